Context: an optimization exercise on an open-source flow, tuned for small area. The choices shown serve that exercise and are no tape-out recipe.
Where RTL was checked, it was by simulation tests only, not by an equivalence proof against the original.
The runs stand in the order in which they began. Some may have run side by side, so a run need not build on the results above it, and the first need not be the original design.
The series may have gaps, and a smaller design here may also do less where the tests do not look.
The RTL of runs 3, 4 and 9 was laid out without a check of its function.
Power figures rest on the tool's default switching activity, not on a simulated workload.

==> flow/design.v <==
module nco_sig 
(input clk,
input rst,
input [63:0] phase_inc_carr,
output reg [63:0] phase_accum
);
always@(posedge clk) begin
	if (rst)
		phase_accum <= 64'b0;
	else
		phase_accum <= phase_accum + phase_inc_carr;
end
endmodule
module SinCos (
    input wire        Clock,
    input wire        ClkEn,
    input wire        Reset,
    input wire [9:0]  Theta,    
    output reg [9:0]  Sine,     
    output reg [9:0]  Cosine    
);
wire [1:0] quad = Theta[9:8];        
wire [7:0] phase = Theta[7:0];       
wire [7:0] lut_addr;                 
reg [9:0] lut_value;                
assign lut_addr = (quad == 2'b01 || quad == 2'b11) ? (8'd255 - phase) : phase;
reg [9:0] sin_lut [0:255];
initial begin
        sin_lut[0] = 10'd0;
        sin_lut[1] = 10'd3;
        sin_lut[2] = 10'd6;
        sin_lut[3] = 10'd9;
        sin_lut[4] = 10'd12;
        sin_lut[5] = 10'd15;
        sin_lut[6] = 10'd18;
        sin_lut[7] = 10'd21;
        sin_lut[8] = 10'd25;
        sin_lut[9] = 10'd28;
        sin_lut[10] = 10'd31;
        sin_lut[11] = 10'd34;
        sin_lut[12] = 10'd37;
        sin_lut[13] = 10'd40;
        sin_lut[14] = 10'd43;
        sin_lut[15] = 10'd46;
        sin_lut[16] = 10'd50;
        sin_lut[17] = 10'd53;
        sin_lut[18] = 10'd56;
        sin_lut[19] = 10'd59;
        sin_lut[20] = 10'd62;
        sin_lut[21] = 10'd65;
        sin_lut[22] = 10'd68;
        sin_lut[23] = 10'd71;
        sin_lut[24] = 10'd74;
        sin_lut[25] = 10'd78;
        sin_lut[26] = 10'd81;
        sin_lut[27] = 10'd84;
        sin_lut[28] = 10'd87;
        sin_lut[29] = 10'd90;
        sin_lut[30] = 10'd93;
        sin_lut[31] = 10'd96;
        sin_lut[32] = 10'd99;
        sin_lut[33] = 10'd102;
        sin_lut[34] = 10'd105;
        sin_lut[35] = 10'd108;
        sin_lut[36] = 10'd111;
        sin_lut[37] = 10'd115;
        sin_lut[38] = 10'd118;
        sin_lut[39] = 10'd121;
        sin_lut[40] = 10'd124;
        sin_lut[41] = 10'd127;
        sin_lut[42] = 10'd130;
        sin_lut[43] = 10'd133;
        sin_lut[44] = 10'd136;
        sin_lut[45] = 10'd139;
        sin_lut[46] = 10'd142;
        sin_lut[47] = 10'd145;
        sin_lut[48] = 10'd148;
        sin_lut[49] = 10'd151;
        sin_lut[50] = 10'd154;
        sin_lut[51] = 10'd157;
        sin_lut[52] = 10'd160;
        sin_lut[53] = 10'd163;
        sin_lut[54] = 10'd166;
        sin_lut[55] = 10'd169;
        sin_lut[56] = 10'd172;
        sin_lut[57] = 10'd175;
        sin_lut[58] = 10'd178;
        sin_lut[59] = 10'd180;
        sin_lut[60] = 10'd183;
        sin_lut[61] = 10'd186;
        sin_lut[62] = 10'd189;
        sin_lut[63] = 10'd192;
        sin_lut[64] = 10'd195;
        sin_lut[65] = 10'd198;
        sin_lut[66] = 10'd201;
        sin_lut[67] = 10'd204;
        sin_lut[68] = 10'd207;
        sin_lut[69] = 10'd209;
        sin_lut[70] = 10'd212;
        sin_lut[71] = 10'd215;
        sin_lut[72] = 10'd218;
        sin_lut[73] = 10'd221;
        sin_lut[74] = 10'd224;
        sin_lut[75] = 10'd226;
        sin_lut[76] = 10'd229;
        sin_lut[77] = 10'd232;
        sin_lut[78] = 10'd235;
        sin_lut[79] = 10'd238;
        sin_lut[80] = 10'd240;
        sin_lut[81] = 10'd243;
        sin_lut[82] = 10'd246;
        sin_lut[83] = 10'd249;
        sin_lut[84] = 10'd251;
        sin_lut[85] = 10'd254;
        sin_lut[86] = 10'd257;
        sin_lut[87] = 10'd260;
        sin_lut[88] = 10'd262;
        sin_lut[89] = 10'd265;
        sin_lut[90] = 10'd268;
        sin_lut[91] = 10'd270;
        sin_lut[92] = 10'd273;
        sin_lut[93] = 10'd276;
        sin_lut[94] = 10'd278;
        sin_lut[95] = 10'd281;
        sin_lut[96] = 10'd283;
        sin_lut[97] = 10'd286;
        sin_lut[98] = 10'd289;
        sin_lut[99] = 10'd291;
        sin_lut[100] = 10'd294;
        sin_lut[101] = 10'd296;
        sin_lut[102] = 10'd299;
        sin_lut[103] = 10'd301;
        sin_lut[104] = 10'd304;
        sin_lut[105] = 10'd306;
        sin_lut[106] = 10'd309;
        sin_lut[107] = 10'd311;
        sin_lut[108] = 10'd314;
        sin_lut[109] = 10'd316;
        sin_lut[110] = 10'd319;
        sin_lut[111] = 10'd321;
        sin_lut[112] = 10'd324;
        sin_lut[113] = 10'd326;
        sin_lut[114] = 10'd328;
        sin_lut[115] = 10'd331;
        sin_lut[116] = 10'd333;
        sin_lut[117] = 10'd336;
        sin_lut[118] = 10'd338;
        sin_lut[119] = 10'd340;
        sin_lut[120] = 10'd343;
        sin_lut[121] = 10'd345;
        sin_lut[122] = 10'd347;
        sin_lut[123] = 10'd350;
        sin_lut[124] = 10'd352;
        sin_lut[125] = 10'd354;
        sin_lut[126] = 10'd356;
        sin_lut[127] = 10'd359;
        sin_lut[128] = 10'd361;
        sin_lut[129] = 10'd363;
        sin_lut[130] = 10'd365;
        sin_lut[131] = 10'd367;
        sin_lut[132] = 10'd370;
        sin_lut[133] = 10'd372;
        sin_lut[134] = 10'd374;
        sin_lut[135] = 10'd376;
        sin_lut[136] = 10'd378;
        sin_lut[137] = 10'd380;
        sin_lut[138] = 10'd382;
        sin_lut[139] = 10'd384;
        sin_lut[140] = 10'd386;
        sin_lut[141] = 10'd388;
        sin_lut[142] = 10'd391;
        sin_lut[143] = 10'd393;
        sin_lut[144] = 10'd395;
        sin_lut[145] = 10'd396;
        sin_lut[146] = 10'd398;
        sin_lut[147] = 10'd400;
        sin_lut[148] = 10'd402;
        sin_lut[149] = 10'd404;
        sin_lut[150] = 10'd406;
        sin_lut[151] = 10'd408;
        sin_lut[152] = 10'd410;
        sin_lut[153] = 10'd412;
        sin_lut[154] = 10'd414;
        sin_lut[155] = 10'd415;
        sin_lut[156] = 10'd417;
        sin_lut[157] = 10'd419;
        sin_lut[158] = 10'd421;
        sin_lut[159] = 10'd423;
        sin_lut[160] = 10'd424;
        sin_lut[161] = 10'd426;
        sin_lut[162] = 10'd428;
        sin_lut[163] = 10'd430;
        sin_lut[164] = 10'd431;
        sin_lut[165] = 10'd433;
        sin_lut[166] = 10'd435;
        sin_lut[167] = 10'd436;
        sin_lut[168] = 10'd438;
        sin_lut[169] = 10'd439;
        sin_lut[170] = 10'd441;
        sin_lut[171] = 10'd443;
        sin_lut[172] = 10'd444;
        sin_lut[173] = 10'd446;
        sin_lut[174] = 10'd447;
        sin_lut[175] = 10'd449;
        sin_lut[176] = 10'd450;
        sin_lut[177] = 10'd452;
        sin_lut[178] = 10'd453;
        sin_lut[179] = 10'd455;
        sin_lut[180] = 10'd456;
        sin_lut[181] = 10'd457;
        sin_lut[182] = 10'd459;
        sin_lut[183] = 10'd460;
        sin_lut[184] = 10'd461;
        sin_lut[185] = 10'd463;
        sin_lut[186] = 10'd464;
        sin_lut[187] = 10'd465;
        sin_lut[188] = 10'd467;
        sin_lut[189] = 10'd468;
        sin_lut[190] = 10'd469;
        sin_lut[191] = 10'd470;
        sin_lut[192] = 10'd472;
        sin_lut[193] = 10'd473;
        sin_lut[194] = 10'd474;
        sin_lut[195] = 10'd475;
        sin_lut[196] = 10'd476;
        sin_lut[197] = 10'd477;
        sin_lut[198] = 10'd478;
        sin_lut[199] = 10'd480;
        sin_lut[200] = 10'd481;
        sin_lut[201] = 10'd482;
        sin_lut[202] = 10'd483;
        sin_lut[203] = 10'd484;
        sin_lut[204] = 10'd485;
        sin_lut[205] = 10'd486;
        sin_lut[206] = 10'd487;
        sin_lut[207] = 10'd488;
        sin_lut[208] = 10'd488;
        sin_lut[209] = 10'd489;
        sin_lut[210] = 10'd490;
        sin_lut[211] = 10'd491;
        sin_lut[212] = 10'd492;
        sin_lut[213] = 10'd493;
        sin_lut[214] = 10'd494;
        sin_lut[215] = 10'd494;
        sin_lut[216] = 10'd495;
        sin_lut[217] = 10'd496;
        sin_lut[218] = 10'd497;
        sin_lut[219] = 10'd497;
        sin_lut[220] = 10'd498;
        sin_lut[221] = 10'd499;
        sin_lut[222] = 10'd499;
        sin_lut[223] = 10'd500;
        sin_lut[224] = 10'd501;
        sin_lut[225] = 10'd501;
        sin_lut[226] = 10'd502;
        sin_lut[227] = 10'd502;
        sin_lut[228] = 10'd503;
        sin_lut[229] = 10'd504;
        sin_lut[230] = 10'd504;
        sin_lut[231] = 10'd504;
        sin_lut[232] = 10'd505;
        sin_lut[233] = 10'd505;
        sin_lut[234] = 10'd506;
        sin_lut[235] = 10'd506;
        sin_lut[236] = 10'd507;
        sin_lut[237] = 10'd507;
        sin_lut[238] = 10'd507;
        sin_lut[239] = 10'd508;
        sin_lut[240] = 10'd508;
        sin_lut[241] = 10'd508;
        sin_lut[242] = 10'd509;
        sin_lut[243] = 10'd509;
        sin_lut[244] = 10'd509;
        sin_lut[245] = 10'd509;
        sin_lut[246] = 10'd510;
        sin_lut[247] = 10'd510;
        sin_lut[248] = 10'd510;
        sin_lut[249] = 10'd510;
        sin_lut[250] = 10'd510;
        sin_lut[251] = 10'd510;
        sin_lut[252] = 10'd510;
        sin_lut[253] = 10'd510;
        sin_lut[254] = 10'd510;
        sin_lut[255] = 10'd510;
end
always @(posedge Clock) begin
    if (ClkEn) lut_value <= sin_lut[lut_addr];
end
wire [9:0] sin_raw = lut_value;
wire [9:0] cos_raw = sin_lut[8'd255 - lut_addr];
always @(posedge Clock) begin
    if (Reset) begin
        Sine   <= 10'd0;
        Cosine <= 10'd511;  
    end
    else if (ClkEn) begin
        case (quad)
            2'b00: Sine <=  sin_raw;        
            2'b01: Sine <=  sin_raw;        
            2'b10: Sine <= -sin_raw;        
            2'b11: Sine <= -sin_raw;        
        endcase
        case (quad)
            2'b00: Cosine <=  cos_raw;      
            2'b01: Cosine <= -cos_raw;      
            2'b10: Cosine <= -cos_raw;      
            2'b11: Cosine <=  cos_raw;      
        endcase
    end
end
endmodule
module CIC 
  (input wire clk,
   input wire rst,
   input wire [7:0]		Gain,
   input wire signed [19:0]  d_in,
   output reg signed [31:0]  d_out,
   output reg 				 d_clk);
  parameter WIDTH = 80;  
  parameter DECIMATION_RATIO = 4096;   
  reg signed [WIDTH-1:0] d_tmp, d_d_tmp;
  reg signed [WIDTH-1:0]  d_out1;
  reg signed [WIDTH-1:0] d1, d1_x;
  reg signed [WIDTH-1:0] d2;
  reg signed [WIDTH-1:0] d3;
  reg signed [WIDTH-1:0] d4;
  reg signed [WIDTH-1:0] d5;
  reg signed [WIDTH-1:0] d6, d_d6;
  reg signed [WIDTH-1:0] d7, d_d7;
  reg signed [WIDTH-1:0] d8, d_d8;
  reg signed [WIDTH-1:0] d9, d_d9;
  reg signed [WIDTH-1:0] d10;
  reg [15:0] count;
  reg v_comb;   
  reg d_clk_tmp;
  always @(posedge clk)
    begin
d1_x <=  $signed(d_in);   
      d1 <= (d1_x) + d1;
      d2 <= d1 + d2;
      d3 <= d2 + d3;
      d4 <= d3 + d4;
      d5 <= d4 + d5;
      if (rst)
        begin
          count <= 16'b0;
          d_clk_tmp <= 1'b0;
          v_comb <= 1'b0;
        end else if (count == DECIMATION_RATIO - 1)
        begin
          count <= 16'b0;
          d_tmp <= d5;
          d_clk_tmp <= 1'b1;
          v_comb <= 1'b1;
        end else if (count == DECIMATION_RATIO >> 1)
          begin
			d_clk_tmp <= 1'b0;
            count <= count + 16'd1;
            v_comb <= 1'b0;
          end else
            begin
			  d_clk_tmp <= 1'b0;
              count <= count + 16'd1;
              v_comb <= 1'b0;
            end
    end
  always @(posedge clk)   
    begin
      d_clk <= rst ? 1'b0 : d_clk_tmp;
      if (v_comb)
        begin
          d_d_tmp <= d_tmp;
          d6 <= d_tmp - d_d_tmp;
          d_d6 <= d6;
          d7 <= d6 - d_d6;
          d_d7 <= d7;
          d8 <= d7 - d_d7;
          d_d8 <= d8;
          d9 <= d8 - d_d8;
          d_d9 <= d9;
          d10 <= d9 - d_d9;
d_out <= (d10 >>> (WIDTH - 32 - Gain));
end
    end		
endmodule
module Hilbert (
 input  clk  ,
 input  data_ready  ,
 input  [31:0] Q_in,
 input  [31:0] I_in,
 output reg signed [31:0] Q_out,
 output reg signed [31:0] I_out
 );
integer TAPS;
integer TAPS_D;
parameter COEFF_WIDTH = 13;
parameter DATA_WIDTH = 32;
parameter N = 55;     
parameter DELAY_TAPS = 28;
reg signed [COEFF_WIDTH-1:0] k[0:N/2-1];
reg signed [DATA_WIDTH-1:0] v_Q[0:N-1];
reg signed [DATA_WIDTH-1:0] v_I[0:DELAY_TAPS ];
reg signed [DATA_WIDTH + COEFF_WIDTH + 2:0] sum[0:N/2-1];
reg signed [DATA_WIDTH+5+COEFF_WIDTH:0] mac_result;
reg [7:0] tap_counter;
initial begin
   k[0] = 8 ;
   k[1] = 10 ;
   k[2] = 15 ;
   k[3] = 23 ;
   k[4] = 36 ;
   k[5] = 55 ;
   k[6] = 80 ;
   k[7] = 114 ;
   k[8] = 159 ;
   k[9] = 223 ;
   k[10] = 319 ;
   k[11] = 482 ;
   k[12] = 845 ;
   k[13] = 2599 ;
end
always @(posedge clk)
 begin
              if (tap_counter < N/4+1) begin
                 mac_result <= mac_result + (sum[tap_counter]);
                 tap_counter <= tap_counter + 1;
             end
   if ((data_ready) && (tap_counter >= N/4+1))
       begin
                 Q_out <= mac_result[DATA_WIDTH + COEFF_WIDTH-2:COEFF_WIDTH-1];  
                 I_out <= v_I[0];
                 mac_result <= 0;
                 tap_counter <= 0;
        sum[0] <= (v_Q[0] - v_Q[54]) * k[0] ;
        sum[1] <= (v_Q[2] - v_Q[52]) * k[1] ;
        sum[2] <= (v_Q[4] - v_Q[50]) * k[2] ;
        sum[3] <= (v_Q[6] - v_Q[48]) * k[3] ;
        sum[4] <= (v_Q[8] - v_Q[46]) * k[4] ;
        sum[5] <= (v_Q[10] - v_Q[44]) * k[5] ;
        sum[6] <= (v_Q[12] - v_Q[42]) * k[6] ;
        sum[7] <= (v_Q[14] - v_Q[40]) * k[7] ;
        sum[8] <= (v_Q[16] - v_Q[38]) * k[8] ;
        sum[9] <= (v_Q[18] - v_Q[36]) * k[9] ;
        sum[10] <= (v_Q[20] - v_Q[34]) * k[10] ;
        sum[11] <= (v_Q[22] - v_Q[32]) * k[11] ;
        sum[12] <= (v_Q[24] - v_Q[30]) * k[12] ;
        sum[13] <= (v_Q[26] - v_Q[28]) * k[13] ;
 for (TAPS = 0 ; TAPS < N-1; TAPS = TAPS + 1) begin
                    v_Q[TAPS] <= v_Q[TAPS+1];
                 end
                 v_Q[N-1] <= Q_in;
 for (TAPS_D = 0 ; TAPS_D < DELAY_TAPS; TAPS_D = TAPS_D + 1) begin
                    v_I[TAPS_D] <= v_I[TAPS_D+1];
                 end
                 v_I[DELAY_TAPS] <= I_in;
      end
   end
endmodule
module SPI_Master (
	input              osc_clk  ,
	input              rst      ,
	input      [ 31:0] data_in  ,
	output reg [ 31:0] data_out ,
	input              MISO     , 
	input              StartSPI ,
	output reg         SCK      ,
	output             MOSI     ,
	output reg         SSEL     
);
	parameter BAUD_DIVISOR = 7;  
	reg  [15:0] SIO_count        ;
	reg  [31:0] MOSIdata         ;  
	reg  [31:0] MISOdata         ;  
	reg  [31:0] data_in_1        ;
	reg         StartSPI_synced  ;
	reg         clk_scaled_enable;
	reg  [ 7:0] clk_counter      ;
	reg  [ 2:0] SCKr             ;
	reg  [ 2:0] SSELr            ;
	wire        SCK_risingedge  ;
	wire        SSEL_fallingedge ;
	always @(posedge osc_clk )
		begin
			if (rst)
				begin
					SSEL            <= 1'b1;
					SIO_count       <= 16'h0;
					SCK             <= 1'b0;
				end
			else if (StartSPI) 
				begin  
					SSEL            <= 1'b0;
					SIO_count       <= 16'h 40 * 8 + 6;
					SCK             <= 1'b0;
					MOSIdata <= data_in;
				end
			else 
				begin
						if (SIO_count == 16'h0)   
							begin  
								SSEL     <= 1'b1;
								SCK      <= 1'b0;
								data_out <= MISOdata;
							end
						else
							begin  
								SIO_count <= SIO_count -16'b1;
								if (SIO_count[2:0] == 3'b 111)
									begin
										SCK <= ~SCK;
									end
								if (SIO_count[3:0] == 4'b 0111)
									begin
										MOSIdata[31:0] <= {MOSIdata[30:0], 1'b0};
									end
							end
				end
	end
always @(posedge osc_clk )
		begin
				begin		
					SCKr <= {SCKr[1:0], SCK};
				end
		end	
assign SCK_risingedge = (SCKr[1:0]==2'b01);
	assign MOSI = MOSIdata[31];   
	always @(posedge osc_clk)
		begin
			if (SCK_risingedge)
				begin
					MISOdata[31:0] <= {MISOdata[30:0], MISO};  
				end
		end
endmodule
module PWM
(input clk,
input rst,
input [11:0] DataIn,
output reg PWMOut
);
reg [9:0] counter;
reg [11:0] SimIn;
reg [11:0] DataInNoSign;
reg [11:0] DataInReg;
always @(posedge clk)
	begin
		if (rst)
			counter <= 10'b0;
		else
			counter <= counter + 1'b 1;
		if (counter == 0)
			DataInReg <= DataIn+  12'd 512;  
		if (counter > (DataInReg[9:0]))  
			PWMOut <= 1'b 0;
		else
			PWMOut <= 1'b 1;
	end
endmodule
module top
  (
	input osc_clk,
	input rst,
	input [63:0] tune,
   	output [7:0] MYLED,
	output TX_NCO,
	input  RFIn,
	output RFOut,
	output MOSI_I,
	input MISO_I,
	output SCK_I,
	output SSEL_I,
	output MOSI_Q,
	input MISO_Q,
	output SCK_Q,
	output SSEL_Q,
	output PWMOut
	);
wire signed[9:0] LOSine;
wire signed[9:0] LOCosine;
reg signed[63:0] phase_inc_carrGen;
reg signed[63:0] phase_inc_carrGen1;
wire [63:0] phase_accum;
wire CIC_out_clkI;   
wire CIC_out_clkQ;
reg [7:0] CICGain;
reg signed [19:0] MixerOutI;
reg signed [19:0] MixerOutQ;
wire [31:0] MOSI_Val_I;
wire [31:0] MOSI_Val_Q;
reg StartSPI_I;
wire [31:0] data_out_I;
reg StartSPI_Q;
wire [31:0] data_out_Q;
reg RFInR;
reg RFInR1;
wire signed [31:0] I_out;
wire signed [31:0] Q_out;
reg signed [31:0] audio_out;
  always @(posedge osc_clk)
    begin
      RFInR1 <= RFIn;
      RFInR <= RFInR1;
    end
  assign RFOut = RFInR1;
  always @(posedge osc_clk)
    begin
      if (RFInR == 1'b 0)
        begin
          MixerOutI <= LOSine <<< 10;
          MixerOutQ <= LOCosine <<< 10;
        end
      else
        begin
          MixerOutI <= -LOSine <<< 10;
          MixerOutQ <= -LOCosine <<< 10;
        end
    end
CIC  #(.WIDTH(80), .DECIMATION_RATIO(4096)) CIC_I (
.clk (osc_clk),
.rst (rst),
.Gain (CICGain[7:0]),
.d_in (MixerOutI[19:0]),
.d_out (MOSI_Val_I),
.d_clk (CIC_out_clkI)
);
CIC  #(.WIDTH(80), .DECIMATION_RATIO(4096)) CIC_Q (
.clk (osc_clk),
.rst (rst),
.Gain (CICGain[7:0]),
.d_in (MixerOutQ[19:0]),
.d_out (MOSI_Val_Q),
.d_clk (CIC_out_clkQ)
);
SinCos SinCos1 (
.Clock (osc_clk),
.ClkEn (1'b 1),
.Reset (1'b 0),
.Theta (phase_accum[63:54]),
.Sine (LOSine),
.Cosine (LOCosine)
);
nco_sig	 ncoGen (
.clk (osc_clk),
.rst (rst),
.phase_inc_carr ( phase_inc_carrGen1),
.phase_accum (phase_accum)
);
Hilbert Hilbert (
.clk (osc_clk),
.I_in (MOSI_Val_Q[31:0]),
.Q_in (MOSI_Val_I[31:0]),
.data_ready (CIC_out_clkI),
.I_out (I_out[31:0]),
.Q_out (Q_out[31:0])
);
assign MYLED[7:6] = 1;  
assign MYLED[5] = data_out_Q[0];  
assign MYLED[4] = data_out_I[0];  
assign MYLED[3] =  1;  
assign MYLED[2] = LOSine[4];  
assign MYLED[1] = LOSine[9]; 
assign MYLED[0] = 1;  
assign TX_NCO = phase_accum[43];
always @ (posedge (osc_clk))
	begin
	phase_inc_carrGen1 <= phase_inc_carrGen;
	CICGain <= 1;   
	audio_out <= Q_out + I_out;   
	phase_inc_carrGen <= tune;  
  end
always @(posedge osc_clk )
begin
		if (CIC_out_clkI)
			begin
				StartSPI_I <= 1'b1;
			end
			else
			begin
				StartSPI_I <= 1'b0;
			end
end
always @(posedge osc_clk )
begin
		if (CIC_out_clkQ)
			begin
				StartSPI_Q <= 1'b1;
			end
			else
			begin
				StartSPI_Q <= 1'b0;
			end
end
SPI_Master SPI_Master_I (
.osc_clk (osc_clk ),
.rst (rst),
.data_in (I_out),
.data_out (data_out_I),
.StartSPI (StartSPI_I),
.SCK (SCK_I),
.MOSI (MOSI_I),
.MISO (MISO_I),
.SSEL (SSEL_I)
);
SPI_Master SPI_Master_Q (
.osc_clk (osc_clk),
.rst (rst),
.data_in (Q_out),
.data_out (data_out_Q),
.StartSPI (StartSPI_Q),
.SCK (SCK_Q),
.MOSI (MOSI_Q),
.MISO (MISO_Q),
.SSEL (SSEL_Q)
);
PWM PWM1 (
.clk (osc_clk),
.rst (rst),
.DataIn (audio_out[31:20]),
.PWMOut (PWMOut)
);
endmodule
==> flow/run.sh <==
#!/bin/bash
# synth_recipe.tcl (not shown) runs the flow's synth.tcl, then flattens the netlist and writes it again
# the make line also repeats each setting of config.mk as NAME=value (left out here)
make -C /OpenROAD-flow-scripts/flow DESIGN_CONFIG=/design/flow/config.mk WORK_HOME=/design/flow/orfs CLKGATE_MAP_FILE= SYNTH_SCRIPT=/design/flow/synth_recipe.tcl finish
==> flow/config.mk <==
export PLATFORM = sky130hd
export DESIGN_NAME = top
export DESIGN_NICKNAME = top
export VERILOG_FILES = /design/flow/design.v
export SDC_FILE = /design/flow/constraint.sdc
export NUM_CORES = 4
export LEC_CHECK = 0
export CAP_MARGIN = 20
export CORE_MARGIN = 2
export CORE_UTILIZATION = 40
export SLEW_MARGIN = 20
==> flow/constraint.sdc <==
create_clock -name core_clock -period 15.4 [get_ports {osc_clk}]
set_input_delay 3.0800 -clock core_clock [delete_from_list [all_inputs] [get_ports {osc_clk}]]
set_output_delay 3.0800 -clock core_clock [all_outputs]
set_load 0.01 [all_outputs]
==> results of run 1 <==
## power breakdown
part	internal, mW	switching, mW
logic	8.54	12.2
clock network	10.1	7.04
registers	19.7	1.17
total	38.4	20.4
## per-stage QoR
| step | TNS [ns] | utilization | area, sq um | instances | worst slack, ns |
|---|---|---|---|---|---|
| after floorplan | -2208.34 | - | 365000 | 31900 | -2.88 |
| after global placement | 0 | 0.419 | 380000 | 43800 | 4.77 |
| after detailed placement | 0 | 0.419 | 381000 | 43800 | 4.93 |
| after CTS | 0 | 0.445 | 404000 | 45100 | 4.92 |
| after global routing | 0 | 0.445 | 404000 | 45100 | 4.53 |
| final | 0 | 0.445 | 404000 | 45100 | 5.01 |
## logic make-up after synthesis
logic type / after synthesis / synth area share
adders and majority gates: 4945 / 0.192
AOI/OAI and AO/OA: 7778 / 0.139
other: 2 / 0.0000206
and+or+nand+nor: 5864 / 0.0784
buffers and inverters: 4603 / 0.0475
muxes: 104 / 0.00313
DFF: 6238 / 0.483
xor gates and xnor gates: 2386 / 0.0574
## how the worst min path moves through the flow
stage / to / slack [ns] / cells past startpoint / start
final: StartSPI_Q / 0.31 / 0 / CIC_Q.d_clk
after detailed placement: CIC_Q.d1_x[12] / 0.31 / 0 / MixerOutQ[12]
after floorplan: CIC_I.d1_x[10] / 0.31 / 0 / MixerOutI[10]
after CTS: StartSPI_Q / 0.31 / 0 / CIC_Q.d_clk
after global placement: phase_inc_carrGen1[1] / 0.32 / 0 / phase_inc_carrGen[1]
after global routing: StartSPI_Q / 0.32 / 0 / CIC_Q.d_clk
## per-layer routing
layer / GRT usage / vias to the layer above / wire, um
li1: - / 116000 / -
met1: 0.240 / 117000 / 384000
met2: 0.370 / 5361 / 488000
met3: 0.0278 / 1889 / 40200
met4: 0.105 / 18 / 56000
met5: 0 / - / 174
## cell usage in the layout (no fill, tap or decap), types with 79 or more instances in the layout
master	instances
a22oi_1	108
clkbuf_16	735
clkinv_2	117
clkbuf_1	120
clkdlybuf4s50_1	80
a221oi_1	182
and4_1	81
xor2_1	766
a21oi_1	2365
clkinv_1	106
or2_2	101
dfxtp_1	1120
xnor2_1	1593
or3_1	124
nor2b_1	390
mux2_2	80
nor2_1	1557
nand2b_1	371
o31ai_1	127
edfxtp_1	5110
a31oi_1	250
a21boi_0	79
and3_1	240
o21a_1	307
a21o_1	1466
and2_1	144
o21bai_1	378
nand3_1	518
nor3_1	360
fa_1	1066
ha_1	3872
inv_1	3982
buf_4	224
a211oi_1	201
nand2_1	1398
o211ai_1	106
o21ai_0	1256
nand4_1	365
## area by class of cell
class	instances	area, sq um	area share
antenna	77	193	0.000477
timing repair buffer	324	2840	0.00704
sequential	6238	176000	0.436
clock buffer	888	19300	0.0477
multi-input combinational	21100	172000	0.425
clock inverter	382	4020	0.00994
inverter	3985	15000	0.0370
tap	12100	15200	0.0376
==> summary.md, run 1 <==
| Metric | Value |
|---|---|
| Max-cap viol count | `0` |
| Core Box Area | `908,000 sq um` |
| Slowest stage delay, CP | `0.79 ns` |
| CTS tree | `built` |
| Hpwl dp | `758,000 um` |
| Finish-stage setup viols | `0` |
| Final nets | `37,400` |
| Crit path launch type | `flop` |
| Post-route ant nets | `0` |
| Root Driver | `clkbuf_16` |
| Layout area overhead | `10.9%` |
| Final Max Tran Viols | `0` |
| Clk sinks | `6,238` |
| WP buf/inv | `7` |
| Post_cts resized | `0` |
| Die H | `958 um` |
| P per Cell Area | `146 nW/um^2` |
| # fillers | `83,600` |
| Starting density of the core | `0.401` |
| Yosys Warn Count | `634` |
| Required @ worst endpoint | `16.26 ns` |
| Worst r2r path cells | `33` |
| DRC | `0` |
| FP Rows | `350` |
| CP startpoint | `Hilbert.v_Q[24][0]` |
| Total global-route track usage | `0.206` |
| Final hold violation count | `0` |
| Largest net degree at the start of global routing | `200` |
| Initial antenna violation count | `66` |
| Slew @ Worst Pin | `1.31 ns` |
| I/O pin cnt | `86` |
| RR Startpoint | `Hilbert.v_Q[24][0]` |
| Port buffer count | `81` |
| Top cell type's share of synthesized area | `0.421` |
| Crit Path Class | `flop to flop` |
| CP top delay family | `compound AO/OA/AOI/OAI gates` |
| Peak supply drop | `0.000228 V` |
| DRT iter0 DRCs | `16,500` |
| Final cycle utilization of the critical path | `0.675` |
| Drt pass-1 iters | `6` |
| Longest Clk Path Bufs | `5` |
| GPL Wtd Cong | `0.956` |
| Share of cells above drive strength 1 | `0.0502` |
| CP max stage cell | `a221oi_1` |
| WP data arrival | `11.26 ns` |
| Largest fanout on the critical path | `6` |
| CP Depth | `33` |
| CP endpoint kind | `flop` |
| Clk latency of the worst-skew pair | `1.16 ns` |
| Synthesized area per cell | `11.4 sq um` |
| Total power | `58.8 mW` |
| R2R setup slack | `5.01 ns` |
| Syn Inst Count | `31,900` |
| Die area | `919,000 sq um` |
| Hold buffer count at cts | `0` |
| Most used DFF post-synth | `edfxtp_1` |
| Commonest cells post-synth | `edfxtp_1, inv_1, ha_1, a21oi_1, xnor2_1` |
| Cell mode on critical path | `inv_1` |
| Total number of vias | `240,000` |
| Final WL | `969,000 um` |
| Wire length per cell | `21.5 um` |
| Leakage | `169 nW` |
| Largest area contributor in the synthesized netlist | `edfxtp_1` |
| Top cells by area, synth | `edfxtp_1, ha_1, dfxtp_1` |
| H-tree depth | `6` |
| RSZ-0062 raised after global routing | `no` |
| Vias/cell | `5.32` |
| Critical path endpoint | `Hilbert.sum[12][43]` |
| Achievable clock frequency | `96.2 MHz` |
| Sequential area share after synthesis | `0.483` |
| Gr ovfl total | `0` |
| Hold Path Class | `flop to flop` |
| Fraction of registers with async set/reset | `0` |
| Largest register FFs | `1,760` |
| Number of enable flip-flop cells after synthesis | `5,110` |
| Top reg by flops | `Hilbert.v_Q` |
| FF+latch count, synth | `6,238` |
| Status | `timing/DRC/antenna clean` |
| # Post-CTS Setup Buffers | `0` |
| Worst r2r dst | `Hilbert.sum[12][43]` |
| Worst Skew | `0.102 ns` |
| Die width | `958 um` |
| Largest registers | `Hilbert.v_Q (1760), Hilbert.v_I (928), Hilbert.sum (596)` |
| First-pass GRT wire length | `1,450,000 um` |
| Synth cell types | `105` |
| Max_slew headroom | `0.116` |
| Synthesized area | `364,000 sq um` |
| CTS clk-pin slew, worst paths | `0.06 ns` |
| Cts bufs inserted | `724` |
| Worst hold margin | `0.312 ns` |
| Final worst path period need | `10.39 ns` |
| Most frequent cell after synthesis | `edfxtp_1` |
| Number of global-route vias before repair | `243,000` |
==> inputs of run 2 (changes only) <==
==> flow/design.v (replaced) <==
module nco_sig (
  input         clk,
  input         rst,
  input  [63:0] tune,
  output [31:0] ph_hi     
);
  reg [63:0] g0;
  reg [31:0] g1h;
  reg [31:0] L, H;
  reg        cL;
  wire [31:0] sL, sH;
  wire        coL, coH;
  rca #(32) al (.a(L), .b(g0[31:0]), .ci(1'b0), .s(sL), .co(coL));
  rca #(32) ah (.a(H), .b(g1h),      .ci(cL),   .s(sH), .co(coH));
  always @(posedge clk) begin
    g0  <= tune;
    g1h <= g0[63:32];
    if (rst) begin
      L  <= g0[31:0];
      cL <= 1'b0;
      H  <= 32'd0;
    end else begin
      L  <= sL;
      cL <= coL;
      H  <= sH;
    end
  end
  assign ph_hi = H;
endmodule
module SinCos (
  input        Clock,
  input  [9:0] Theta,
  output reg       sin_neg,
  output reg [8:0] sin_mag,
  output reg       cos_neg,
  output reg [8:0] cos_mag
);
  wire [1:0] quad = Theta[9:8];
  wire [7:0] addr = quad[0] ? ~Theta[7:0] : Theta[7:0];
  wire [8:0] sv, cv;
  reg  [8:0] lut_value;
  sin_tbl ts (.a(addr),  .v(sv));
  sin_tbl tc (.a(~addr), .v(cv));
  always @(posedge Clock) begin
    lut_value <= sv;
    sin_neg   <= quad[1];
    sin_mag   <= lut_value;
    cos_neg   <= quad[1] ^ quad[0];
    cos_mag   <= cv;
  end
endmodule
module sin_tbl(input [7:0] a, output reg [8:0] v);
always @* begin
  case (a)
    8'd0: v = 9'd0;
    8'd1: v = 9'd3;
    8'd2: v = 9'd6;
    8'd3: v = 9'd9;
    8'd4: v = 9'd12;
    8'd5: v = 9'd15;
    8'd6: v = 9'd18;
    8'd7: v = 9'd21;
    8'd8: v = 9'd25;
    8'd9: v = 9'd28;
    8'd10: v = 9'd31;
    8'd11: v = 9'd34;
    8'd12: v = 9'd37;
    8'd13: v = 9'd40;
    8'd14: v = 9'd43;
    8'd15: v = 9'd46;
    8'd16: v = 9'd50;
    8'd17: v = 9'd53;
    8'd18: v = 9'd56;
    8'd19: v = 9'd59;
    8'd20: v = 9'd62;
    8'd21: v = 9'd65;
    8'd22: v = 9'd68;
    8'd23: v = 9'd71;
    8'd24: v = 9'd74;
    8'd25: v = 9'd78;
    8'd26: v = 9'd81;
    8'd27: v = 9'd84;
    8'd28: v = 9'd87;
    8'd29: v = 9'd90;
    8'd30: v = 9'd93;
    8'd31: v = 9'd96;
    8'd32: v = 9'd99;
    8'd33: v = 9'd102;
    8'd34: v = 9'd105;
    8'd35: v = 9'd108;
    8'd36: v = 9'd111;
    8'd37: v = 9'd115;
    8'd38: v = 9'd118;
    8'd39: v = 9'd121;
    8'd40: v = 9'd124;
    8'd41: v = 9'd127;
    8'd42: v = 9'd130;
    8'd43: v = 9'd133;
    8'd44: v = 9'd136;
    8'd45: v = 9'd139;
    8'd46: v = 9'd142;
    8'd47: v = 9'd145;
    8'd48: v = 9'd148;
    8'd49: v = 9'd151;
    8'd50: v = 9'd154;
    8'd51: v = 9'd157;
    8'd52: v = 9'd160;
    8'd53: v = 9'd163;
    8'd54: v = 9'd166;
    8'd55: v = 9'd169;
    8'd56: v = 9'd172;
    8'd57: v = 9'd175;
    8'd58: v = 9'd178;
    8'd59: v = 9'd180;
    8'd60: v = 9'd183;
    8'd61: v = 9'd186;
    8'd62: v = 9'd189;
    8'd63: v = 9'd192;
    8'd64: v = 9'd195;
    8'd65: v = 9'd198;
    8'd66: v = 9'd201;
    8'd67: v = 9'd204;
    8'd68: v = 9'd207;
    8'd69: v = 9'd209;
    8'd70: v = 9'd212;
    8'd71: v = 9'd215;
    8'd72: v = 9'd218;
    8'd73: v = 9'd221;
    8'd74: v = 9'd224;
    8'd75: v = 9'd226;
    8'd76: v = 9'd229;
    8'd77: v = 9'd232;
    8'd78: v = 9'd235;
    8'd79: v = 9'd238;
    8'd80: v = 9'd240;
    8'd81: v = 9'd243;
    8'd82: v = 9'd246;
    8'd83: v = 9'd249;
    8'd84: v = 9'd251;
    8'd85: v = 9'd254;
    8'd86: v = 9'd257;
    8'd87: v = 9'd260;
    8'd88: v = 9'd262;
    8'd89: v = 9'd265;
    8'd90: v = 9'd268;
    8'd91: v = 9'd270;
    8'd92: v = 9'd273;
    8'd93: v = 9'd276;
    8'd94: v = 9'd278;
    8'd95: v = 9'd281;
    8'd96: v = 9'd283;
    8'd97: v = 9'd286;
    8'd98: v = 9'd289;
    8'd99: v = 9'd291;
    8'd100: v = 9'd294;
    8'd101: v = 9'd296;
    8'd102: v = 9'd299;
    8'd103: v = 9'd301;
    8'd104: v = 9'd304;
    8'd105: v = 9'd306;
    8'd106: v = 9'd309;
    8'd107: v = 9'd311;
    8'd108: v = 9'd314;
    8'd109: v = 9'd316;
    8'd110: v = 9'd319;
    8'd111: v = 9'd321;
    8'd112: v = 9'd324;
    8'd113: v = 9'd326;
    8'd114: v = 9'd328;
    8'd115: v = 9'd331;
    8'd116: v = 9'd333;
    8'd117: v = 9'd336;
    8'd118: v = 9'd338;
    8'd119: v = 9'd340;
    8'd120: v = 9'd343;
    8'd121: v = 9'd345;
    8'd122: v = 9'd347;
    8'd123: v = 9'd350;
    8'd124: v = 9'd352;
    8'd125: v = 9'd354;
    8'd126: v = 9'd356;
    8'd127: v = 9'd359;
    8'd128: v = 9'd361;
    8'd129: v = 9'd363;
    8'd130: v = 9'd365;
    8'd131: v = 9'd367;
    8'd132: v = 9'd370;
    8'd133: v = 9'd372;
    8'd134: v = 9'd374;
    8'd135: v = 9'd376;
    8'd136: v = 9'd378;
    8'd137: v = 9'd380;
    8'd138: v = 9'd382;
    8'd139: v = 9'd384;
    8'd140: v = 9'd386;
    8'd141: v = 9'd388;
    8'd142: v = 9'd391;
    8'd143: v = 9'd393;
    8'd144: v = 9'd395;
    8'd145: v = 9'd396;
    8'd146: v = 9'd398;
    8'd147: v = 9'd400;
    8'd148: v = 9'd402;
    8'd149: v = 9'd404;
    8'd150: v = 9'd406;
    8'd151: v = 9'd408;
    8'd152: v = 9'd410;
    8'd153: v = 9'd412;
    8'd154: v = 9'd414;
    8'd155: v = 9'd415;
    8'd156: v = 9'd417;
    8'd157: v = 9'd419;
    8'd158: v = 9'd421;
    8'd159: v = 9'd423;
    8'd160: v = 9'd424;
    8'd161: v = 9'd426;
    8'd162: v = 9'd428;
    8'd163: v = 9'd430;
    8'd164: v = 9'd431;
    8'd165: v = 9'd433;
    8'd166: v = 9'd435;
    8'd167: v = 9'd436;
    8'd168: v = 9'd438;
    8'd169: v = 9'd439;
    8'd170: v = 9'd441;
    8'd171: v = 9'd443;
    8'd172: v = 9'd444;
    8'd173: v = 9'd446;
    8'd174: v = 9'd447;
    8'd175: v = 9'd449;
    8'd176: v = 9'd450;
    8'd177: v = 9'd452;
    8'd178: v = 9'd453;
    8'd179: v = 9'd455;
    8'd180: v = 9'd456;
    8'd181: v = 9'd457;
    8'd182: v = 9'd459;
    8'd183: v = 9'd460;
    8'd184: v = 9'd461;
    8'd185: v = 9'd463;
    8'd186: v = 9'd464;
    8'd187: v = 9'd465;
    8'd188: v = 9'd467;
    8'd189: v = 9'd468;
    8'd190: v = 9'd469;
    8'd191: v = 9'd470;
    8'd192: v = 9'd472;
    8'd193: v = 9'd473;
    8'd194: v = 9'd474;
    8'd195: v = 9'd475;
    8'd196: v = 9'd476;
    8'd197: v = 9'd477;
    8'd198: v = 9'd478;
    8'd199: v = 9'd480;
    8'd200: v = 9'd481;
    8'd201: v = 9'd482;
    8'd202: v = 9'd483;
    8'd203: v = 9'd484;
    8'd204: v = 9'd485;
    8'd205: v = 9'd486;
    8'd206: v = 9'd487;
    8'd207: v = 9'd488;
    8'd208: v = 9'd488;
    8'd209: v = 9'd489;
    8'd210: v = 9'd490;
    8'd211: v = 9'd491;
    8'd212: v = 9'd492;
    8'd213: v = 9'd493;
    8'd214: v = 9'd494;
    8'd215: v = 9'd494;
    8'd216: v = 9'd495;
    8'd217: v = 9'd496;
    8'd218: v = 9'd497;
    8'd219: v = 9'd497;
    8'd220: v = 9'd498;
    8'd221: v = 9'd499;
    8'd222: v = 9'd499;
    8'd223: v = 9'd500;
    8'd224: v = 9'd501;
    8'd225: v = 9'd501;
    8'd226: v = 9'd502;
    8'd227: v = 9'd502;
    8'd228: v = 9'd503;
    8'd229: v = 9'd504;
    8'd230: v = 9'd504;
    8'd231: v = 9'd504;
    8'd232: v = 9'd505;
    8'd233: v = 9'd505;
    8'd234: v = 9'd506;
    8'd235: v = 9'd506;
    8'd236: v = 9'd507;
    8'd237: v = 9'd507;
    8'd238: v = 9'd507;
    8'd239: v = 9'd508;
    8'd240: v = 9'd508;
    8'd241: v = 9'd508;
    8'd242: v = 9'd509;
    8'd243: v = 9'd509;
    8'd244: v = 9'd509;
    8'd245: v = 9'd509;
    8'd246: v = 9'd510;
    8'd247: v = 9'd510;
    8'd248: v = 9'd510;
    8'd249: v = 9'd510;
    8'd250: v = 9'd510;
    8'd251: v = 9'd510;
    8'd252: v = 9'd510;
    8'd253: v = 9'd510;
    8'd254: v = 9'd510;
    8'd255: v = 9'd510;
    default: v = 9'd0;
  endcase
end
endmodule
module rca #(parameter N = 8) (
  input  [N-1:0] a,
  input  [N-1:0] b,
  input          ci,
  output [N-1:0] s,
  output         co
);
  wire [N:0] c;
  assign c[0] = ci;
  genvar i;
  generate
    for (i = 0; i < N; i = i + 1) begin : g
      assign s[i]   = a[i] ^ b[i] ^ c[i];
      assign c[i+1] = (a[i] & b[i]) | (a[i] & c[i]) | (b[i] & c[i]);
    end
  endgenerate
  assign co = c[N];
endmodule
module cic_ch (
  input        clk,
  input        sgn,       
  input  [8:0] mag,
  input  [2:0] dump,      
  input        go,        
  input  [6:0] ph,
  input        ph_last,   
  input        s_in_en,   
  input        s_out_en,  
  output       s_out
);
  localparam W = 23;
  reg [W-1:0] d1 [0:2];
  reg [W-1:0] d2 [0:2];
  reg [W-1:0] d3 [0:2];
  reg [W-1:0] d4 [0:2];
  reg [W-1:0] e5 [0:2];
  reg [W-1:0] dt [0:2];
  reg [1:0] c1r, c2r, c3r, c4r, c5r;
  wire [W-1:0] xs [0:2];
  assign xs[0] = {{(W-10){1'b0}}, ~sgn, mag ^ {9{sgn}}};
  assign xs[1] = {W{1'b0}};
  assign xs[2] = {W{1'b0}};
  genvar s;
  generate
    for (s = 0; s < 3; s = s + 1) begin : seg
      wire ci1 = (s == 0) ? sgn  : c1r[(s==0)?0:s-1];
      wire ci2 = (s == 0) ? 1'b0 : c2r[(s==0)?0:s-1];
      wire ci3 = (s == 0) ? 1'b0 : c3r[(s==0)?0:s-1];
      wire ci4 = (s == 0) ? 1'b0 : c4r[(s==0)?0:s-1];
      wire ci5 = (s == 0) ? 1'b0 : c5r[(s==0)?0:s-1];
      wire [W-1:0] s1, s2, s3, s4, s5;
      wire co1, co2, co3, co4, co5;
      wire [W-1:0] e5in = dump[s] ? {W{1'b0}} : e5[s];
      rca #(W) a1 (.a(d1[s]), .b(xs[s]), .ci(ci1), .s(s1), .co(co1));
      rca #(W) a2 (.a(d2[s]), .b(d1[s]), .ci(ci2), .s(s2), .co(co2));
      rca #(W) a3 (.a(d3[s]), .b(d2[s]), .ci(ci3), .s(s3), .co(co3));
      rca #(W) a4 (.a(d4[s]), .b(d3[s]), .ci(ci4), .s(s4), .co(co4));
      rca #(W) a5 (.a(e5in),  .b(d4[s]), .ci(ci5), .s(s5), .co(co5));
      always @(posedge clk) begin
        d1[s] <= s1;
        d2[s] <= s2;
        d3[s] <= s3;
        d4[s] <= s4;
        e5[s] <= s5;
        if (dump[s]) dt[s] <= e5[s];
      end
      if (s < 2) begin : cr
        always @(posedge clk) begin
          c1r[s] <= co1;
          c2r[s] <= co2;
          c3r[s] <= co3;
          c4r[s] <= co4;
          c5r[s] <= co5;
        end
      end
    end
  endgenerate
  wire [68:0] dtw = {dt[2], dt[1], dt[0]};
  wire c1 = dtw[ph];
  reg [68:0] p1, p2, p3, p4;
  reg b2, b3, b4, b5;
  wire q1 = p1[0], q2 = p2[0], q3 = p3[0], q4 = p4[0];
  wire c2 = c1 ^ q1 ^ b2;
  wire c3 = c2 ^ q2 ^ b3;
  wire c4 = c3 ^ q3 ^ b4;
  wire c5 = c4 ^ q4 ^ b5;
  wire o2 = (~c1 & (q1 | b2)) | (q1 & b2);
  wire o3 = (~c2 & (q2 | b3)) | (q2 & b3);
  wire o4 = (~c3 & (q3 | b4)) | (q3 & b4);
  wire o5 = (~c4 & (q4 | b5)) | (q4 & b5);
  always @(posedge clk) begin
    b2 <= ph_last ? 1'b0 : o2;
    b3 <= ph_last ? 1'b0 : o3;
    b4 <= ph_last ? 1'b0 : o4;
    b5 <= ph_last ? 1'b0 : o5;
    p1 <= {go ? c1 : q1, p1[68:1]};
    p2 <= {go ? c2 : q2, p2[68:1]};
    p3 <= {go ? c3 : q3, p3[68:1]};
    p4 <= {go ? c4 : q4, p4[68:1]};
  end
  reg [31:0] S;
  always @(posedge clk)
    if (s_in_en | s_out_en) S <= {c5, S[31:1]};
  assign s_out = S[0];
endmodule
module Hilbert (
  input             clk,
  input             rst,
  input      [11:0] count,
  input             sI,       
  input             sQ,       
  output            wrI,      
  output            wrQ,      
  output reg [31:0] accl,
  output reg [11:0] acch,
  output reg [31:0] Iout
);
  wire [4:0] b5   = count[4:0];
  wire       last = (b5 == 5'd31);
  wire       b0   = (b5 == 5'd0);
  wire       tick = (count == 12'd4000);
  reg [5:0] aI, aQ;
  always @(posedge clk) begin
    if (rst) begin
      aI <= 6'd0;
      aQ <= 6'd0;
    end else begin
      if (last)      aI <= (aI == 6'd0)  ? 6'd59 : aI - 6'd1;
      else if (tick) aI <= (aI == 6'd59) ? 6'd0  : aI + 6'd1;
      if (last)      aQ <= (aQ == 6'd0)  ? 6'd32 : aQ - 6'd1;
      else if (tick) aQ <= (aQ == 6'd32) ? 6'd0  : aQ + 6'd1;
    end
  end
  reg [11:0] cmag;
  reg        cneg;
  always @* begin
    cmag = 12'd0;
    case (aI)
      6'd0: cmag = 12'd8;
      6'd6: cmag = 12'd8;
      6'd8: cmag = 12'd10;
      6'd10: cmag = 12'd15;
      6'd12: cmag = 12'd23;
      6'd14: cmag = 12'd36;
      6'd16: cmag = 12'd55;
      6'd18: cmag = 12'd80;
      6'd20: cmag = 12'd114;
      6'd22: cmag = 12'd159;
      6'd24: cmag = 12'd223;
      6'd26: cmag = 12'd319;
      6'd28: cmag = 12'd482;
      6'd30: cmag = 12'd845;
      6'd32: cmag = 12'd2599;
      6'd34: cmag = 12'd2599;
      6'd36: cmag = 12'd845;
      6'd38: cmag = 12'd482;
      6'd40: cmag = 12'd319;
      6'd42: cmag = 12'd223;
      6'd44: cmag = 12'd159;
      6'd46: cmag = 12'd114;
      6'd48: cmag = 12'd80;
      6'd50: cmag = 12'd55;
      6'd52: cmag = 12'd36;
      6'd54: cmag = 12'd23;
      6'd56: cmag = 12'd15;
      6'd58: cmag = 12'd10;
      default: cmag = 12'd0;
    endcase
  end
  always @* begin
    cneg = 1'b0;
    case (aI)
      6'd6: cneg = 1'b1;
      6'd8: cneg = 1'b1;
      6'd10: cneg = 1'b1;
      6'd12: cneg = 1'b1;
      6'd14: cneg = 1'b1;
      6'd16: cneg = 1'b1;
      6'd18: cneg = 1'b1;
      6'd20: cneg = 1'b1;
      6'd22: cneg = 1'b1;
      6'd24: cneg = 1'b1;
      6'd26: cneg = 1'b1;
      6'd28: cneg = 1'b1;
      6'd30: cneg = 1'b1;
      6'd32: cneg = 1'b1;
      default: cneg = 1'b0;
    endcase
  end
  reg [1919:0] RI;
  wire bitI = RI[0];
  wire pass  = (count >= 12'd1056) && (count < 12'd2976);
  wire firstw = (count[11:5] == 7'd33);           
  assign wrI = pass && (aI == 6'd0);
  always @(posedge clk)
    RI <= {wrI ? sI : bitI, RI[1919:1]};
  wire        neg  = cneg ^ last;
  wire        xb   = pass & bitI;
  wire [13:0] opnd = {14{xb}} & ({2'b00, cmag} ^ {14{neg}});
  reg  [12:0] T;
  wire [13:0] tin  = b0 ? 14'd0 : {T[12], T};
  wire [13:0] tsum;
  wire        tco;
  rca #(14) at (.a(tin), .b(opnd), .ci(xb & neg), .s(tsum), .co(tco));
  reg  cy;
  wire ab  = firstw ? 1'b0 : accl[0];
  wire e   = tsum[0];
  wire ci  = b0 ? 1'b0 : cy;
  wire sb  = ab ^ e ^ ci;
  wire co  = (ab & e) | (ab & ci) | (e & ci);
  wire [11:0] hsum;
  wire        hco;
  wire hadd = b0 && (count >= 12'd1088) && (count <= 12'd2976);
  rca #(12) ah (.a((count == 12'd1088) ? 12'd0 : acch), .b(T[11:0]), .ci(cy),
                .s(hsum), .co(hco));
  always @(posedge clk) begin
    T    <= tsum[13:1];
    cy   <= co;
    accl <= {pass ? sb : accl[0], accl[31:1]};
    if (hadd) acch <= hsum;
  end
  reg [1055:0] RQ;
  wire bitQ = RQ[0];
  reg  qp;
  assign wrQ = qp && (aQ == 6'd0);
  always @(posedge clk) begin
    RQ   <= {wrQ ? sQ : bitQ, RQ[1055:1]};
    Iout <= {wrQ ? bitQ : Iout[0], Iout[31:1]};
    if (rst)                    qp <= 1'b0;
    else if (count == 12'd1055) qp <= 1'b1;
    else if (wrQ && last)       qp <= 1'b0;
  end
endmodule
module SPI_Master (
  input         osc_clk,
  input  [11:0] count,
  input  [31:0] rot,        
  input  [11:0] hi,         
  input         MISO,
  output        MOSI,
  output reg    led         
);
  parameter LO = 0;         
  wire       win = (count >= 12'd3) && (count <= 12'd514);
  wire [8:0] rem = 9'd2 - count[8:0];      
  wire [5:0] k   = {1'b0, rem[8:4]} + LO;  
  wire [4:0] pos = k[4:0] - count[4:0];
  assign MOSI = win & (k[5] ? hi[k[3:0]] : rot[pos]);
  reg m0;
  always @(posedge osc_clk) begin
    if (count == 12'd508) m0  <= MISO;
    if (count == 12'd521) led <= m0;
  end
endmodule
module SPI_Ctl (
  input  [11:0] count,
  output        SCK,
  output        SSEL
);
  wire [11:0] t = count - 12'd11;
  assign SSEL = !((count >= 12'd3) && (count <= 12'd521));
  assign SCK  = (count >= 12'd11) && (count <= 12'd514) && !t[3];
endmodule
module PWM (
  input         clk,
  input  [11:0] count,
  input  [31:0] a,
  input  [31:0] b,
  output reg    PWMOut
);
  wire [29:0] s;
  wire        co;
  rca #(30) ad (.a(a[29:0]), .b(b[29:0]), .ci(1'b0), .s(s), .co(co));
  reg [9:0] DataInReg;
  always @(posedge clk) begin
    if (count == 12'd1024) DataInReg <= {~s[29], s[28:20]};
    PWMOut <= !(count[9:0] > DataInReg);
  end
endmodule
module top
  (
	input osc_clk,
	input rst,
	input [63:0] tune,
	output [7:0] MYLED,
	output TX_NCO,
	input  RFIn,
	output RFOut,
	output MOSI_I,
	input MISO_I,
	output SCK_I,
	output SSEL_I,
	output MOSI_Q,
	input MISO_Q,
	output SCK_Q,
	output SSEL_Q,
	output PWMOut
	);
  reg [11:0] count;
  always @(posedge osc_clk)
    count <= rst ? 12'd0 : count + 12'd1;
  reg RFInR1, RFInR;
  always @(posedge osc_clk) begin
    RFInR1 <= RFIn;
    RFInR  <= RFInR1;
  end
  assign RFOut = RFInR1;
  wire [31:0] ph_hi;
  nco_sig ncoGen (.clk(osc_clk), .rst(rst), .tune(tune), .ph_hi(ph_hi));
  wire sin_neg, cos_neg;
  wire [8:0] sin_mag, cos_mag;
  SinCos SinCos1 (.Clock(osc_clk), .Theta(ph_hi[31:22]),
                  .sin_neg(sin_neg), .sin_mag(sin_mag),
                  .cos_neg(cos_neg), .cos_mag(cos_mag));
  assign TX_NCO = ph_hi[11];
  assign MYLED[2] = sin_mag[4] ^ (sin_neg & (|sin_mag[3:0]));
  assign MYLED[1] = sin_neg & (|sin_mag);
  assign MYLED[7:6] = 2'b01;
  assign MYLED[3] = 1'b1;
  assign MYLED[0] = 1'b1;
  wire [2:0] dump = {count == 12'd4095, count == 12'd4094, count == 12'd4093};
  reg [6:0] ph;
  reg go, pend;
  wire ph_last = (ph == 7'd68);
  always @(posedge osc_clk) begin
    if (rst) begin
      ph <= 7'd0;
      go <= 1'b0;
      pend <= 1'b0;
    end else begin
      ph <= ph_last ? 7'd0 : ph + 7'd1;
      if (ph_last) go <= pend;
      if (count == 12'd4095) pend <= 1'b1;
      else if (ph_last) pend <= 1'b0;
    end
  end
  wire s_in_en = go && (ph >= 7'd37);
  wire sI, sQ, wrI, wrQ;
  cic_ch CIC_I (.clk(osc_clk), .sgn(RFInR ^ sin_neg), .mag(sin_mag), .dump(dump),
                .go(go), .ph(ph), .ph_last(ph_last), .s_in_en(s_in_en),
                .s_out_en(wrI), .s_out(sI));
  cic_ch CIC_Q (.clk(osc_clk), .sgn(RFInR ^ cos_neg), .mag(cos_mag), .dump(dump),
                .go(go), .ph(ph), .ph_last(ph_last), .s_in_en(s_in_en),
                .s_out_en(wrQ), .s_out(sQ));
  wire [31:0] accl, Iout;
  wire [11:0] acch;
  Hilbert Hilbert (.clk(osc_clk), .rst(rst), .count(count), .sI(sI), .sQ(sQ),
                   .wrI(wrI), .wrQ(wrQ), .accl(accl), .acch(acch), .Iout(Iout));
  SPI_Master #(.LO(0)) SPI_Master_I (.osc_clk(osc_clk), .count(count), .rot(Iout),
                           .hi(12'd0), .MISO(MISO_I), .MOSI(MOSI_I), .led(MYLED[4]));
  SPI_Master #(.LO(12)) SPI_Master_Q (.osc_clk(osc_clk), .count(count), .rot(accl),
                           .hi(acch), .MISO(MISO_Q), .MOSI(MOSI_Q), .led(MYLED[5]));
  wire sck, ssel;
  SPI_Ctl spictl (.count(count), .SCK(sck), .SSEL(ssel));
  assign SCK_I = sck;
  assign SCK_Q = sck;
  assign SSEL_I = ssel;
  assign SSEL_Q = ssel;
  PWM PWM1 (.clk(osc_clk), .count(count), .a({acch, accl[31:12]}), .b(Iout),
            .PWMOut(PWMOut));
endmodule
==> run 2 against run 1 <==
- still clean
- clock skew is 0.027 ns lower
- register-to-register slack worse by 4.4 ns
- sequential cell count fell by 1447
- first-iteration DRC count fell by 86%
- hold slack lost 0.060 ns
- count of clock-buffer cells in the layout is 258 lower
- critical path depth up 1
- non-clock buffer count down 204
- sequential power down 35%
- clock power shrank 36%
- critical path type unchanged
- highest routed layer unchanged
==> summary.md, run 2 <==
| Metric | Value |
|---|---|
| CP top delay family | `adder cells` |
| CTS tree | `built` |
| Die width | `564 um (-41%)` |
| Final core utilization | `0.469 (+0.0239)` |
| Syn Inst Count | `7,507 (-76%)` |
| Synthesized area | `126,000 sq um (-66%)` |
| Crit Path Class | `flop to flop` |
| Gr ovfl total | `0 (unchanged)` |
| Clk sinks | `4,791 (-23%)` |
| I/O pin cnt | `86 (unchanged)` |
| Hold Path Class | `flop to flop` |
| GPL Wtd Cong | `0.830 (-13%)` |
| Clk latency of the worst-skew pair | `0.91 ns (-0.25 ns)` |
| Largest registers | `Hilbert.RI (1920), Hilbert.RQ (1056)` |
| Final hold violation count | `0 (unchanged)` |
| Fraction of synthesized cell area in xor and xnor cells | `0.00740 (-0.0500)` |
| Longest Clk Path Bufs | `4 (-1)` |
| Multi-input logic area | `25,800 sq um (-85%)` |
| First-pass GRT wire length | `301,000 um (-79%)` |
| Max_slew headroom | `0.335 (+0.219)` |
| Sequential area share after synthesis | `0.782 (+0.299)` |
| # fillers | `26,300 (-69%)` |
| Required @ worst endpoint | `16.20 ns (-0.06 ns)` |
| Largest fanout on the critical path | `1 (-5)` |
| Yosys Warn Count | `21 (-97%)` |
| Multiplexer area fraction after synthesis | `0.0185 (+0.0154)` |
| Number of global-route vias before repair | `55,700 (-77%)` |
| Starting density of the core | `0.402 (+0.000823)` |
| Fraction of registers with async set/reset | `0 (unchanged)` |
| Most frequent cells in the layout | `dfxtp_1, fa_1, clkbuf_16` |
| Storage cell area | `98,200 sq um (-44%)` |
| Final worst path period need | `14.82 ns (+4.42 ns)` |
| Root Driver | `clkbuf_16` |
| Layout area overhead | `16.6%` |
| Worst Skew | `0.0749 ns (-0.0271 ns)` |
| Share of cells above drive strength 1 | `0.111 (+0.0607)` |
| Cts bufs inserted | `435 (-40%)` |
| Commonest cells post-synth | `dfxtp_1, fa_1, inv_1, edfxtp_1, ha_1` |
| Synth Area in Compound Gates | `0.0282 (-0.111)` |
| Combinational family with the most area after synthesis | `adder cells` |
| Clk pwr share | `0.380 (+0.089)` |
| Die area | `318,000 sq um (-65%)` |
| Vias/cell | `4.21 (-21%)` |
| NetSw | `7.45 mW (-64%)` |
| Dpl cells | `11,600 (-74%)` |
| Top cells by area, synth | `dfxtp_1, fa_1, edfxtp_1` |
| DRC | `0 (unchanged)` |
| Achievable clock frequency | `67.5 MHz (-30%)` |
| Top cell type's share of synthesized area | `0.728 (+0.307)` |
| Leakage | `59.4 nW (-65%)` |
| Final cycle utilization of the critical path | `0.962 (+0.287)` |
| Combinational share of power | `0.146 (-0.207)` |
| # Post-CTS Setup Buffers | `0 (unchanged)` |
| Drt pass-1 iters | `8 (+2)` |
| WP buf/inv | `1 (-6)` |
| Top reg by flops | `Hilbert.RI` |
| Post-Synth Simple-Gate Area | `0.0281 (-0.0503)` |
| DRT iter0 DRCs | `2,375 (-86%)` |
| Cell mode on critical path | `fa_1` |
| Finish-stage setup viols | `0 (unchanged)` |
| Die H | `564 um (-41%)` |
| WP data arrival | `15.62 ns (+4.36 ns)` |
| Total number of vias | `52,100 (-78%)` |
| Commonest non-fill, non-tap cell in the layout | `dfxtp_1` |
| Initial antenna violation count | `11 (-83%)` |
| Largest register FFs | `1,920 (+9.1%)` |
| FF+latch count, synth | `4,791 (-23%)` |
| Final cell count without fillers | `12,400 (-73%)` |
| Largest net degree at the start of global routing | `69 (-66%)` |
| Total global-route track usage | `0.115 (-0.0907)` |
| Core Box Area | `312,000 sq um (-66%)` |
| Post-route ant nets | `0 (unchanged)` |
| CP endpoint kind | `flop` |
| Largest area contributor in the synthesized netlist | `dfxtp_1` |
| Total power | `28.7 mW (-51%)` |
| Slowest stage delay, CP | `0.47 ns (-0.32 ns)` |
| Sw Share | `0.260 (-0.0879)` |
| FP Rows | `205 (-41%)` |
| Hpwl dp | `105,000 um (-86%)` |
| Max-cap viol count | `0 (unchanged)` |
| Flop pwr share | `0.474 (+0.119)` |
| Wire length per cell | `14.2 um (-34%)` |
| Post-synthesis adder-cell area fraction | `0.122 (-0.0696)` |
| H-tree depth | `5 (-1)` |
| Status | `timing/DRC/antenna clean` |
| Peak supply drop | `0.000122 V (-46%)` |
| Final WL | `176,000 um (-82%)` |
| Port buffer count | `81 (unchanged)` |
| Final nets | `8,784 (-77%)` |
| Internal | `21.2 mW (-45%)` |
| Crit path launch type | `flop` |
| Most used DFF post-synth | `dfxtp_1` |
| Synth cell types | `90 (-14%)` |
| Synthesized area per cell | `16.7 sq um (+46%)` |
| CTS clk-pin slew, worst paths | `0.06 ns (about the same)` |
| P per Cell Area | `196 nW/um^2 (+35%)` |
| Final Max Tran Viols | `0 (unchanged)` |
| Number of enable flip-flop cells after synthesis | `228 (-96%)` |
| Most frequent cell after synthesis | `dfxtp_1` |
| CP max stage cell | `fa_1` |
| RSZ-0062 raised after global routing | `no` |
| Slew @ Worst Pin | `0.973 ns (-0.333 ns)` |
| Setup TNS | `0 ns (unchanged)` |
[run 2: cell types whose count changed in the layout (fill, tap and decap cells not counted), moves of 1258 or more]
cell,before,now
a21o_1,1466,16
a21oi_1,2365,121
dfxtp_1,1120,4556
edfxtp_1,5110,228
ha_1,3872,164
inv_1,3982,234
nand2_1,1398,140
nor2_1,1557,161
xnor2_1,1593,66
[run 2: worst paths after layout]
path	start	end	slack (ns)	cells past startpoint
max	ncoGen.L[0]	ncoGen.L[31]	0.58	34
min	Hilbert.RI[962]	Hilbert.RI[961]	0.25	0
max reg2reg	ncoGen.L[0]	ncoGen.L[31]	0.58	34
min reg2reg	Hilbert.RI[962]	Hilbert.RI[961]	0.25	0
[run 2: metal layers]
layer | vias up | wire (um) | part of all wire | global-route usage
met4 | 6 | 5540 | 0.031 | 0.0405
met3 | 439 | 9090 | 0.051 | 0.0261
li1 | 25200 | - | - | -
met2 | 1052 | 74200 | 0.42 | 0.169
met1 | 25400 | 87600 | 0.50 | 0.168
met5 | - | 37 | 0.00021 | 0
[run 2: through the flow]
stage	setup WS (ns)	hold WS, ns	cell area (sq um)
after global placement	0.227	0.310	131000
final	0.582	0.252	146000
after detailed placement	0.215	0.312	131000
after CTS	0.175	0.255	146000
after floorplan	0.715	0.310	126000
after global routing	0.0285	0.254	146000
[run 2: final cells by class]
class / count / share of cell area
Multi-Input combinational cell: 2299 / 0.176
Clock inverter: 173 / 0.0158
Tap cell: 4140 / 0.0354
Timing Repair Buffer: 120 / 0.00753
Clock buffer: 630 / 0.0874
Antenna cell: 2 / 0.0000342
Inverter: 243 / 0.00624
Sequential cell: 4791 / 0.671
[run 2: kinds of logic after synthesis]
| kind of cell | count (synthesis) |
|---|---|
| DFF | 4791 |
| adders and majority gates | 829 |
| and+or+nand+nor | 691 |
| AOI/OAI and AO/OA | 528 |
| buffers and inverters | 419 |
| muxes | 141 |
| xor gates and xnor gates | 106 |
| other | 2 |
[run 2: power by group through the flow]
| stage | Combinational, mW | Sequential [mW] | Clock (mW) |
|---|---|---|---|
| after global placement | 4.12 | 13.9 | 0 |
| final | 4.18 | 13.6 | 10.9 |
| after global routing | 4.87 | 13.7 | 11.8 |
| after floorplan | 2.97 | 13.8 | 0 |
| after detailed placement | 4.24 | 13.9 | 0 |
| after CTS | 4.27 | 13.6 | 11.2 |
[run 2: repair_timing]
action / CTS / global route
gates resized for setup: 0 / 6
hold buffers: 0 / 0
setup endpoints to repair: 0 / 2
==> inputs of run 3 (changes only) <==
--- a/flow/design.v
+++ b/flow/design.v
@@ -2,30 +2,22 @@
   input         clk,
   input         rst,
   input  [63:0] tune,
-  output [31:0] ph_hi     
+  output reg [10:0] Pobs    
 );
   reg [63:0] g0;
-  reg [31:0] g1h;
-  reg [31:0] L, H;
-  reg        cL;
-  wire [31:0] sL, sH;
-  wire        coL, coH;
-  rca #(32) al (.a(L), .b(g0[31:0]), .ci(1'b0), .s(sL), .co(coL));
-  rca #(32) ah (.a(H), .b(g1h),      .ci(cL),   .s(sH), .co(coH));
+  reg [31:0] E, H;
+  reg        cE;
+  wire [31:0] sE, sH;
+  wire        coE, coH;
+  rca #(32) al (.a(rst ? g0[31:0] : E), .b(tune[31:0]), .ci(1'b0), .s(sE), .co(coE));
+  rca #(32) ah (.a(rst ? 32'd0 : H), .b(g0[63:32]), .ci(~rst & cE), .s(sH), .co(coH));
   always @(posedge clk) begin
-    g0  <= tune;
-    g1h <= g0[63:32];
-    if (rst) begin
-      L  <= g0[31:0];
-      cL <= 1'b0;
-      H  <= 32'd0;
-    end else begin
-      L  <= sL;
-      cL <= coL;
-      H  <= sH;
-    end
+    g0   <= tune;
+    E    <= sE;
+    cE   <= coE;
+    H    <= sH;
+    Pobs <= rst ? 11'd0 : {H[31:22], H[11]};
   end
-  assign ph_hi = H;
 endmodule
 module SinCos (
   input        Clock,
@@ -335,11 +327,10 @@
   input        sgn,       
   input  [8:0] mag,
   input  [2:0] dump,      
-  input        go,        
-  input  [6:0] ph,
-  input        ph_last,   
-  input        s_in_en,   
-  input        s_out_en,  
+  input        plo,       
+  input        phi,       
+  input        pfirst,    
+  input        pout,      
   output       s_out
 );
   localparam W = 23;
@@ -348,7 +339,6 @@
   reg [W-1:0] d3 [0:2];
   reg [W-1:0] d4 [0:2];
   reg [W-1:0] e5 [0:2];
-  reg [W-1:0] dt [0:2];
   reg [1:0] c1r, c2r, c3r, c4r, c5r;
   wire [W-1:0] xs [0:2];
   assign xs[0] = {{(W-10){1'b0}}, ~sgn, mag ^ {9{sgn}}};
@@ -376,7 +366,6 @@
         d3[s] <= s3;
         d4[s] <= s4;
         e5[s] <= s5;
-        if (dump[s]) dt[s] <= e5[s];
       end
       if (s < 2) begin : cr
         always @(posedge clk) begin
@@ -389,32 +378,60 @@
       end
     end
   endgenerate
-  wire [68:0] dtw = {dt[2], dt[1], dt[0]};
-  wire c1 = dtw[ph];
-  reg [68:0] p1, p2, p3, p4;
+  wire [68:0] e5w = {e5[2], e5[1], e5[0]};
+  reg  [63:0] dt;
+  reg  [4:0]  dth;
+  genvar p;
+  generate
+    for (p = 0; p < 64; p = p + 1) begin : dtp
+      localparam integer J0 = (p - 29 + 128) % 64;    
+      localparam integer J1 = (p - 28 + 128) % 64;    
+      localparam integer J2 = (p - 27 + 128) % 64;    
+      wire ld0 = dump[0] && (J0 < 23);
+      wire ld1 = dump[1] && (J1 >= 23) && (J1 < 46);
+      wire ld2 = dump[2] && (J2 >= 46);
+      always @(posedge clk)
+        dt[p] <= ld0 ? e5w[J0] : ld1 ? e5w[J1] : ld2 ? e5w[J2] : dt[(p + 1) % 64];
+    end
+  endgenerate
+  always @(posedge clk)
+    if (dump[2])  dth <= e5w[68:64];
+    else if (phi) dth <= {1'b0, dth[4:1]};
+  wire c1 = plo ? dt[0] : dth[0];
+  reg [63:0] p1, p2, p3, p4;
+  reg [4:0]  h1, h2, h3, h4;
   reg b2, b3, b4, b5;
-  wire q1 = p1[0], q2 = p2[0], q3 = p3[0], q4 = p4[0];
-  wire c2 = c1 ^ q1 ^ b2;
-  wire c3 = c2 ^ q2 ^ b3;
-  wire c4 = c3 ^ q3 ^ b4;
-  wire c5 = c4 ^ q4 ^ b5;
-  wire o2 = (~c1 & (q1 | b2)) | (q1 & b2);
-  wire o3 = (~c2 & (q2 | b3)) | (q2 & b3);
-  wire o4 = (~c3 & (q3 | b4)) | (q3 & b4);
-  wire o5 = (~c4 & (q4 | b5)) | (q4 & b5);
+  wire q1 = plo ? p1[0] : h1[0];
+  wire q2 = plo ? p2[0] : h2[0];
+  wire q3 = plo ? p3[0] : h3[0];
+  wire q4 = plo ? p4[0] : h4[0];
+  wire i2 = pfirst ? 1'b0 : b2;
+  wire i3 = pfirst ? 1'b0 : b3;
+  wire i4 = pfirst ? 1'b0 : b4;
+  wire i5 = pfirst ? 1'b0 : b5;
+  wire c2 = c1 ^ q1 ^ i2;
+  wire c3 = c2 ^ q2 ^ i3;
+  wire c4 = c3 ^ q3 ^ i4;
+  wire c5 = c4 ^ q4 ^ i5;
   always @(posedge clk) begin
-    b2 <= ph_last ? 1'b0 : o2;
-    b3 <= ph_last ? 1'b0 : o3;
-    b4 <= ph_last ? 1'b0 : o4;
-    b5 <= ph_last ? 1'b0 : o5;
-    p1 <= {go ? c1 : q1, p1[68:1]};
-    p2 <= {go ? c2 : q2, p2[68:1]};
-    p3 <= {go ? c3 : q3, p3[68:1]};
-    p4 <= {go ? c4 : q4, p4[68:1]};
+    b2 <= (~c1 & (q1 | i2)) | (q1 & i2);
+    b3 <= (~c2 & (q2 | i3)) | (q2 & i3);
+    b4 <= (~c3 & (q3 | i4)) | (q3 & i4);
+    b5 <= (~c4 & (q4 | i5)) | (q4 & i5);
+    p1 <= {plo ? c1 : p1[0], p1[63:1]};
+    p2 <= {plo ? c2 : p2[0], p2[63:1]};
+    p3 <= {plo ? c3 : p3[0], p3[63:1]};
+    p4 <= {plo ? c4 : p4[0], p4[63:1]};
+    if (phi) begin
+      h1 <= {c1, h1[4:1]};
+      h2 <= {c2, h2[4:1]};
+      h3 <= {c3, h3[4:1]};
+      h4 <= {c4, h4[4:1]};
+    end
   end
   reg [31:0] S;
   always @(posedge clk)
-    if (s_in_en | s_out_en) S <= {c5, S[31:1]};
+    S <= {pout ? c5 : S[0], S[31:1]};
   assign s_out = S[0];
 endmodule
 module Hilbert (
@@ -619,43 +636,29 @@
     RFInR  <= RFInR1;
   end
   assign RFOut = RFInR1;
-  wire [31:0] ph_hi;
-  nco_sig ncoGen (.clk(osc_clk), .rst(rst), .tune(tune), .ph_hi(ph_hi));
+  wire [10:0] Pobs;
+  nco_sig ncoGen (.clk(osc_clk), .rst(rst), .tune(tune), .Pobs(Pobs));
   wire sin_neg, cos_neg;
   wire [8:0] sin_mag, cos_mag;
-  SinCos SinCos1 (.Clock(osc_clk), .Theta(ph_hi[31:22]),
+  SinCos SinCos1 (.Clock(osc_clk), .Theta(Pobs[10:1]),
                   .sin_neg(sin_neg), .sin_mag(sin_mag),
                   .cos_neg(cos_neg), .cos_mag(cos_mag));
-  assign TX_NCO = ph_hi[11];
+  assign TX_NCO = Pobs[0];
   assign MYLED[2] = sin_mag[4] ^ (sin_neg & (|sin_mag[3:0]));
   assign MYLED[1] = sin_neg & (|sin_mag);
   assign MYLED[7:6] = 2'b01;
   assign MYLED[3] = 1'b1;
   assign MYLED[0] = 1'b1;
   wire [2:0] dump = {count == 12'd4095, count == 12'd4094, count == 12'd4093};
-  reg [6:0] ph;
-  reg go, pend;
-  wire ph_last = (ph == 7'd68);
-  always @(posedge osc_clk) begin
-    if (rst) begin
-      ph <= 7'd0;
-      go <= 1'b0;
-      pend <= 1'b0;
-    end else begin
-      ph <= ph_last ? 7'd0 : ph + 7'd1;
-      if (ph_last) go <= pend;
-      if (count == 12'd4095) pend <= 1'b1;
-      else if (ph_last) pend <= 1'b0;
-    end
-  end
-  wire s_in_en = go && (ph >= 7'd37);
+  wire plo    = (count >= 12'd27) && (count <= 12'd90);
+  wire phi    = (count >= 12'd91) && (count <= 12'd95);
+  wire pfirst = (count == 12'd27);
+  wire pout   = (count >= 12'd64) && (count <= 12'd95);
   wire sI, sQ, wrI, wrQ;
   cic_ch CIC_I (.clk(osc_clk), .sgn(RFInR ^ sin_neg), .mag(sin_mag), .dump(dump),
-                .go(go), .ph(ph), .ph_last(ph_last), .s_in_en(s_in_en),
-                .s_out_en(wrI), .s_out(sI));
+                .plo(plo), .phi(phi), .pfirst(pfirst), .pout(pout), .s_out(sI));
   cic_ch CIC_Q (.clk(osc_clk), .sgn(RFInR ^ cos_neg), .mag(cos_mag), .dump(dump),
-                .go(go), .ph(ph), .ph_last(ph_last), .s_in_en(s_in_en),
-                .s_out_en(wrQ), .s_out(sQ));
+                .plo(plo), .phi(phi), .pfirst(pfirst), .pout(pout), .s_out(sQ));
   wire [31:0] accl, Iout;
   wire [11:0] acch;
   Hilbert Hilbert (.clk(osc_clk), .rst(rst), .count(count), .sI(sI), .sQ(sQ),
--- a/flow/config.mk
+++ b/flow/config.mk
@@ -5,7 +5,10 @@
 export SDC_FILE = /design/flow/constraint.sdc
 export NUM_CORES = 4
 export LEC_CHECK = 0
+export ABC_AREA = 1
 export CAP_MARGIN = 20
 export CORE_MARGIN = 2
 export CORE_UTILIZATION = 40
+export CTS_CLUSTER_DIAMETER = 60
+export CTS_CLUSTER_SIZE = 30
 export SLEW_MARGIN = 20
==> run 3 against run 2 <==
- worst setup slack worse by 0.25 ns
- register-to-register slack better by 1.9 ns
- final area is 4.9% lower
- sequential cell count decreased by 30
- still clean
- utilization fell by 1.3 points
- power decreased by 12%
- clock skew decreased by 0.022 ns
- sequential power about the same
- largest power group unchanged
- largest cell class unchanged
- global-route usage is 0.66 points lower
==> summary.md, run 3 <==
| Metric | Value |
|---|---|
| Achievable clock frequency | `66.4 MHz (-1.7%)` |
| Combinational share of power | `0.124 (-0.022)` |
| Most used DFF post-synth | `dfxtp_1` |
| Gr ovfl total | `0 (unchanged)` |
| FF+latch count, synth | `4,761 (-0.63%)` |
| Clk latency of the worst-skew pair | `0.90 ns (about the same)` |
| Slew @ Worst Pin | `0.939 ns (-0.0333 ns)` |
| Final WL | `162,000 um (-8.5%)` |
| Die area | `311,000 sq um (-2.3%)` |
| Commonest non-fill, non-tap cell in the layout | `dfxtp_1` |
| WP data arrival | `15.82 ns (+0.20 ns)` |
| Core Box Area | `305,000 sq um (-2.2%)` |
| Die width | `558 um (-1.2%)` |
| Post-route ant nets | `0 (unchanged)` |
| Cell mode on critical path | `fa_1` |
| Top cell type's share of synthesized area | `0.765 (+0.0374)` |
| Final core utilization | `0.456 (-0.0131)` |
| Hold Path Class | `flop to flop` |
| Port buffer count | `81 (unchanged)` |
| RSZ-0062 raised after global routing | `no` |
| NetSw | `6.82 mW (-8.5%)` |
| # Post-CTS Setup Buffers | `0 (unchanged)` |
| Root Driver | `clkbuf_16` |
| Worst setup margin | `0.332 ns (-0.251 ns)` |
| P per Cell Area | `181 nW/um^2 (-7.9%)` |
| Post-route cell area | `139,000 sq um (-4.9%)` |
| Placement Setup Slack | `-0.599 ns (-0.814 ns)` |
| Sequential area share after synthesis | `0.784 (+0.00145)` |
| DRT iter0 DRCs | `2,298 (-3.2%)` |
| Flop pwr share | `0.533 (+0.059)` |
| Met3 WL | `6610 um (-27%)` |
| Max_slew headroom | `0.373 (+0.0381)` |
| Multi-input logic area | `23,900 sq um (-7.3%)` |
| CTS tree | `built` |
| Wire length per cell | `13.0 um (-9.0%)` |
| CP endpoint kind | `flop` |
| DRC | `0 (unchanged)` |
| Syn Inst Count | `7,836 (+4.4%)` |
| I/O pin cnt | `86 (unchanged)` |
| Synthesized area per cell | `15.6 sq um (-6.4%)` |
| Post_cts resized | `0 (unchanged)` |
| Synthesized area | `123,000 sq um (-2.3%)` |
| Final cycle utilization of the critical path | `0.978 (+0.0163)` |
| Slowest stage delay, CP | `0.42 ns (-0.05 ns)` |
| Leakage | `59.1 nW (-0.64%)` |
| Storage cell area | `96,100 sq um (-2.2%)` |
| Layout area overhead | `13.5%` |
| Uppermost layer routed | `met4` |
| Internal | `18.3 mW (-14%)` |
| Final worst path period need | `15.07 ns (+0.251 ns)` |
| FP Rows | `203 (-0.98%)` |
| Post-route met1 wirelength | `82,900 um (-5.4%)` |
| H-tree depth | `5 (unchanged)` |
| Most frequent cell after synthesis | `dfxtp_1` |
| Wire length on met2 | `66,000 um (-11%)` |
| Starting density of the core | `0.401 (-0.000599)` |
| Final nets | `9,025 (+2.7%)` |
| Cts bufs inserted | `289 (-34%)` |
| Share of cells above drive strength 1 | `0.0907 (-0.0201)` |
| First-pass GRT wire length | `280,000 um (-7.0%)` |
| Yosys Warn Count | `19 (-9.5%)` |
| Die H | `558 um (-1.2%)` |
| Status | `timing/DRC/antenna clean` |
| Fraction of registers with async set/reset | `0 (unchanged)` |
| Largest register FFs | `1,920 (unchanged)` |
| Peak supply drop | `0.000109 V (-11%)` |
| Clk pwr share | `0.343 (-0.037)` |
| CTS clk-pin slew, worst paths | `0.10 ns (+0.04 ns)` |
| # fillers | `26,600 (+1.2%)` |
| Initial antenna violation count | `4 (-7)` |
| Worst hold margin | `0.272 ns (+0.0199 ns)` |
| Sw Share | `0.271 (+0.0117)` |
| Hpwl dp | `97,700 um (-6.6%)` |
| Clk sinks | `4,761 (-0.63%)` |
| Commonest cells post-synth | `dfxtp_1, fa_1, nand2_1, inv_1, nor2_1` |
| Number of global-route vias before repair | `53,600 (-3.7%)` |
| Required @ worst endpoint | `16.15 ns (-0.05 ns)` |
| Number of enable flip-flop cells after synthesis | `76 (-67%)` |
| Largest area contributor in the synthesized netlist | `dfxtp_1` |
| Hold buffer count at cts | `0 (unchanged)` |
| CP max stage cell | `fa_1` |
| Final Max Tran Viols | `0 (unchanged)` |
| GPL Wtd Cong | `0.801 (-3.4%)` |
| Total number of vias | `50,500 (-3.2%)` |
| Crit Path Class | `primary input to flop` |
| Total global-route track usage | `0.109 (-0.00657)` |
| Final hold violation count | `0 (unchanged)` |
| Total power | `25.1 mW (-12%)` |
| Largest net degree at the start of global routing | `97 (+41%)` |
| Placed Area | `128,000 sq um (-2.2%)` |
| Synth cell types | `68 (-24%)` |
| Top cells by area, synth | `dfxtp_1, fa_1, edfxtp_1` |
| Largest fanout on the critical path | `7 (+6)` |
| Drt pass-1 iters | `6 (-2)` |
| Crit path launch type | `primary input` |
| Worst Skew | `0.0525 ns (-0.0224 ns)` |
| Finish-stage setup viols | `0 (unchanged)` |
| Most frequent cells in the layout | `dfxtp_1, fa_1, nand2_1` |
| Largest registers | `Hilbert.RI (1920), Hilbert.RQ (1056)` |
| Top reg by flops | `Hilbert.RI` |
| Longest Clk Path Bufs | `4 (unchanged)` |
| Vias/cell | `4.05 (-3.8%)` |
| Max-cap viol count | `0 (unchanged)` |
-- run 3: cell count changes after synthesis, moves of 23 or more --
cell,before,now
nand2_1,141,608
dfxtp_1,4563,4685
mux2_2,46,129
mux4_2,68,0
nor2_1,161,207
nor2b_1,62,0
xnor2_1,72,30
inv_1,236,562
and2_1,150,0
edfxtp_1,228,76
o21ai_0,117,140
clkbuf_1,109,55
mux2i_1,27,4
-- run 3: cell type report --
cell class                 count  area share
timing repair buffer         116     0.00802
tap                         4100      0.0369
clock inverter               199      0.0211
inverter                     580      0.0157
antenna                        7    0.000126
clock buffer                 322      0.0555
sequential                  4761       0.691
multi-input combinational   2387       0.172
-- run 3: path summary, 6_finish.rpt --
| kind | slack, ns | from | depth (start not counted) | to |
|---|---|---|---|---|
| worst max-delay path | 0.33 | rst | 36 | ncoGen.H[31] |
| worst min-delay path | 0.27 | Hilbert.RQ[602] | 0 | Hilbert.RQ[601] |
| worst max register to register | 2.48 | ncoGen.H[0] | 35 | ncoGen.H[31] |
| worst min register to register | 0.27 | Hilbert.RQ[602] | 0 | Hilbert.RQ[601] |
-- run 3: logic make-up after synthesis --
family	Yosys count	share of synthesized area
fa+ha+maj	821	0.124
xor+xnor	88	0.00678
mux	133	0.0122
flops	4761	0.784
other cells	2	0.0000613
buf+inv	690	0.0220
simple gates	941	0.0314
compound gates	400	0.0195
-- run 3: metrics by stage --
stage	std cells	setup TNS, ns
floorplan	7838	-0.0314
global placement	11900	-1.93
detailed placement	11900	-1.92
CTS	12500	0
global route	12500	0
finish	12500	0
-- run 3: power by group through the flow --
stage	Combinational, mW	Sequential, mW	Clock [mW]
finish	3.13	13.4	8.62
global route	3.78	13.5	9.42
CTS	3.23	13.4	8.97
detailed placement	3.18	13.7	0
global placement	3.10	13.7	0
floorplan	2.25	13.6	0
-- run 3: routing by layer --
| metal | GRT usage | up-vias |
|---|---|---|
| met5 | 0 | - |
| met4 | 0.0445 | 0 |
| met3 | 0.0194 | 401 |
| met2 | 0.155 | 764 |
| met1 | 0.163 | 24400 |
| li1 | - | 25000 |
-- run 3: critical path, delay by kind of cell --
| family | cells | cell delay [ns] |
|---|---|---|
| fa+ha+maj | 31 | 12.12 |
| xor+xnor | 2 | 0.29 |
| buf+inv | 2 | 0.26 |
| simple gates | 1 | 0.05 |
==> inputs of run 4 (changes only) <==
--- a/flow/config.mk
+++ b/flow/config.mk
@@ -9,6 +9,6 @@
 export CAP_MARGIN = 20
 export CORE_MARGIN = 2
 export CORE_UTILIZATION = 40
-export CTS_CLUSTER_DIAMETER = 60
-export CTS_CLUSTER_SIZE = 30
+export CTS_CLUSTER_DIAMETER = 100
+export CTS_CLUSTER_SIZE = 24
 export SLEW_MARGIN = 20
==> run 4 against run 3 <==
- via count decreased by 1.3%
- first-iteration DRC count is 2.0% lower
- non-clock buffer count unchanged
- register-to-register slack worse by 0.04 ns
- combinational power about the same
- still clean on timing, DRC and antenna
- synthesized cell count stayed put
- power decreased by 9.4%
- critical path depth fell by 1
- final area fell by 3.3%
- maximum frequency hardly changed
==> summary.md, run 4 <==
| Metric | Value |
|---|---|
| Final Max Tran Viols | `0 (unchanged)` |
| Hpwl dp | `97,700 um (unchanged)` |
| Final worst path period need | `15.08 ns (+0.00889 ns)` |
| Final cycle utilization of the critical path | `0.979 (about the same)` |
| Sw Share | `0.258 (-0.0136)` |
| Worst r2r dst | `ncoGen.H[31]` |
| Synth cell types | `68 (unchanged)` |
| Commonest non-fill, non-tap cell in the layout | `dfxtp_1` |
| NetSw | `5.87 mW (-14%)` |
| Synthesized area | `123,000 sq um (unchanged)` |
| Post-route cell area | `134,000 sq um (-3.3%)` |
| FP Rows | `203 (unchanged)` |
| Yosys Warn Count | `19 (unchanged)` |
| Crit Path Class | `primary input to flop` |
| GPL Wtd Cong | `0.801 (unchanged)` |
| Placed Area | `128,000 sq um (unchanged)` |
| Total number of vias | `49,800 (-1.3%)` |
| Core Box Area | `305,000 sq um (unchanged)` |
| Clk sinks | `4,761 (unchanged)` |
| Starting density of the core | `0.401 (unchanged)` |
| Post_cts resized | `0 (unchanged)` |
| DRT iter0 DRCs | `2,251 (-2.0%)` |
| Clk latency of the worst-skew pair | `0.91 ns (about the same)` |
| Largest fanout on the critical path | `2 (-5)` |
| # Post-CTS Setup Buffers | `0 (unchanged)` |
| Cell mode on critical path | `fa_1` |
| Peak supply drop | `0.000122 V (+12%)` |
| Final nets | `8,959 (-0.73%)` |
| Die H | `558 um (unchanged)` |
| Layout area overhead | `9.72%` |
| Sequential area share after synthesis | `0.784 (unchanged)` |
| Root Driver | `clkbuf_16` |
| Internal | `16.9 mW (-7.7%)` |
| Die area | `311,000 sq um (unchanged)` |
| Top reg by flops | `Hilbert.RI` |
| Post-route ant nets | `0 (unchanged)` |
| CP startpoint | `tune[0]` |
| Largest register FFs | `1,920 (unchanged)` |
| Final hold violation count | `0 (unchanged)` |
| Share of cells above drive strength 1 | `0.0606 (-0.0302)` |
| Max-cap viol count | `0 (unchanged)` |
| Total power | `22.8 mW (-9.4%)` |
| RSZ-0062 raised after global routing | `no` |
| RR Startpoint | `ncoGen.H[0]` |
| Number of global-route vias before repair | `52,900 (-1.3%)` |
| Synthesized area per cell | `15.6 sq um (unchanged)` |
| Die width | `558 um (unchanged)` |
| CTS clk-pin slew, worst paths | `0.10 ns (about the same)` |
| WP data arrival | `15.96 ns (+0.14 ns)` |
| Port buffer count | `81 (unchanged)` |
| Top cell type's share of synthesized area | `0.765 (unchanged)` |
| P per Cell Area | `169 nW/um^2 (-6.3%)` |
| Setup TNS | `0 ns (unchanged)` |
| Top cells by area, synth | `dfxtp_1, fa_1, edfxtp_1` |
| CTS tree | `built` |
| Cts bufs inserted | `223 (-23%)` |
| First-pass GRT wire length | `277,000 um (-1.3%)` |
| Initial antenna violation count | `4 (unchanged)` |
| DRC | `0 (unchanged)` |
| Worst hold margin | `0.276 ns (+0.00441 ns)` |
| Flop pwr share | `0.588 (+0.055)` |
| Required @ worst endpoint | `16.28 ns (+0.13 ns)` |
| CP top delay family | `adder cells` |
| R2R setup slack | `2.44 ns (-0.04 ns)` |
| Max_slew headroom | `0.375 (+0.00208)` |
| Achievable clock frequency | `66.3 MHz (about the same)` |
| FF+latch count, synth | `4,761 (unchanged)` |
| Clk pwr share | `0.276 (-0.067)` |
| Crit path launch type | `primary input` |
| WP buf/inv | `3 (+1)` |
| Most frequent cells in the layout | `dfxtp_1, fa_1, nand2_1` |
| Largest registers | `Hilbert.RI (1920), Hilbert.RQ (1056)` |
| Final core utilization | `0.440 (-0.0151)` |
| Combinational share of power | `0.137 (+0.013)` |
| Vias/cell | `4.08 (+0.81%)` |
| Wire length per cell | `13.1 um (+0.83%)` |
| Hold Path Class | `flop to flop` |
| Worst r2r path cells | `35 (unchanged)` |
| H-tree depth | `4 (-1)` |
| CP max stage cell | `clkdlybuf4s50_1` |
| Status | `timing/DRC/antenna clean` |
| Largest net degree at the start of global routing | `97 (unchanged)` |
| Drt pass-1 iters | `6 (unchanged)` |
| CP Depth | `35 (-2.8%)` |
| Number of enable flip-flop cells after synthesis | `76 (unchanged)` |
| Critical path endpoint | `ncoGen.E[31]` |
| Longest Clk Path Bufs | `4 (unchanged)` |
| Finish-stage setup viols | `0 (unchanged)` |
| Fraction of registers with async set/reset | `0 (unchanged)` |
| Final WL | `159,000 um (-1.3%)` |
| Commonest cells post-synth | `dfxtp_1, fa_1, nand2_1, inv_1, nor2_1` |
| Leakage | `56.9 nW (-3.7%)` |
| Most frequent cell after synthesis | `dfxtp_1` |
| Most used DFF post-synth | `dfxtp_1` |
| Slowest stage delay, CP | `0.43 ns (about the same)` |
| Largest area contributor in the synthesized netlist | `dfxtp_1` |
| Gr ovfl total | `0 (unchanged)` |
| Hold buffer count at cts | `0 (unchanged)` |
| Syn Inst Count | `7,836 (unchanged)` |
| CP endpoint kind | `flop` |
| Worst Skew | `0.0603 ns (+0.00775 ns)` |
| Total global-route track usage | `0.107 (-0.00140)` |
| I/O pin cnt | `86 (unchanged)` |
| Slew @ Worst Pin | `0.936 ns (-0.00311 ns)` |
==> run 4: power by group through the flow <==
stage	clock network [mW]	logic, mW	registers [mW]
after floorplan	0	2.25	13.6
after global placement	0	3.10	13.7
after detailed placement	0	3.18	13.7
after CTS	6.60	3.22	13.4
after global routing	7.02	3.77	13.5
final	6.28	3.12	13.4
==> run 4: kinds of logic (layout without fill, tap and decap cells) <==
group / after synthesis / count (layout) / synth area share
DFF: 4761 / 4761 / 0.784
and+or+nand+nor: 941 / 941 / 0.0314
AOI/OAI and AO/OA: 400 / 400 / 0.0195
buffers and inverters: 690 / 959 / 0.0220
xor gates and xnor gates: 88 / 88 / 0.00678
adders and majority gates: 821 / 821 / 0.124
other: 2 / 7 / 0.0000613
muxes: 133 / 133 / 0.0122
==> run 4: metal layers <==
metal / vias up / track usage / share of wire
met4: 0 / 0.0347 / 0.032
met2: 713 / 0.154 / 0.41
met5: - / 0 / 0
met3: 333 / 0.0204 / 0.043
met1: 24200 / 0.162 / 0.51
li1: 24600 / - / -
==> run 4: cell type report <==
class / count / area [sq um]
Timing Repair Buffer: 116 / 1120
Tap cell: 4100 / 5130
Inverter: 580 / 2180
Multi-Input combinational cell: 2387 / 23900
Clock buffer: 246 / 5770
Fill cell: 27000 / 171000
Sequential cell: 4761 / 96100
Clock inverter: 17 / 280
Antenna cell: 3 / 7.51
==> run 4: metrics by stage <==
step	std cells	worst slack, ns
3_5_place_dp	11900	-0.599
3_3_place_gp	11900	-0.622
5_1_grt	12200	0.0115
4_1_cts	12200	0.411
2_1_floorplan	7838	-0.0314
6_report	12200	0.323
==> run 4: worst min-delay path by stage <==
stage                startpoint          endpoint  slack [ns]  cells after the start
2_1_floorplan        CIC_I.S[1]        CIC_I.S[0]        0.31                      0
3_3_place_gp   Hilbert.RI[1817]  Hilbert.RI[1816]        0.31                      0
3_5_place_dp       CIC_I.p4[51]      CIC_I.p4[50]        0.31                      0
4_1_cts         Hilbert.RQ[264]   Hilbert.RQ[263]        0.29                      0
5_1_grt        Hilbert.RI[1883]  Hilbert.RI[1882]        0.30                      0
6_report        Hilbert.RQ[264]   Hilbert.RQ[263]        0.28                      0
==> run 4: worst register-to-register path: cells and delay by family (launching register included) <==
family | cells | cell delay, ns
flops | 1 | 0.31
buf+inv | 1 | 0.05
simple gates | 1 | 0.05
fa+ha+maj | 31 | 12.12
xor+xnor | 2 | 0.29
==> inputs of run 5 (changes only) <==
--- a/flow/design.v
+++ b/flow/design.v
@@ -31,8 +31,7 @@
   wire [7:0] addr = quad[0] ? ~Theta[7:0] : Theta[7:0];
   wire [8:0] sv, cv;
   reg  [8:0] lut_value;
-  sin_tbl ts (.a(addr),  .v(sv));
-  sin_tbl tc (.a(~addr), .v(cv));
+  sc_tbl t (.a(addr), .s(sv), .c(cv));
   always @(posedge Clock) begin
     lut_value <= sv;
     sin_neg   <= quad[1];
@@ -41,268 +40,144 @@
     cos_mag   <= cv;
   end
 endmodule
-module sin_tbl(input [7:0] a, output reg [8:0] v);
-always @* begin
-  case (a)
-    8'd0: v = 9'd0;
-    8'd1: v = 9'd3;
-    8'd2: v = 9'd6;
-    8'd3: v = 9'd9;
-    8'd4: v = 9'd12;
-    8'd5: v = 9'd15;
-    8'd6: v = 9'd18;
-    8'd7: v = 9'd21;
-    8'd8: v = 9'd25;
-    8'd9: v = 9'd28;
-    8'd10: v = 9'd31;
-    8'd11: v = 9'd34;
-    8'd12: v = 9'd37;
-    8'd13: v = 9'd40;
-    8'd14: v = 9'd43;
-    8'd15: v = 9'd46;
-    8'd16: v = 9'd50;
-    8'd17: v = 9'd53;
-    8'd18: v = 9'd56;
-    8'd19: v = 9'd59;
-    8'd20: v = 9'd62;
-    8'd21: v = 9'd65;
-    8'd22: v = 9'd68;
-    8'd23: v = 9'd71;
-    8'd24: v = 9'd74;
-    8'd25: v = 9'd78;
-    8'd26: v = 9'd81;
-    8'd27: v = 9'd84;
-    8'd28: v = 9'd87;
-    8'd29: v = 9'd90;
-    8'd30: v = 9'd93;
-    8'd31: v = 9'd96;
-    8'd32: v = 9'd99;
-    8'd33: v = 9'd102;
-    8'd34: v = 9'd105;
-    8'd35: v = 9'd108;
-    8'd36: v = 9'd111;
-    8'd37: v = 9'd115;
-    8'd38: v = 9'd118;
-    8'd39: v = 9'd121;
-    8'd40: v = 9'd124;
-    8'd41: v = 9'd127;
-    8'd42: v = 9'd130;
-    8'd43: v = 9'd133;
-    8'd44: v = 9'd136;
-    8'd45: v = 9'd139;
-    8'd46: v = 9'd142;
-    8'd47: v = 9'd145;
-    8'd48: v = 9'd148;
-    8'd49: v = 9'd151;
-    8'd50: v = 9'd154;
-    8'd51: v = 9'd157;
-    8'd52: v = 9'd160;
-    8'd53: v = 9'd163;
-    8'd54: v = 9'd166;
-    8'd55: v = 9'd169;
-    8'd56: v = 9'd172;
-    8'd57: v = 9'd175;
-    8'd58: v = 9'd178;
-    8'd59: v = 9'd180;
-    8'd60: v = 9'd183;
-    8'd61: v = 9'd186;
-    8'd62: v = 9'd189;
-    8'd63: v = 9'd192;
-    8'd64: v = 9'd195;
-    8'd65: v = 9'd198;
-    8'd66: v = 9'd201;
-    8'd67: v = 9'd204;
-    8'd68: v = 9'd207;
-    8'd69: v = 9'd209;
-    8'd70: v = 9'd212;
-    8'd71: v = 9'd215;
-    8'd72: v = 9'd218;
-    8'd73: v = 9'd221;
-    8'd74: v = 9'd224;
-    8'd75: v = 9'd226;
-    8'd76: v = 9'd229;
-    8'd77: v = 9'd232;
-    8'd78: v = 9'd235;
-    8'd79: v = 9'd238;
-    8'd80: v = 9'd240;
-    8'd81: v = 9'd243;
-    8'd82: v = 9'd246;
-    8'd83: v = 9'd249;
-    8'd84: v = 9'd251;
-    8'd85: v = 9'd254;
-    8'd86: v = 9'd257;
-    8'd87: v = 9'd260;
-    8'd88: v = 9'd262;
-    8'd89: v = 9'd265;
-    8'd90: v = 9'd268;
-    8'd91: v = 9'd270;
-    8'd92: v = 9'd273;
-    8'd93: v = 9'd276;
-    8'd94: v = 9'd278;
-    8'd95: v = 9'd281;
-    8'd96: v = 9'd283;
-    8'd97: v = 9'd286;
-    8'd98: v = 9'd289;
-    8'd99: v = 9'd291;
-    8'd100: v = 9'd294;
-    8'd101: v = 9'd296;
-    8'd102: v = 9'd299;
-    8'd103: v = 9'd301;
-    8'd104: v = 9'd304;
-    8'd105: v = 9'd306;
-    8'd106: v = 9'd309;
-    8'd107: v = 9'd311;
-    8'd108: v = 9'd314;
-    8'd109: v = 9'd316;
-    8'd110: v = 9'd319;
-    8'd111: v = 9'd321;
-    8'd112: v = 9'd324;
-    8'd113: v = 9'd326;
-    8'd114: v = 9'd328;
-    8'd115: v = 9'd331;
-    8'd116: v = 9'd333;
-    8'd117: v = 9'd336;
-    8'd118: v = 9'd338;
-    8'd119: v = 9'd340;
-    8'd120: v = 9'd343;
-    8'd121: v = 9'd345;
-    8'd122: v = 9'd347;
-    8'd123: v = 9'd350;
-    8'd124: v = 9'd352;
-    8'd125: v = 9'd354;
-    8'd126: v = 9'd356;
-    8'd127: v = 9'd359;
-    8'd128: v = 9'd361;
-    8'd129: v = 9'd363;
-    8'd130: v = 9'd365;
-    8'd131: v = 9'd367;
-    8'd132: v = 9'd370;
-    8'd133: v = 9'd372;
-    8'd134: v = 9'd374;
-    8'd135: v = 9'd376;
-    8'd136: v = 9'd378;
-    8'd137: v = 9'd380;
-    8'd138: v = 9'd382;
-    8'd139: v = 9'd384;
-    8'd140: v = 9'd386;
-    8'd141: v = 9'd388;
-    8'd142: v = 9'd391;
-    8'd143: v = 9'd393;
-    8'd144: v = 9'd395;
-    8'd145: v = 9'd396;
-    8'd146: v = 9'd398;
-    8'd147: v = 9'd400;
-    8'd148: v = 9'd402;
-    8'd149: v = 9'd404;
-    8'd150: v = 9'd406;
-    8'd151: v = 9'd408;
-    8'd152: v = 9'd410;
-    8'd153: v = 9'd412;
-    8'd154: v = 9'd414;
-    8'd155: v = 9'd415;
-    8'd156: v = 9'd417;
-    8'd157: v = 9'd419;
-    8'd158: v = 9'd421;
-    8'd159: v = 9'd423;
-    8'd160: v = 9'd424;
-    8'd161: v = 9'd426;
-    8'd162: v = 9'd428;
-    8'd163: v = 9'd430;
-    8'd164: v = 9'd431;
-    8'd165: v = 9'd433;
-    8'd166: v = 9'd435;
-    8'd167: v = 9'd436;
-    8'd168: v = 9'd438;
-    8'd169: v = 9'd439;
-    8'd170: v = 9'd441;
-    8'd171: v = 9'd443;
-    8'd172: v = 9'd444;
-    8'd173: v = 9'd446;
-    8'd174: v = 9'd447;
-    8'd175: v = 9'd449;
-    8'd176: v = 9'd450;
-    8'd177: v = 9'd452;
-    8'd178: v = 9'd453;
-    8'd179: v = 9'd455;
-    8'd180: v = 9'd456;
-    8'd181: v = 9'd457;
-    8'd182: v = 9'd459;
-    8'd183: v = 9'd460;
-    8'd184: v = 9'd461;
-    8'd185: v = 9'd463;
-    8'd186: v = 9'd464;
-    8'd187: v = 9'd465;
-    8'd188: v = 9'd467;
-    8'd189: v = 9'd468;
-    8'd190: v = 9'd469;
-    8'd191: v = 9'd470;
-    8'd192: v = 9'd472;
-    8'd193: v = 9'd473;
-    8'd194: v = 9'd474;
-    8'd195: v = 9'd475;
-    8'd196: v = 9'd476;
-    8'd197: v = 9'd477;
-    8'd198: v = 9'd478;
-    8'd199: v = 9'd480;
-    8'd200: v = 9'd481;
-    8'd201: v = 9'd482;
-    8'd202: v = 9'd483;
-    8'd203: v = 9'd484;
-    8'd204: v = 9'd485;
-    8'd205: v = 9'd486;
-    8'd206: v = 9'd487;
-    8'd207: v = 9'd488;
-    8'd208: v = 9'd488;
-    8'd209: v = 9'd489;
-    8'd210: v = 9'd490;
-    8'd211: v = 9'd491;
-    8'd212: v = 9'd492;
-    8'd213: v = 9'd493;
-    8'd214: v = 9'd494;
-    8'd215: v = 9'd494;
-    8'd216: v = 9'd495;
-    8'd217: v = 9'd496;
-    8'd218: v = 9'd497;
-    8'd219: v = 9'd497;
-    8'd220: v = 9'd498;
-    8'd221: v = 9'd499;
-    8'd222: v = 9'd499;
-    8'd223: v = 9'd500;
-    8'd224: v = 9'd501;
-    8'd225: v = 9'd501;
-    8'd226: v = 9'd502;
-    8'd227: v = 9'd502;
-    8'd228: v = 9'd503;
-    8'd229: v = 9'd504;
-    8'd230: v = 9'd504;
-    8'd231: v = 9'd504;
-    8'd232: v = 9'd505;
-    8'd233: v = 9'd505;
-    8'd234: v = 9'd506;
-    8'd235: v = 9'd506;
-    8'd236: v = 9'd507;
-    8'd237: v = 9'd507;
-    8'd238: v = 9'd507;
-    8'd239: v = 9'd508;
-    8'd240: v = 9'd508;
-    8'd241: v = 9'd508;
-    8'd242: v = 9'd509;
-    8'd243: v = 9'd509;
-    8'd244: v = 9'd509;
-    8'd245: v = 9'd509;
-    8'd246: v = 9'd510;
-    8'd247: v = 9'd510;
-    8'd248: v = 9'd510;
-    8'd249: v = 9'd510;
-    8'd250: v = 9'd510;
-    8'd251: v = 9'd510;
-    8'd252: v = 9'd510;
-    8'd253: v = 9'd510;
-    8'd254: v = 9'd510;
-    8'd255: v = 9'd510;
-    default: v = 9'd0;
-  endcase
-end
+module sc_tbl (input [7:0] a, output [8:0] s, output [8:0] c);
+  wire [6:0] x = a[7] ? ~a[6:0] : a[6:0];
+  reg  [8:0] t1, t2;      
+  always @* begin
+    case (x)
+      7'd0: begin t1 = 9'd0; t2 = 9'd510; end
+      7'd1: begin t1 = 9'd3; t2 = 9'd510; end
+      7'd2: begin t1 = 9'd6; t2 = 9'd510; end
+      7'd3: begin t1 = 9'd9; t2 = 9'd510; end
+      7'd4: begin t1 = 9'd12; t2 = 9'd510; end
+      7'd5: begin t1 = 9'd15; t2 = 9'd510; end
+      7'd6: begin t1 = 9'd18; t2 = 9'd510; end
+      7'd7: begin t1 = 9'd21; t2 = 9'd510; end
+      7'd8: begin t1 = 9'd25; t2 = 9'd510; end
+      7'd9: begin t1 = 9'd28; t2 = 9'd510; end
+      7'd10: begin t1 = 9'd31; t2 = 9'd509; end
+      7'd11: begin t1 = 9'd34; t2 = 9'd509; end
+      7'd12: begin t1 = 9'd37; t2 = 9'd509; end
+      7'd13: begin t1 = 9'd40; t2 = 9'd509; end
+      7'd14: begin t1 = 9'd43; t2 = 9'd508; end
+      7'd15: begin t1 = 9'd46; t2 = 9'd508; end
+      7'd16: begin t1 = 9'd50; t2 = 9'd508; end
+      7'd17: begin t1 = 9'd53; t2 = 9'd507; end
+      7'd18: begin t1 = 9'd56; t2 = 9'd507; end
+      7'd19: begin t1 = 9'd59; t2 = 9'd507; end
+      7'd20: begin t1 = 9'd62; t2 = 9'd506; end
+      7'd21: begin t1 = 9'd65; t2 = 9'd506; end
+      7'd22: begin t1 = 9'd68; t2 = 9'd505; end
+      7'd23: begin t1 = 9'd71; t2 = 9'd505; end
+      7'd24: begin t1 = 9'd74; t2 = 9'd504; end
+      7'd25: begin t1 = 9'd78; t2 = 9'd504; end
+      7'd26: begin t1 = 9'd81; t2 = 9'd504; end
+      7'd27: begin t1 = 9'd84; t2 = 9'd503; end
+      7'd28: begin t1 = 9'd87; t2 = 9'd502; end
+      7'd29: begin t1 = 9'd90; t2 = 9'd502; end
+      7'd30: begin t1 = 9'd93; t2 = 9'd501; end
+      7'd31: begin t1 = 9'd96; t2 = 9'd501; end
+      7'd32: begin t1 = 9'd99; t2 = 9'd500; end
+      7'd33: begin t1 = 9'd102; t2 = 9'd499; end
+      7'd34: begin t1 = 9'd105; t2 = 9'd499; end
+      7'd35: begin t1 = 9'd108; t2 = 9'd498; end
+      7'd36: begin t1 = 9'd111; t2 = 9'd497; end
+      7'd37: begin t1 = 9'd115; t2 = 9'd497; end
+      7'd38: begin t1 = 9'd118; t2 = 9'd496; end
+      7'd39: begin t1 = 9'd121; t2 = 9'd495; end
+      7'd40: begin t1 = 9'd124; t2 = 9'd494; end
+      7'd41: begin t1 = 9'd127; t2 = 9'd494; end
+      7'd42: begin t1 = 9'd130; t2 = 9'd493; end
+      7'd43: begin t1 = 9'd133; t2 = 9'd492; end
+      7'd44: begin t1 = 9'd136; t2 = 9'd491; end
+      7'd45: begin t1 = 9'd139; t2 = 9'd490; end
+      7'd46: begin t1 = 9'd142; t2 = 9'd489; end
+      7'd47: begin t1 = 9'd145; t2 = 9'd488; end
+      7'd48: begin t1 = 9'd148; t2 = 9'd488; end
+      7'd49: begin t1 = 9'd151; t2 = 9'd487; end
+      7'd50: begin t1 = 9'd154; t2 = 9'd486; end
+      7'd51: begin t1 = 9'd157; t2 = 9'd485; end
+      7'd52: begin t1 = 9'd160; t2 = 9'd484; end
+      7'd53: begin t1 = 9'd163; t2 = 9'd483; end
+      7'd54: begin t1 = 9'd166; t2 = 9'd482; end
+      7'd55: begin t1 = 9'd169; t2 = 9'd481; end
+      7'd56: begin t1 = 9'd172; t2 = 9'd480; end
+      7'd57: begin t1 = 9'd175; t2 = 9'd478; end
+      7'd58: begin t1 = 9'd178; t2 = 9'd477; end
+      7'd59: begin t1 = 9'd180; t2 = 9'd476; end
+      7'd60: begin t1 = 9'd183; t2 = 9'd475; end
+      7'd61: begin t1 = 9'd186; t2 = 9'd474; end
+      7'd62: begin t1 = 9'd189; t2 = 9'd473; end
+      7'd63: begin t1 = 9'd192; t2 = 9'd472; end
+      7'd64: begin t1 = 9'd195; t2 = 9'd470; end
+      7'd65: begin t1 = 9'd198; t2 = 9'd469; end
+      7'd66: begin t1 = 9'd201; t2 = 9'd468; end
+      7'd67: begin t1 = 9'd204; t2 = 9'd467; end
+      7'd68: begin t1 = 9'd207; t2 = 9'd465; end
+      7'd69: begin t1 = 9'd209; t2 = 9'd464; end
+      7'd70: begin t1 = 9'd212; t2 = 9'd463; end
+      7'd71: begin t1 = 9'd215; t2 = 9'd461; end
+      7'd72: begin t1 = 9'd218; t2 = 9'd460; end
+      7'd73: begin t1 = 9'd221; t2 = 9'd459; end
+      7'd74: begin t1 = 9'd224; t2 = 9'd457; end
+      7'd75: begin t1 = 9'd226; t2 = 9'd456; end
+      7'd76: begin t1 = 9'd229; t2 = 9'd455; end
+      7'd77: begin t1 = 9'd232; t2 = 9'd453; end
+      7'd78: begin t1 = 9'd235; t2 = 9'd452; end
+      7'd79: begin t1 = 9'd238; t2 = 9'd450; end
+      7'd80: begin t1 = 9'd240; t2 = 9'd449; end
+      7'd81: begin t1 = 9'd243; t2 = 9'd447; end
+      7'd82: begin t1 = 9'd246; t2 = 9'd446; end
+      7'd83: begin t1 = 9'd249; t2 = 9'd444; end
+      7'd84: begin t1 = 9'd251; t2 = 9'd443; end
+      7'd85: begin t1 = 9'd254; t2 = 9'd441; end
+      7'd86: begin t1 = 9'd257; t2 = 9'd439; end
+      7'd87: begin t1 = 9'd260; t2 = 9'd438; end
+      7'd88: begin t1 = 9'd262; t2 = 9'd436; end
+      7'd89: begin t1 = 9'd265; t2 = 9'd435; end
+      7'd90: begin t1 = 9'd268; t2 = 9'd433; end
+      7'd91: begin t1 = 9'd270; t2 = 9'd431; end
+      7'd92: begin t1 = 9'd273; t2 = 9'd430; end
+      7'd93: begin t1 = 9'd276; t2 = 9'd428; end
+      7'd94: begin t1 = 9'd278; t2 = 9'd426; end
+      7'd95: begin t1 = 9'd281; t2 = 9'd424; end
+      7'd96: begin t1 = 9'd283; t2 = 9'd423; end
+      7'd97: begin t1 = 9'd286; t2 = 9'd421; end
+      7'd98: begin t1 = 9'd289; t2 = 9'd419; end
+      7'd99: begin t1 = 9'd291; t2 = 9'd417; end
+      7'd100: begin t1 = 9'd294; t2 = 9'd415; end
+      7'd101: begin t1 = 9'd296; t2 = 9'd414; end
+      7'd102: begin t1 = 9'd299; t2 = 9'd412; end
+      7'd103: begin t1 = 9'd301; t2 = 9'd410; end
+      7'd104: begin t1 = 9'd304; t2 = 9'd408; end
+      7'd105: begin t1 = 9'd306; t2 = 9'd406; end
+      7'd106: begin t1 = 9'd309; t2 = 9'd404; end
+      7'd107: begin t1 = 9'd311; t2 = 9'd402; end
+      7'd108: begin t1 = 9'd314; t2 = 9'd400; end
+      7'd109: begin t1 = 9'd316; t2 = 9'd398; end
+      7'd110: begin t1 = 9'd319; t2 = 9'd396; end
+      7'd111: begin t1 = 9'd321; t2 = 9'd395; end
+      7'd112: begin t1 = 9'd324; t2 = 9'd393; end
+      7'd113: begin t1 = 9'd326; t2 = 9'd391; end
+      7'd114: begin t1 = 9'd328; t2 = 9'd388; end
+      7'd115: begin t1 = 9'd331; t2 = 9'd386; end
+      7'd116: begin t1 = 9'd333; t2 = 9'd384; end
+      7'd117: begin t1 = 9'd336; t2 = 9'd382; end
+      7'd118: begin t1 = 9'd338; t2 = 9'd380; end
+      7'd119: begin t1 = 9'd340; t2 = 9'd378; end
+      7'd120: begin t1 = 9'd343; t2 = 9'd376; end
+      7'd121: begin t1 = 9'd345; t2 = 9'd374; end
+      7'd122: begin t1 = 9'd347; t2 = 9'd372; end
+      7'd123: begin t1 = 9'd350; t2 = 9'd370; end
+      7'd124: begin t1 = 9'd352; t2 = 9'd367; end
+      7'd125: begin t1 = 9'd354; t2 = 9'd365; end
+      7'd126: begin t1 = 9'd356; t2 = 9'd363; end
+      7'd127: begin t1 = 9'd359; t2 = 9'd361; end
+      default: begin t1 = 9'd0; t2 = 9'd0; end
+    endcase
+  end
+  assign s = a[7] ? t2 : t1;
+  assign c = a[7] ? t1 : t2;
 endmodule
 module rca #(parameter N = 8) (
   input  [N-1:0] a,
@@ -330,8 +205,8 @@
   input        plo,       
   input        phi,       
   input        pfirst,    
-  input        pout,      
-  output       s_out
+  input        alt,       
+  output       c5         
 );
   localparam W = 23;
   reg [W-1:0] d1 [0:2];
@@ -397,14 +272,16 @@
   always @(posedge clk)
     if (dump[2])  dth <= e5w[68:64];
     else if (phi) dth <= {1'b0, dth[4:1]};
-  wire c1 = plo ? dt[0] : dth[0];
+  wire c1 = plo ? (alt ? dt[32] : dt[0]) : dth[0];
   reg [63:0] p1, p2, p3, p4;
   reg [4:0]  h1, h2, h3, h4;
   reg b2, b3, b4, b5;
-  wire q1 = plo ? p1[0] : h1[0];
-  wire q2 = plo ? p2[0] : h2[0];
-  wire q3 = plo ? p3[0] : h3[0];
-  wire q4 = plo ? p4[0] : h4[0];
+  wire q1 = plo ? (alt ? p1[32] : p1[0]) : h1[0];
+  wire q2 = plo ? (alt ? p2[32] : p2[0]) : h2[0];
+  wire q3 = plo ? (alt ? p3[32] : p3[0]) : h3[0];
+  wire q4 = plo ? (alt ? p4[32] : p4[0]) : h4[0];
+  wire w0 = plo & ~alt;     
+  wire w1 = plo &  alt;     
   wire i2 = pfirst ? 1'b0 : b2;
   wire i3 = pfirst ? 1'b0 : b3;
   wire i4 = pfirst ? 1'b0 : b4;
@@ -412,16 +289,16 @@
   wire c2 = c1 ^ q1 ^ i2;
   wire c3 = c2 ^ q2 ^ i3;
   wire c4 = c3 ^ q3 ^ i4;
-  wire c5 = c4 ^ q4 ^ i5;
+  assign c5 = c4 ^ q4 ^ i5;
   always @(posedge clk) begin
     b2 <= (~c1 & (q1 | i2)) | (q1 & i2);
     b3 <= (~c2 & (q2 | i3)) | (q2 & i3);
     b4 <= (~c3 & (q3 | i4)) | (q3 & i4);
     b5 <= (~c4 & (q4 | i5)) | (q4 & i5);
-    p1 <= {plo ? c1 : p1[0], p1[63:1]};
-    p2 <= {plo ? c2 : p2[0], p2[63:1]};
-    p3 <= {plo ? c3 : p3[0], p3[63:1]};
-    p4 <= {plo ? c4 : p4[0], p4[63:1]};
+    p1 <= {w0 ? c1 : p1[0], p1[63:33], w1 ? c1 : p1[32], p1[31:1]};
+    p2 <= {w0 ? c2 : p2[0], p2[63:33], w1 ? c2 : p2[32], p2[31:1]};
+    p3 <= {w0 ? c3 : p3[0], p3[63:33], w1 ? c3 : p3[32], p3[31:1]};
+    p4 <= {w0 ? c4 : p4[0], p4[63:33], w1 ? c4 : p4[32], p4[31:1]};
     if (phi) begin
       h1 <= {c1, h1[4:1]};
       h2 <= {c2, h2[4:1]};
@@ -429,10 +306,6 @@
       h4 <= {c4, h4[4:1]};
     end
   end
-  reg [31:0] S;
-  always @(posedge clk)
-    S <= {pout ? c5 : S[0], S[31:1]};
-  assign s_out = S[0];
 endmodule
 module Hilbert (
   input             clk,
@@ -442,6 +315,8 @@
   input             sQ,       
   output            wrI,      
   output            wrQ,      
+  output            stI,      
+  output            stQ,      
   output reg [31:0] accl,
   output reg [11:0] acch,
   output reg [31:0] Iout
@@ -518,6 +393,8 @@
       default: cneg = 1'b0;
     endcase
   end
+  assign stI = (aI == 6'd2) && (b5 == 5'd27) && (count >= 12'd1019) && (count < 12'd2939);
+  assign stQ = (aQ == 6'd2) && (b5 == 5'd27) && (count >= 12'd1019) && (count < 12'd2075);
   reg [1919:0] RI;
   wire bitI = RI[0];
   wire pass  = (count >= 12'd1056) && (count < 12'd2976);
@@ -650,19 +527,20 @@
   assign MYLED[3] = 1'b1;
   assign MYLED[0] = 1'b1;
   wire [2:0] dump = {count == 12'd4095, count == 12'd4094, count == 12'd4093};
-  wire plo    = (count >= 12'd27) && (count <= 12'd90);
-  wire phi    = (count >= 12'd91) && (count <= 12'd95);
-  wire pfirst = (count == 12'd27);
-  wire pout   = (count >= 12'd64) && (count <= 12'd95);
-  wire sI, sQ, wrI, wrQ;
+  wire sI, sQ, wrI, wrQ, stI, stQ;
+  wire ploI, phiI, pfI, altI, ploQ, phiQ, pfQ, altQ;
+  comb_ctl ctlI (.clk(osc_clk), .rst(rst), .start(stI), .count5(count[5]),
+                 .plo(ploI), .phi(phiI), .pfirst(pfI), .alt(altI));
+  comb_ctl ctlQ (.clk(osc_clk), .rst(rst), .start(stQ), .count5(count[5]),
+                 .plo(ploQ), .phi(phiQ), .pfirst(pfQ), .alt(altQ));
   cic_ch CIC_I (.clk(osc_clk), .sgn(RFInR ^ sin_neg), .mag(sin_mag), .dump(dump),
-                .plo(plo), .phi(phi), .pfirst(pfirst), .pout(pout), .s_out(sI));
+                .plo(ploI), .phi(phiI), .pfirst(pfI), .alt(altI), .c5(sI));
   cic_ch CIC_Q (.clk(osc_clk), .sgn(RFInR ^ cos_neg), .mag(cos_mag), .dump(dump),
-                .plo(plo), .phi(phi), .pfirst(pfirst), .pout(pout), .s_out(sQ));
+                .plo(ploQ), .phi(phiQ), .pfirst(pfQ), .alt(altQ), .c5(sQ));
   wire [31:0] accl, Iout;
   wire [11:0] acch;
   Hilbert Hilbert (.clk(osc_clk), .rst(rst), .count(count), .sI(sI), .sQ(sQ),
-                   .wrI(wrI), .wrQ(wrQ), .accl(accl), .acch(acch), .Iout(Iout));
+                   .wrI(wrI), .wrQ(wrQ), .stI(stI), .stQ(stQ), .accl(accl), .acch(acch), .Iout(Iout));
   SPI_Master #(.LO(0)) SPI_Master_I (.osc_clk(osc_clk), .count(count), .rot(Iout),
                            .hi(12'd0), .MISO(MISO_I), .MOSI(MOSI_I), .led(MYLED[4]));
   SPI_Master #(.LO(12)) SPI_Master_Q (.osc_clk(osc_clk), .count(count), .rot(accl),
@@ -676,3 +554,29 @@
   PWM PWM1 (.clk(osc_clk), .count(count), .a({acch, accl[31:12]}), .b(Iout),
             .PWMOut(PWMOut));
 endmodule
+module comb_ctl (
+  input  clk,
+  input  rst,
+  input  start,
+  input  count5,    
+  output plo,
+  output phi,
+  output pfirst,
+  output alt
+);
+  reg       act, alt_r;
+  reg [6:0] k;
+  wire      run = act | start;
+  wire [6:0] kk = start ? 7'd0 : k;
+  always @(posedge clk) begin
+    if (rst)              act <= 1'b0;
+    else if (start)       act <= 1'b1;
+    else if (k == 7'd68)  act <= 1'b0;
+    k <= kk + 7'd1;
+    if (start) alt_r <= count5;
+  end
+  assign alt    = start ? count5 : alt_r;
+  assign plo    = run && (kk < 7'd64);
+  assign phi    = run && (kk >= 7'd64);
+  assign pfirst = start;
+endmodule
==> run 5 against run 4 <==
- combinational power up 4%
- wire length fell by 5.5%
- synthesized area fell by 1.1%
- via count shrank 2.7%
- sequential cell count shrank 46
- utilization fell by 0.053 points
==> summary.md, run 5 <==
| Metric | Value |
|---|---|
| Layout area overhead | `9.69% (about the same)` |
| Top reg by flops | `Hilbert.RI` |
| Combinational share of power | `0.142 (+0.005)` |
| Final Max Tran Viols | `0 (unchanged)` |
| Vias/cell | `4.05 (-0.82%)` |
| Hold Path Class | `flop to flop` |
| Wire length per cell | `12.6 um (-3.6%)` |
| Syn Inst Count | `7,721 (-1.5%)` |
| Finish-stage setup viols | `0 (unchanged)` |
| Clk pwr share | `0.275 (about the same)` |
| Die H | `555 um (-0.54%)` |
| Largest area contributor in the synthesized netlist | `dfxtp_1` |
| RR Startpoint | `ncoGen.H[0]` |
| FF+latch count, synth | `4,715 (-0.97%)` |
| Final worst path period need | `14.97 ns (-0.108 ns)` |
| Final WL | `151,000 um (-5.5%)` |
| Total number of vias | `48,400 (-2.7%)` |
| I/O pin cnt | `86 (unchanged)` |
| CTS tree | `built` |
| Synthesized area per cell | `15.7 sq um (+0.39%)` |
| H-tree depth | `4 (unchanged)` |
| Fraction of registers with async set/reset | `0 (unchanged)` |
| Worst r2r path cells | `36 (+2.9%)` |
| Initial antenna violation count | `13 (+9)` |
| Number of global-route vias before repair | `51,000 (-3.6%)` |
| Final hold violation count | `0 (unchanged)` |
| Die area | `308,000 sq um (-1.1%)` |
| Die width | `555 um (-0.54%)` |
| Largest register FFs | `1,920 (unchanged)` |
| CP Depth | `35 (unchanged)` |
| Achievable clock frequency | `66.8 MHz (+0.72%)` |
| Synth cell types | `59 (-13%)` |
| Worst r2r dst | `ncoGen.H[31]` |
| GPL Wtd Cong | `0.777 (-3.1%)` |
| # Post-CTS Setup Buffers | `0 (unchanged)` |
| Core Box Area | `302,000 sq um (-0.99%)` |
| Status | `timing/DRC/antenna clean` |
| Clk sinks | `4,715 (-0.97%)` |
| Post-route ant nets | `0 (unchanged)` |
| R2R setup slack | `2.56 ns (+0.12 ns)` |
| Leakage | `56.6 nW (-0.61%)` |
| P per Cell Area | `171 nW/um^2 (+1.1%)` |
| FP Rows | `202 (-0.49%)` |
| Root Driver | `clkbuf_16` |
| CTS clk-pin slew, worst paths | `0.09 ns (about the same)` |
| CP max stage cell | `fa_1` |
| Commonest cells post-synth | `dfxtp_1, fa_1, nand2_1, inv_1, nor2_1` |
| Number of enable flip-flop cells after synthesis | `76 (unchanged)` |
| WP buf/inv | `3 (unchanged)` |
| Sequential area share after synthesis | `0.785 (+0.000971)` |
| Internal | `16.8 mW (-0.36%)` |
| Max_slew headroom | `0.298 (-0.0771)` |
| Longest Clk Path Bufs | `4 (unchanged)` |
| Setup TNS | `0 ns (unchanged)` |
| Largest fanout on the critical path | `2 (unchanged)` |
| Most frequent cells in the layout | `dfxtp_1, fa_1, nand2_1` |
| Most used DFF post-synth | `dfxtp_1` |
| Max-cap viol count | `0 (unchanged)` |
| Total power | `22.8 mW (about the same)` |
| Share of cells above drive strength 1 | `0.0598 (-0.000770)` |
| WP data arrival | `15.82 ns (-0.14 ns)` |
| Gr ovfl total | `0 (unchanged)` |
| Total global-route track usage | `0.102 (-0.00545)` |
| Required @ worst endpoint | `16.25 ns (-0.03 ns)` |
| Worst Skew | `0.108 ns (+0.0473 ns)` |
| First-pass GRT wire length | `263,000 um (-4.9%)` |
| Crit path launch type | `primary input` |
| Post-route cell area | `133,000 sq um (-1.1%)` |
| Largest registers | `Hilbert.RI (1920), Hilbert.RQ (1056)` |
| Slowest stage delay, CP | `0.43 ns (about the same)` |
| Final cycle utilization of the critical path | `0.972 (-0.00699)` |
| Critical path endpoint | `ncoGen.E[31]` |
| Peak supply drop | `0.000138 V (+13%)` |
| Most frequent cell after synthesis | `dfxtp_1` |
| Crit Path Class | `primary input to flop` |
| Final nets | `8,851 (-1.2%)` |
| RSZ-0062 raised after global routing | `no` |
| Synthesized area | `121,000 sq um (-1.1%)` |
| Commonest non-fill, non-tap cell in the layout | `dfxtp_1` |
| DRC | `0 (unchanged)` |
| Sw Share | `0.260 (+0.00246)` |
| CP endpoint kind | `flop` |
| Largest net degree at the start of global routing | `54 (-44%)` |
| Top cells by area, synth | `dfxtp_1, fa_1, edfxtp_1` |
| Flop pwr share | `0.583 (-0.005)` |
| Clk latency of the worst-skew pair | `0.92 ns (about the same)` |
| DRT iter0 DRCs | `2,353 (+4.5%)` |
| Starting density of the core | `0.401 (about the same)` |
| Top cell type's share of synthesized area | `0.766 (+0.000768)` |
| Placed Area | `127,000 sq um (-1.2%)` |
| Post_cts resized | `0 (unchanged)` |
| Cts bufs inserted | `224 (+0.45%)` |
| NetSw | `5.92 mW (+0.92%)` |
| Hold buffer count at cts | `0 (unchanged)` |
| Cell mode on critical path | `fa_1` |
| CP startpoint | `tune[0]` |
| CP top delay family | `adder cells` |
| Final cell count without fillers | `12,000 (-1.9%)` |
| Yosys Warn Count | `20 (+1)` |
| Slew @ Worst Pin | `1.05 ns (+0.113 ns)` |
| Drt pass-1 iters | `7 (+1)` |
| Dpl cells | `11,700 (-2.0%)` |
| Port buffer count | `81 (unchanged)` |
| Hpwl dp | `93,400 um (-4.3%)` |
run 5: metal layers:
metal  wire, um  share of wire  global-route usage
met1      76500           0.51               0.150
met2      63500           0.42               0.151
met3       5600          0.037              0.0174
met4       5120          0.034              0.0358
met5         15        0.00010                   0
run 5: worst register-to-register path: cells and delay by family (launching register included):
kind | cells | cell delay [ns]
xor+xnor | 2 | 0.28
fa+ha+maj | 31 | 11.88
buf+inv | 2 | 0.23
flops | 1 | 0.31
simple gates | 1 | 0.04
run 5: stage by stage:
step	utilization	worst slack, ns	hold WS (ns)
final	0.440	0.431	0.242
after global routing	0.440	0.144	0.247
after CTS	0.440	0.498	0.236
after detailed placement	0.420	-0.472	0.312
after global placement	0.420	-0.378	0.310
after floorplan	-	-0.0295	0.310
run 5: cell families after synthesis:
group	after synthesis	share of synthesized area
xor+xnor	101	0.00770
mux	131	0.0121
other cells	2	0.0000619
buf+inv	670	0.0214
flops	4715	0.785
fa+ha+maj	824	0.126
simple gates	950	0.0321
compound gates	328	0.0159
run 5: power groups by stage:
| stage | Sequential [mW] | Clock (mW) | Combinational, mW |
|---|---|---|---|
| finish | 13.3 | 6.26 | 3.23 |
| global route | 13.4 | 6.99 | 3.88 |
| CTS | 13.3 | 6.58 | 3.34 |
| detailed placement | 13.6 | 0 | 3.31 |
| global placement | 13.6 | 0 | 3.19 |
| floorplan | 13.5 | 0 | 2.42 |
run 5: worst min-delay path by stage:
stage                       to  cells after the start  slack (ns)             from
2_1_floorplan     CIC_I.dt[27]                      0        0.31     CIC_I.dt[28]
3_3_place_gp    Hilbert.RQ[22]                      0        0.31   Hilbert.RQ[23]
3_5_place_dp      CIC_Q.p3[35]                      0        0.31     CIC_Q.p3[36]
4_1_cts        Hilbert.RQ[410]                      0        0.24  Hilbert.RQ[411]
5_1_grt        Hilbert.RQ[410]                      0        0.25  Hilbert.RQ[411]
6_report       Hilbert.RQ[410]                      0        0.24  Hilbert.RQ[411]
run 5: cell type report:
class                   instances  area (sq um)
fillers                     26600        169000
flip-flops and latches       4715         95200
multi-input cells            2338         23600
clock buffers                 237          5680
well taps                    3978          4980
inverters                     570          2140
repair buffers                109          1020
clock inverters                25           445
diodes                          1          2.50
==> inputs of run 6 (changes only) <==
--- a/flow/config.mk
+++ b/flow/config.mk
@@ -8,7 +8,7 @@
 export ABC_AREA = 1
 export CAP_MARGIN = 20
 export CORE_MARGIN = 2
-export CORE_UTILIZATION = 40
-export CTS_CLUSTER_DIAMETER = 100
-export CTS_CLUSTER_SIZE = 24
+export CORE_UTILIZATION = 55
+export CTS_CLUSTER_DIAMETER = 150
+export CTS_CLUSTER_SIZE = 28
 export SLEW_MARGIN = 20
==> run 6 against run 5 <==
- global-route usage rose by 3.5 points
- power fell by 2.5%
- highest routed layer is now met4
- critical path depth rose by 1
- hold slack improved by 0.043 ns
- worst setup slack improved by 0.023 ns
- synthesized cell count did not move
- clock skew fell by 0.048 ns
- largest power group unchanged
- register-to-register slack got worse by 0.07 ns
- sequential share of layout area rose by 1.3 points
- synthesized area did not move
- critical path type unchanged
- still clean
==> summary.md, run 6 <==
| Metric | Value |
|---|---|
| Cell mode on critical path | `fa_1` |
| CTS clk-pin slew, worst paths | `0.10 ns (about the same)` |
| Largest area contributor in the synthesized netlist | `dfxtp_1` |
| H-tree depth | `4 (unchanged)` |
| Post-Synth Simple-Gate Area | `0.0321 (unchanged)` |
| Commonest non-fill, non-tap cell in the layout | `dfxtp_1` |
| Max-cap viol count | `0 (unchanged)` |
| Commonest cells post-synth | `dfxtp_1, fa_1, nand2_1, inv_1, nor2_1` |
| Final cell count without fillers | `10,800 (-9.6%)` |
| Post-route ant nets | `0 (unchanged)` |
| Achievable clock frequency | `66.9 MHz (+0.15%)` |
| Worst r2r dst | `ncoGen.H[31]` |
| Total number of vias | `48,000 (-0.92%)` |
| Syn Inst Count | `7,721 (unchanged)` |
| Die area | `224,000 sq um (-27%)` |
| R2R setup slack | `2.49 ns (-0.07 ns)` |
| GPL Wtd Cong | `0.787 (+1.4%)` |
| Number of global-route vias before repair | `49,300 (-3.4%)` |
| First-pass GRT wire length | `254,000 um (-3.4%)` |
| Core Box Area | `220,000 sq um (-27%)` |
| Most frequent cell after synthesis | `dfxtp_1` |
| Synth Area in Compound Gates | `0.0159 (unchanged)` |
| Post-synthesis adder-cell area fraction | `0.126 (unchanged)` |
| Slowest stage delay, CP | `0.44 ns (about the same)` |
| Combinational share of power | `0.146 (+0.004)` |
| Largest fanout on the critical path | `8 (+6)` |
| Worst Skew | `0.0599 ns (-0.0476 ns)` |
| Total power | `22.2 mW (-2.5%)` |
| Worst hold margin | `0.286 ns (+0.0434 ns)` |
| Sw Share | `0.260 (+0.000401)` |
| Final core utilization | `0.595 (+0.155)` |
| Final WL | `145,000 um (-3.8%)` |
| Worst hold endpoint | `Hilbert.RQ[1014]` |
| Top cells by area, synth | `dfxtp_1, fa_1, edfxtp_1` |
| Clk pwr share | `0.256 (-0.019)` |
| Top cell type's share of synthesized area | `0.766 (unchanged)` |
| Leakage | `56.1 nW (-0.84%)` |
| DRC | `0 (unchanged)` |
| Status | `timing/DRC/antenna clean` |
| Max_slew headroom | `0.365 (+0.0671)` |
| Post_cts resized | `0 (unchanged)` |
| Top reg by flops | `Hilbert.RI` |
| Share of cells above drive strength 1 | `0.0547 (-0.00509)` |
| # Post-CTS Setup Buffers | `0 (unchanged)` |
| Synth cell types | `59 (unchanged)` |
| Synthesized area per cell | `15.7 sq um (unchanged)` |
| Initial antenna violation count | `15 (+2)` |
| P per Cell Area | `170 nW/um^2 (-0.75%)` |
| Root Driver | `clkbuf_16` |
| Port buffer count | `81 (unchanged)` |
| Placed Area | `125,000 sq um (-1.1%)` |
| Hold Path Class | `flop to flop` |
| Hold path start | `Hilbert.RQ[1015]` |
| Slew @ Worst Pin | `0.949 ns (-0.100 ns)` |
| Fraction of synthesized cell area in xor and xnor cells | `0.00770 (unchanged)` |
| Setup TNS | `0 ns (unchanged)` |
| Most frequent cells in the layout | `dfxtp_1, fa_1, nand2_1` |
| Fraction of registers with async set/reset | `0 (unchanged)` |
| Flop pwr share | `0.598 (+0.015)` |
| Starting density of the core | `0.552 (+0.151)` |
| Worst setup margin | `0.454 ns (+0.0229 ns)` |
| Drt pass-1 iters | `7 (unchanged)` |
| Die H | `474 um (-15%)` |
| CP max stage cell | `fa_1` |
| Clk latency of the worst-skew pair | `0.86 ns (-0.06 ns)` |
| Largest net degree at the start of global routing | `62 (+15%)` |
| Combinational family with the most area after synthesis | `adder cells` |
| Most used DFF post-synth | `dfxtp_1` |
| Dpl cells | `10,600 (-9.4%)` |
| RR Startpoint | `ncoGen.cE` |
| CP endpoint kind | `flop` |
| Final Max Tran Viols | `0 (unchanged)` |
| Final worst path period need | `14.95 ns (-0.0229 ns)` |
| Multiplexer area fraction after synthesis | `0.0121 (unchanged)` |
| Required @ worst endpoint | `16.13 ns (-0.12 ns)` |
| Synthesized area | `121,000 sq um (unchanged)` |
| FP Rows | `172 (-15%)` |
| Die width | `474 um (-15%)` |
| Total global-route track usage | `0.137 (+0.0350)` |
| Placement Setup Slack | `-0.479 ns (-0.00709 ns)` |
| Peak supply drop | `0.000124 V (-9.9%)` |
| Layout area overhead | `7.77%` |
| DRT iter0 DRCs | `2,146 (-8.8%)` |
| Crit path launch type | `primary input` |
| Longest Clk Path Bufs | `3 (-1)` |
| CTS tree | `built` |
| Hpwl dp | `90,600 um (-3.1%)` |
| Wire length per cell | `13.4 um (+6.5%)` |
| Finish-stage setup viols | `0 (unchanged)` |
| FF+latch count, synth | `4,715 (unchanged)` |
| WP data arrival | `15.68 ns (-0.14 ns)` |
| WHS Path Cells | `0 (unchanged)` |
| Worst r2r path cells | `36 (unchanged)` |
| RSZ-0062 raised after global routing | `no` |
| Vias/cell | `4.43 (+9.6%)` |
| Post-route cell area | `131,000 sq um (-1.7%)` |
| Sequential area share after synthesis | `0.785 (unchanged)` |
| Crit Path Class | `primary input to flop` |
| Final nets | `8,816 (-0.40%)` |
| Cts bufs inserted | `187 (-17%)` |
| Largest registers | `Hilbert.RI (1920), Hilbert.RQ (1056)` |
| Yosys Warn Count | `20 (unchanged)` |
| Final hold violation count | `0 (unchanged)` |
| Clk sinks | `4,715 (unchanged)` |
| Internal | `16.4 mW (-2.5%)` |
| Number of enable flip-flop cells after synthesis | `76 (unchanged)` |
| I/O pin cnt | `86 (unchanged)` |
| Final cycle utilization of the critical path | `0.971 (-0.00149)` |
| NetSw | `5.78 mW (-2.3%)` |
| Hold buffer count at cts | `0 (unchanged)` |
| Largest register FFs | `1,920 (unchanged)` |
| Gr ovfl total | `0 (unchanged)` |
==> run 6: area by class of cell <==
class,instances,area (sq um)
diodes,2,5.00
clock buffers,202,4760
clock inverters,16,404
fillers,16800,88800
inverters,570,2140
multi-input cells,2338,23600
flip-flops and latches,4715,95200
well taps,2871,3590
repair buffers,111,1030
==> run 6: worst max-delay path by stage <==
stage / from / endpoint / cells after the start
4_1_cts: rst / ncoGen.H[31] / 36
2_1_floorplan: rst / ncoGen.H[31] / 37
3_5_place_dp: rst / ncoGen.H[31] / 36
5_1_grt: rst / ncoGen.H[31] / 36
6_report: rst / ncoGen.H[31] / 36
3_3_place_gp: tune[0] / ncoGen.E[31] / 35
==> run 6: cell families after synthesis <==
logic type | Yosys count
adders and majority gates | 824
xor gates and xnor gates | 101
muxes | 131
and+or+nand+nor | 950
DFF | 4715
buffers and inverters | 670
AOI/OAI and AO/OA | 328
other | 2
==> run 6: worst max-delay path: cells and delay by family <==
family	cells	cell delay, ns
XOR/XNOR	2	0.28
AND/OR/NAND/NOR	1	0.07
buffers and inverters	2	0.32
adder cells (fa/ha/maj)	31	11.91
==> run 6: layer usage <==
| layer | GRT usage | routed length (um) | vias up |
|---|---|---|---|
| li1 | - | - | 24100 |
| met4 | 0.0365 | 3430 | 0 |
| met3 | 0.0254 | 5410 | 238 |
| met1 | 0.215 | 76400 | 23200 |
| met5 | 0 | 0 | - |
| met2 | 0.194 | 59800 | 502 |
==> run 6: power groups by stage <==
stage / logic, mW / registers [mW] / clock network, mW
finish: 3.23 / 13.3 / 5.68
global route: 3.91 / 13.4 / 6.36
CTS: 3.35 / 13.3 / 5.93
detailed placement: 3.33 / 13.6 / 0
global placement: 3.22 / 13.6 / 0
floorplan: 2.42 / 13.5 / 0
==> inputs of run 7 (changes only) <==
--- a/flow/config.mk
+++ b/flow/config.mk
@@ -8,7 +8,7 @@
 export ABC_AREA = 1
 export CAP_MARGIN = 20
 export CORE_MARGIN = 2
-export CORE_UTILIZATION = 55
-export CTS_CLUSTER_DIAMETER = 150
-export CTS_CLUSTER_SIZE = 28
+export CORE_UTILIZATION = 65
+export CTS_CLUSTER_DIAMETER = 200
+export CTS_CLUSTER_SIZE = 30
 export SLEW_MARGIN = 20
==> run 7 against run 6 <==
- still clean on timing, DRC and antenna
- utilization rose by 10 points
- critical path depth fell by 1
- global-route usage rose by 2.9 points
- synthesized area did not move
- hold slack improved by 0.015 ns
- combinational power barely moved
- final cell count fell by 3.7%
- synthesized cell count did not move
- sequential power barely moved
- sequential cell count did not move
- count of clock-buffer cells in the layout fell by 10
==> summary.md, run 7 <==
| Metric | Value |
|---|---|
| Status | `timing/DRC/antenna clean` |
| Synthesized area per cell | `15.7 sq um (unchanged)` |
| Top cells by area, synth | `dfxtp_1, fa_1, edfxtp_1` |
| Core Box Area | `185,000 sq um (-16%)` |
| Clk latency of the worst-skew pair | `0.86 ns (about the same)` |
| Syn Inst Count | `7,721 (unchanged)` |
| Largest fanout on the critical path | `2 (-6)` |
| Synth cell types | `59 (unchanged)` |
| Most used DFF post-synth | `dfxtp_1` |
| FF+latch count, synth | `4,715 (unchanged)` |
| Slowest stage delay, CP | `0.42 ns (-0.02 ns)` |
| Slew @ Worst Pin | `0.927 ns (-0.0224 ns)` |
| Gr ovfl total | `0 (unchanged)` |
| FP Rows | `158 (-8.1%)` |
| Worst hold endpoint | `Hilbert.RI[1907]` |
| Largest registers | `Hilbert.RI (1920), Hilbert.RQ (1056)` |
| DRC | `0 (unchanged)` |
| Wire length per cell | `14.3 um (+6.7%)` |
| Final cycle utilization of the critical path | `0.972 (+0.00133)` |
| First-pass GRT wire length | `259,000 um (+1.9%)` |
| Vias/cell | `4.60 (+3.8%)` |
| Setup TNS | `0 ns (unchanged)` |
| Max-cap viol count | `0 (unchanged)` |
| Starting density of the core | `0.654 (+0.102)` |
| Largest net degree at the start of global routing | `59 (-4.8%)` |
| Placed Area | `125,000 sq um (-0.39%)` |
| Synthesized area | `121,000 sq um (unchanged)` |
| RR Startpoint | `ncoGen.cE` |
| Most frequent cell after synthesis | `dfxtp_1` |
| Hold buffer count at cts | `0 (unchanged)` |
| Die area | `190,000 sq um (-15%)` |
| Required @ worst endpoint | `16.22 ns (+0.09 ns)` |
| I/O pin cnt | `86 (unchanged)` |
| Largest register FFs | `1,920 (unchanged)` |
| Post-route cell area | `130,000 sq um (-0.64%)` |
| Layout area overhead | `7.08%` |
| Crit Path Class | `primary input to flop` |
| CTS tree | `built` |
| Hold Path Class | `flop to flop` |
| Number of global-route vias before repair | `50,300 (+2.1%)` |
| Hold path start | `Hilbert.RI[1908]` |
| Root Driver | `clkbuf_16` |
| Leakage | `55.9 nW (-0.29%)` |
| # Post-CTS Setup Buffers | `0 (unchanged)` |
| Final nets | `8,804 (-0.14%)` |
| Sequential area share after synthesis | `0.785 (unchanged)` |
| Top cell type's share of synthesized area | `0.766 (unchanged)` |
| Total global-route track usage | `0.166 (+0.0292)` |
| Final hold violation count | `0 (unchanged)` |
| P per Cell Area | `170 nW/um^2 (-0.11%)` |
| Post-route ant nets | `0 (unchanged)` |
| WHS Path Cells | `0 (unchanged)` |
| Hpwl dp | `91,900 um (+1.5%)` |
| Peak supply drop | `0.000149 V (+20%)` |
| Clk sinks | `4,715 (unchanged)` |
| DRT iter0 DRCs | `2,402 (+12%)` |
| Top reg by flops | `Hilbert.RI` |
| Cell mode on critical path | `fa_1` |
| CP max stage cell | `clkdlybuf4s50_1` |
| Achievable clock frequency | `66.8 MHz (-0.14%)` |
| CP endpoint kind | `flop` |
| Total number of vias | `48,000 (-0.056%)` |
| Crit path launch type | `primary input` |
| Fraction of registers with async set/reset | `0 (unchanged)` |
| CP startpoint | `tune[0]` |
| Final WL | `149,000 um (+2.8%)` |
| Number of enable flip-flop cells after synthesis | `76 (unchanged)` |
| Yosys Warn Count | `20 (unchanged)` |
| Finish-stage setup viols | `0 (unchanged)` |
| Die width | `436 um (-7.9%)` |
| Total power | `22.0 mW (-0.75%)` |
| RSZ-0062 raised after global routing | `no` |
| Dpl cells | `10,200 (-3.7%)` |
| Drt pass-1 iters | `8 (+1)` |
| R2R setup slack | `2.49 ns (about the same)` |
| H-tree depth | `4 (unchanged)` |
| Longest Clk Path Bufs | `3 (unchanged)` |
| Commonest non-fill, non-tap cell in the layout | `dfxtp_1` |
| Initial antenna violation count | `3 (-12)` |
| CTS clk-pin slew, worst paths | `0.11 ns (about the same)` |
| Worst r2r path cells | `36 (unchanged)` |
| Port buffer count | `81 (unchanged)` |
| Cts bufs inserted | `175 (-6.4%)` |
| Final worst path period need | `14.97 ns (+0.0205 ns)` |
| Post_cts resized | `0 (unchanged)` |
| WP data arrival | `15.79 ns (+0.11 ns)` |
| Final cell count without fillers | `10,400 (-3.7%)` |
| Worst Skew | `0.0403 ns (-0.0196 ns)` |
| Max_slew headroom | `0.380 (+0.0150)` |
| Worst r2r dst | `ncoGen.H[31]` |
| Die H | `436 um (-7.9%)` |
| Share of cells above drive strength 1 | `0.0530 (-0.00168)` |
| Commonest cells post-synth | `dfxtp_1, fa_1, nand2_1, inv_1, nor2_1` |
| Final core utilization | `0.700 (+0.105)` |
| Largest area contributor in the synthesized netlist | `dfxtp_1` |
| Final Max Tran Viols | `0 (unchanged)` |
| GPL Wtd Cong | `0.813 (+3.2%)` |
| Most frequent cells in the layout | `dfxtp_1, fa_1, nand2_1` |
## run 7: critical path: cells and delay by family
kind / cells / cell delay (ns)
buf+inv: 3 / 0.56
fa+ha+maj: 32 / 12.11
## run 7: worst max path at each step
stage	to	slack (ns)
2_1_floorplan	ncoGen.H[31]	-0.03
3_3_place_gp	ncoGen.E[31]	-0.24
3_5_place_dp	ncoGen.E[31]	-0.41
4_1_cts	ncoGen.H[31]	0.48
5_1_grt	ncoGen.H[31]	0.09
6_report	ncoGen.E[31]	0.43
## run 7: kinds of logic after synthesis
logic type	Yosys count	synth area share
AND/OR/NAND/NOR	950	0.0321
other	2	0.0000619
buffers and inverters	670	0.0214
AO/OA/AOI/OAI	328	0.0159
adder cells (fa/ha/maj)	824	0.126
multiplexers	131	0.0121
flip-flops	4715	0.785
XOR/XNOR	101	0.00770
## run 7: power by group
part           switching (mW)  internal [mW]  leakage (nW)
Clock                    3.38           2.13          2.33
Sequential              0.383           12.9          38.2
Combinational            1.98           1.26          15.4
Total                    5.74           16.3          55.9
## run 7: stage by stage
stage	hold slack (ns)	worst slack, ns
6_report	0.301	0.433
2_1_floorplan	0.310	-0.0295
4_1_cts	0.295	0.483
3_3_place_gp	0.309	-0.242
3_5_place_dp	0.312	-0.409
5_1_grt	0.302	0.0878
## run 7: area by class of cell
class                      count  area [sq um]
clock inverter                14           333
fill                       12400         55600
inverter                     570          2140
timing repair buffer         111          1030
clock buffer                 192          4490
sequential                  4715         95200
multi-input combinational   2338         23600
antenna                        2          5.00
tap                         2480          3100
## run 7: routing by layer
layer	vias to the layer above	GRT usage	routed length (um)	part of all wire
li1	24100	-	-	-
met5	-	0	0	0
met3	208	0.0278	4590	0.031
met4	0	0.0390	2860	0.019
met2	470	0.253	66500	0.45
met1	23200	0.252	75100	0.50
==> inputs of run 8 (changes only) <==
--- a/flow/design.v
+++ b/flow/design.v
@@ -337,62 +337,50 @@
       else if (tick) aQ <= (aQ == 6'd32) ? 6'd0  : aQ + 6'd1;
     end
   end
-  reg [11:0] cmag;
-  reg        cneg;
-  always @* begin
-    cmag = 12'd0;
-    case (aI)
-      6'd0: cmag = 12'd8;
-      6'd6: cmag = 12'd8;
-      6'd8: cmag = 12'd10;
-      6'd10: cmag = 12'd15;
-      6'd12: cmag = 12'd23;
-      6'd14: cmag = 12'd36;
-      6'd16: cmag = 12'd55;
-      6'd18: cmag = 12'd80;
-      6'd20: cmag = 12'd114;
-      6'd22: cmag = 12'd159;
-      6'd24: cmag = 12'd223;
-      6'd26: cmag = 12'd319;
-      6'd28: cmag = 12'd482;
-      6'd30: cmag = 12'd845;
-      6'd32: cmag = 12'd2599;
-      6'd34: cmag = 12'd2599;
-      6'd36: cmag = 12'd845;
-      6'd38: cmag = 12'd482;
-      6'd40: cmag = 12'd319;
-      6'd42: cmag = 12'd223;
-      6'd44: cmag = 12'd159;
-      6'd46: cmag = 12'd114;
-      6'd48: cmag = 12'd80;
-      6'd50: cmag = 12'd55;
-      6'd52: cmag = 12'd36;
-      6'd54: cmag = 12'd23;
-      6'd56: cmag = 12'd15;
-      6'd58: cmag = 12'd10;
-      default: cmag = 12'd0;
-    endcase
-  end
-  always @* begin
-    cneg = 1'b0;
-    case (aI)
-      6'd6: cneg = 1'b1;
-      6'd8: cneg = 1'b1;
-      6'd10: cneg = 1'b1;
-      6'd12: cneg = 1'b1;
-      6'd14: cneg = 1'b1;
-      6'd16: cneg = 1'b1;
-      6'd18: cneg = 1'b1;
-      6'd20: cneg = 1'b1;
-      6'd22: cneg = 1'b1;
-      6'd24: cneg = 1'b1;
-      6'd26: cneg = 1'b1;
-      6'd28: cneg = 1'b1;
-      6'd30: cneg = 1'b1;
-      6'd32: cneg = 1'b1;
-      default: cneg = 1'b0;
-    endcase
-  end
+  wire [11:0] cmag =
+    ({12{aI == 6'd0}} & 12'd8) |
+    ({12{aI == 6'd6}} & 12'd8) |
+    ({12{aI == 6'd8}} & 12'd10) |
+    ({12{aI == 6'd10}} & 12'd15) |
+    ({12{aI == 6'd12}} & 12'd23) |
+    ({12{aI == 6'd14}} & 12'd36) |
+    ({12{aI == 6'd16}} & 12'd55) |
+    ({12{aI == 6'd18}} & 12'd80) |
+    ({12{aI == 6'd20}} & 12'd114) |
+    ({12{aI == 6'd22}} & 12'd159) |
+    ({12{aI == 6'd24}} & 12'd223) |
+    ({12{aI == 6'd26}} & 12'd319) |
+    ({12{aI == 6'd28}} & 12'd482) |
+    ({12{aI == 6'd30}} & 12'd845) |
+    ({12{aI == 6'd32}} & 12'd2599) |
+    ({12{aI == 6'd34}} & 12'd2599) |
+    ({12{aI == 6'd36}} & 12'd845) |
+    ({12{aI == 6'd38}} & 12'd482) |
+    ({12{aI == 6'd40}} & 12'd319) |
+    ({12{aI == 6'd42}} & 12'd223) |
+    ({12{aI == 6'd44}} & 12'd159) |
+    ({12{aI == 6'd46}} & 12'd114) |
+    ({12{aI == 6'd48}} & 12'd80) |
+    ({12{aI == 6'd50}} & 12'd55) |
+    ({12{aI == 6'd52}} & 12'd36) |
+    ({12{aI == 6'd54}} & 12'd23) |
+    ({12{aI == 6'd56}} & 12'd15) |
+    ({12{aI == 6'd58}} & 12'd10);
+  wire cneg =
+    (aI == 6'd6) |
+    (aI == 6'd8) |
+    (aI == 6'd10) |
+    (aI == 6'd12) |
+    (aI == 6'd14) |
+    (aI == 6'd16) |
+    (aI == 6'd18) |
+    (aI == 6'd20) |
+    (aI == 6'd22) |
+    (aI == 6'd24) |
+    (aI == 6'd26) |
+    (aI == 6'd28) |
+    (aI == 6'd30) |
+    (aI == 6'd32);
   assign stI = (aI == 6'd2) && (b5 == 5'd27) && (count >= 12'd1019) && (count < 12'd2939);
   assign stQ = (aQ == 6'd2) && (b5 == 5'd27) && (count >= 12'd1019) && (count < 12'd2075);
   reg [1919:0] RI;
@@ -449,11 +437,20 @@
   output reg    led         
 );
   parameter LO = 0;         
-  wire       win = (count >= 12'd3) && (count <= 12'd514);
-  wire [8:0] rem = 9'd2 - count[8:0];      
-  wire [5:0] k   = {1'b0, rem[8:4]} + LO;  
-  wire [4:0] pos = k[4:0] - count[4:0];
-  assign MOSI = win & (k[5] ? hi[k[3:0]] : rot[pos]);
+  wire        win = (count >= 12'd3) && (count <= 12'd514);
+  wire [11:0] r   = 12'd514 - count;
+  wire [4:0]  idx = r[8:4];                  
+  wire [7:0]  w   = r[11:4];                 
+  wire [4:0]  i   = w[4:0] - 5'd1;
+  wire [5:0]  j   = {1'b0, i} + LO;          
+  wire [4:0]  d   = j[4:0] - count[4:0];
+  wire        cat = (w >= 8'd1) && (w <= 8'd32) && !j[5] && (count[3:0] == j[3:0]);
+  wire        tap = d[4] ? rot[16] : rot[0];
+  reg  [1:0]  m;
+  always @(posedge osc_clk)
+    if (cat) m[i[0]] <= tap;
+  wire [5:0]  k   = {1'b0, idx} + LO;
+  assign MOSI = win & (k[5] ? hi[k[3:0]] : m[idx[0]]);
   reg m0;
   always @(posedge osc_clk) begin
     if (count == 12'd508) m0  <= MISO;
@@ -529,9 +526,9 @@
   wire [2:0] dump = {count == 12'd4095, count == 12'd4094, count == 12'd4093};
   wire sI, sQ, wrI, wrQ, stI, stQ;
   wire ploI, phiI, pfI, altI, ploQ, phiQ, pfQ, altQ;
-  comb_ctl ctlI (.clk(osc_clk), .rst(rst), .start(stI), .count5(count[5]),
+  comb_ctl ctlI (.clk(osc_clk), .rst(rst), .start(stI), .cnt(count[5:0]),
                  .plo(ploI), .phi(phiI), .pfirst(pfI), .alt(altI));
-  comb_ctl ctlQ (.clk(osc_clk), .rst(rst), .start(stQ), .count5(count[5]),
+  comb_ctl ctlQ (.clk(osc_clk), .rst(rst), .start(stQ), .cnt(count[5:0]),
                  .plo(ploQ), .phi(phiQ), .pfirst(pfQ), .alt(altQ));
   cic_ch CIC_I (.clk(osc_clk), .sgn(RFInR ^ sin_neg), .mag(sin_mag), .dump(dump),
                 .plo(ploI), .phi(phiI), .pfirst(pfI), .alt(altI), .c5(sI));
@@ -555,28 +552,29 @@
             .PWMOut(PWMOut));
 endmodule
 module comb_ctl (
-  input  clk,
-  input  rst,
-  input  start,
-  input  count5,    
-  output plo,
-  output phi,
-  output pfirst,
-  output alt
+  input        clk,
+  input        rst,
+  input        start,
+  input  [5:0] cnt,     
+  output       plo,
+  output       phi,
+  output       pfirst,
+  output       alt
 );
   reg       act, alt_r;
-  reg [6:0] k;
+  reg [1:0] blk;
   wire      run = act | start;
-  wire [6:0] kk = start ? 7'd0 : k;
+  wire [1:0] b  = start ? 2'd0 : blk;
   always @(posedge clk) begin
-    if (rst)              act <= 1'b0;
-    else if (start)       act <= 1'b1;
-    else if (k == 7'd68)  act <= 1'b0;
-    k <= kk + 7'd1;
-    if (start) alt_r <= count5;
-  end
-  assign alt    = start ? count5 : alt_r;
-  assign plo    = run && (kk < 7'd64);
-  assign phi    = run && (kk >= 7'd64);
+    if (rst)                                     act <= 1'b0;
+    else if (start)                              act <= 1'b1;
+    else if (blk == 2'd2 && cnt[4:0] == 5'd31)   act <= 1'b0;
+    if (start)                    blk <= 2'd0;
+    else if (cnt[4:0] == 5'd26)   blk <= blk + 2'd1;
+    if (start) alt_r <= cnt[5];
+  end
+  assign alt    = start ? cnt[5] : alt_r;
+  assign plo    = run && (b != 2'd2);
+  assign phi    = run && (b == 2'd2);
   assign pfirst = start;
 endmodule
--- a/flow/config.mk
+++ b/flow/config.mk
@@ -8,7 +8,7 @@
 export ABC_AREA = 1
 export CAP_MARGIN = 20
 export CORE_MARGIN = 2
-export CORE_UTILIZATION = 65
-export CTS_CLUSTER_DIAMETER = 200
-export CTS_CLUSTER_SIZE = 30
+export CORE_UTILIZATION = 60
+export CTS_CLUSTER_DIAMETER = 150
+export CTS_CLUSTER_SIZE = 28
 export SLEW_MARGIN = 20
==> run 8 against run 7 <==
- still clean on timing, DRC and antenna
- combinational power is 1% higher
- final cell count rose by 0.64%
- synthesized cell count down 1.7%
- die area grew 7.6%
- via count down 2.3%
- synthesized area decreased by 0.60%
- count of clock-buffer cells in the layout grew 12
- global-route usage fell by 1.8 points
- critical path type unchanged
- largest cell class unchanged
- largest power group unchanged
==> summary.md, run 8 <==
| Metric | Value |
|---|---|
| Die area | `204,000 sq um (+7.6%)` |
| Dpl cells | `10,300 (+0.50%)` |
| Most frequent cell after synthesis | `dfxtp_1` |
| Layout area overhead | `7.49%` |
| Synthesized area | `121,000 sq um (-0.60%)` |
| Yosys Warn Count | `20 (unchanged)` |
| Syn Inst Count | `7,592 (-1.7%)` |
| Final WL | `143,000 um (-4.1%)` |
| Wire length per cell | `13.6 um (-4.7%)` |
| Post-route cell area | `130,000 sq um (-0.22%)` |
| Placement Setup Slack | `-0.535 ns (-0.126 ns)` |
| CP max stage cell | `clkdlybuf4s50_1` |
| Largest net degree at the start of global routing | `74 (+25%)` |
| Max_slew headroom | `0.316 (-0.0640)` |
| Largest registers | `Hilbert.RI (1920), Hilbert.RQ (1056)` |
| # fillers | `14,300 (+15%)` |
| Top cells by area, synth | `dfxtp_1, fa_1, edfxtp_1` |
| Longest Clk Path Bufs | `3 (unchanged)` |
| Cts bufs inserted | `185 (+5.7%)` |
| Status | `timing/DRC/antenna clean` |
| Final nets | `8,692 (-1.3%)` |
| Core Box Area | `200,000 sq um (+7.7%)` |
| Starting density of the core | `0.604 (-0.0502)` |
| Gr ovfl total | `0 (unchanged)` |
| Commonest non-fill, non-tap cell in the layout | `dfxtp_1` |
| Fraction of registers with async set/reset | `0 (unchanged)` |
| Port buffer count | `81 (unchanged)` |
| Final hold violation count | `0 (unchanged)` |
| Synth cell types | `62 (+5.1%)` |
| Clk sinks | `4,697 (-0.38%)` |
| WP data arrival | `15.80 ns (about the same)` |
| Largest register FFs | `1,920 (unchanged)` |
| DRC | `0 (unchanged)` |
| H-tree depth | `4 (unchanged)` |
| Synthesized area per cell | `15.9 sq um (+1.1%)` |
| Worst Skew | `0.0732 ns (+0.0329 ns)` |
| # Post-CTS Setup Buffers | `0 (unchanged)` |
| Top cell type's share of synthesized area | `0.767 (+0.000998)` |
| CTS clk-pin slew, worst paths | `0.10 ns (about the same)` |
| Final Max Tran Viols | `0 (unchanged)` |
| Commonest cells post-synth | `dfxtp_1, fa_1, inv_1, nand2_1, nor2_1` |
| Achievable clock frequency | `66.6 MHz (-0.25%)` |
| Required @ worst endpoint | `16.20 ns (-0.02 ns)` |
| DRT iter0 DRCs | `2,057 (-14%)` |
| I/O pin cnt | `86 (unchanged)` |
| FP Rows | `164 (+3.8%)` |
| Max-cap viol count | `0 (unchanged)` |
| Top reg by flops | `Hilbert.RI` |
| First-pass GRT wire length | `248,000 um (-4.1%)` |
| Clk latency of the worst-skew pair | `0.88 ns (+0.02 ns)` |
| Slew @ Worst Pin | `1.03 ns (+0.0994 ns)` |
| Number of global-route vias before repair | `48,800 (-3.1%)` |
| Placed Area | `124,000 sq um (-0.47%)` |
| Most frequent cells in the layout | `dfxtp_1, fa_1, inv_1` |
| Largest area contributor in the synthesized netlist | `dfxtp_1` |
| Root Driver | `clkbuf_16` |
| P per Cell Area | `171 nW/um^2 (+0.64%)` |
| Crit Path Class | `primary input to flop` |
| Finish-stage setup viols | `0 (unchanged)` |
| Cell mode on critical path | `fa_1` |
| Worst setup margin | `0.395 ns (-0.0380 ns)` |
| Hold Path Class | `flop to flop` |
| CP endpoint kind | `flop` |
| Largest fanout on the critical path | `2 (unchanged)` |
| Total global-route track usage | `0.148 (-0.0181)` |
| FF+latch count, synth | `4,697 (-0.38%)` |
| Slowest stage delay, CP | `0.42 ns (about the same)` |
| Peak supply drop | `0.000113 V (-25%)` |
| GPL Wtd Cong | `0.829 (+2.0%)` |
| Initial antenna violation count | `6 (+3)` |
| Share of cells above drive strength 1 | `0.0540 (+0.00101)` |
| Total number of vias | `46,900 (-2.3%)` |
| Leakage | `55.9 nW (about the same)` |
| RSZ-0062 raised after global routing | `no` |
| Most used DFF post-synth | `dfxtp_1` |
| Vias/cell | `4.47 (-2.9%)` |
| CTS tree | `built` |
| Crit path launch type | `primary input` |
| Hold buffer count at cts | `0 (unchanged)` |
| Total power | `22.1 mW (+0.41%)` |
| Final cell count without fillers | `10,500 (+0.64%)` |
| Hpwl dp | `89,900 um (-2.2%)` |
| Drt pass-1 iters | `5 (-3)` |
| Sequential area share after synthesis | `0.787 (+0.00211)` |
| Number of enable flip-flop cells after synthesis | `80 (+5.3%)` |
| Post-route ant nets | `0 (unchanged)` |
| Final cycle utilization of the critical path | `0.974 (+0.00247)` |
| Final worst path period need | `15.00 ns (+0.0380 ns)` |
| Post_cts resized | `0 (unchanged)` |
| Die width | `452 um (+3.7%)` |
| Die H | `452 um (+3.7%)` |
[run 8: power by group]
group          total (mW)  leakage [nW]  switching [mW]  internal (mW)
Sequential           13.2          38.1           0.373           12.9
Combinational        3.28          15.3            1.99           1.29
Clock                5.62          2.46            3.39           2.22
Total                22.1          55.9            5.75           16.4
[run 8: metal layers]
layer / vias up / routed length (um) / part of all wire / global-route usage
met2: 427 / 60200 / 0.42 / 0.218
met4: 0 / 3930 / 0.027 / 0.0412
met5: - / 0 / 0 / 0
met1: 22500 / 74500 / 0.52 / 0.228
met3: 256 / 4340 / 0.030 / 0.0241
li1: 23700 / - / - / -
[run 8: worst paths after layout]
path | startpoint | to | slack, ns | cells after the start
worst min register to register | CIC_Q.p1[25] | CIC_Q.p1[24] | 0.29 | 0
worst min-delay path | CIC_Q.p1[25] | CIC_Q.p1[24] | 0.29 | 0
worst max register to register | ncoGen.cE | ncoGen.H[31] | 2.52 | 35
worst max-delay path | tune[0] | ncoGen.E[31] | 0.40 | 35
[run 8: through the flow]
stage	hold slack (ns)	utilization	TNS (ns)
final	0.291	0.649	0
after global routing	0.287	0.649	0
after CTS	0.280	0.649	0
after detailed placement	0.312	0.623	-1.42
after global placement	0.310	0.623	-0.772
after floorplan	0.310	-	0
[run 8: cell families after synthesis]
family                     Yosys count  share of synthesized area
muxes                              130                     0.0121
xor gates and xnor gates            96                    0.00785
adders and majority gates          827                      0.127
DFF                               4697                      0.787
and+or+nand+nor                    907                     0.0311
AOI/OAI and AO/OA                  267                     0.0133
buffers and inverters              666                     0.0217
other                                2                  0.0000623
[run 8: final cells by class]
class / instances / area, sq um / area share
clock inverters: 16 / 417 / 0.00322
diodes: 4 / 10.0 / 0.0000773
repair buffers: 102 / 966 / 0.00746
flip-flops and latches: 4697 / 94800 / 0.732
multi-input cells: 2231 / 23100 / 0.178
clock buffers: 204 / 4700 / 0.0363
inverters: 579 / 2180 / 0.0168
well taps: 2656 / 3320 / 0.0257
[run 8: worst max-delay path: cells and delay by family]
kind       cells  cell delay [ns]
fa+ha+maj     32            12.14
buf+inv        3             0.56
==> inputs of run 9 (changes only) <==
--- a/flow/design.v
+++ b/flow/design.v
@@ -201,59 +201,36 @@
   input        clk,
   input        sgn,       
   input  [8:0] mag,
-  input  [2:0] dump,      
+  input  [1:0] dump,      
   input        plo,       
   input        phi,       
   input        pfirst,    
   input        alt,       
   output       c5         
 );
-  localparam W = 23;
-  reg [W-1:0] d1 [0:2];
-  reg [W-1:0] d2 [0:2];
-  reg [W-1:0] d3 [0:2];
-  reg [W-1:0] d4 [0:2];
-  reg [W-1:0] e5 [0:2];
-  reg [1:0] c1r, c2r, c3r, c4r, c5r;
-  wire [W-1:0] xs [0:2];
-  assign xs[0] = {{(W-10){1'b0}}, ~sgn, mag ^ {9{sgn}}};
-  assign xs[1] = {W{1'b0}};
-  assign xs[2] = {W{1'b0}};
-  genvar s;
-  generate
-    for (s = 0; s < 3; s = s + 1) begin : seg
-      wire ci1 = (s == 0) ? sgn  : c1r[(s==0)?0:s-1];
-      wire ci2 = (s == 0) ? 1'b0 : c2r[(s==0)?0:s-1];
-      wire ci3 = (s == 0) ? 1'b0 : c3r[(s==0)?0:s-1];
-      wire ci4 = (s == 0) ? 1'b0 : c4r[(s==0)?0:s-1];
-      wire ci5 = (s == 0) ? 1'b0 : c5r[(s==0)?0:s-1];
-      wire [W-1:0] s1, s2, s3, s4, s5;
-      wire co1, co2, co3, co4, co5;
-      wire [W-1:0] e5in = dump[s] ? {W{1'b0}} : e5[s];
-      rca #(W) a1 (.a(d1[s]), .b(xs[s]), .ci(ci1), .s(s1), .co(co1));
-      rca #(W) a2 (.a(d2[s]), .b(d1[s]), .ci(ci2), .s(s2), .co(co2));
-      rca #(W) a3 (.a(d3[s]), .b(d2[s]), .ci(ci3), .s(s3), .co(co3));
-      rca #(W) a4 (.a(d4[s]), .b(d3[s]), .ci(ci4), .s(s4), .co(co4));
-      rca #(W) a5 (.a(e5in),  .b(d4[s]), .ci(ci5), .s(s5), .co(co5));
-      always @(posedge clk) begin
-        d1[s] <= s1;
-        d2[s] <= s2;
-        d3[s] <= s3;
-        d4[s] <= s4;
-        e5[s] <= s5;
-      end
-      if (s < 2) begin : cr
-        always @(posedge clk) begin
-          c1r[s] <= co1;
-          c2r[s] <= co2;
-          c3r[s] <= co3;
-          c4r[s] <= co4;
-          c5r[s] <= co5;
-        end
-      end
-    end
-  endgenerate
-  wire [68:0] e5w = {e5[2], e5[1], e5[0]};
+  reg [34:0] d1a, d2a, d3a, d4a, e5a;
+  reg [33:0] d1b, d2b, d3b, d4b, e5b;
+  reg c1r, c2r, c3r, c4r, c5r;
+  wire [34:0] x0 = {25'd0, ~sgn, mag ^ {9{sgn}}};
+  wire [34:0] s1a, s2a, s3a, s4a, s5a;
+  wire [33:0] s1b, s2b, s3b, s4b, s5b;
+  wire co1, co2, co3, co4, co5, cb1, cb2, cb3, cb4, cb5;
+  rca #(35) a1a (.a(d1a), .b(x0),  .ci(sgn),  .s(s1a), .co(co1));
+  rca #(35) a2a (.a(d2a), .b(d1a), .ci(1'b0), .s(s2a), .co(co2));
+  rca #(35) a3a (.a(d3a), .b(d2a), .ci(1'b0), .s(s3a), .co(co3));
+  rca #(35) a4a (.a(d4a), .b(d3a), .ci(1'b0), .s(s4a), .co(co4));
+  rca #(35) a5a (.a(dump[0] ? 35'd0 : e5a), .b(d4a), .ci(1'b0), .s(s5a), .co(co5));
+  rca #(34) a1b (.a(d1b), .b(34'd0), .ci(c1r), .s(s1b), .co(cb1));
+  rca #(34) a2b (.a(d2b), .b(d1b),   .ci(c2r), .s(s2b), .co(cb2));
+  rca #(34) a3b (.a(d3b), .b(d2b),   .ci(c3r), .s(s3b), .co(cb3));
+  rca #(34) a4b (.a(d4b), .b(d3b),   .ci(c4r), .s(s4b), .co(cb4));
+  rca #(34) a5b (.a(dump[1] ? 34'd0 : e5b), .b(d4b), .ci(c5r), .s(s5b), .co(cb5));
+  always @(posedge clk) begin
+    d1a <= s1a; d2a <= s2a; d3a <= s3a; d4a <= s4a; e5a <= s5a;
+    d1b <= s1b; d2b <= s2b; d3b <= s3b; d4b <= s4b; e5b <= s5b;
+    c1r <= co1; c2r <= co2; c3r <= co3; c4r <= co4; c5r <= co5;
+  end
+  wire [68:0] e5w = {e5b, e5a};
   reg  [63:0] dt;
   reg  [4:0]  dth;
   genvar p;
@@ -261,16 +238,14 @@
     for (p = 0; p < 64; p = p + 1) begin : dtp
       localparam integer J0 = (p - 29 + 128) % 64;    
       localparam integer J1 = (p - 28 + 128) % 64;    
-      localparam integer J2 = (p - 27 + 128) % 64;    
-      wire ld0 = dump[0] && (J0 < 23);
-      wire ld1 = dump[1] && (J1 >= 23) && (J1 < 46);
-      wire ld2 = dump[2] && (J2 >= 46);
+      wire ld0 = dump[0] && (J0 < 35);
+      wire ld1 = dump[1] && (J1 >= 35);
       always @(posedge clk)
-        dt[p] <= ld0 ? e5w[J0] : ld1 ? e5w[J1] : ld2 ? e5w[J2] : dt[(p + 1) % 64];
+        dt[p] <= ld0 ? e5w[J0] : ld1 ? e5w[J1] : dt[(p + 1) % 64];
     end
   endgenerate
   always @(posedge clk)
-    if (dump[2])  dth <= e5w[68:64];
+    if (dump[1])  dth <= e5w[68:64];
     else if (phi) dth <= {1'b0, dth[4:1]};
   wire c1 = plo ? (alt ? dt[32] : dt[0]) : dth[0];
   reg [63:0] p1, p2, p3, p4;
@@ -523,7 +498,7 @@
   assign MYLED[7:6] = 2'b01;
   assign MYLED[3] = 1'b1;
   assign MYLED[0] = 1'b1;
-  wire [2:0] dump = {count == 12'd4095, count == 12'd4094, count == 12'd4093};
+  wire [1:0] dump = {count == 12'd4094, count == 12'd4093};
   wire sI, sQ, wrI, wrQ, stI, stQ;
   wire ploI, phiI, pfI, altI, ploQ, phiQ, pfQ, altQ;
   comb_ctl ctlI (.clk(osc_clk), .rst(rst), .start(stI), .cnt(count[5:0]),
==> run 9 against run 8 <==
- still clean on timing, DRC and antenna
- clock skew is 0.012 ns lower
- sequential cell count decreased by 10
- maximum frequency grew 0.22%
- first-iteration DRC count rose by 8.0%
- final area rose by 0.34%
- largest cell class unchanged
==> summary.md, run 9 <==
| Metric | Value |
|---|---|
| Status | `timing/DRC/antenna clean` |
| CP max stage cell | `fa_1` |
| Core Box Area | `199,000 sq um (-0.21%)` |
| Most used DFF post-synth | `dfxtp_1` |
| Achievable clock frequency | `66.8 MHz (+0.22%)` |
| Cell mode on critical path | `fa_2` |
| Synth cell types | `63 (+1.6%)` |
| CP endpoint kind | `flop` |
| Top reg by flops | `Hilbert.RI` |
| Multi-input logic area | `23,800 sq um (+2.8%)` |
| CTS tree | `built` |
| Fraction of registers with async set/reset | `0 (unchanged)` |
| # fillers | `14,300 (-0.13%)` |
| Starting density of the core | `0.602 (-0.00164)` |
| Number of global-route vias before repair | `48,000 (-1.7%)` |
| Largest area contributor in the synthesized netlist | `dfxtp_1` |
| First-pass GRT wire length | `248,000 um (-0.24%)` |
| Root Driver | `clkbuf_16` |
| Hpwl dp | `90,000 um (+0.10%)` |
| Required @ worst endpoint | `16.18 ns (-0.02 ns)` |
| FF+latch count, synth | `4,687 (-0.21%)` |
| Hold Path Class | `flop to flop` |
| Syn Inst Count | `7,521 (-0.94%)` |
| Top cells by area, synth | `dfxtp_1, fa_1, edfxtp_1` |
| Total number of vias | `46,700 (-0.39%)` |
| Number of enable flip-flop cells after synthesis | `80 (unchanged)` |
| DRT iter0 DRCs | `2,222 (+8.0%)` |
| Final worst path period need | `14.97 ns (-0.0335 ns)` |
| Final cycle utilization of the critical path | `0.972 (-0.00217)` |
| Finish-stage setup viols | `0 (unchanged)` |
| Total global-route track usage | `0.148 (about the same)` |
| Post-route cell area | `130,000 sq um (+0.34%)` |
| Largest net degree at the start of global routing | `93 (+26%)` |
| FP Rows | `164 (unchanged)` |
| Final hold violation count | `0 (unchanged)` |
| Die width | `451 um (-0.24%)` |
| Final core utilization | `0.652 (+0.00356)` |
| I/O pin cnt | `86 (unchanged)` |
| Crit Path Class | `flop to flop` |
| Slew @ Worst Pin | `0.818 ns (-0.208 ns)` |
| Commonest non-fill, non-tap cell in the layout | `dfxtp_1` |
| Max-cap viol count | `0 (unchanged)` |
| Post-route ant nets | `0 (unchanged)` |
| Storage cell area | `94,600 sq um (-0.21%)` |
| Crit path launch type | `flop` |
| Most frequent cell after synthesis | `dfxtp_1` |
| Placed Area | `124,000 sq um (about the same)` |
| Longest Clk Path Bufs | `3 (unchanged)` |
| Drt pass-1 iters | `5 (unchanged)` |
| Largest register FFs | `1,920 (unchanged)` |
| H-tree depth | `4 (unchanged)` |
| Die area | `203,000 sq um (-0.47%)` |
| Port buffer count | `81 (unchanged)` |
| Max_slew headroom | `0.455 (+0.139)` |
| Setup TNS | `0 ns (unchanged)` |
| Peak supply drop | `0.000129 V (+15%)` |
| Layout area overhead | `8.38%` |
| Cts bufs inserted | `185 (unchanged)` |
| Clk latency of the worst-skew pair | `0.86 ns (-0.02 ns)` |
| CP top delay family | `adder cells` |
| Die H | `451 um (-0.24%)` |
| Gr ovfl total | `0 (unchanged)` |
| Yosys Warn Count | `10 (-50%)` |
| Final WL | `144,000 um (+0.38%)` |
| Synthesized area per cell | `15.9 sq um (+0.46%)` |
| Leakage | `55.1 nW (-1.3%)` |
| DRC | `0 (unchanged)` |
| Initial antenna violation count | `5 (-1)` |
| Largest registers | `Hilbert.RI (1920), Hilbert.RQ (1056)` |
| Top cell type's share of synthesized area | `0.769 (+0.00200)` |
| Clk sinks | `4,687 (-0.21%)` |
| P per Cell Area | `168 nW/um^2 (-1.4%)` |
| Wire length per cell | `13.7 um (+0.75%)` |
| Most frequent cells in the layout | `dfxtp_1, nand2_1, inv_1` |
| RSZ-0062 raised after global routing | `no` |
| WP buf/inv | `2 (-1)` |
| Largest fanout on the critical path | `2 (unchanged)` |
| Synthesized area | `120,000 sq um (-0.48%)` |
| Share of cells above drive strength 1 | `0.0954 (+0.0414)` |
| Final Max Tran Viols | `0 (unchanged)` |
| WP data arrival | `15.75 ns (-0.05 ns)` |
| Sequential area share after synthesis | `0.789 (+0.00210)` |
| GPL Wtd Cong | `0.822 (-0.78%)` |
| Slowest stage delay, CP | `0.47 ns (+0.05 ns)` |
| CTS clk-pin slew, worst paths | `0.11 ns (about the same)` |
| Vias/cell | `4.47 (about the same)` |
| Worst Skew | `0.0611 ns (-0.0121 ns)` |
| Commonest cells post-synth | `dfxtp_1, fa_1, nand2_1, inv_1, nor2_1` |
| Final nets | `8,657 (-0.40%)` |
run 9: cell count changes after synthesis, moves of 10 or more:
cell	delta
nor2_1	+22
buf_1	-14
dfxtp_1	-10
nor3_1	-10
clkbuf_1	+22
xor2_1	-11
inv_1	-52
a21oi_1	+18
run 9: worst paths after layout:
kind,start,endpoint,slack (ns),cells after the start
worst max-delay path,CIC_I.d4a[0],CIC_I.d4a[34],0.43,37
worst min-delay path,CIC_Q.p3[35],CIC_Q.p3[34],0.30,0
worst max register to register,CIC_I.d4a[0],CIC_I.d4a[34],0.43,37
worst min register to register,CIC_Q.p3[35],CIC_Q.p3[34],0.30,0
run 9: area by class of cell:
cell class / instances / area share
diodes: 6 / 0.000116
inverters: 522 / 0.0151
repair buffers: 136 / 0.00969
clock inverters: 12 / 0.00219
multi-input cells: 2229 / 0.183
clock buffers: 203 / 0.0365
flip-flops and latches: 4687 / 0.728
well taps: 2656 / 0.0256
run 9: layer usage:
metal / track usage / share of wire / vias up
li1: - / - / 23700
met1: 0.228 / 0.52 / 22400
met2: 0.216 / 0.42 / 442
met3: 0.0247 / 0.031 / 225
met4: 0.0438 / 0.024 / 0
met5: 0 / 0 / -
run 9: cells by family after synthesis:
group	Yosys count	share of synthesized area
AO/OA/AOI/OAI	275	0.0135
XOR/XNOR	86	0.00675
adder cells (fa/ha/maj)	827	0.128
buffers and inverters	607	0.0196
flip-flops	4687	0.789
multiplexers	136	0.0127
other	2	0.0000626
AND/OR/NAND/NOR	901	0.0308
run 9: what timing repair did:
action | in CTS | in global routing
gates cloned | 0 | 0
resized for setup | 78 | 114
pin swaps | 6 | 10
setup buffers | 2 | 0
endpoints found under the setup margin | 29 | 33
hold buffers | 0 | 0
run 9: per-stage QoR:
stage,total power [mW],hold WS [ns],setup WS (ns),std cells
floorplan,15.6,0.310,-0.0440,7523
finish,21.9,0.304,0.429,10500
global route,23.2,0.317,0.000318,10500
CTS,22.1,0.304,0.00165,10400
detailed placement,16.5,0.312,-0.469,10200
global placement,16.5,0.310,-0.464,10200
run 9: worst reg2reg max path: cells and delay by family, from the launching register on:
family	cells	cell delay [ns]
adders and majority gates	35	14.45
DFF	1	0.33
buffers and inverters	2	0.14
run 9: where the power goes:
part           total, mW  internal (mW)  switching [mW]
clock               5.60           2.23            3.37
sequential          13.1           12.7           0.365
combinational       3.20           1.27            1.93
==> inputs of run 10 (changes only) <==
==> flow/design.v: back to that of run 8 <==
--- a/flow/config.mk
+++ b/flow/config.mk
@@ -8,7 +8,7 @@
 export ABC_AREA = 1
 export CAP_MARGIN = 20
 export CORE_MARGIN = 2
-export CORE_UTILIZATION = 60
-export CTS_CLUSTER_DIAMETER = 150
+export CORE_UTILIZATION = 62
+export CTS_CLUSTER_DIAMETER = 120
 export CTS_CLUSTER_SIZE = 28
 export SLEW_MARGIN = 20
==> run 10 against run 9 <==
- utilization grew 1.8 points
- largest cell class unchanged
- highest routed layer is now met5
- clock power is essentially flat
- final cell count shrank 1.0%
- still clean
- wire length shrank 1.6%
- critical path depth shrank 2
- critical path type is now primary input to flop
- sequential share of layout area grew 0.55 points
- hold slack gained 0.012 ns
- worst setup slack lost 0.066 ns
- die area shrank 2.7%
==> summary.md, run 10 <==
| Metric | Value |
|---|---|
| Max_slew headroom | `0.262 (-0.193)` |
| Cts bufs inserted | `185 (unchanged)` |
| Slew @ Worst Pin | `1.10 ns (+0.282 ns)` |
| I/O pin cnt | `86 (unchanged)` |
| Worst hold margin | `0.315 ns (+0.0115 ns)` |
| Total global-route track usage | `0.151 (+0.00330)` |
| Most frequent cells in the layout | `dfxtp_1, fa_1, inv_1` |
| Post-route ant nets | `0 (unchanged)` |
| Slowest stage delay, CP | `0.48 ns (about the same)` |
| Commonest cells post-synth | `dfxtp_1, fa_1, inv_1, nand2_1, nor2_1` |
| Status | `timing/DRC/antenna clean` |
| Largest register FFs | `1,920 (unchanged)` |
| Top cells by area, synth | `dfxtp_1, fa_1, edfxtp_1` |
| RSZ-0062 raised after global routing | `no` |
| Core Box Area | `193,000 sq um (-3.2%)` |
| Total number of vias | `46,800 (+0.22%)` |
| Largest area contributor in the synthesized netlist | `dfxtp_1` |
| NetSw | `5.67 mW (+0.19%)` |
| CP endpoint kind | `flop` |
| Worst Skew | `0.0443 ns (-0.0168 ns)` |
| Vias/cell | `4.52 (+1.2%)` |
| Clk pwr share | `0.253 (-0.003)` |
| Grt met2 use | `0.219 (+0.00263)` |
| Yosys Warn Count | `20 (+10)` |
| Combinational share of power | `0.147 (about the same)` |
| Worst setup margin | `0.362 ns (-0.0663 ns)` |
| Clk sinks | `4,697 (+0.21%)` |
| Final Max Tran Viols | `0 (unchanged)` |
| Most frequent cell after synthesis | `dfxtp_1` |
| Internal | `16.4 mW (+0.81%)` |
| Synth Area in Compound Gates | `0.0133 (-0.000199)` |
| # Post-CTS Setup Buffers | `0 (-2)` |
| Synthesized area per cell | `15.9 sq um (-0.46%)` |
| Top cell type's share of synthesized area | `0.767 (-0.00200)` |
| N_diodes | `0 (-6)` |
| Largest net degree at the start of global routing | `95 (+2.2%)` |
| Hold Path Class | `flop to flop` |
| Post-Synth Simple-Gate Area | `0.0311 (+0.000331)` |
| Gr busiest metal | `met1` |
| Wire length per cell | `13.6 um (-0.62%)` |
| Final hold violation count | `0 (unchanged)` |
| Commonest non-fill, non-tap cell in the layout | `dfxtp_1` |
| Achievable clock frequency | `66.5 MHz (-0.44%)` |
| Cell mode on critical path | `fa_1` |
| GR Util met3 | `0.0261 (+0.00142)` |
| Syn Inst Count | `7,592 (+0.94%)` |
| Flop pwr share | `0.600 (+0.002)` |
| DRT iter0 DRCs | `2,104 (-5.3%)` |
| Finish-stage setup viols | `0 (unchanged)` |
| Longest Clk Path Bufs | `3 (unchanged)` |
| H-tree depth | `4 (unchanged)` |
| Sequential area share after synthesis | `0.787 (-0.00210)` |
| Die width | `445 um (-1.4%)` |
| Crit path launch type | `primary input` |
| Max-cap viol count | `0 (unchanged)` |
| Fraction of registers with async set/reset | `0 (unchanged)` |
| Peak supply drop | `0.000141 V (+9.1%)` |
| WHS Path Cells | `0 (unchanged)` |
| CTS tree | `built` |
| Top reg by flops | `Hilbert.RI` |
| Required @ worst endpoint | `16.16 ns (-0.02 ns)` |
| Largest registers | `Hilbert.RI (1920), Hilbert.RQ (1056)` |
| Drt pass-1 iters | `5 (unchanged)` |
| Synthesized area | `121,000 sq um (+0.48%)` |
| Post_cts resized | `0 (-100%)` |
| Post-synthesis adder-cell area fraction | `0.127 (-0.000608)` |
| DRC | `0 (unchanged)` |
| Met1 Use GR | `0.236 (+0.00777)` |
| Starting density of the core | `0.625 (+0.0232)` |
| Fraction of synthesized cell area in xor and xnor cells | `0.00785 (+0.00110)` |
| Initial antenna violation count | `4 (-1)` |
| Number of global-route vias before repair | `48,300 (+0.67%)` |
| Worst r2r path cells | `35 (-5.4%)` |
| Combinational family with the most area after synthesis | `adder cells` |
| Die H | `445 um (-1.4%)` |
| CP Depth | `35 (-5.4%)` |
| Sw Share | `0.257 (-0.00119)` |
| Layout area overhead | `7.27%` |
| Gr ovfl total | `0 (unchanged)` |
| Port buffer count | `81 (unchanged)` |
| Final cycle utilization of the critical path | `0.976 (+0.00431)` |
| Leakage | `55.9 nW (+1.3%)` |
| Number of enable flip-flop cells after synthesis | `80 (unchanged)` |
| Clk latency of the worst-skew pair | `0.85 ns (about the same)` |
| Die area | `198,000 sq um (-2.7%)` |
| CP top delay family | `adder cells` |
| Final WL | `141,000 um (-1.6%)` |
| Hpwl dp | `88,600 um (-1.6%)` |
| P per Cell Area | `171 nW/um^2 (+1.2%)` |
| Multiplexer area fraction after synthesis | `0.0121 (-0.000611)` |
| CP max stage cell | `fa_1` |
| GPL Wtd Cong | `0.807 (-1.8%)` |
| WP data arrival | `15.79 ns (+0.04 ns)` |
| CTS clk-pin slew, worst paths | `0.10 ns (about the same)` |
| Synth cell types | `62 (-1.6%)` |
| First-pass GRT wire length | `246,000 um (-0.74%)` |
| Final nets | `8,689 (+0.37%)` |
| FF+latch count, synth | `4,697 (+0.21%)` |
| Largest fanout on the critical path | `6 (+4)` |
| WP buf/inv | `1 (-1)` |
| Share of cells above drive strength 1 | `0.0537 (-0.0417)` |
| Most used DFF post-synth | `dfxtp_1` |
| FP Rows | `161 (-1.8%)` |
| Setup TNS | `0 ns (unchanged)` |
| Crit Path Class | `primary input to flop` |
| Placement Setup Slack | `-0.495 ns (-0.0262 ns)` |
| Final worst path period need | `15.04 ns (+0.0663 ns)` |
| Hold buffer count at cts | `0 (unchanged)` |
| Root Driver | `clkbuf_16` |
[run 10: changes by cell type after synthesis, moves of 10 or more]
cell,previous run,this run
xor2_1,51,62
nor2_1,211,189
buf_1,2,16
dfxtp_1,4607,4617
a21oi_1,79,61
nor3_1,15,25
inv_1,509,561
clkbuf_1,58,36
[run 10: metal layers]
layer  wire (um)  up-vias
li1            -    23600
met1       73500    22500
met2       59400      460
met3        4830      239
met4        3460        2
met5          11        -
[run 10: cells by family (layout without fill, tap and decap cells)]
family | Yosys count | after routing
xor+xnor | 96 | 96
compound gates | 267 | 267
flops | 4697 | 4697
other cells | 2 | 4
fa+ha+maj | 827 | 827
mux | 130 | 130
buf+inv | 666 | 893
simple gates | 907 | 907
[run 10: layout make-up]
| type | count | area, sq um |
|---|---|---|
| Sequential cell | 4697 | 94800 |
| Fill cell | 13500 | 63500 |
| Multi-Input combinational cell | 2231 | 23100 |
| Clock buffer | 204 | 4790 |
| Tap cell | 2526 | 3160 |
| Inverter | 579 | 2180 |
| Timing Repair Buffer | 99 | 956 |
| Clock inverter | 11 | 246 |
[run 10: final timing paths]
check / from / end / slack, ns
setup reg to reg: ncoGen.cE / ncoGen.H[31] / 2.41
hold reg to reg: Hilbert.RI[1777] / Hilbert.RI[1776] / 0.32
hold / removal: Hilbert.RI[1777] / Hilbert.RI[1776] / 0.32
setup / recovery: rst / ncoGen.H[31] / 0.36
[run 10: metrics by stage]
step	instances	power, mW	util	cell area (sq um)
after floorplan	7594	15.9	-	121000
after global placement	10100	16.7	0.644	124000
after detailed placement	10100	16.8	0.644	124000
after CTS	10300	22.4	0.671	129000
after global routing	10300	23.4	0.671	129000
final	10300	22.0	0.671	129000
[run 10: power groups by stage]
stage	registers, mW	clock network (mW)	logic, mW
floorplan	13.4	0	2.50
global placement	13.5	0	3.19
detailed placement	13.5	0	3.32
CTS	13.2	5.81	3.33
global route	13.3	6.23	3.89
finish	13.2	5.58	3.23
==> inputs of run 11 (changes only) <==
--- a/flow/config.mk
+++ b/flow/config.mk
@@ -8,7 +8,7 @@
 export ABC_AREA = 1
 export CAP_MARGIN = 20
 export CORE_MARGIN = 2
-export CORE_UTILIZATION = 62
-export CTS_CLUSTER_DIAMETER = 120
-export CTS_CLUSTER_SIZE = 28
+export CORE_UTILIZATION = 60
+export CTS_CLUSTER_DIAMETER = 150
+export CTS_CLUSTER_SIZE = 29
 export SLEW_MARGIN = 20
==> run 11 against run 10 <==
- critical endpoint is now ncoGen.E[31]
- largest cell class unchanged
- largest power group unchanged
- final cell count increased by 1.3%
- clock skew is 0.0042 ns higher
- synthesized cell count unchanged
- hold slack got worse by 0.015 ns
- worst setup slack better by 0.023 ns
- still clean on timing, DRC and antenna
- count of clock-buffer cells in the layout decreased by 5
- global-route usage is 0.43 points lower
==> summary.md, run 11 <==
| Metric | Value |
|---|---|
| Status | `timing/DRC/antenna clean` |
| Fraction of registers with async set/reset | `0 (unchanged)` |
| Post-synthesis adder-cell area fraction | `0.127 (unchanged)` |
| Hold buffer count at cts | `0 (unchanged)` |
| Peak supply drop | `0.000132 V (-6.5%)` |
| FF+latch count, synth | `4,697 (unchanged)` |
| Finish-stage setup viols | `0 (unchanged)` |
| Layout area overhead | `7.27% (about the same)` |
| Achievable clock frequency | `66.6 MHz (+0.16%)` |
| Final nets | `8,686 (-0.035%)` |
| Post-Synth Simple-Gate Area | `0.0311 (unchanged)` |
| Crit Path Class | `primary input to flop` |
| Yosys Warn Count | `20 (unchanged)` |
| Initial antenna violation count | `6 (+2)` |
| Synth cell types | `62 (unchanged)` |
| CTS clk-pin slew, worst paths | `0.10 ns (about the same)` |
| Clk sinks | `4,697 (unchanged)` |
| Gr ovfl total | `0 (unchanged)` |
| Top reg by flops | `Hilbert.RI` |
| Hold path start | `Hilbert.accl[4]` |
| Largest area contributor in the synthesized netlist | `dfxtp_1` |
| Multiplexer area fraction after synthesis | `0.0121 (unchanged)` |
| Placed Area | `124,000 sq um (+0.14%)` |
| Synthesized area | `121,000 sq um (unchanged)` |
| Total global-route track usage | `0.147 (-0.00432)` |
| I/O pin cnt | `86 (unchanged)` |
| Largest fanout on the critical path | `2 (-4)` |
| Most used DFF post-synth | `dfxtp_1` |
| GPL Wtd Cong | `0.829 (+2.7%)` |
| Post-route cell area | `129,000 sq um (about the same)` |
| Largest net degree at the start of global routing | `74 (-22%)` |
| Wire length per cell | `13.6 um (-0.34%)` |
| Final hold violation count | `0 (unchanged)` |
| Final WL | `143,000 um (+0.91%)` |
| Hpwl dp | `89,900 um (+1.5%)` |
| Placement Setup Slack | `-0.535 ns (-0.0393 ns)` |
| First-pass GRT wire length | `247,000 um (+0.43%)` |
| Worst hold endpoint | `Hilbert.accl[3]` |
| DRC | `0 (unchanged)` |
| R2R setup slack | `2.55 ns (+0.14 ns)` |
| Fraction of synthesized cell area in xor and xnor cells | `0.00785 (unchanged)` |
| Longest Clk Path Bufs | `3 (unchanged)` |
| Synthesized area per cell | `15.9 sq um (unchanged)` |
| CP max stage cell | `clkdlybuf4s50_1` |
| Largest register FFs | `1,920 (unchanged)` |
| FP Rows | `164 (+1.9%)` |
| CTS tree | `built` |
| Vias/cell | `4.47 (-1.1%)` |
| Leakage | `55.8 nW (-0.15%)` |
| Total number of vias | `46,900 (+0.096%)` |
| Slew @ Worst Pin | `1.02 ns (-0.0760 ns)` |
| Max_slew headroom | `0.317 (+0.0556)` |
| Number of enable flip-flop cells after synthesis | `80 (unchanged)` |
| Dpl cells | `10,300 (+1.3%)` |
| CP endpoint kind | `flop` |
| Final Max Tran Viols | `0 (unchanged)` |
| Cell mode on critical path | `fa_1` |
| Most frequent cell after synthesis | `dfxtp_1` |
| Worst setup margin | `0.386 ns (+0.0235 ns)` |
| Die width | `452 um (+1.6%)` |
| Die H | `452 um (+1.6%)` |
| # Post-CTS Setup Buffers | `0 (unchanged)` |
| Final cell count without fillers | `10,500 (+1.3%)` |
| Syn Inst Count | `7,592 (unchanged)` |
| Hold Path Class | `flop to flop` |
| Root Driver | `clkbuf_16` |
| Synth Area in Compound Gates | `0.0133 (unchanged)` |
| Clk latency of the worst-skew pair | `0.85 ns (about the same)` |
| RSZ-0062 raised after global routing | `no` |
| Post_cts resized | `0 (unchanged)` |
| Top cell type's share of synthesized area | `0.767 (unchanged)` |
| Die area | `204,000 sq um (+3.3%)` |
| H-tree depth | `4 (unchanged)` |
| Most frequent cells in the layout | `dfxtp_1, fa_1, inv_1` |
| Final worst path period need | `15.01 ns (-0.0235 ns)` |
| Post-route ant nets | `0 (unchanged)` |
| Starting density of the core | `0.604 (-0.0215)` |
| Commonest cells post-synth | `dfxtp_1, fa_1, inv_1, nand2_1, nor2_1` |
| Crit path launch type | `primary input` |
| Core Box Area | `200,000 sq um (+3.6%)` |
| Combinational family with the most area after synthesis | `adder cells` |
| Worst Skew | `0.0485 ns (+0.00418 ns)` |
| WHS Path Cells | `0 (unchanged)` |
| Max-cap viol count | `0 (unchanged)` |
| Number of global-route vias before repair | `48,500 (+0.51%)` |
| Port buffer count | `81 (unchanged)` |
| Worst r2r dst | `ncoGen.H[31]` |
| Top cells by area, synth | `dfxtp_1, fa_1, edfxtp_1` |
| Largest registers | `Hilbert.RI (1920), Hilbert.RQ (1056)` |
| Sequential area share after synthesis | `0.787 (unchanged)` |
| Final cycle utilization of the critical path | `0.975 (-0.00152)` |
| WP data arrival | `15.82 ns (+0.03 ns)` |
| Required @ worst endpoint | `16.21 ns (+0.05 ns)` |
| P per Cell Area | `170 nW/um^2 (-0.19%)` |
| RR Startpoint | `ncoGen.cE` |
| Cts bufs inserted | `179 (-3.2%)` |
| Drt pass-1 iters | `5 (unchanged)` |
| Share of cells above drive strength 1 | `0.0529 (-0.000760)` |
| DRT iter0 DRCs | `2,012 (-4.4%)` |
| Slowest stage delay, CP | `0.42 ns (-0.06 ns)` |
| Worst r2r path cells | `35 (unchanged)` |
| Commonest non-fill, non-tap cell in the layout | `dfxtp_1` |
[run 11: cell counts after synthesis]
Identical to the previous run, type by type.
[run 11: worst max path at each step]
stage,slack [ns],end,from
after floorplan,0.006,ncoGen.H[31],rst
after global placement,-0.38,ncoGen.E[31],tune[0]
after detailed placement,-0.53,ncoGen.E[31],tune[0]
after CTS,0.40,ncoGen.E[31],tune[0]
after global routing,0.03,ncoGen.E[31],tune[0]
final,0.39,ncoGen.E[31],tune[0]
[run 11: layout make-up]
| type | instances | area, sq um |
|---|---|---|
| Fill cell | 14300 | 70400 |
| Timing Repair Buffer | 102 | 966 |
| Antenna cell | 1 | 2.50 |
| Multi-Input combinational cell | 2231 | 23100 |
| Clock buffer | 199 | 4580 |
| Sequential cell | 4697 | 94800 |
| Clock inverter | 12 | 288 |
| Inverter | 579 | 2180 |
| Tap cell | 2656 | 3320 |
[run 11: worst max-delay path: cells and delay by family]
kind	cells	cell delay, ns
buf+inv	3	0.56
fa+ha+maj	32	12.14
[run 11: logic make-up after synthesis]
group	count (synthesis)
flip-flops	4697
AND/OR/NAND/NOR	907
multiplexers	130
buffers and inverters	666
adder cells (fa/ha/maj)	827
AO/OA/AOI/OAI	267
XOR/XNOR	96
other	2
[run 11: per-layer routing]
layer,vias up,global-route usage,part of all wire
li1,23700,-,-
met1,22500,0.228,0.52
met2,459,0.215,0.42
met3,249,0.0250,0.031
met4,0,0.0389,0.024
met5,-,0,0
[run 11: report_power, final]
part,internal [mW],leakage (nW),total (mW),switching [mW]
clock,2.16,2.36,5.50,3.34
combinational,1.29,15.3,3.28,1.99
sequential,12.9,38.1,13.2,0.373
[run 11: stage by stage]
step                      hold WS [ns]  utilization  power, mW  setup TNS [ns]
after floorplan                  0.310            -       15.9               0
after global placement           0.310        0.623       16.8          -0.772
after detailed placement         0.312        0.623       16.9           -1.42
after CTS                        0.302        0.647       22.4               0
after global routing             0.311        0.647       23.4               0
final                            0.301        0.647       22.0               0
==> inputs of run 12 (changes only) <==
--- a/flow/config.mk
+++ b/flow/config.mk
@@ -9,6 +9,7 @@
 export CAP_MARGIN = 20
 export CORE_MARGIN = 2
 export CORE_UTILIZATION = 60
+export CTS_BUF_LIST = sky130_fd_sc_hd__clkbuf_8 sky130_fd_sc_hd__clkbuf_16
 export CTS_CLUSTER_DIAMETER = 150
-export CTS_CLUSTER_SIZE = 29
+export CTS_CLUSTER_SIZE = 28
 export SLEW_MARGIN = 20
==> run 12 against run 11 <==
- still clean on timing, DRC and antenna
- final area rose by 0.20%
- sequential power barely moved
- register-to-register slack got worse by 0.03 ns
- global-route usage rose by 0.10 points
- sequential share of layout area fell by 0.15 points
- sequential cell count did not move
- largest power group unchanged
==> summary.md, run 12 <==
| Metric | Value |
|---|---|
| Status | `timing/DRC/antenna clean` |
| CP max stage cell | `clkdlybuf4s50_1` |
| Met1 Use GR | `0.228 (about the same)` |
| Largest net degree at the start of global routing | `74 (unchanged)` |
| Hpwl dp | `89,900 um (unchanged)` |
| Crit path launch type | `primary input` |
| Most frequent cell after synthesis | `dfxtp_1` |
| Final WL | `143,000 um (+0.30%)` |
| Clk latency of the worst-skew pair | `0.88 ns (+0.03 ns)` |
| Top reg by flops | `Hilbert.RI` |
| Gr ovfl total | `0 (unchanged)` |
| Most frequent cells in the layout | `dfxtp_1, fa_1, inv_1` |
| Slew @ Worst Pin | `1.03 ns (+0.00141 ns)` |
| Starting density of the core | `0.604 (unchanged)` |
| Port buffer count | `81 (unchanged)` |
| Root Driver | `clkbuf_16` |
| NetSw | `5.75 mW (+0.91%)` |
| Total number of vias | `46,900 (+0.045%)` |
| Gr busiest metal | `met1` |
| RR Startpoint | `ncoGen.cE` |
| Number of enable flip-flop cells after synthesis | `80 (unchanged)` |
| Worst Skew | `0.0734 ns (+0.0249 ns)` |
| Initial antenna violation count | `6 (unchanged)` |
| Syn Inst Count | `7,592 (unchanged)` |
| Final nets | `8,692 (+0.069%)` |
| Die H | `452 um (unchanged)` |
| Hold buffer count at cts | `0 (unchanged)` |
| # Post-CTS Setup Buffers | `0 (unchanged)` |
| RSZ-0062 raised after global routing | `no` |
| GPL Wtd Cong | `0.829 (unchanged)` |
| Sw Share | `0.260 (+0.00108)` |
| Commonest cells post-synth | `dfxtp_1, fa_1, inv_1, nand2_1, nor2_1` |
| Finish-stage setup viols | `0 (unchanged)` |
| Layout area overhead | `7.49%` |
| R2R setup slack | `2.52 ns (-0.03 ns)` |
| FF+latch count, synth | `4,697 (unchanged)` |
| H-tree depth | `4 (unchanged)` |
| Fraction of registers with async set/reset | `0 (unchanged)` |
| WP data arrival | `15.80 ns (-0.02 ns)` |
| Synthesized area | `121,000 sq um (unchanged)` |
| Wire length per cell | `13.6 um (+0.19%)` |
| Max-cap viol count | `0 (unchanged)` |
| First-pass GRT wire length | `248,000 um (+0.56%)` |
| CTS tree | `built` |
| Worst r2r path cells | `35 (unchanged)` |
| Vias/cell | `4.47 (about the same)` |
| Peak supply drop | `0.000113 V (-14%)` |
| Top cells by area, synth | `dfxtp_1, fa_1, edfxtp_1` |
| DRC | `0 (unchanged)` |
| Share of cells above drive strength 1 | `0.0540 (+0.00109)` |
| Synth cell types | `62 (unchanged)` |
| Crit Path Class | `primary input to flop` |
| I/O pin cnt | `86 (unchanged)` |
| Top cell type's share of synthesized area | `0.767 (unchanged)` |
| Cell mode on critical path | `fa_1` |
| Largest registers | `Hilbert.RI (1920), Hilbert.RQ (1056)` |
| Worst setup margin | `0.395 ns (+0.00916 ns)` |
| Final cycle utilization of the critical path | `0.974 (about the same)` |
| CP top delay family | `adder cells` |
| Total global-route track usage | `0.148 (+0.00102)` |
| Clk sinks | `4,697 (unchanged)` |
| CTS clk-pin slew, worst paths | `0.10 ns (about the same)` |
| DRT iter0 DRCs | `2,065 (+2.6%)` |
| Largest area contributor in the synthesized netlist | `dfxtp_1` |
| Final worst path period need | `15.01 ns (-0.00916 ns)` |
| Internal | `16.4 mW (+0.35%)` |
| Worst r2r dst | `ncoGen.H[31]` |
| Die area | `204,000 sq um (unchanged)` |
| Placement Setup Slack | `-0.535 ns (unchanged)` |
| Final Max Tran Viols | `0 (unchanged)` |
| Die width | `452 um (unchanged)` |
| Hold path start | `CIC_Q.p1[25]` |
| Yosys Warn Count | `20 (unchanged)` |
| Worst hold margin | `0.291 ns (-0.00976 ns)` |
| Synthesized area per cell | `15.9 sq um (unchanged)` |
| Sequential area share after synthesis | `0.787 (unchanged)` |
| Slowest stage delay, CP | `0.42 ns (about the same)` |
| GR Util met3 | `0.0241 (-0.000881)` |
| FP Rows | `164 (unchanged)` |
| WP buf/inv | `3 (unchanged)` |
| Post_cts resized | `0 (unchanged)` |
| Flop pwr share | `0.598 (-0.003)` |
| Grt met2 use | `0.218 (+0.00313)` |
| Cts bufs inserted | `185 (+3.4%)` |
| Post-route ant nets | `0 (unchanged)` |
| Drt pass-1 iters | `5 (unchanged)` |
| P per Cell Area | `171 nW/um^2 (+0.29%)` |
| Clk pwr share | `0.254 (+0.004)` |
| WHS Path Cells | `0 (unchanged)` |
| Number of global-route vias before repair | `48,800 (+0.51%)` |
| Longest Clk Path Bufs | `3 (unchanged)` |
| Worst hold endpoint | `CIC_Q.p1[24]` |
| Commonest non-fill, non-tap cell in the layout | `dfxtp_1` |
| Required @ worst endpoint | `16.20 ns (about the same)` |
| Largest fanout on the critical path | `2 (unchanged)` |
| Combinational share of power | `0.148 (about the same)` |
| Achievable clock frequency | `66.6 MHz (about the same)` |
| Most used DFF post-synth | `dfxtp_1` |
| # fillers | `14,300 (-0.53%)` |
| Hold Path Class | `flop to flop` |
| Core Box Area | `200,000 sq um (unchanged)` |
| Largest register FFs | `1,920 (unchanged)` |
| CP endpoint kind | `flop` |
| Max_slew headroom | `0.316 (-0.000940)` |
| Leakage | `56.0 nW (+0.34%)` |
| Final hold violation count | `0 (unchanged)` |
-- run 12: cell counts after synthesis --
No cell type changed its count.
-- run 12: layer usage --
| metal | vias to the layer above | share of wire |
|---|---|---|
| met5 | - | 0 |
| met4 | 0 | 0.026 |
| met3 | 256 | 0.031 |
| met2 | 438 | 0.42 |
| met1 | 22500 | 0.52 |
| li1 | 23700 | - |
-- run 12: layout make-up --
cell class / instances / area (sq um) / area share
Clock inverter: 35 / 488 / 0.00377
Antenna cell: 4 / 10.0 / 0.0000773
Timing Repair Buffer: 102 / 966 / 0.00746
Tap cell: 2656 / 3320 / 0.0257
Clock buffer: 185 / 4630 / 0.0357
Sequential cell: 4697 / 94800 / 0.732
Inverter: 579 / 2180 / 0.0168
Multi-Input combinational cell: 2231 / 23100 / 0.178
-- run 12: logic make-up (layout without fill, tap and decap cells) --
family,after synthesis,after routing,share of synthesized area
compound gates,267,267,0.0133
xor+xnor,96,96,0.00785
fa+ha+maj,827,827,0.127
buf+inv,666,901,0.0217
flops,4697,4697,0.787
mux,130,130,0.0121
other cells,2,8,0.0000623
simple gates,907,907,0.0311
-- run 12: power groups by stage --
stage / clock [mW] / sequential (mW) / combinational, mW
2_1_floorplan: 0 / 13.4 / 2.50
3_3_place_gp: 0 / 13.5 / 3.25
3_5_place_dp: 0 / 13.5 / 3.38
4_1_cts: 5.83 / 13.2 / 3.40
5_1_grt: 6.25 / 13.3 / 3.95
6_report: 5.61 / 13.2 / 3.28
-- run 12: how the worst max path moves through the flow --
stage | startpoint | endpoint | slack [ns] | depth (start not counted)
floorplan | rst | ncoGen.H[31] | 0.006 | 37
global placement | tune[0] | ncoGen.E[31] | -0.38 | 35
detailed placement | tune[0] | ncoGen.E[31] | -0.53 | 35
CTS | tune[0] | ncoGen.E[31] | 0.43 | 35
global route | tune[0] | ncoGen.E[31] | 0.02 | 35
finish | tune[0] | ncoGen.E[31] | 0.39 | 35
-- run 12: through the flow --
step | power [mW] | TNS [ns] | instance area, sq um | utilization | cells
3_3_place_gp | 16.8 | -0.772 | 124000 | 0.623 | 10300
3_5_place_dp | 16.9 | -1.42 | 124000 | 0.623 | 10300
2_1_floorplan | 15.9 | 0 | 121000 | - | 7594
6_report | 22.1 | 0 | 130000 | 0.649 | 10500
4_1_cts | 22.5 | 0 | 130000 | 0.649 | 10500
5_1_grt | 23.5 | 0 | 130000 | 0.649 | 10500
==> inputs of run 13 (changes only) <==
--- a/flow/config.mk
+++ b/flow/config.mk
@@ -9,7 +9,7 @@
 export CAP_MARGIN = 20
 export CORE_MARGIN = 2
 export CORE_UTILIZATION = 60
-export CTS_BUF_LIST = sky130_fd_sc_hd__clkbuf_8 sky130_fd_sc_hd__clkbuf_16
-export CTS_CLUSTER_DIAMETER = 150
-export CTS_CLUSTER_SIZE = 28
+export CTS_BUF_LIST = sky130_fd_sc_hd__clkbuf_8
+export CTS_CLUSTER_DIAMETER = 100
+export CTS_CLUSTER_SIZE = 16
 export SLEW_MARGIN = 20
==> run 13 against run 12 <==
- clock power is 3% lower
- final cell count is 1.6% higher
- global-route usage is 0.19 points higher
- hold slack worse by 0.018 ns
- critical endpoint unchanged
- non-clock buffer count stayed put
- sequential cell count stayed put
- final area hardly changed
==> summary.md, run 13 <==
| Metric | Value |
|---|---|
| CTS tree | `built` |
| Sequential area share after synthesis | `0.787 (unchanged)` |
| Hold buffer count at cts | `0 (unchanged)` |
| Final WL | `144,000 um (+0.92%)` |
| Starting density of the core | `0.604 (unchanged)` |
| Number of enable flip-flop cells after synthesis | `80 (unchanged)` |
| Finish-stage setup viols | `0 (unchanged)` |
| DRC | `0 (unchanged)` |
| First-pass GRT wire length | `252,000 um (+1.4%)` |
| Top cells by area, synth | `dfxtp_1, fa_1, edfxtp_1` |
| Layout area overhead | `7.39% (about the same)` |
| Hpwl dp | `89,900 um (unchanged)` |
| GPL Wtd Cong | `0.829 (unchanged)` |
| CTS clk-pin slew, worst paths | `0.10 ns (about the same)` |
| Largest area contributor in the synthesized netlist | `dfxtp_1` |
| FF+latch count, synth | `4,697 (unchanged)` |
| Longest Clk Path Bufs | `4 (+1)` |
| Largest registers | `Hilbert.RI (1920), Hilbert.RQ (1056)` |
| # Post-CTS Setup Buffers | `0 (unchanged)` |
| Share of cells above drive strength 1 | `0.0728 (+0.0188)` |
| Crit Path Class | `primary input to flop` |
| Gr ovfl total | `0 (unchanged)` |
| Initial antenna violation count | `7 (+1)` |
| Top cell type's share of synthesized area | `0.767 (unchanged)` |
| Uppermost layer routed | `met4` |
| Worst setup margin | `0.609 ns (+0.214 ns)` |
| DRT iter0 DRCs | `1,834 (-11%)` |
| # fillers | `14,300 (+0.50%)` |
| Final core utilization | `0.648 (about the same)` |
| Die area | `204,000 sq um (unchanged)` |
| Post-route met1 wirelength | `73,900 um (-0.51%)` |
| Final worst path period need | `14.79 ns (-0.214 ns)` |
| Slowest stage delay, CP | `0.42 ns (about the same)` |
| Vias/cell | `4.48 (+0.35%)` |
| Multi-input logic area | `23,100 sq um (unchanged)` |
| Synthesized area | `121,000 sq um (unchanged)` |
| Status | `timing/DRC/antenna clean` |
| Total global-route track usage | `0.150 (+0.00189)` |
| Dpl cells | `10,300 (unchanged)` |
| Drt pass-1 iters | `6 (+1)` |
| CP max stage cell | `clkdlybuf4s50_1` |
| Placement Setup Slack | `-0.535 ns (unchanged)` |
| CP startpoint | `tune[0]` |
| Post-route ant nets | `0 (unchanged)` |
| Placed Area | `124,000 sq um (unchanged)` |
| I/O pin cnt | `86 (unchanged)` |
| Wire length on met2 | `60,700 um (+0.31%)` |
| WP data arrival | `15.79 ns (about the same)` |
| Storage cell area | `94,800 sq um (unchanged)` |
| Most frequent cell after synthesis | `dfxtp_1` |
| R2R setup slack | `2.48 ns (-0.04 ns)` |
| RR Startpoint | `ncoGen.cE` |
| Worst hold margin | `0.273 ns (-0.0177 ns)` |
| Largest net degree at the start of global routing | `74 (unchanged)` |
| Hold path start | `Hilbert.RI[1773]` |
| Final nets | `8,851 (+1.8%)` |
| FP Rows | `164 (unchanged)` |
| Clk latency of the worst-skew pair | `1.04 ns (+0.16 ns)` |
| Max-cap viol count | `0 (unchanged)` |
| Most used DFF post-synth | `dfxtp_1` |
| Peak supply drop | `0.000130 V (+16%)` |
| Die H | `452 um (unchanged)` |
| Number of global-route vias before repair | `50,200 (+2.9%)` |
| Largest register FFs | `1,920 (unchanged)` |
| Post_cts resized | `0 (unchanged)` |
| Core Box Area | `200,000 sq um (unchanged)` |
| Top reg by flops | `Hilbert.RI` |
| Die width | `452 um (unchanged)` |
| Yosys Warn Count | `20 (unchanged)` |
| Met3 WL | `5080 um (+15%)` |
| CP endpoint kind | `flop` |
| Commonest cells post-synth | `dfxtp_1, fa_1, inv_1, nand2_1, nor2_1` |
| Hold Path Class | `flop to flop` |
| P per Cell Area | `170 nW/um^2 (-0.70%)` |
| Cts bufs inserted | `344 (+86%)` |
| Worst Skew | `0.0938 ns (+0.0204 ns)` |
| Most frequent cells in the layout | `dfxtp_1, fa_1, inv_1` |
| Fraction of registers with async set/reset | `0 (unchanged)` |
| Root Driver | `clkbuf_8` |
| Required @ worst endpoint | `16.40 ns (+0.20 ns)` |
| H-tree depth | `5 (+1)` |
| Synth cell types | `62 (unchanged)` |
| Slew @ Worst Pin | `1.03 ns (-0.000195 ns)` |
| Cell mode on critical path | `fa_1` |
| Port buffer count | `81 (unchanged)` |
| Achievable clock frequency | `67.6 MHz (+1.4%)` |
| Final hold violation count | `0 (unchanged)` |
| Clk sinks | `4,697 (unchanged)` |
| Synthesized area per cell | `15.9 sq um (unchanged)` |
| Final cycle utilization of the critical path | `0.960 (-0.0139)` |
| Total number of vias | `47,800 (+1.9%)` |
| Wire length per cell | `13.5 um (-0.64%)` |
| Commonest non-fill, non-tap cell in the layout | `dfxtp_1` |
| Final cell count without fillers | `10,700 (+1.6%)` |
| Final Max Tran Viols | `0 (unchanged)` |
| Leakage | `56.1 nW (+0.22%)` |
| Syn Inst Count | `7,592 (unchanged)` |
| Crit path launch type | `primary input` |
| Post-route cell area | `129,000 sq um (about the same)` |
| Max_slew headroom | `0.317 (about the same)` |
| RSZ-0062 raised after global routing | `no` |
| Largest fanout on the critical path | `2 (unchanged)` |
==> run 13: cell counts after synthesis <==
No cell type changed its count.
==> run 13: report_power, final <==
part	total (mW)	leakage (nW)	switching, mW	internal [mW]
clock	5.44	2.66	3.38	2.06
combinational	3.28	15.3	1.99	1.29
sequential	13.2	38.1	0.372	12.8
total	21.9	56.1	5.74	16.2
==> run 13: path summary, 6_finish.rpt <==
| check | to | cells after the start |
|---|---|---|
| min | Hilbert.RI[1772] | 0 |
| max | ncoGen.E[31] | 35 |
| min reg2reg | Hilbert.RI[1772] | 0 |
| max reg2reg | ncoGen.H[31] | 35 |
==> run 13: cell families (layout without fill, tap and decap cells) <==
kind of cell    count (synthesis)  count (layout)  share of synthesized area
flops                        4697            4697                      0.787
simple gates                  907             907                     0.0311
fa+ha+maj                     827             827                      0.127
buf+inv                       666            1062                     0.0217
compound gates                267             267                     0.0133
mux                           130             130                     0.0121
xor+xnor                       96              96                    0.00785
other cells                     2              11                  0.0000623
==> run 13: area by class of cell <==
class	instances	area share
Sequential cell	4697	0.733
Tap cell	2656	0.0257
Clock inverter	32	0.00140
Antenna cell	7	0.000135
Multi-Input combinational cell	2231	0.179
Clock buffer	349	0.0371
Inverter	579	0.0168
Timing Repair Buffer	102	0.00746
==> run 13: through the flow <==
step                TNS (ns)  power (mW)
floorplan                  0        15.9
global placement      -0.772        16.8
detailed placement     -1.42        16.9
CTS                        0        22.3
global route               0        23.4
finish                     0        21.9
==> run 13: metal layers <==
metal,vias to the layer above,track usage
met5,-,0
met4,0,0.0543
met3,354,0.0281
met2,634,0.216
met1,22800,0.227
li1,24000,-
==> run 13: worst max-delay path: cells and delay by family <==
| kind | cells | cell delay (ns) |
|---|---|---|
| fa+ha+maj | 32 | 12.13 |
| buf+inv | 3 | 0.56 |

separate check: timing with driven ports:
Ports are ideal in the flow. The routed layouts listed here were re-timed in OpenROAD. Step 1: set_driving_cell puts a clkbuf_16 on osc_clk and a buf_2 on each other input, an assumption about the parent block. Step 2 adds t to the input delays and takes it off the output delays; t is the mean of the earliest and latest rising clock arrival at the registers after step 1. Input paths then give back, and output paths get back, about the clock's delay inside the block. Three values: no drivers, after step 1, after step 2; two values: the first two.
run	t (ns)	slack for setup (ns)	worst hold slack (ns)
run 1	1.239	5.005 / 5.005 / 5.005	0.312 / 0.312 / 0.312
run 2	0.984	0.582 / 0.582 / 0.582	0.252 / 0.252 / 0.252
run 3	0.953	0.332 / 0.202 / -0.751	0.272 / 0.272 / 0.272
run 4	0.982	0.323 / 0.235 / -0.747	0.276 / 0.276 / 0.276
run 5	0.953	0.431 / 0.493 / -0.459	0.242 / 0.242 / 0.242
run 6	0.910	0.454 / 0.506 / -0.404	0.286 / 0.286 / 0.286
run 7	0.935	0.433 / 0.488 / -0.447	0.301 / 0.301 / 0.301
run 8	0.922	0.395 / 0.452 / -0.470	0.291 / 0.291 / 0.291
run 9	0.913	0.429 / 0.429 / -0.420	0.304 / 0.304 / 0.304
run 10	0.908	0.362 / 0.414 / -0.494	0.315 / 0.315 / 0.315
run 11	0.907	0.386 / 0.447 / -0.461	0.301 / 0.301 / 0.301
run 12	0.922	0.395 / 0.452 / -0.471	0.291 / 0.291 / 0.291
run 13	1.084	0.609 / 0.665 / -0.419	0.273 / 0.273 / 0.273
Met with ideal ports but missed after step 2: setup timing in 11 of these runs. For run 3, which loses most, drivers alone change the setup slack by -0.130 ns; drivers and shift together by -1.083 ns.
